What follows belongs to an exercise in optimizing a design on an open flow for small area; a production flow would make more cautious choices. At most, simulation tests tie the RTL to the original design; equivalence was not proved. Order is by start time. A run may have started before the one above it ended, and the first run may already hold edits. The series may have gaps, and a smaller design here may also do less where the tests do not look. Only the layout flow was run in runs 2 and 3; the RTL was not checked for function there. No driver is modelled on the clock port, so clocking that relies on it looks cheaper here than on a real chip. Power and IR drop assume default switching activity.

==> flow/design.v <==
`timescale 1ns / 1ps
module qam_mapper #(
	parameter B = 8
)(
	input	wire				aclk,
	input	wire				reset,
	input wire	[7:0]		carrier_control,
	input	wire	[B-1: 0]	s_data_in,
	input	wire				s_dvalid,
	output reg				s_dready,
	output wire	[31: 0]	m_data_out,
	input	wire				m_dready,
	output reg				m_dvalid,
	output wire				m_dlast,
	output wire	[9 : 0]	m_symbol_index
	);
	reg		[3:0]	nb;			 
	reg				w1;			 
	reg				fft_valid;
	reg				filled;		 
	reg		[3:0]	carry;		 
	reg		[4:0]	idx;
	reg				o_nz;
	reg		[5:0]	o_sym;
	reg		[5:0]	lo [2:13];	 
	reg		[5:0]	ul [2:14];	 
	wire	[7:0]	d = s_data_in;
	wire			acc = s_dready & s_dvalid;
	wire	[5:0]	sy_p0  = d[7:2];				 
	wire	[5:0]	sy_p1  = {carry[1:0], d[7:4]};	 
	wire	[5:0]	sy_p2a = {carry[3:0], d[7:6]};	 
	wire	[5:0]	sy_p2b = d[5:0];				 
	always @(posedge aclk or posedge reset) begin
		if (reset) begin
			s_dready	<= 1'b1;
			w1			<= 1'b0;
			nb			<= 4'd0;
			fft_valid	<= 1'b0;
			filled		<= 1'b0;
		end else begin
			if (acc) begin
				s_dready	<= 1'b0;
				w1			<= 1'b1;
				nb			<= (nb == 4'd11) ? 4'd0 : nb + 4'd1;
				if (nb == 4'd11) filled <= 1'b1;
			end else if (!s_dready) begin
				w1			<= 1'b0;
				if (!w1) s_dready <= 1'b1;
			end
			if (!s_dready && !w1 && nb >= 4'd6)
				fft_valid <= 1'b1;
			else if (idx == 5'd31)
				fft_valid <= 1'b0;
		end
	end
	always @(posedge aclk) begin
		if (acc) begin
			carry <= d[3:0];
			case (nb)
				4'd2:  begin lo[2]  <= sy_p2a; lo[3]  <= sy_p2b; end
				4'd3:  lo[4]  <= sy_p0;
				4'd4:  lo[5]  <= sy_p1;
				4'd5:  begin lo[6]  <= sy_p2a; lo[7]  <= sy_p2b; end
				4'd7:  lo[9]  <= sy_p1;
				4'd8:  begin lo[10] <= sy_p2a; lo[11] <= sy_p2b; end
				4'd9:  lo[12] <= sy_p0;
				4'd10: lo[13] <= sy_p1;
				default: ;
			endcase
			if (nb == 4'd11) begin
				ul[2]  <= lo[2];  ul[3]  <= lo[3];  ul[4]  <= lo[4];
				ul[5]  <= lo[5];  ul[6]  <= lo[6];  ul[7]  <= lo[7];
				ul[9]  <= lo[9];  ul[10] <= lo[10]; ul[11] <= lo[11];
				ul[12] <= lo[12]; ul[13] <= lo[13]; ul[14] <= sy_p2a;
			end
		end
	end
	reg		[5:0]	rd;
	reg				rd_ok;		 
	reg				rd_up;		 
	always @(*) begin
		rd = 6'd0; rd_ok = filled; rd_up = 1'b0;
		case (idx)
			5'd9:  begin rd = lo[9];  rd_ok = filled | (nb >= 4'd8);  end
			5'd10: begin rd = lo[10]; rd_ok = filled | (nb >= 4'd9);  end
			5'd11: begin rd = lo[11]; rd_ok = filled | (nb >= 4'd9);  end
			5'd12: begin rd = lo[12]; rd_ok = filled | (nb >= 4'd10); end
			5'd13: begin rd = lo[13]; rd_ok = filled | (nb >= 4'd11); end
			5'd14: rd = ul[14];
			5'd18: begin rd = ul[14]; rd_up = 1'b1; end
			5'd19: begin rd = ul[13]; rd_up = 1'b1; end
			5'd20: begin rd = ul[12]; rd_up = 1'b1; end
			5'd21: begin rd = ul[11]; rd_up = 1'b1; end
			5'd22: begin rd = ul[10]; rd_up = 1'b1; end
			5'd23: begin rd = ul[9];  rd_up = 1'b1; end
			5'd25: begin rd = ul[7];  rd_up = 1'b1; end
			5'd26: begin rd = ul[6];  rd_up = 1'b1; end
			5'd27: begin rd = ul[5];  rd_up = 1'b1; end
			5'd28: begin rd = ul[4];  rd_up = 1'b1; end
			5'd29: begin rd = ul[3];  rd_up = 1'b1; end
			5'd30: begin rd = ul[2];  rd_up = 1'b1; end
			default: ;
		endcase
	end
	reg		[2:0]	cbit;
	reg				is_data;
	reg				is_zero;
	always @(*) begin
		is_data = 1'b0; is_zero = 1'b0; cbit = 3'd1;
		case (idx)
			5'd0, 5'd16:			is_zero = 1'b1;
			5'd1, 5'd31:			cbit = 3'd1;
			5'd8, 5'd24:			cbit = 3'd4;
			5'd15, 5'd17:			cbit = 3'd7;
			5'd2, 5'd3, 5'd4:		cbit = 3'd2;
			5'd5, 5'd6, 5'd7:		cbit = 3'd3;
			5'd9, 5'd10, 5'd11:		begin cbit = 3'd5; is_data = 1'b1; end
			5'd12, 5'd13, 5'd14:	begin cbit = 3'd6; is_data = 1'b1; end
			5'd18, 5'd19, 5'd20:	begin cbit = 3'd6; is_data = 1'b1; end
			5'd21, 5'd22, 5'd23:	begin cbit = 3'd5; is_data = 1'b1; end
			5'd25, 5'd26, 5'd27:	begin cbit = 3'd3; is_data = 1'b1; end
			default:				begin cbit = 3'd2; is_data = 1'b1; end	 
		endcase
	end
	wire	[5:0]	dsym = rd_ok ? (rd ^ {3'b000, rd_up, 2'b00}) : 6'd0;
	always @(posedge aclk or posedge reset) begin
		if (reset) begin
			idx			<= 5'd0;
			m_dvalid	<= 1'b0;
			o_nz		<= 1'b0;
		end else begin
			m_dvalid	<= fft_valid;
			if (fft_valid) begin
				idx		<= idx + 5'd1;
				o_nz	<= !is_zero && carrier_control[cbit];
			end
		end
	end
	always @(posedge aclk) begin
		if (fft_valid)
			o_sym <= is_data ? dsym : 6'd36;
	end
	function [15:0] qam_level;
		input [2:0] k;
		begin
			case (k)
				3'd0: qam_level = 16'h8020;
				3'd1: qam_level = 16'ha4a9;
				3'd2: qam_level = 16'hedbb;
				3'd3: qam_level = 16'hc932;
				3'd4: qam_level = 16'h7fe0;
				3'd5: qam_level = 16'h5b57;
				3'd6: qam_level = 16'h1245;
				default: qam_level = 16'h36ce;
			endcase
		end
	endfunction
	assign m_data_out = o_nz ? {qam_level(o_sym[5:3]), qam_level(o_sym[2:0])} : 32'h0;
	assign m_dlast = m_dvalid & (idx == 5'd0);
	assign m_symbol_index = {5'd0, idx};
endmodule
==> flow/run.sh <==
#!/bin/bash
# synth_recipe.tcl (not shown) runs the flow's synth.tcl, then flattens the netlist and writes it again
# the make line also repeats each setting of config.mk as NAME=value (left out here)
make -C /OpenROAD-flow-scripts/flow DESIGN_CONFIG=/design/flow/config.mk WORK_HOME=/design/flow/orfs CLKGATE_MAP_FILE= SYNTH_SCRIPT=/design/flow/synth_recipe.tcl finish
==> flow/config.mk <==
export PLATFORM = sky130hd
export DESIGN_NAME = qam_mapper
export DESIGN_NICKNAME = qam_mapper
export VERILOG_FILES = /design/flow/design.v
export SDC_FILE = /design/flow/constraint.sdc
export NUM_CORES = 4
export LEC_CHECK = 0
export CAP_MARGIN = 20
export CORE_MARGIN = 2
export CORE_UTILIZATION = 40
export SLEW_MARGIN = 20
==> flow/constraint.sdc <==
create_clock -name core_clock -period 14.0 [get_ports {aclk}]
set_input_delay 2.8000 -clock core_clock [delete_from_list [all_inputs] [get_ports {aclk}]]
set_output_delay 2.8000 -clock core_clock [all_outputs]
set_load 0.01 [all_outputs]
==> metrics.cfg, run 1 <==
[synthesis]
netlist_top_cells_area = edfxtp_1 (63%), dfrtp_1 (5.0%), ha_1 (1.9%)
ys_ff_latch = 163
synth_flop_cell = edfxtp_1
synthDistinctLibCells = 68
yosysSeqAreaShare_pct = 68.2
synthArstFlopShare_pct = 9.20
syn_inst = 499
ys_warn_count = 3
synth_edf_count = 148
syn_avg_cell_area_um2 = 14.2
synth_top_area_share_pct = 62.9
synth_area_mm2 = 0.00707
synth_top_cell_by_area = edfxtp_1

[floorplanning]
core_mm2 = 0.0173
dieArea_mm2 = 0.0187
fp.dieH_um = 137
io_pins = 65
die_w_um = 137
num_rows = 48
start_util_pct = 40.9

[critical_path]
critPathMaxStageDelay_ns = 0.53
regToRegSetupSlack_ns = 11.13
crit_slowest_cell = clkdlybuf4s50_1
crit_required_ns = 11.20
path_cells = inv_1, ha_1, nor2b_1, and3_1, clkdlybuf4s50_1
cp_top_family = buffers and inverters
cp_num_buf_inv = 2
critical_path_class = reg -> out
crit_path_end_kind = primary output
worstPathArrival_ns = 2.44
critical_path_peak_fanout = 10
worst_setup_path_start_kind = flop

[clock_tree]
clkLatencyLatePin_ns = 0.42
cts_resized = 0
cts_tree = done
clkTransAtPathRegs_ns = 0.06
clk_root_buffer_cell = clkbuf_16
postCtsHoldBufs = 0
cts_sinks = 163
htreeDepth = 4
cts_made_buffers = 17
postCtsSetupBuffers = 0
clk_path_buf_depth = 2

[global_routing]
grt_pass1_vias = 4276
antenna_found_initial = 0
grt_max_degree = 70
met2_usage_pct = 29.5
grt-busiest-layer = met2
met3_usage_pct = 5.74
grt_pass1_wl_um = 25100
grt_overflow = 0
use_met1_pct = 23.8
groute.usage.overall_pct = 18.6

[pwr]
ir_worst_vdd_v = 0.000120
p_leak_uw = 0.00287
p_per_area_mw_per_mm2 = 210
total_power_uw = 1750

[sta]
max_slew_margin_pct = 36.8
rsz0062_at_grt = false
tns_ns = 0
drv_slew = 0
fin_ws_ns = 8.76
setup_viol = 0
tightest_slew_ns = 0.947
min_period_over_period_pct = 37.4
clock-skew-final_ns = 0.0104
max_freq_mhz = 191
final_hold_viol_count = 0
fin_crit_ns = 5.24

[run]
drv_cap = 0

[final_layout]
fill_cells = 1498
final_cell_mix = edfxtp_1 (148), clkdlybuf4s50_1 (58), nand2_1 (33)
drive_above_1_share_pct = 11.2
final_nets = 574
area_growth_pct = 18.0
final_common_cell = edfxtp_1
antenna_cells = 0
multi_input_area_mm2 = 0.00197
final_area_mm2 = 0.00834
ff_latch_area_mm2 = 0.00482

[place]
gp_congestion = 0.897
placed_cell_area_mm2 = 0.00775
place_ws_ns = 8.51
dp_hpwl_um = 10800
io_buffers = 58

[routing]
initialDrtViolationCount = 377
drc_errors = 0
num_vias = 4363
ant_nets = 0
wl_per_cell_um = 21.1
vias_per_cell = 5.59
drt_first_pass_iters = 6
wl_um = 16500

[hold_path]
hp-class = reg -> reg

[status]
status = finished clean

==> state kept, by name, summed over array words and instances (netlist names), 4 cells and up <==
name,cells
idx,5
carry,4
o_sym,6
lo,66
nb,4
ul,72
==> cells in the mapped netlist, drive strengths merged (2+ instances only) <==
| cell | count |
|---|---|
| nor2 | 19 |
| o211a | 3 |
| o32ai | 2 |
| or2 | 2 |
| nor2b | 9 |
| buf | 31 |
| o22ai | 6 |
| a22o | 3 |
| a21o | 2 |
| o21ai | 19 |
| a21boi | 3 |
| edfxtp | 148 |
| xnor2 | 3 |
| a22oi | 16 |
| clkbuf | 13 |
| a221oi | 5 |
| nor3 | 5 |
| a32oi | 4 |
| nand4 | 2 |
| o21bai | 2 |
| o211ai | 3 |
| mux2i | 11 |
| xor2 | 6 |
| a222oi | 4 |
| nand3b | 2 |
| mux2 | 5 |
| and2b | 2 |
| o31ai | 4 |
| ha | 11 |
| a2bb2oi | 2 |
| nand4b | 2 |
| nand2 | 34 |
| nand2b | 7 |
| a211oi | 4 |
| a21oi | 16 |
| o21a | 4 |
| inv | 12 |
| dfrtp | 14 |
| and3 | 4 |
| and4b | 5 |
| nor4 | 2 |
| and2 | 16 |
| nand3 | 17 |
==> through the flow <==
step / instances / hold WS [ns] / util, %
after detailed placement: 749 / 0.405 / 44.8
after global routing: 781 / 0.421 / 48.2
after global placement: 749 / 0.401 / 44.8
after floorplan: 503 / 0.400 / -
final: 781 / 0.417 / 48.2
after CTS: 781 / 0.417 / 48.2
==> worst paths after layout <==
check                                 to     start  cells past startpoint
worst max register to register  o_sym[4]    idx[1]                      8
worst min-delay path            ul[5][4]  lo[5][4]                      0
min in group asynchronous             w1     reset                      2
max in group asynchronous       m_dvalid     reset                      2
worst min register to register  ul[5][4]  lo[5][4]                      0
worst max-delay path             m_dlast    idx[1]                      5
==> power breakdown <==
part           internal, µW  switching, µW
clock                   280            181
combinational           269            367
sequential              599           54.5
total                  1150            603
==> logic make-up after synthesis <==
| kind of cell | Yosys count | synth area share (%) |
|---|---|---|
| mux | 16 | 2.35 |
| buf+inv | 57 | 4.64 |
| simple gates | 132 | 10.3 |
| other cells | 1 | 0.0531 |
| fa+ha+maj | 11 | 1.95 |
| xor+xnor | 9 | 1.12 |
| flops | 163 | 68.2 |
| compound gates | 110 | 11.4 |
==> per-layer routing <==
layer / wire, µm / vias up / part of all wire [%]
met2: 7770 / 189 / 47
met5: 0 / - / 0
met4: 506 / 0 / 3.1
met3: 1200 / 29 / 7.3
li1: - / 1980 / -
met1: 6980 / 2165 / 42
==> area by class of cell <==
cell class / instances / area share [%]
Clock inverter: 13 / 1.89
Clock buffer: 19 / 5.19
Timing Repair Buffer: 65 / 7.59
Inverter: 13 / 0.585
Tap cell: 225 / 3.38
Multi-Input combinational cell: 283 / 23.6
Sequential cell: 163 / 57.8
==> run 2, diff against run 1 <==
--- a/flow/design.v
+++ b/flow/design.v
@@ -137,8 +137,7 @@
 		end
 	end
 	always @(posedge aclk) begin
-		if (fft_valid)
-			o_sym <= is_data ? dsym : 6'd36;
+		o_sym <= (fft_valid && is_data) ? dsym : 6'd36;
 	end
 	function [15:0] qam_level;
 		input [2:0] k;
--- a/flow/config.mk
+++ b/flow/config.mk
@@ -5,7 +5,10 @@
 export SDC_FILE = /design/flow/constraint.sdc
 export NUM_CORES = 4
 export LEC_CHECK = 0
+export ABC_AREA = 1
 export CAP_MARGIN = 20
 export CORE_MARGIN = 2
-export CORE_UTILIZATION = 40
+export CORE_UTILIZATION = 70
+export CTS_BUF_LIST = sky130_fd_sc_hd__clkbuf_8
+export PLACE_DENSITY = 0.8
 export SLEW_MARGIN = 20
==> metrics.cfg, run 2 <==
[sta]
fin_crit_ns = 5.23  ; was 5.24 ns
tightest_slew_ns = 0.849  ; was 0.947 ns
rsz0062_at_grt = false  ; unchanged
final_hold_viol_count = 0  ; unchanged
max_slew_margin_pct = 43.2  ; was 36.8%
max_freq_mhz = 191  ; about the same
tns_ns = 0  ; unchanged
min_period_over_period_pct = 37.4  ; about the same
fin_ws_ns = 8.77  ; was 8.76 ns
clock-skew-final_ns = 0.0117  ; was 0.0104 ns
setup_viol = 0  ; unchanged
drv_slew = 0  ; unchanged

[synthesis]
synth_compound_gate_area_share_pct = 3.28  ; was 11.4%
synth_top_area_share_pct = 62.1  ; was 62.9%
ys_ff_latch = 163  ; unchanged
synthAdderAreaFrac_pct = 2.00  ; was 1.95%
synth_edf_count = 142  ; was 148
netlist_top_cells_area = edfxtp_1 (62%), nand2_1 (9.3%), dfrtp_1 (5.1%)  ; was edfxtp_1 (63%), dfrtp_1 (5.0%), ha_1 (1.9%)
synth_area_mm2 = 0.00687  ; was 0.00707 mm²
synthArstFlopShare_pct = 9.20  ; unchanged
synthMuxAreaShare_pct = 0  ; was 2.35%
yosys.area_share.simple_pct = 20.1  ; was 10.3%
synthDistinctLibCells = 37  ; was 68
synthXorXnorAreaFrac_pct = 0.255  ; was 1.12%
synth_top_cell_by_area = edfxtp_1  ; unchanged
yosysSeqAreaShare_pct = 69.3  ; was 68.2%
syn_inst = 593  ; was 499
synth_top_family_by_area = simple AND/OR/NAND/NOR gates  ; was compound AO/OA/AOI/OAI gates
synth_common_cells = nand2_1 (171), edfxtp_1 (142), nor2_1 (53)  ; was edfxtp_1 (148), nand2_1 (33), nor2_1 (19)
synth_flop_cell = edfxtp_1  ; unchanged
syn_avg_cell_area_um2 = 11.6  ; was 14.2 µm²
ys_warn_count = 3  ; unchanged
yosysMostFrequentCell = nand2_1  ; was edfxtp_1

[pwr]
p_clk_share_pct = 22.2  ; was 26.3%
switchingPower_uw = 552  ; was 603 µW
internal_power_uw = 952  ; was 1150 µW
p_per_area_mw_per_mm2 = 191  ; was 210 mW/mm²
ir_worst_vdd_v = 0.000123  ; was 0.000120 V
seqPwrFrac_pct = 43.0  ; was 37.3%
netSwitchingFraction_pct = 36.7  ; was 34.4%
p_comb_share_pct = 34.8  ; was 36.4%
p_leak_uw = 0.00297  ; was 0.00287 µW

[hold_path]
whs_path_depth = 0  ; unchanged
holdPathEnd = ul[6][0]  ; was ul[5][4]
hp-class = reg -> reg  ; unchanged
hp-start = lo[6][0]  ; was lo[5][4]

[floorplanning]
fp.dieH_um = 103  ; was 137 µm
dieArea_mm2 = 0.0106  ; was 0.0187 mm²
start_util_pct = 71.2  ; was 40.9%
io_pins = 65  ; unchanged
num_rows = 36  ; was 48
core_mm2 = 0.00964  ; was 0.0173 mm²
die_w_um = 103  ; was 137 µm

[place]
io_buffers = 58  ; unchanged
dp_hpwl_um = 10400  ; was 10800 µm
place_ws_ns = 8.44  ; was 8.51 ns
gp_congestion = 0.903  ; was 0.897

[clock_tree]
clkTransAtPathRegs_ns = 0.09  ; was 0.06 ns
cts_sinks = 163  ; unchanged
cts_tree = done  ; unchanged
postCtsHoldBufs = 0  ; unchanged
cts_made_buffers = 17  ; unchanged
clk_root_buffer_cell = clkbuf_8  ; was clkbuf_16
htreeDepth = 4  ; unchanged
cts_resized = 0  ; unchanged
postCtsSetupBuffers = 0  ; unchanged
clkLatencyLatePin_ns = 0.45  ; was 0.42 ns
clk_path_buf_depth = 2  ; unchanged

[critical_path]
critical_path_class = reg -> out  ; unchanged
r2r_cells = 5  ; was 8
crit_slowest_cell = clkdlybuf4s50_1  ; unchanged
regToRegSetupSlack_ns = 11.11  ; was 11.13 ns
cp_top_family = buffers and inverters  ; unchanged
worstReg2RegEnd = ul[5][0]  ; was o_sym[4]
r2r-start = s_dready  ; was idx[1]
critPathMaxStageDelay_ns = 0.54  ; was 0.53 ns
worst_setup_path_start_kind = flop  ; unchanged
worstPathArrival_ns = 2.43  ; was 2.44 ns
crit_path_end_kind = primary output  ; unchanged
critical_path_peak_fanout = 8  ; was 10
cp_num_buf_inv = 2  ; unchanged
crit_required_ns = 11.20  ; about the same
path_cells = inv_1, ha_1, nand2_1, nor2_1, nand2_1, nor2_1, clkdlybuf4s50_1  ; was inv_1, ha_1, nor2b_1, and3_1, clkdlybuf4s50_1

[final_layout]
final_common_cell = nand2_1  ; was edfxtp_1
final_nets = 684  ; was 574
drive_above_1_share_pct = 10.8  ; was 11.2%
largestRegisters = ul: 72 flops, lo: 66 flops, o_sym: 6 flops  ; unchanged
largest_reg_flops = 72  ; unchanged
area_growth_pct = 14.8  ; was 18.0%
antenna_cells = 0  ; unchanged
regMostFlops = ul  ; unchanged
final_cell_mix = nand2_1 (171), edfxtp_1 (142), clkdlybuf4s50_1 (58)  ; was edfxtp_1 (148), clkdlybuf4s50_1 (58), nand2_1 (33)

[global_routing]
grt_pass1_vias = 4392  ; was 4276
grt_overflow = 0  ; unchanged
antenna_found_initial = 0  ; unchanged
grt_max_degree = 45  ; was 70
grt_pass1_wl_um = 22600  ; was 25100 µm
groute.usage.overall_pct = 30.4  ; was 18.6%

[status]
status = finished clean  ; unchanged

[routing]
wl_per_cell_um = 19.3  ; was 21.1 µm
initialDrtViolationCount = 471  ; was 377
ant_nets = 0  ; unchanged
num_vias = 4646  ; was 4363
wl_um = 15400  ; was 16500 µm
vias_per_cell = 5.81  ; was 5.59
drt_first_pass_iters = 6  ; unchanged
drc_errors = 0  ; unchanged

[run]
drv_cap = 0  ; unchanged

[run 2: changes by cell type after synthesis, moves of 8 or more]
cell,change
nand2_1,+138
nor2_1,+34
inv_1,+24
nand4_1,+20
a22oi_1,-15
and2_1,-15
nor2_2,+12
mux2i_1,-11
clkbuf_1,-10
inv_2,+9
o21ai_0,-9
nand3_1,+8
nor2b_1,-8
[run 2: kinds of logic (layout without fill, tap and decap cells)]
logic type | count (synthesis) | count (layout)
AOI/OAI and AO/OA | 38 | 38
and+or+nand+nor | 308 | 308
adders and majority gates | 11 | 11
DFF | 163 | 163
other | 1 | 5
buffers and inverters | 70 | 139
xor gates and xnor gates | 2 | 2
[run 2: worst max-delay path by stage]
stage	startpoint	to	slack (ns)	depth (start not counted)
CTS	idx[1]	m_dlast	8.76	7
global route	idx[1]	m_dlast	8.61	7
floorplan	s_dvalid	ul[10][0]	7.21	4
detailed placement	s_dvalid	ul[3][5]	8.44	6
finish	idx[1]	m_dlast	8.77	7
global placement	s_dvalid	ul[3][5]	8.48	6
[run 2: routing by layer]
layer	track usage [%]	up-vias	part of all wire (%)
met5	0	-	0
met4	14.3	0	3.4
met3	7.25	43	10
met2	51.8	284	51
met1	36.9	2187	36
li1	-	2132	-
[run 2: power groups by stage]
stage	combinational [µW]	clock [µW]	sequential (µW)
after floorplan	366	0	628
after global placement	498	0	652
after detailed placement	515	0	655
after CTS	521	335	645
after global routing	577	350	655
final	524	334	646
[run 2: final cells by class]
class | instances | area (µm²)
Clock buffer | 17 | 234
Tap cell | 133 | 166
Fill cell | 569 | 1760
Inverter | 46 | 173
Multi-Input combinational cell | 364 | 1790
Sequential cell | 163 | 4760
Clock inverter | 15 | 155
Timing Repair Buffer | 61 | 603
[run 2: metrics by stage]
step / power (µW) / instances / hold WS [ns] / area, µm² / utilization, %
floorplan: 994 / 597 / 0.352 / 6880 / -
global placement: 1150 / 767 / 0.401 / 7490 / 77.7
detailed placement: 1170 / 767 / 0.398 / 7490 / 77.7
CTS: 1500 / 799 / 0.423 / 7880 / 81.7
global route: 1580 / 799 / 0.430 / 7880 / 81.8
finish: 1500 / 799 / 0.420 / 7880 / 81.8
==> run 3, diff against run 2 <==
--- a/flow/design.v
+++ b/flow/design.v
@@ -14,7 +14,9 @@
 	output wire				m_dlast,
 	output wire	[9 : 0]	m_symbol_index
 	);
-	reg		[3:0]	nb;			 
+	reg		[1:0]	ph;			 
+	reg		[1:0]	gr;			 
+	wire			last = (gr == 2'd3) && (ph == 2'd2);	 
 	reg				w1;			 
 	reg				fft_valid;
 	reg				filled;		 
@@ -34,20 +36,22 @@
 		if (reset) begin
 			s_dready	<= 1'b1;
 			w1			<= 1'b0;
-			nb			<= 4'd0;
+			ph			<= 2'd0;
+			gr			<= 2'd0;
 			fft_valid	<= 1'b0;
 			filled		<= 1'b0;
 		end else begin
 			if (acc) begin
 				s_dready	<= 1'b0;
 				w1			<= 1'b1;
-				nb			<= (nb == 4'd11) ? 4'd0 : nb + 4'd1;
-				if (nb == 4'd11) filled <= 1'b1;
+				ph			<= (ph == 2'd2) ? 2'd0 : ph + 2'd1;
+				if (ph == 2'd2) gr <= gr + 2'd1;
+				if (last) filled <= 1'b1;
 			end else if (!s_dready) begin
 				w1			<= 1'b0;
 				if (!w1) s_dready <= 1'b1;
 			end
-			if (!s_dready && !w1 && nb >= 4'd6)
+			if (!s_dready && !w1 && gr[1])
 				fft_valid <= 1'b1;
 			else if (idx == 5'd31)
 				fft_valid <= 1'b0;
@@ -56,18 +60,18 @@
 	always @(posedge aclk) begin
 		if (acc) begin
 			carry <= d[3:0];
-			case (nb)
-				4'd2:  begin lo[2]  <= sy_p2a; lo[3]  <= sy_p2b; end
-				4'd3:  lo[4]  <= sy_p0;
-				4'd4:  lo[5]  <= sy_p1;
-				4'd5:  begin lo[6]  <= sy_p2a; lo[7]  <= sy_p2b; end
-				4'd7:  lo[9]  <= sy_p1;
-				4'd8:  begin lo[10] <= sy_p2a; lo[11] <= sy_p2b; end
-				4'd9:  lo[12] <= sy_p0;
-				4'd10: lo[13] <= sy_p1;
+			case ({gr, ph})
+				4'b0010: begin lo[2]  <= sy_p2a; lo[3]  <= sy_p2b; end
+				4'b0100: lo[4]  <= sy_p0;
+				4'b0101: lo[5]  <= sy_p1;
+				4'b0110: begin lo[6]  <= sy_p2a; lo[7]  <= sy_p2b; end
+				4'b1001: lo[9]  <= sy_p1;
+				4'b1010: begin lo[10] <= sy_p2a; lo[11] <= sy_p2b; end
+				4'b1100: lo[12] <= sy_p0;
+				4'b1101: lo[13] <= sy_p1;
 				default: ;
 			endcase
-			if (nb == 4'd11) begin
+			if (last) begin
 				ul[2]  <= lo[2];  ul[3]  <= lo[3];  ul[4]  <= lo[4];
 				ul[5]  <= lo[5];  ul[6]  <= lo[6];  ul[7]  <= lo[7];
 				ul[9]  <= lo[9];  ul[10] <= lo[10]; ul[11] <= lo[11];
@@ -75,33 +79,25 @@
 			end
 		end
 	end
-	reg		[5:0]	rd;
-	reg				rd_ok;		 
-	reg				rd_up;		 
-	always @(*) begin
-		rd = 6'd0; rd_ok = filled; rd_up = 1'b0;
-		case (idx)
-			5'd9:  begin rd = lo[9];  rd_ok = filled | (nb >= 4'd8);  end
-			5'd10: begin rd = lo[10]; rd_ok = filled | (nb >= 4'd9);  end
-			5'd11: begin rd = lo[11]; rd_ok = filled | (nb >= 4'd9);  end
-			5'd12: begin rd = lo[12]; rd_ok = filled | (nb >= 4'd10); end
-			5'd13: begin rd = lo[13]; rd_ok = filled | (nb >= 4'd11); end
-			5'd14: rd = ul[14];
-			5'd18: begin rd = ul[14]; rd_up = 1'b1; end
-			5'd19: begin rd = ul[13]; rd_up = 1'b1; end
-			5'd20: begin rd = ul[12]; rd_up = 1'b1; end
-			5'd21: begin rd = ul[11]; rd_up = 1'b1; end
-			5'd22: begin rd = ul[10]; rd_up = 1'b1; end
-			5'd23: begin rd = ul[9];  rd_up = 1'b1; end
-			5'd25: begin rd = ul[7];  rd_up = 1'b1; end
-			5'd26: begin rd = ul[6];  rd_up = 1'b1; end
-			5'd27: begin rd = ul[5];  rd_up = 1'b1; end
-			5'd28: begin rd = ul[4];  rd_up = 1'b1; end
-			5'd29: begin rd = ul[3];  rd_up = 1'b1; end
-			5'd30: begin rd = ul[2];  rd_up = 1'b1; end
-			default: ;
-		endcase
-	end
+	wire			f   = fft_valid & filled;
+	wire			s9  = fft_valid & (idx == 5'd9)  & (filled | gr == 2'd3 | (gr == 2'd2 && ph == 2'd2));
+	wire			s10 = fft_valid & (idx == 5'd10) & (filled | gr == 2'd3);
+	wire			s11 = fft_valid & (idx == 5'd11) & (filled | gr == 2'd3);
+	wire			s12 = fft_valid & (idx == 5'd12) & (filled | (gr == 2'd3 && ph != 2'd0));
+	wire			s13 = fft_valid & (idx == 5'd13) & (filled | last);
+	wire			s14 = f & (idx == 5'd14);
+	wire			s18 = f & (idx == 5'd18);
+	wire			s19 = f & (idx == 5'd19);
+	wire			s20 = f & (idx == 5'd20);
+	wire			s21 = f & (idx == 5'd21);
+	wire			s22 = f & (idx == 5'd22);
+	wire			s23 = f & (idx == 5'd23);
+	wire			s25 = f & (idx == 5'd25);
+	wire			s26 = f & (idx == 5'd26);
+	wire			s27 = f & (idx == 5'd27);
+	wire			s28 = f & (idx == 5'd28);
+	wire			s29 = f & (idx == 5'd29);
+	wire			s30 = f & (idx == 5'd30);
 	reg		[2:0]	cbit;
 	reg				is_data;
 	reg				is_zero;
@@ -122,7 +118,16 @@
 			default:				begin cbit = 3'd2; is_data = 1'b1; end	 
 		endcase
 	end
-	wire	[5:0]	dsym = rd_ok ? (rd ^ {3'b000, rd_up, 2'b00}) : 6'd0;
+	wire			pil = !(fft_valid && is_data);	 
+	wire	[5:0]	F   = 6'b000100;
+	wire	[5:0]	nsym =
+		  {6{s9}}  & lo[9]  | {6{s10}} & lo[10] | {6{s11}} & lo[11]
+		| {6{s12}} & lo[12] | {6{s13}} & lo[13] | {6{s14}} & ul[14]
+		| {6{s18}} & (ul[14] ^ F) | {6{s19}} & (ul[13] ^ F) | {6{s20}} & (ul[12] ^ F)
+		| {6{s21}} & (ul[11] ^ F) | {6{s22}} & (ul[10] ^ F) | {6{s23}} & (ul[9] ^ F)
+		| {6{s25}} & (ul[7] ^ F)  | {6{s26}} & (ul[6] ^ F)  | {6{s27}} & (ul[5] ^ F)
+		| {6{s28}} & (ul[4] ^ F)  | {6{s29}} & (ul[3] ^ F)  | {6{s30}} & (ul[2] ^ F)
+		| {6{pil}} & 6'd36;
 	always @(posedge aclk or posedge reset) begin
 		if (reset) begin
 			idx			<= 5'd0;
@@ -137,7 +142,7 @@
 		end
 	end
 	always @(posedge aclk) begin
-		o_sym <= (fft_valid && is_data) ? dsym : 6'd36;
+		o_sym <= nsym;
 	end
 	function [15:0] qam_level;
 		input [2:0] k;
==> flow/flow/run.sh (new file) <==
#!/bin/bash
set -euo pipefail
bash standard.sh \
  "BUFFER_PORTS_ARGS=-buffer_cell sky130_fd_sc_hd__buf_1" \
  "CTS_ARGS=-sink_clustering_enable -repair_clock_nets -dont_use_dummy_load -buf_list sky130_fd_sc_hd__clkbuf_8" \
  finish > standard.log 2>&1
==> flow/standard.sh (new file) <==
#!/bin/bash
# synth_recipe.tcl (not shown) runs the flow's synth.tcl, then flattens the netlist and writes it again
# the make line also repeats each setting of config.mk as NAME=value (left out here)
make -C /OpenROAD-flow-scripts/flow DESIGN_CONFIG=/design/flow/config.mk WORK_HOME=/design/flow/orfs CLKGATE_MAP_FILE= SYNTH_SCRIPT=/design/flow/synth_recipe.tcl "${@:-finish}"
--- a/flow/config.mk
+++ b/flow/config.mk
@@ -8,7 +8,5 @@
 export ABC_AREA = 1
 export CAP_MARGIN = 20
 export CORE_MARGIN = 2
-export CORE_UTILIZATION = 70
-export CTS_BUF_LIST = sky130_fd_sc_hd__clkbuf_8
-export PLACE_DENSITY = 0.8
+export CORE_UTILIZATION = 40
 export SLEW_MARGIN = 20
removed: flow/run.sh
==> metrics.cfg, run 3 <==
[synthesis]
synth_common_cells = nand2_1 (144), edfxtp_1 (142), inv_1 (56), nor2_1 (56), nand3_1 (33)  ; was nand2_1 (171), edfxtp_1 (142), nor2_1 (53)
netlist_top_cells_area = edfxtp_1 (63%), nand2_1 (8.0%), dfrtp_1 (5.2%)  ; was edfxtp_1 (62%), nand2_1 (9.3%), dfrtp_1 (5.1%)
syn_inst = 575  ; was 593
ys_ff_latch = 163  ; unchanged
synth_top_cell_by_area = edfxtp_1  ; unchanged
synth_area_mm2 = 0.00678  ; was 0.00687 mm²
synth_top_area_share_pct = 62.9  ; was 62.1%
yosysSeqAreaShare_pct = 70.3  ; was 69.3%
syn_avg_cell_area_um2 = 11.8  ; was 11.6 µm²
yosysMostFrequentCell = nand2_1  ; unchanged
synthDistinctLibCells = 35  ; was 37
synth_edf_count = 142  ; unchanged
synth_flop_cell = edfxtp_1  ; unchanged
synthArstFlopShare_pct = 9.20  ; unchanged
ys_warn_count = 3  ; unchanged

[clock_tree]
cts_resized = 0  ; unchanged
postCtsSetupBuffers = 0  ; unchanged
cts_tree = done  ; unchanged
cts_made_buffers = 17  ; unchanged
clkLatencyLatePin_ns = 0.46  ; was 0.45 ns
cts_sinks = 163  ; unchanged
clk_root_buffer_cell = clkbuf_8  ; unchanged
clk_path_buf_depth = 2  ; unchanged
clkTransAtPathRegs_ns = 0.07  ; was 0.09 ns
postCtsHoldBufs = 0  ; unchanged
htreeDepth = 4  ; unchanged

[floorplanning]
core_mm2 = 0.0166  ; was 0.00964 mm²
start_util_pct = 40.9  ; was 71.2%
num_rows = 47  ; was 36
io_pins = 65  ; unchanged
fp.dieH_um = 134  ; was 103 µm
dieArea_mm2 = 0.0180  ; was 0.0106 mm²
die_w_um = 134  ; was 103 µm

[hold_path]
hp-class = reg -> reg  ; unchanged
whs_path_depth = 0  ; unchanged
holdPathEnd = ul[5][1]  ; was ul[6][0]
hp-start = lo[5][1]  ; was lo[6][0]

[sta]
max_freq_mhz = 219  ; was 191 MHz
fin_crit_ns = 4.56  ; was 5.23 ns
final_hold_viol_count = 0  ; unchanged
tightest_slew_ns = 0.954  ; was 0.849 ns
clock-skew-final_ns = 0.0396  ; was 0.0117 ns
setup_viol = 0  ; unchanged
tns_ns = 0  ; unchanged
drv_slew = 0  ; unchanged
min_period_over_period_pct = 32.6  ; was 37.4%
rsz0062_at_grt = false  ; unchanged
max_slew_margin_pct = 36.4  ; was 43.2%

[place]
dp_hpwl_um = 10000  ; was 10400 µm
io_buffers = 58  ; unchanged
placed_cell_area_mm2 = 0.00714  ; was 0.00749 mm²
gp_congestion = 0.846  ; was 0.903

[critical_path]
path_cells = nor2_2, nand2_1, nor2_1, buf_1  ; was inv_1, ha_1, nand2_1, nor2_1, nand2_1, nor2_1, clkdlybuf4s50_1
critPathMaxStageDelay_ns = 0.60  ; was 0.54 ns
critical_path_class = reg -> out  ; unchanged
regToRegSetupSlack_ns = 11.64  ; was 11.11 ns
r2r_cells = 5  ; unchanged
crit_slowest_cell = dfrtp_1  ; was clkdlybuf4s50_1
worstPathArrival_ns = 1.76  ; was 2.43 ns
worst_setup_path_start_kind = flop  ; unchanged
worstReg2RegEnd = ul[2][2]  ; was ul[5][0]
crit_required_ns = 11.20  ; about the same
crit_path_end_kind = primary output  ; unchanged
r2r-start = s_dready  ; unchanged
critical_path_peak_fanout = 15  ; was 8

[final_layout]
ff_latch_area_mm2 = 0.00476  ; unchanged
largest_reg_flops = 72  ; unchanged
regMostFlops = ul  ; unchanged
final_area_mm2 = 0.00739  ; was 0.00788 mm²
largestRegisters = ul: 72 flops, lo: 66 flops, o_sym: 6 flops  ; unchanged
final_common_cell = nand2_1  ; unchanged
drive_above_1_share_pct = 8.03  ; was 10.8%
area_growth_pct = 9.01  ; was 14.8%
finalCoreUtilization_pct = 44.5  ; was 81.8%
antenna_cells = 0  ; unchanged
multi_input_area_mm2 = 0.00166  ; was 0.00179 mm²
final_cell_mix = nand2_1 (144), edfxtp_1 (142), buf_1 (58)  ; was nand2_1 (171), edfxtp_1 (142), clkdlybuf4s50_1 (58)
fill_cells = 1562  ; was 569
final_nets = 668  ; was 684

[pwr]
total_power_uw = 1280  ; was 1500 µW
p_leak_uw = 0.00274  ; was 0.00297 µW
ir_worst_vdd_v = 0.0000682  ; was 0.000123 V
p_per_area_mw_per_mm2 = 173  ; was 191 mW/mm²

[routing]
drt_first_pass_iters = 5  ; was 6
wl_per_cell_um = 17.1  ; was 19.3 µm
wl_um = 14600  ; was 15400 µm
num_vias = 4239  ; was 4646
ant_nets = 0  ; unchanged
initialDrtViolationCount = 411  ; was 471
vias_per_cell = 4.96  ; was 5.81
drc_errors = 0  ; unchanged

[global_routing]
grt_pass1_wl_um = 22800  ; was 22600 µm
groute.usage.overall_pct = 17.3  ; was 30.4%
grt_pass1_vias = 4067  ; was 4392
grt_overflow = 0  ; unchanged
grt_max_degree = 73  ; was 45
antenna_found_initial = 0  ; unchanged

[status]
status = finished clean  ; unchanged

[run]
drv_cap = 0  ; unchanged

-- run 3: cell types whose count changed after synthesis, moves of 3 or more --
cell / previous run / this run
nor2_1: 53 / 56
o21ai_0: 9 / 14
a22o_1: 5 / 0
a211oi_1: 3 / 0
nor2_2: 12 / 6
nand4_1: 22 / 15
clkbuf_1: 3 / 0
inv_2: 10 / 5
nand3_1: 25 / 33
a21oi_1: 15 / 12
nand2_1: 171 / 144
inv_1: 35 / 56
-- run 3: final cells by class --
| type | instances | area share (%) |
|---|---|---|
| Clock buffer | 17 | 3.17 |
| Inverter | 62 | 3.15 |
| Multi-Input combinational cell | 334 | 22.4 |
| Sequential cell | 163 | 64.5 |
| Tap cell | 220 | 3.73 |
| Timing Repair Buffer | 59 | 3.05 |
-- run 3: worst max-delay path, delay by kind of cell, from the launching register on --
family | cells | cell delay (ns)
flops | 1 | 0.60
buf+inv | 1 | 0.16
simple gates | 3 | 0.57
-- run 3: layer usage --
metal  part of all wire, %  global-route usage, %  up-vias
met3                   5.7                   3.70       16
met5                     0                      0        -
met1                    46                   23.8     2057
li1                      -                      -     2028
met2                    47                   27.5      138
met4                   1.2                   5.79        0
-- run 3: kinds of logic (layout without fill, tap and decap cells) --
kind of cell             after synthesis  after routing  share of synthesized area [%]
other                                  1              5                         0.0553
flip-flops                           163            163                           70.3
buffers and inverters                 82            138                           5.71
AO/OA/AOI/OAI                         32             32                           2.64
XOR/XNOR                               3              3                          0.388
adder cells (fa/ha/maj)               11             11                           2.03
AND/OR/NAND/NOR                      283            283                           18.9
-- run 3: metrics by stage --
step	worst slack (ns)	hold WS [ns]	std cells
after floorplan	7.29	0.393	579
after global placement	9.36	0.401	838
after detailed placement	9.31	0.405	838
after CTS	9.42	0.409	855
after global routing	9.25	0.416	855
final	9.44	0.411	855
-- run 3: worst max path at each step --
stage	startpoint	endpoint	cells after the start
floorplan	s_dvalid	ul[10][0]	4
global placement	s_dvalid	lo[10][0]	5
detailed placement	s_dvalid	lo[11][4]	5
CTS	idx[2]	m_dlast	4
global route	idx[2]	m_dlast	4
finish	idx[2]	m_dlast	4
-- run 3: report_power, final --
part | leakage [µW] | internal, µW | switching (µW)
sequential | 0.00150 | 582 | 52.5
clock | 0.000122 | 107 | 140
combinational | 0.00112 | 121 | 276
==> run 4, diff against run 3 <==
--- a/flow/design.v
+++ b/flow/design.v
@@ -79,25 +79,33 @@
 			end
 		end
 	end
-	wire			f   = fft_valid & filled;
-	wire			s9  = fft_valid & (idx == 5'd9)  & (filled | gr == 2'd3 | (gr == 2'd2 && ph == 2'd2));
-	wire			s10 = fft_valid & (idx == 5'd10) & (filled | gr == 2'd3);
-	wire			s11 = fft_valid & (idx == 5'd11) & (filled | gr == 2'd3);
-	wire			s12 = fft_valid & (idx == 5'd12) & (filled | (gr == 2'd3 && ph != 2'd0));
-	wire			s13 = fft_valid & (idx == 5'd13) & (filled | last);
-	wire			s14 = f & (idx == 5'd14);
-	wire			s18 = f & (idx == 5'd18);
-	wire			s19 = f & (idx == 5'd19);
-	wire			s20 = f & (idx == 5'd20);
-	wire			s21 = f & (idx == 5'd21);
-	wire			s22 = f & (idx == 5'd22);
-	wire			s23 = f & (idx == 5'd23);
-	wire			s25 = f & (idx == 5'd25);
-	wire			s26 = f & (idx == 5'd26);
-	wire			s27 = f & (idx == 5'd27);
-	wire			s28 = f & (idx == 5'd28);
-	wire			s29 = f & (idx == 5'd29);
-	wire			s30 = f & (idx == 5'd30);
+	reg		[5:0]	rd;
+	reg				rd_ok;		 
+	reg				rd_up;		 
+	always @(*) begin
+		rd = 6'd0; rd_ok = filled; rd_up = 1'b0;
+		case (idx)
+			5'd9:  begin rd = lo[9];  rd_ok = filled | (gr == 2'd3 || (gr == 2'd2 && ph == 2'd2));  end
+			5'd10: begin rd = lo[10]; rd_ok = filled | (gr == 2'd3);  end
+			5'd11: begin rd = lo[11]; rd_ok = filled | (gr == 2'd3);  end
+			5'd12: begin rd = lo[12]; rd_ok = filled | (gr == 2'd3 && ph != 2'd0); end
+			5'd13: begin rd = lo[13]; rd_ok = filled | last; end
+			5'd14: rd = ul[14];
+			5'd18: begin rd = ul[14]; rd_up = 1'b1; end
+			5'd19: begin rd = ul[13]; rd_up = 1'b1; end
+			5'd20: begin rd = ul[12]; rd_up = 1'b1; end
+			5'd21: begin rd = ul[11]; rd_up = 1'b1; end
+			5'd22: begin rd = ul[10]; rd_up = 1'b1; end
+			5'd23: begin rd = ul[9];  rd_up = 1'b1; end
+			5'd25: begin rd = ul[7];  rd_up = 1'b1; end
+			5'd26: begin rd = ul[6];  rd_up = 1'b1; end
+			5'd27: begin rd = ul[5];  rd_up = 1'b1; end
+			5'd28: begin rd = ul[4];  rd_up = 1'b1; end
+			5'd29: begin rd = ul[3];  rd_up = 1'b1; end
+			5'd30: begin rd = ul[2];  rd_up = 1'b1; end
+			default: ;
+		endcase
+	end
 	reg		[2:0]	cbit;
 	reg				is_data;
 	reg				is_zero;
@@ -118,16 +126,7 @@
 			default:				begin cbit = 3'd2; is_data = 1'b1; end	 
 		endcase
 	end
-	wire			pil = !(fft_valid && is_data);	 
-	wire	[5:0]	F   = 6'b000100;
-	wire	[5:0]	nsym =
-		  {6{s9}}  & lo[9]  | {6{s10}} & lo[10] | {6{s11}} & lo[11]
-		| {6{s12}} & lo[12] | {6{s13}} & lo[13] | {6{s14}} & ul[14]
-		| {6{s18}} & (ul[14] ^ F) | {6{s19}} & (ul[13] ^ F) | {6{s20}} & (ul[12] ^ F)
-		| {6{s21}} & (ul[11] ^ F) | {6{s22}} & (ul[10] ^ F) | {6{s23}} & (ul[9] ^ F)
-		| {6{s25}} & (ul[7] ^ F)  | {6{s26}} & (ul[6] ^ F)  | {6{s27}} & (ul[5] ^ F)
-		| {6{s28}} & (ul[4] ^ F)  | {6{s29}} & (ul[3] ^ F)  | {6{s30}} & (ul[2] ^ F)
-		| {6{pil}} & 6'd36;
+	wire	[5:0]	dsym = rd_ok ? (rd ^ {3'b000, rd_up, 2'b00}) : 6'd0;
 	always @(posedge aclk or posedge reset) begin
 		if (reset) begin
 			idx			<= 5'd0;
@@ -142,7 +141,7 @@
 		end
 	end
 	always @(posedge aclk) begin
-		o_sym <= nsym;
+		o_sym <= (fft_valid && is_data) ? dsym : 6'd36;
 	end
 	function [15:0] qam_level;
 		input [2:0] k;
==> metrics.cfg, run 4 <==
[place]
dp_hpwl_um = 9920  ; was 10000 µm
gp_congestion = 0.855  ; was 0.846
io_buffers = 58  ; unchanged

[global_routing]
grt_max_degree = 73  ; unchanged
grt_pass1_wl_um = 21800  ; was 22800 µm
antenna_found_initial = 0  ; unchanged
groute.usage.overall_pct = 16.3  ; was 17.3%
grt_overflow = 0  ; unchanged
grt_pass1_vias = 4065  ; was 4067

[clock_tree]
clk_root_buffer_cell = clkbuf_8  ; unchanged
postCtsHoldBufs = 0  ; unchanged
postCtsSetupBuffers = 0  ; unchanged
clk_path_buf_depth = 2  ; unchanged
cts_tree = done  ; unchanged
htreeDepth = 4  ; unchanged
cts_sinks = 163  ; unchanged
cts_resized = 0  ; unchanged
cts_made_buffers = 17  ; unchanged
clkLatencyLatePin_ns = 0.45  ; was 0.46 ns
clkTransAtPathRegs_ns = 0.08  ; was 0.07 ns

[final_layout]
largest_reg_flops = 72  ; unchanged
largestRegisters = ul: 72 flops, lo: 66 flops, o_sym: 6 flops  ; unchanged
antenna_cells = 0  ; unchanged
fill_cells = 1502  ; was 1562
drive_above_1_share_pct = 4.35  ; was 8.03%
final_nets = 677  ; was 668
final_cell_mix = nand2_1 (183), edfxtp_1 (142), buf_1 (58)  ; was nand2_1 (144), edfxtp_1 (142), buf_1 (58)
area_growth_pct = 8.99  ; was 9.01%
regMostFlops = ul  ; unchanged
final_common_cell = nand2_1  ; unchanged

[sta]
max_freq_mhz = 213  ; was 219 MHz
clock-skew-final_ns = 0.0244  ; was 0.0396 ns
drv_slew = 0  ; unchanged
max_slew_margin_pct = 39.0  ; was 36.4%
fin_crit_ns = 4.71  ; was 4.56 ns
final_hold_viol_count = 0  ; unchanged
rsz0062_at_grt = false  ; unchanged
min_period_over_period_pct = 33.6  ; was 32.6%
tightest_slew_ns = 0.915  ; was 0.954 ns
tns_ns = 0  ; unchanged
setup_viol = 0  ; unchanged

[critical_path]
crit_cells = 7  ; was 4
regToRegSetupSlack_ns = 11.60  ; was 11.64 ns
setup.worst_path.start = idx[1]  ; was idx[2]
cp_num_buf_inv = 2  ; was 1
worst_setup_path_start_kind = flop  ; unchanged
crit_required_ns = 11.20  ; about the same
cp_top_family = flip-flops  ; unchanged
worstReg2RegEnd = o_sym[2]  ; was ul[2][2]
critPathMaxStageDelay_ns = 0.44  ; was 0.60 ns
r2r-start = idx[3]  ; was s_dready
path_cells = inv_1, ha_1, nand2_1, nor2_1, nand2_1, nor2_1, buf_1  ; was nor2_2, nand2_1, nor2_1, buf_1
worstPathArrival_ns = 1.91  ; was 1.76 ns
critPathCapture = m_dlast  ; unchanged
critical_path_peak_fanout = 6  ; was 15
r2r_cells = 11  ; was 5
critical_path_class = reg -> out  ; unchanged
crit_slowest_cell = dfrtp_1  ; unchanged
crit_path_end_kind = primary output  ; unchanged

[pwr]
seqPwrFrac_pct = 49.7  ; was 49.6%
p_comb_share_pct = 30.9  ; was 31.0%
p_clk_share_pct = 19.4  ; was 19.3%
p_per_area_mw_per_mm2 = 174  ; was 173 mW/mm²
netSwitchingFraction_pct = 36.6  ; about the same
total_power_uw = 1280  ; about the same
switchingPower_uw = 467  ; was 469 µW
ir_worst_vdd_v = 0.0000697  ; was 0.0000682 V
internal_power_uw = 810  ; about the same
p_leak_uw = 0.00275  ; was 0.00274 µW

[synthesis]
synthArstFlopShare_pct = 9.20  ; unchanged
yosysSeqAreaShare_pct = 70.7  ; was 70.3%
syn_avg_cell_area_um2 = 11.5  ; was 11.8 µm²
synth_edf_count = 142  ; unchanged
synth_flop_cell = edfxtp_1  ; unchanged
syn_inst = 587  ; was 575
synth_top_area_share_pct = 63.3  ; was 62.9%
ys_ff_latch = 163  ; unchanged
synth_top_cell_by_area = edfxtp_1  ; unchanged
netlist_top_cells_area = edfxtp_1 (63%), nand2_1 (10%), dfrtp_1 (5.2%)  ; was edfxtp_1 (63%), nand2_1 (8.0%), dfrtp_1 (5.2%)
synth_area_mm2 = 0.00673  ; was 0.00678 mm²
yosysMostFrequentCell = nand2_1  ; unchanged
synth_common_cells = nand2_1 (183), edfxtp_1 (142), nor2_1 (60)  ; was nand2_1 (144), edfxtp_1 (142), inv_1 (56), nor2_1 (56), nand3_1 (33)
synthDistinctLibCells = 31  ; was 35
ys_warn_count = 3  ; unchanged

[floorplanning]
num_rows = 47  ; unchanged
start_util_pct = 40.8  ; was 40.9%
dieArea_mm2 = 0.0179  ; was 0.0180 mm²
core_mm2 = 0.0165  ; was 0.0166 mm²
io_pins = 65  ; unchanged
die_w_um = 134  ; about the same
fp.dieH_um = 134  ; about the same

[routing]
vias_per_cell = 4.97  ; was 4.96
ant_nets = 0  ; unchanged
num_vias = 4296  ; was 4239
drt_first_pass_iters = 6  ; was 5
drc_errors = 0  ; unchanged
wl_per_cell_um = 16.2  ; was 17.1 µm
initialDrtViolationCount = 419  ; was 411
wl_um = 14000  ; was 14600 µm

[hold_path]
hp-class = reg -> reg  ; unchanged

[status]
status = finished clean  ; unchanged

[run]
drv_cap = 0  ; unchanged

[run 4: worst min-delay path by stage]
stage	from	to	slack [ns]	cells after the start
CTS	lo[2][3]	ul[2][3]	0.41	0
detailed placement	lo[3][3]	ul[3][3]	0.40	0
floorplan	fft_valid	m_dvalid	0.35	0
global route	lo[5][2]	ul[5][2]	0.43	0
finish	lo[2][3]	ul[2][3]	0.41	0
global placement	lo[3][1]	ul[3][1]	0.40	0
[run 4: power by group through the flow]
stage | Clock (µW) | Combinational (µW) | Sequential, µW
after CTS | 254 | 395 | 634
after global routing | 270 | 450 | 642
after global placement | 0 | 387 | 641
after detailed placement | 0 | 394 | 644
after floorplan | 0 | 321 | 621
final | 247 | 395 | 635
[run 4: area by class of cell]
cell class	instances	area (µm²)	area share, %
inverter	48	180	2.45
multi-input combinational	357	1660	22.7
tap	220	275	3.75
timing repair buffer	59	225	3.07
clock buffer	17	234	3.19
sequential	163	4760	64.9
[run 4: layer usage]
layer / routed length, µm / global-route usage, % / part of all wire (%) / vias to the layer above
li1: - / - / - / 2077
met4: 199 / 5.67 / 1.4 / 0
met3: 866 / 3.61 / 6.2 / 18
met1: 6330 / 22.1 / 45 / 2029
met2: 6570 / 26.0 / 47 / 172
met5: 0 / 0 / 0 / -
[run 4: logic make-up after synthesis]
group                      synth area share, %
and+or+nand+nor                           18.8
DFF                                       70.7
buffers and inverters                     5.04
AOI/OAI and AO/OA                         2.95
adders and majority gates                 2.04
xor gates and xnor gates                 0.390
other                                   0.0557
[run 4: per-stage QoR]
| stage | hold WS [ns] | worst slack (ns) | utilization, % | instance area (µm²) | cells |
|---|---|---|---|---|---|
| 3_5_place_dp | 0.405 | 9.29 | 43.0 | 7100 | 847 |
| 3_3_place_gp | 0.400 | 9.31 | 43.0 | 7100 | 847 |
| 5_1_grt | 0.432 | 9.14 | 44.4 | 7340 | 864 |
| 2_1_floorplan | 0.352 | 7.52 | - | 6750 | 591 |
| 6_report | 0.414 | 9.29 | 44.4 | 7340 | 864 |
| 4_1_cts | 0.414 | 9.28 | 44.4 | 7340 | 864 |
==> run 5, diff against run 4 <==
==> flow/flow/run.sh (replaced) <==
#!/bin/bash
set -euo pipefail
rm -rf scripts_area
cp -r "$FLOW_HOME/scripts" scripts_area
cp flow/abc_area.script scripts_area/abc_area.script
bash standard.sh \
  "SCRIPTS_DIR=$PWD/scripts_area" \
  "ADDER_MAP_FILE=" \
  "BUFFER_PORTS_ARGS=-buffer_cell sky130_fd_sc_hd__buf_1" \
  "CTS_ARGS=-sink_clustering_enable -repair_clock_nets -dont_use_dummy_load -buf_list sky130_fd_sc_hd__clkbuf_8" \
  finish > standard.log 2>&1
==> flow/flow/abc_area.script (new file) <==
strash
dch -f
amap
topo
==> metrics.cfg, run 5 <==
[critical_path]
critPathMaxStageDelay_ns = 0.46  ; was 0.44 ns
crit_required_ns = 11.20  ; about the same
crit_path_end_kind = primary output  ; unchanged
critical_path_class = reg -> out  ; unchanged
crit_slowest_cell = dfrtp_1  ; unchanged
worst_setup_path_start_kind = flop  ; unchanged
critical_path_peak_fanout = 7  ; was 6
worstPathArrival_ns = 2.01  ; was 1.91 ns
cp_num_buf_inv = 2  ; unchanged
cp_top_family = simple AND/OR/NAND/NOR gates  ; was flip-flops
cpMostUsedCell = nor2_1
path_cells = nor2_1, clkinv_1, nor2_1, and3_1, buf_1  ; was inv_1, ha_1, nand2_1, nor2_1, nand2_1, nor2_1, buf_1

[floorplanning]
die_w_um = 129  ; was 134 µm
core_mm2 = 0.0152  ; was 0.0165 mm²
io_pins = 65  ; unchanged
num_rows = 45  ; was 47
fp.dieH_um = 129  ; was 134 µm
start_util_pct = 40.9  ; was 40.8%
dieArea_mm2 = 0.0166  ; was 0.0179 mm²

[pwr]
ir_worst_vdd_v = 0.0000614  ; was 0.0000697 V
switchingPower_uw = 404  ; was 467 µW
netSwitchingFraction_pct = 33.8  ; was 36.6%
p_per_area_mw_per_mm2 = 174  ; about the same
seqPwrFrac_pct = 51.9  ; was 49.7%
p_leak_uw = 0.00217  ; was 0.00275 µW
p_clk_share_pct = 20.7  ; was 19.4%
p_comb_share_pct = 27.4  ; was 30.9%
internal_power_uw = 790  ; was 810 µW

[clock_tree]
clkLatencyLatePin_ns = 0.45  ; about the same
clkTransAtPathRegs_ns = 0.08  ; about the same
cts_sinks = 163  ; unchanged
postCtsSetupBuffers = 0  ; unchanged
postCtsHoldBufs = 0  ; unchanged
clk_root_buffer_cell = clkbuf_8  ; unchanged
cts_made_buffers = 17  ; unchanged
cts_resized = 0  ; unchanged
clk_path_buf_depth = 2  ; unchanged
htreeDepth = 4  ; unchanged
cts_tree = done  ; unchanged

[synthesis]
synth_flop_cell = edfxtp_1  ; unchanged
synthArstFlopShare_pct = 9.20  ; unchanged
syn_avg_cell_area_um2 = 14.6  ; was 11.5 µm²
netlist_top_cells_area = edfxtp_1 (69%), dfrtp_1 (5.6%), nor2_1 (3.2%)  ; was edfxtp_1 (63%), nand2_1 (10%), dfrtp_1 (5.2%)
synth_top_area_share_pct = 68.6  ; was 63.3%
synth_area_mm2 = 0.00622  ; was 0.00673 mm²
synthXorXnorAreaFrac_pct = 0  ; was 0.390%
yosysMostFrequentCell = edfxtp_1  ; was nand2_1
syn_inst = 426  ; was 587
synthDistinctLibCells = 36  ; was 31
synth_top_cell_by_area = edfxtp_1  ; unchanged
synth_top_family_by_area = compound AO/OA/AOI/OAI gates  ; was simple AND/OR/NAND/NOR gates
yosysSeqAreaShare_pct = 76.6  ; was 70.7%
ys_ff_latch = 163  ; unchanged
yosys.area_share.simple_pct = 7.77  ; was 18.8%
synthMuxAreaShare_pct = 0  ; unchanged
ys_warn_count = 3  ; unchanged
synth_compound_gate_area_share_pct = 10.9  ; was 2.95%
synth_edf_count = 142  ; unchanged
synthAdderAreaFrac_pct = 0  ; was 2.04%
synth_common_cells = edfxtp_1 (142), nor2_1 (53), clkinv_1 (43)  ; was nand2_1 (183), edfxtp_1 (142), nor2_1 (60)

[final_layout]
largest_reg_flops = 72  ; unchanged
ff_latch_area_mm2 = 0.00476  ; unchanged
area_growth_pct = 10.1  ; was 8.99%
drive_above_1_share_pct = 5.48  ; was 4.35%
final_nets = 515  ; was 677
regMostFlops = ul  ; unchanged
final_common_cell = edfxtp_1  ; was nand2_1
fill_cells = 1346  ; was 1502
multi_input_area_mm2 = 0.00120  ; was 0.00166 mm²
largestRegisters = ul: 72 flops, lo: 66 flops, o_sym: 6 flops  ; unchanged
antenna_cells = 0  ; unchanged
final_cell_mix = edfxtp_1 (142), buf_1 (58), nor2_1 (50)  ; was nand2_1 (183), edfxtp_1 (142), buf_1 (58)

[routing]
wl_um = 13300  ; was 14000 µm
vias_per_cell = 5.49  ; was 4.97
wl_per_cell_um = 19.5  ; was 16.2 µm
drc_errors = 0  ; unchanged
initialDrtViolationCount = 489  ; was 419
drt_first_pass_iters = 5  ; was 6
ant_nets = 0  ; unchanged
num_vias = 3742  ; was 4296

[sta]
tns_ns = 0  ; unchanged
drv_slew = 0  ; unchanged
max_freq_mhz = 208  ; was 213 MHz
min_period_over_period_pct = 34.3  ; was 33.6%
max_slew_margin_pct = 34.6  ; was 39.0%
tightest_slew_ns = 0.974  ; was 0.915 ns
final_hold_viol_count = 0  ; unchanged
clock-skew-final_ns = 0.0262  ; was 0.0244 ns
fin_crit_ns = 4.81  ; was 4.71 ns
setup_viol = 0  ; unchanged
fin_ws_ns = 9.19  ; was 9.29 ns
rsz0062_at_grt = false  ; unchanged

[place]
dp_hpwl_um = 9060  ; was 9920 µm
io_buffers = 58  ; unchanged
gp_congestion = 0.830  ; was 0.855
place_ws_ns = 9.25  ; was 9.29 ns

[status]
status = finished clean  ; unchanged

[run]
drv_cap = 0  ; unchanged

[global_routing]
groute.usage.overall_pct = 17.0  ; was 16.3%
grt_overflow = 0  ; unchanged
grt_pass1_wl_um = 20200  ; was 21800 µm
grt_max_degree = 74  ; was 73
grt_pass1_vias = 3671  ; was 4065
antenna_found_initial = 0  ; unchanged

[hold_path]
hp-class = reg -> reg  ; unchanged

==> run 5: cell count changes after synthesis, sizes merged, moves of 7 or more <==
cell    change
nand4      -13
o22ai      +10
clkinv     +43
nand2     -157
a22o       +10
ha         -11
nor2        -8
a221oi     +12
a21oi       -7
nand3      -18
inv        -48
==> run 5: path summary, 6_finish.rpt <==
check	startpoint	endpoint	slack, ns	depth (start not counted)
min in group asynchronous	reset	gr[1]	2.31	2
worst min-delay path	lo[2][0]	ul[2][0]	0.41	0
worst min register to register	lo[2][0]	ul[2][0]	0.41	0
worst max register to register	idx[2]	o_sym[0]	10.50	10
max in group asynchronous	reset	s_dready	11.38	2
worst max-delay path	idx[0]	m_dlast	9.19	5
==> run 5: kinds of logic after synthesis <==
logic type             Yosys count
flip-flops                     163
buffers and inverters           60
AND/OR/NAND/NOR                112
other                            1
AO/OA/AOI/OAI                   90
==> run 5: worst reg2reg max path: stages (launching register included) <==
cell,delay (ns)
dfrtp_1,0.43
clkinv_1,0.16
nor2_1,0.28
clkinv_1,0.26
nor3_1,0.84
clkinv_1,0.21
o21ai_0,0.20
nand3_1,0.09
a31oi_1,0.33
o21ai_0,0.29
a31oi_1,0.29
==> run 5: layout make-up <==
type / instances / area share, %
multi-input cells: 207 / 17.5
clock buffers: 17 / 3.42
flip-flops and latches: 163 / 69.5
well taps: 188 / 3.44
repair buffers: 63 / 3.73
inverters: 43 / 2.36
==> run 5: power groups by stage <==
stage | Clock, µW | Sequential, µW | Combinational [µW]
2_1_floorplan | 0 | 622 | 246
3_3_place_gp | 0 | 627 | 318
3_5_place_dp | 0 | 630 | 324
4_1_cts | 253 | 620 | 326
5_1_grt | 273 | 627 | 371
6_report | 247 | 620 | 327
==> run 5: through the flow <==
step | power [µW] | hold slack (ns) | instance area, µm² | cells | utilization (%)
final | 1190 | 0.407 | 6850 | 681 | 45.0
after global routing | 1270 | 0.414 | 6850 | 681 | 45.0
after CTS | 1200 | 0.410 | 6840 | 681 | 45.0
after detailed placement | 955 | 0.405 | 6610 | 664 | 43.5
after global placement | 945 | 0.401 | 6600 | 664 | 43.4
after floorplan | 868 | 0.400 | 6230 | 430 | -
==> run 5: routing by layer <==
| metal | vias to the layer above | wire [µm] | GRT usage, % |
|---|---|---|---|
| met5 | - | 0 | 0 |
| met1 | 1821 | 5780 | 21.7 |
| li1 | 1740 | - | - |
| met4 | 0 | 269 | 8.38 |
| met2 | 160 | 6300 | 27.0 |
| met3 | 21 | 948 | 4.74 |
==> run 6, diff against run 5 <==
==> flow/flow/abc_area.script (replaced) <==
strash
dch -f
amap
strash
dch -f
amap
topo
==> metrics.cfg, run 6 <==
[final_layout]
ff_latch_area_mm2 = 0.00476  ; unchanged
largestRegisters = ul: 72 flops, lo: 66 flops, o_sym: 6 flops  ; unchanged
area_growth_pct = 10.7  ; was 10.1%
multi_input_area_mm2 = 0.00115  ; was 0.00120 mm²
drive_above_1_share_pct = 6.11  ; was 5.48%
final_cells = 663  ; was 681
fill_cells = 1361  ; was 1346
antenna_cells = 0  ; unchanged
final_nets = 497  ; was 515
regMostFlops = ul  ; unchanged
final_common_cell = edfxtp_1  ; unchanged
largest_reg_flops = 72  ; unchanged
final_cell_mix = edfxtp_1 (142), buf_1 (58), nor2_1 (55)  ; was edfxtp_1 (142), buf_1 (58), nor2_1 (50)

[critical_path]
r2r_cells = 9  ; was 10
cp_num_buf_inv = 2  ; unchanged
worstPathArrival_ns = 2.04  ; was 2.01 ns
critPathMaxStageDelay_ns = 0.47  ; was 0.46 ns
crit_slowest_cell = dfrtp_1  ; unchanged
cp_top_family = simple AND/OR/NAND/NOR gates  ; unchanged
crit_path_end_kind = primary output  ; unchanged
crit_required_ns = 11.20  ; about the same
critical_path_peak_fanout = 8  ; was 7
worstReg2RegEnd = o_sym[2]  ; was o_sym[0]
cpMostUsedCell = nor2_1  ; unchanged
path_cells = nor2_1, clkinv_1, nor2_1, and3_1, buf_1  ; unchanged
regToRegSetupSlack_ns = 10.97  ; was 10.50 ns
worst_setup_path_start_kind = flop  ; unchanged
r2r-start = idx[3]  ; was idx[2]
critical_path_class = reg -> out  ; unchanged

[pwr]
p_leak_uw = 0.00214  ; was 0.00217 µW
ir_worst_vdd_v = 0.0000569  ; was 0.0000614 V
p_per_area_mw_per_mm2 = 179  ; was 174 mW/mm²
total_power_uw = 1210  ; was 1190 µW

[sta]
drv_slew = 0  ; unchanged
max_slew_margin_pct = 33.8  ; was 34.6%
tns_ns = 0  ; unchanged
rsz0062_at_grt = false  ; unchanged
min_period_over_period_pct = 34.5  ; was 34.3%
max_freq_mhz = 207  ; was 208 MHz
tightest_slew_ns = 0.985  ; was 0.974 ns
fin_ws_ns = 9.16  ; was 9.19 ns
setup_viol = 0  ; unchanged
holdWs_ns = 0.417  ; was 0.407 ns
fin_crit_ns = 4.84  ; was 4.81 ns
final_hold_viol_count = 0  ; unchanged
clock-skew-final_ns = 0.0278  ; was 0.0262 ns

[routing]
drt_first_pass_iters = 6  ; was 5
num_vias = 3785  ; was 3742
wl_um = 14000  ; was 13300 µm
ant_nets = 0  ; unchanged
wl_per_cell_um = 21.1  ; was 19.5 µm
drc_errors = 0  ; unchanged
initialDrtViolationCount = 563  ; was 489
vias_per_cell = 5.71  ; was 5.49

[synthesis]
synth_top_cell_by_area = edfxtp_1  ; unchanged
synthArstFlopShare_pct = 9.20  ; unchanged
netlist_top_cells_area = edfxtp_1 (70%), dfrtp_1 (5.7%), a222oi_1 (3.8%)  ; was edfxtp_1 (69%), dfrtp_1 (5.6%), nor2_1 (3.2%)
yosysSeqAreaShare_pct = 77.7  ; was 76.6%
synthDistinctLibCells = 36  ; unchanged
synth_edf_count = 142  ; unchanged
synth_area_mm2 = 0.00613  ; was 0.00622 mm²
ys_warn_count = 3  ; unchanged
synth_top_area_share_pct = 69.6  ; was 68.6%
syn_inst = 405  ; was 426
synth_common_cells = edfxtp_1 (142), nor2_1 (57), clkinv_1 (33)  ; was edfxtp_1 (142), nor2_1 (53), clkinv_1 (43)
yosysMostFrequentCell = edfxtp_1  ; unchanged
syn_avg_cell_area_um2 = 15.1  ; was 14.6 µm²
synth_flop_cell = edfxtp_1  ; unchanged
ys_ff_latch = 163  ; unchanged

[global_routing]
grt_overflow = 0  ; unchanged
grt_pass1_wl_um = 21100  ; was 20200 µm
grt_max_degree = 73  ; was 74
groute.usage.overall_pct = 18.0  ; was 17.0%
grt_pass1_vias = 3633  ; was 3671
antenna_found_initial = 0  ; unchanged

[floorplanning]
io_pins = 65  ; unchanged
die_w_um = 128  ; was 129 µm
core_mm2 = 0.0151  ; was 0.0152 mm²
start_util_pct = 40.6  ; was 40.9%
dieArea_mm2 = 0.0163  ; was 0.0166 mm²
fp.dieH_um = 128  ; was 129 µm
num_rows = 45  ; unchanged

[place]
gp_congestion = 0.895  ; was 0.830
dp.cells = 646  ; was 664
place_ws_ns = 9.32  ; was 9.25 ns
dp_hpwl_um = 9110  ; was 9060 µm
io_buffers = 58  ; unchanged

[clock_tree]
postCtsSetupBuffers = 0  ; unchanged
postCtsHoldBufs = 0  ; unchanged
cts_sinks = 163  ; unchanged
clk_path_buf_depth = 2  ; unchanged
htreeDepth = 4  ; unchanged
cts_tree = done  ; unchanged
cts_resized = 0  ; unchanged
clkLatencyLatePin_ns = 0.45  ; about the same
clk_root_buffer_cell = clkbuf_8  ; unchanged
cts_made_buffers = 17  ; unchanged
clkTransAtPathRegs_ns = 0.07  ; was 0.08 ns

[hold_path]
hp-class = reg -> reg  ; unchanged
holdPathEnd = ul[2][4]  ; was ul[2][0]
hp-start = lo[2][4]  ; was lo[2][0]
whs_path_depth = 0  ; unchanged

[run]
drv_cap = 0  ; unchanged

[status]
status = finished clean  ; unchanged

## run 6: changes by cell type after synthesis, moves of 6 or more
cell      before  now
a222oi_1       6   23
clkinv_1      43   33
nand2_1       26   17
a221oi_1      12    4
a22o_1        11    3
o22ai_1       11    5
## run 6: layout make-up
type	instances	share of cell area [%]
multi-input cells	196	17.0
repair buffers	66	4.10
inverters	33	1.83
clock buffers	17	3.45
well taps	188	3.47
flip-flops and latches	163	70.2
## run 6: per-layer routing
metal / wire length (µm) / track usage [%] / vias up
li1: - / - / 1706
met1: 6130 / 24.4 / 1870
met2: 6470 / 27.8 / 187
met3: 1030 / 4.30 / 22
met4: 374 / 8.47 / 0
met5: 0 / 0 / -
## run 6: metrics by stage
stage               instance area (µm²)  utilization (%)
finish                             6780             45.0
global route                       6780             45.0
CTS                                6780             44.9
detailed placement                 6550             43.4
global placement                   6550             43.4
floorplan                          6140                -
## run 6: worst max-delay path by stage
stage | end | start | slack [ns] | cells past startpoint
after floorplan | ul[10][0] | s_dvalid | 7.30 | 4
after global placement | ul[2][1] | s_dvalid | 9.40 | 6
after detailed placement | ul[2][1] | s_dvalid | 9.32 | 6
after CTS | m_dlast | idx[0] | 9.16 | 5
after global routing | m_dlast | idx[0] | 8.95 | 5
final | m_dlast | idx[0] | 9.16 | 5
## run 6: power breakdown
group | internal, µW | switching [µW] | total [µW]
clock | 107 | 135 | 242
combinational | 110 | 241 | 351
sequential | 578 | 40.8 | 619
total | 796 | 417 | 1210
## run 6: cell families after synthesis
group,count (synthesis),synth area share [%]
DFF,163,77.7
and+or+nand+nor,105,7.43
AOI/OAI and AO/OA,86,10.7
buffers and inverters,50,4.10
other,1,0.0612
==> run 7, diff against run 6 <==
==> flow/flow/run.sh (replaced) <==
#!/bin/bash
set -euo pipefail
rm -rf scripts_area
cp -r "$FLOW_HOME/scripts" scripts_area
cp flow/abc_area.script scripts_area/abc_area.script
bash standard.sh \
  "SCRIPTS_DIR=$PWD/scripts_area" \
  "ADDER_MAP_FILE=" \
  "BUFFER_PORTS_ARGS=-buffer_cell sky130_fd_sc_hd__buf_1" \
  "CTS_ARGS=-sink_clustering_enable -repair_clock_nets -dont_use_dummy_load -buf_list sky130_fd_sc_hd__clkbuf_4" \
  "POST_CTS_TCL=$PWD/flow/post_cts.tcl" "POST_CTS_SLEW_NS=0.100" \
  finish > standard.log 2>&1
==> flow/flow/post_cts.tcl (new file) <==
# Sourced by ORFS's cts.tcl after CTS (POST_CTS_TCL). CTS builds the tree from
# clkbuf_4 cells; a leaf buffer whose clock pins would see a slow slew is
# swapped for a clkbuf_8, then the placement is legalized again.
estimate_parasitics -placement
set upsized 0
foreach inst [get_cells *] {
  if {[get_property $inst ref_name] ne "sky130_fd_sc_hd__clkbuf_4"} { continue }
  set worst 0.0
  foreach opin [get_pins -of_objects $inst -filter "direction == output"] {
    foreach net [get_nets -of_objects $opin] {
      foreach p [get_pins -of_objects $net -filter "direction == input"] {
        foreach e {rise fall} {
          set s [get_property $p slew_max_$e]
          if {[string is double -strict $s] && $s > $worst} { set worst $s }
        }
      }
    }
  }
  puts "post_cts: [get_full_name $inst] worst load slew $worst"
  if {$worst > $::env(POST_CTS_SLEW_NS)} {
    replace_cell $inst sky130_fd_sc_hd__clkbuf_8
    incr upsized
  }
}
puts "post_cts: upsized $upsized clock buffers"
if {$upsized > 0} {
  estimate_parasitics -placement
  detailed_placement
  check_placement -verbose
}
==> metrics.cfg, run 7 <==
[status]
status = finished clean  ; unchanged

[synthesis]
synth_top_family_by_area = compound AO/OA/AOI/OAI gates  ; unchanged
synth_area_mm2 = 0.00613  ; unchanged
synth_compound_gate_area_share_pct = 10.7  ; unchanged
synthXorXnorAreaFrac_pct = 0  ; unchanged
syn_inst = 405  ; unchanged
netlist_top_cells_area = edfxtp_1 (70%), dfrtp_1 (5.7%), a222oi_1 (3.8%)  ; unchanged
synthAdderAreaFrac_pct = 0  ; unchanged
synth_top_cell_by_area = edfxtp_1  ; unchanged
synth_flop_cell = edfxtp_1  ; unchanged
synthArstFlopShare_pct = 9.20  ; unchanged
yosys.area_share.simple_pct = 7.43  ; unchanged
yosysMostFrequentCell = edfxtp_1  ; unchanged
syn_avg_cell_area_um2 = 15.1  ; unchanged
synth_edf_count = 142  ; unchanged
synthDistinctLibCells = 36  ; unchanged
ys_warn_count = 3  ; unchanged
yosysSeqAreaShare_pct = 77.7  ; unchanged
synth_common_cells = edfxtp_1 (142), nor2_1 (57), clkinv_1 (33)  ; unchanged
synth_top_area_share_pct = 69.6  ; unchanged
synthMuxAreaShare_pct = 0  ; unchanged
ys_ff_latch = 163  ; unchanged

[global_routing]
grt_max_degree = 73  ; unchanged
use_met1_pct = 24.3  ; was 24.4%
grt-busiest-layer = met2  ; unchanged
met3_usage_pct = 4.38  ; was 4.30%
met2_usage_pct = 27.6  ; was 27.8%
groute.usage.overall_pct = 17.9  ; was 18.0%
grt_overflow = 0  ; unchanged
grt_pass1_wl_um = 21100  ; about the same
antenna_found_initial = 0  ; unchanged
grt_pass1_vias = 3636  ; was 3633

[final_layout]
drive_above_1_share_pct = 6.11  ; unchanged
fill_cells = 1373  ; was 1361
largest_reg_flops = 72  ; unchanged
antenna_cells = 0  ; unchanged
final_cell_mix = edfxtp_1 (142), buf_1 (58), nor2_1 (55)  ; unchanged
final_nets = 497  ; unchanged
finalCoreUtilization_pct = 44.6  ; was 45.0%
final_common_cell = edfxtp_1  ; unchanged
regMostFlops = ul  ; unchanged
largestRegisters = ul: 72 flops, lo: 66 flops, o_sym: 6 flops  ; unchanged
area_growth_pct = 9.74  ; was 10.7%

[pwr]
p_leak_uw = 0.00212  ; was 0.00214 µW
p_per_area_mw_per_mm2 = 176  ; was 179 mW/mm²
ir_worst_vdd_v = 0.0000529  ; was 0.0000569 V
total_power_uw = 1180  ; was 1210 µW

[critical_path]
critPathCapture = m_dlast  ; unchanged
path_cells = nor2_1, clkinv_1, nor2_1, and3_1, buf_1  ; unchanged
worst_setup_path_start_kind = flop  ; unchanged
worstReg2RegEnd = o_sym[2]  ; unchanged
worstPathArrival_ns = 2.05  ; was 2.04 ns
critical_path_class = reg -> out  ; unchanged
setup.worst_path.start = idx[0]  ; unchanged
regToRegSetupSlack_ns = 10.97  ; about the same
crit_slowest_cell = dfrtp_1  ; unchanged
critPathMaxStageDelay_ns = 0.48  ; was 0.47 ns
critical_path_peak_fanout = 8  ; unchanged
r2r-start = idx[3]  ; unchanged
r2r_cells = 10  ; was 9
crit_required_ns = 11.20  ; about the same
crit_path_end_kind = primary output  ; unchanged
cpMostUsedCell = nor2_1  ; unchanged

[hold_path]
whs_path_depth = 0  ; unchanged
hp-class = reg -> reg  ; unchanged

[floorplanning]
core_mm2 = 0.0151  ; unchanged
start_util_pct = 40.6  ; unchanged
dieArea_mm2 = 0.0163  ; unchanged
fp.dieH_um = 128  ; unchanged
die_w_um = 128  ; unchanged
io_pins = 65  ; unchanged
num_rows = 45  ; unchanged

[sta]
rsz0062_at_grt = false  ; unchanged
fin_crit_ns = 4.85  ; was 4.84 ns
min_period_over_period_pct = 34.6  ; was 34.5%
final_hold_viol_count = 0  ; unchanged
tns_ns = 0  ; unchanged
max_slew_margin_pct = 36.2  ; was 33.8%
tightest_slew_ns = 0.957  ; was 0.985 ns
setup_viol = 0  ; unchanged
clock-skew-final_ns = 0.0359  ; was 0.0278 ns
max_freq_mhz = 206  ; was 207 MHz
drv_slew = 0  ; unchanged

[clock_tree]
cts_sinks = 163  ; unchanged
clkTransAtPathRegs_ns = 0.10  ; was 0.07 ns
cts_tree = done  ; unchanged
clkLatencyLatePin_ns = 0.44  ; was 0.45 ns

[routing]
vias_per_cell = 5.71  ; about the same
wl_per_cell_um = 21.1  ; about the same
initialDrtViolationCount = 549  ; was 563
wl_um = 14000  ; about the same
num_vias = 3789  ; was 3785
drc_errors = 0  ; unchanged
drt_first_pass_iters = 5  ; was 6
ant_nets = 0  ; unchanged

[run]
drv_cap = 0  ; unchanged

[place]
dp_hpwl_um = 9110  ; unchanged
io_buffers = 58  ; unchanged
gp_congestion = 0.895  ; unchanged

## run 7: cell counts after synthesis
Identical to the previous run, type by type.
## run 7: cell type report
cell class                 instances  area (µm²)  area share, %
sequential                       163        4760           70.8
clock buffer                      17         178           2.64
inverter                          33         124           1.84
timing repair buffer              66         278           4.13
multi-input combinational        196        1150           17.1
tap                              188         235           3.50
## run 7: metal layers
| layer | wire length, µm | up-vias |
|---|---|---|
| met2 | 6330 | 216 |
| met3 | 1200 | 30 |
| met5 | 0 | - |
| met4 | 468 | 0 |
| li1 | - | 1710 |
| met1 | 5990 | 1833 |
## run 7: kinds of logic after synthesis
kind of cell           after synthesis
AOI/OAI and AO/OA                   86
buffers and inverters               50
DFF                                163
other                                1
and+or+nand+nor                    105
## run 7: worst min-delay path by stage
stage | start | endpoint | slack (ns)
2_1_floorplan | lo[2][0] | ul[2][0] | 0.40
3_5_place_dp | lo[2][3] | ul[2][3] | 0.40
5_1_grt | lo[2][4] | ul[2][4] | 0.38
3_3_place_gp | lo[6][0] | ul[6][0] | 0.40
6_report | lo[2][4] | ul[2][4] | 0.38
## run 7: worst max-delay path, delay by kind of cell, from the launching register on
family / cells / cell delay [ns]
and+or+nand+nor: 3 / 0.76
DFF: 1 / 0.48
buffers and inverters: 2 / 0.38
## run 7: per-stage QoR
stage | instance area, µm² | hold WS [ns] | setup slack, ns | cells
floorplan | 6140 | 0.400 | 7.30 | 409
global placement | 6550 | 0.402 | 9.40 | 646
detailed placement | 6550 | 0.405 | 9.32 | 646
global route | 6730 | 0.384 | 8.94 | 663
finish | 6730 | 0.380 | 9.15 | 663
## run 7: power breakdown
| part | internal, µW | switching, µW |
|---|---|---|
| logic | 110 | 242 |
| registers | 578 | 40.7 |
| clock network | 80.4 | 131 |
| total | 769 | 414 |
==> run 8, diff against run 7 <==
--- a/flow/flow/run.sh
+++ b/flow/flow/run.sh
@@ -8,5 +8,5 @@
   "ADDER_MAP_FILE=" \
   "BUFFER_PORTS_ARGS=-buffer_cell sky130_fd_sc_hd__buf_1" \
   "CTS_ARGS=-sink_clustering_enable -repair_clock_nets -dont_use_dummy_load -buf_list sky130_fd_sc_hd__clkbuf_4" \
-  "POST_CTS_TCL=$PWD/flow/post_cts.tcl" "POST_CTS_SLEW_NS=0.100" \
+  "POST_CTS_TCL=$PWD/flow/post_cts.tcl" "POST_CTS_SLEW_NS=0.112" \
   finish > standard.log 2>&1
==> flow/flow/post_cts.tcl (replaced) <==
# Sourced by ORFS's cts.tcl after CTS (POST_CTS_TCL). CTS builds the tree from
# clkbuf_4 cells. While some clock buffer's loads would see a slew above
# POST_CTS_SLEW_NS, the buffer whose loads see the slowest slew is swapped for
# the next larger clkbuf; then the placement is legalized again.
proc load_slew {inst} {
  set worst 0.0
  foreach opin [get_pins -of_objects $inst -filter "direction == output"] {
    foreach net [get_nets -of_objects $opin] {
      foreach p [get_pins -of_objects $net -filter "direction == input"] {
        foreach e {rise fall} {
          set s [get_property $p slew_max_$e]
          if {[string is double -strict $s] && $s > $worst} { set worst $s }
        }
      }
    }
  }
  return $worst
}
set next(sky130_fd_sc_hd__clkbuf_4) sky130_fd_sc_hd__clkbuf_8
set next(sky130_fd_sc_hd__clkbuf_8) sky130_fd_sc_hd__clkbuf_16
set upsized 0
for {set iter 0} {$iter < 40} {incr iter} {
  estimate_parasitics -placement
  set worst_inst ""
  set worst 0.0
  foreach inst [get_cells *] {
    set ref [get_property $inst ref_name]
    if {![info exists next($ref)]} { continue }
    set s [load_slew $inst]
    if {$s > $worst} { set worst $s; set worst_inst $inst }
  }
  if {$worst_inst eq "" || $worst <= $::env(POST_CTS_SLEW_NS)} { break }
  set ref [get_property $worst_inst ref_name]
  puts "post_cts: [get_full_name $worst_inst] ($ref) worst load slew $worst, upsized"
  replace_cell $worst_inst $next($ref)
  incr upsized
}
puts "post_cts: upsized $upsized times; worst load slew now $worst"
if {$upsized > 0} {
  detailed_placement
  check_placement -verbose
  estimate_parasitics -placement
}
==> metrics.cfg, run 8 <==
[hold_path]
whs_path_depth = 0  ; unchanged
hp-start = lo[4][5]  ; was lo[2][4]
hp-class = reg -> reg  ; unchanged

[synthesis]
synth_top_cell_by_area = edfxtp_1  ; unchanged
ys_ff_latch = 163  ; unchanged
synth_edf_count = 142  ; unchanged
synthArstFlopShare_pct = 9.20  ; unchanged
netlist_top_cells_area = edfxtp_1 (70%), dfrtp_1 (5.7%), a222oi_1 (3.8%)  ; unchanged
synth_area_mm2 = 0.00613  ; unchanged
yosysSeqAreaShare_pct = 77.7  ; unchanged
synthDistinctLibCells = 36  ; unchanged
ys_warn_count = 3  ; unchanged
synth_top_area_share_pct = 69.6  ; unchanged
syn_avg_cell_area_um2 = 15.1  ; unchanged
synth_common_cells = edfxtp_1 (142), nor2_1 (57), clkinv_1 (33)  ; unchanged
yosysMostFrequentCell = edfxtp_1  ; unchanged
syn_inst = 405  ; unchanged
synth_flop_cell = edfxtp_1  ; unchanged

[floorplanning]
num_rows = 45  ; unchanged
dieArea_mm2 = 0.0163  ; unchanged
core_mm2 = 0.0151  ; unchanged
die_w_um = 128  ; unchanged
start_util_pct = 40.6  ; unchanged
fp.dieH_um = 128  ; unchanged
io_pins = 65  ; unchanged

[sta]
max_slew_margin_pct = 36.0  ; was 36.2%
final_hold_viol_count = 0  ; unchanged
fin_ws_ns = 9.23  ; was 9.15 ns
max_freq_mhz = 209  ; was 206 MHz
fin_crit_ns = 4.77  ; was 4.85 ns
tns_ns = 0  ; unchanged
min_period_over_period_pct = 34.1  ; was 34.6%
tightest_slew_ns = 0.959  ; was 0.957 ns
drv_slew = 0  ; unchanged
rsz0062_at_grt = false  ; unchanged
clock-skew-final_ns = 0.0296  ; was 0.0359 ns
setup_viol = 0  ; unchanged

[global_routing]
groute.usage.overall_pct = 18.0  ; was 17.9%
grt_pass1_vias = 3623  ; was 3636
grt_pass1_wl_um = 21000  ; was 21100 µm
grt_overflow = 0  ; unchanged
antenna_found_initial = 0  ; unchanged
grt_max_degree = 73  ; unchanged

[critical_path]
worstPathArrival_ns = 1.97  ; was 2.05 ns
worst_setup_path_start_kind = flop  ; unchanged
r2r-start = idx[3]  ; unchanged
crit_required_ns = 11.20  ; about the same
setup.worst_path.start = idx[0]  ; unchanged
r2r_cells = 9  ; was 10
critPathMaxStageDelay_ns = 0.48  ; about the same
critical_path_peak_fanout = 8  ; unchanged
crit_path_end_kind = primary output  ; unchanged
cp_top_family = simple AND/OR/NAND/NOR gates  ; unchanged
regToRegSetupSlack_ns = 10.99  ; was 10.97 ns
path_cells = nor2_1, clkinv_1, nor2_1, and3_1, buf_1  ; unchanged
cp_num_buf_inv = 2  ; unchanged
cpMostUsedCell = nor2_1  ; unchanged
crit_cells = 5  ; unchanged
crit_slowest_cell = dfrtp_1  ; unchanged
critical_path_class = reg -> out  ; unchanged

[routing]
wl_per_cell_um = 21.0  ; was 21.1 µm
vias_per_cell = 5.73  ; was 5.71
ant_nets = 0  ; unchanged
initialDrtViolationCount = 593  ; was 549
drc_errors = 0  ; unchanged
num_vias = 3798  ; was 3789
drt_first_pass_iters = 6  ; was 5
wl_um = 13900  ; was 14000 µm

[place]
io_buffers = 58  ; unchanged
gp_congestion = 0.895  ; unchanged
dp_hpwl_um = 9110  ; unchanged
place_ws_ns = 9.32  ; unchanged
placed_cell_area_mm2 = 0.00655  ; unchanged

[clock_tree]
cts_sinks = 163  ; unchanged
clkTransAtPathRegs_ns = 0.09  ; was 0.10 ns
clkLatencyLatePin_ns = 0.37  ; was 0.44 ns
cts_tree = done  ; unchanged

[final_layout]
ff_latch_area_mm2 = 0.00476  ; unchanged
regMostFlops = ul  ; unchanged
final_cell_mix = edfxtp_1 (142), buf_1 (58), nor2_1 (55)  ; unchanged
largest_reg_flops = 72  ; unchanged
area_growth_pct = 9.61  ; was 9.74%
final_nets = 497  ; unchanged
final_area_mm2 = 0.00672  ; was 0.00673 mm²
final_common_cell = edfxtp_1  ; unchanged
multi_input_area_mm2 = 0.00115  ; unchanged
largestRegisters = ul: 72 flops, lo: 66 flops, o_sym: 6 flops  ; unchanged
antenna_cells = 0  ; unchanged
drive_above_1_share_pct = 6.11  ; unchanged
fill_cells = 1376  ; was 1373

[status]
status = finished clean  ; unchanged

[pwr]
ir_worst_vdd_v = 0.0000622  ; was 0.0000529 V
p_leak_uw = 0.00211  ; was 0.00212 µW
p_per_area_mw_per_mm2 = 175  ; was 176 mW/mm²
total_power_uw = 1180  ; about the same

[run]
drv_cap = 0  ; unchanged

[run 8: cell counts after synthesis]
Identical to the previous run, type by type.
[run 8: final cells by class]
| class | instances | area share [%] |
|---|---|---|
| clock buffer | 17 | 2.53 |
| inverter | 33 | 1.84 |
| multi-input combinational | 196 | 17.1 |
| sequential | 163 | 70.9 |
| tap | 188 | 3.50 |
| timing repair buffer | 66 | 4.13 |
[run 8: power breakdown]
part / leakage, µW / internal, µW / switching (µW)
registers: 0.00150 / 577 / 40.5
logic: 0.000516 / 110 / 240
clock network: 0.0000963 / 78.7 / 130
[run 8: cells by family (layout without fill, tap and decap cells)]
family / count (synthesis) / in the layout / share of synthesized area [%]
buffers and inverters: 50 / 116 / 4.10
other: 1 / 5 / 0.0612
flip-flops: 163 / 163 / 77.7
AND/OR/NAND/NOR: 105 / 105 / 7.43
AO/OA/AOI/OAI: 86 / 86 / 10.7
[run 8: per-layer routing]
layer	GRT usage [%]	part of all wire, %	routed length [µm]
met3	4.51	10	1450
met1	24.3	41	5660
met4	8.34	2.6	361
met2	27.6	46	6430
met5	0	0	0
[run 8: worst paths after layout]
kind	endpoint
worst max-delay path	m_dlast
worst min-delay path	ul[4][5]
worst max register to register	o_sym[2]
worst min register to register	ul[4][5]
max in group asynchronous	s_dready
min in group asynchronous	idx[3]
[run 8: per-stage QoR]
| step | util (%) | cells | hold WS, ns |
|---|---|---|---|
| after floorplan | - | 409 | 0.400 |
| after global placement | 43.4 | 646 | 0.402 |
| after detailed placement | 43.4 | 646 | 0.405 |
| after global routing | 44.5 | 663 | 0.418 |
| final | 44.5 | 663 | 0.403 |
==> run 9, diff against run 8 <==
--- a/flow/config.mk
+++ b/flow/config.mk
@@ -8,5 +8,5 @@
 export ABC_AREA = 1
 export CAP_MARGIN = 20
 export CORE_MARGIN = 2
-export CORE_UTILIZATION = 40
+export CORE_UTILIZATION = 60
 export SLEW_MARGIN = 20
==> metrics.cfg, run 9 <==
[global_routing]
grt_max_degree = 73  ; unchanged
groute.usage.overall_pct = 25.5  ; was 18.0%
grt_overflow = 0  ; unchanged
antenna_found_initial = 0  ; unchanged
grt_pass1_vias = 3580  ; was 3623
grt_pass1_wl_um = 20200  ; was 21000 µm

[clock_tree]
clkLatencyLatePin_ns = 0.36  ; was 0.37 ns
cts_tree = done  ; unchanged
clkTransAtPathRegs_ns = 0.11  ; was 0.09 ns
cts_sinks = 163  ; unchanged

[routing]
num_vias = 3723  ; was 3798
wl_per_cell_um = 21.8  ; was 21.0 µm
drt_first_pass_iters = 5  ; was 6
drc_errors = 0  ; unchanged
wl_um = 13300  ; was 13900 µm
initialDrtViolationCount = 561  ; was 593
ant_nets = 0  ; unchanged
vias_per_cell = 6.11  ; was 5.73

[hold_path]
whs_path_depth = 0  ; unchanged
holdPathEnd = ul[4][4]  ; was ul[4][5]
hp-class = reg -> reg  ; unchanged
hp-start = lo[4][4]  ; was lo[4][5]

[synthesis]
synth_top_area_share_pct = 69.6  ; unchanged
synthDistinctLibCells = 36  ; unchanged
netlist_top_cells_area = edfxtp_1 (70%), dfrtp_1 (5.7%), a222oi_1 (3.8%)  ; unchanged
synth_edf_count = 142  ; unchanged
ys_ff_latch = 163  ; unchanged
yosysSeqAreaShare_pct = 77.7  ; unchanged
yosysMostFrequentCell = edfxtp_1  ; unchanged
syn_inst = 405  ; unchanged
synth_flop_cell = edfxtp_1  ; unchanged
ys_warn_count = 3  ; unchanged
synth_common_cells = edfxtp_1 (142), nor2_1 (57), clkinv_1 (33)  ; unchanged
syn_avg_cell_area_um2 = 15.1  ; unchanged
synth_area_mm2 = 0.00613  ; unchanged
synth_top_cell_by_area = edfxtp_1  ; unchanged
synthArstFlopShare_pct = 9.20  ; unchanged

[place]
io_buffers = 58  ; unchanged
place_ws_ns = 9.36  ; was 9.32 ns
dp_hpwl_um = 8590  ; was 9110 µm
gp_congestion = 0.931  ; was 0.895
placed_cell_area_mm2 = 0.00648  ; was 0.00655 mm²

[critical_path]
setup.worst_path.start = idx[0]  ; unchanged
cpMostUsedCell = nor2_1  ; unchanged
worst_setup_path_start_kind = flop  ; unchanged
crit_slowest_cell = dfrtp_1  ; unchanged
crit_path_end_kind = primary output  ; unchanged
cp_top_family = simple AND/OR/NAND/NOR gates  ; unchanged
cp_num_buf_inv = 2  ; unchanged
r2r_cells = 9  ; unchanged
crit_required_ns = 11.20  ; about the same
critical_path_class = reg -> out  ; unchanged
crit_cells = 5  ; unchanged
worstPathArrival_ns = 1.96  ; was 1.97 ns
path_cells = nor2_1, clkinv_1, nor2_1, and3_1, buf_1  ; unchanged
r2r-start = idx[3]  ; unchanged
critPathMaxStageDelay_ns = 0.47  ; was 0.48 ns
regToRegSetupSlack_ns = 10.90  ; was 10.99 ns
critical_path_peak_fanout = 8  ; unchanged
worstReg2RegEnd = o_sym[2]  ; unchanged

[floorplanning]
start_util_pct = 62.1  ; was 40.6%
io_pins = 65  ; unchanged
core_mm2 = 0.00986  ; was 0.0151 mm²
dieArea_mm2 = 0.0110  ; was 0.0163 mm²
num_rows = 36  ; was 45
die_w_um = 105  ; was 128 µm
fp.dieH_um = 105  ; was 128 µm

[sta]
setup_viol = 0  ; unchanged
drv_slew = 0  ; unchanged
holdWs_ns = 0.410  ; was 0.403 ns
fin_crit_ns = 4.76  ; was 4.77 ns
clock-skew-final_ns = 0.0348  ; was 0.0296 ns
final_hold_viol_count = 0  ; unchanged
tns_ns = 0  ; unchanged
max_freq_mhz = 210  ; was 209 MHz
min_period_over_period_pct = 34.0  ; was 34.1%
fin_ws_ns = 9.24  ; was 9.23 ns
tightest_slew_ns = 1.13  ; was 0.959 ns
max_slew_margin_pct = 22.9  ; was 36.0%
rsz0062_at_grt = false  ; unchanged

[pwr]
netSwitchingFraction_pct = 34.7  ; was 34.9%
total_power_uw = 1180  ; about the same
p_comb_share_pct = 30.0  ; was 29.8%
p_clk_share_pct = 17.7  ; about the same
seqPwrFrac_pct = 52.3  ; was 52.5%
p_leak_uw = 0.00212  ; was 0.00211 µW
internal_power_uw = 769  ; was 767 µW
switchingPower_uw = 409  ; was 411 µW
p_per_area_mw_per_mm2 = 177  ; was 175 mW/mm²
ir_worst_vdd_v = 0.0000815  ; was 0.0000622 V

[final_layout]
final_nets = 498  ; was 497
drive_above_1_share_pct = 6.09  ; was 6.11%
largest_reg_flops = 72  ; unchanged
fill_cells = 714  ; was 1376
regMostFlops = ul  ; unchanged
area_growth_pct = 8.53  ; was 9.61%
final_cell_mix = edfxtp_1 (142), buf_1 (58), nor2_1 (56)  ; was edfxtp_1 (142), buf_1 (58), nor2_1 (55)
antenna_cells = 0  ; unchanged
final_area_mm2 = 0.00665  ; was 0.00672 mm²
final_common_cell = edfxtp_1  ; unchanged
largestRegisters = ul: 72 flops, lo: 66 flops, o_sym: 6 flops  ; unchanged

[run]
drv_cap = 0  ; unchanged

[status]
status = finished clean  ; unchanged

run 9: cell counts after synthesis:
No cell type changed its count.
run 9: cells by family (layout without fill, tap and decap cells):
group           after synthesis  in the layout  synth area share [%]
flops                       163            163                  77.7
simple gates                105            105                  7.43
compound gates               86             86                  10.7
buf+inv                      50            117                  4.10
other cells                   1              5                0.0612
run 9: layout make-up:
type	count	area (µm²)	area share, %
sequential	163	4760	71.6
timing repair buffer	67	285	4.29
clock buffer	17	170	2.56
inverter	33	124	1.86
multi-input combinational	196	1150	17.2
tap	133	166	2.50
run 9: worst register-to-register path, cell delays in order, from the launching register on:
cell      delay [ns]
dfrtp_1         0.44
clkinv_1        0.16
nor2_1          0.28
clkinv_1        0.29
nor4_2          0.97
a222oi_1        0.29
nand4b_1        0.20
nor2_1          0.06
a21oi_1         0.17
o21ai_0         0.10
run 9: metal layers:
layer | global-route usage, % | share of wire [%] | vias to the layer above
met4 | 12.6 | 4.4 | 0
met1 | 33.9 | 40 | 1776
met3 | 6.30 | 8.0 | 33
li1 | - | - | 1709
met2 | 39.8 | 48 | 205
met5 | 0 | 0 | -
run 9: how the worst max path moves through the flow:
stage	slack, ns	end
after global placement	9.41	lo[5][5]
after detailed placement	9.36	ul[3][5]
after global routing	9.04	m_dlast
after floorplan	7.30	ul[10][0]
final	9.24	m_dlast
run 9: power groups by stage:
stage / clock, µW / sequential [µW] / combinational (µW)
after global routing: 231 / 623 / 391
after global placement: 0 / 625 / 342
after floorplan: 0 / 621 / 250
final: 208 / 616 / 353
after detailed placement: 0 / 627 / 350
run 9: metrics by stage:
step	cells	utilization, %
after floorplan	409	-
after global placement	592	65.7
after detailed placement	592	65.7
after global routing	609	67.4
final	609	67.4
==> run 10, diff against run 9 <==
--- a/flow/config.mk
+++ b/flow/config.mk
@@ -8,5 +8,5 @@
 export ABC_AREA = 1
 export CAP_MARGIN = 20
 export CORE_MARGIN = 2
-export CORE_UTILIZATION = 60
+export CORE_UTILIZATION = 75
 export SLEW_MARGIN = 20
==> metrics.cfg, run 10 <==
[status]
status = finished clean  ; unchanged

[synthesis]
synthMuxAreaShare_pct = 0  ; unchanged
syn_avg_cell_area_um2 = 15.1  ; unchanged
ys_ff_latch = 163  ; unchanged
synth_area_mm2 = 0.00613  ; unchanged
synth_common_cells = edfxtp_1 (142), nor2_1 (57), clkinv_1 (33)  ; unchanged
netlist_top_cells_area = edfxtp_1 (70%), dfrtp_1 (5.7%), a222oi_1 (3.8%)  ; unchanged
yosys.area_share.simple_pct = 7.43  ; unchanged
synth_edf_count = 142  ; unchanged
yosysMostFrequentCell = edfxtp_1  ; unchanged
synthXorXnorAreaFrac_pct = 0  ; unchanged
synth_flop_cell = edfxtp_1  ; unchanged
synthArstFlopShare_pct = 9.20  ; unchanged
ys_warn_count = 3  ; unchanged
synth_top_cell_by_area = edfxtp_1  ; unchanged
synthAdderAreaFrac_pct = 0  ; unchanged
yosysSeqAreaShare_pct = 77.7  ; unchanged
synth_top_area_share_pct = 69.6  ; unchanged
synth_compound_gate_area_share_pct = 10.7  ; unchanged
syn_inst = 405  ; unchanged
synth_top_family_by_area = compound AO/OA/AOI/OAI gates  ; unchanged
synthDistinctLibCells = 36  ; unchanged

[run]
drv_cap = 0  ; unchanged

[place]
dp.cells = 560  ; was 592
dp_hpwl_um = 8650  ; was 8590 µm
io_buffers = 58  ; unchanged
gp_congestion = 0.942  ; was 0.931

[floorplanning]
start_util_pct = 78.5  ; was 62.1%
die_w_um = 94.4  ; was 105 µm
fp.dieH_um = 94.4  ; was 105 µm
num_rows = 32  ; was 36
dieArea_mm2 = 0.00891  ; was 0.0110 mm²
io_pins = 65  ; unchanged
core_mm2 = 0.00781  ; was 0.00986 mm²

[global_routing]
antenna_found_initial = 0  ; unchanged
groute.usage.overall_pct = 32.7  ; was 25.5%
grt_pass1_wl_um = 20100  ; was 20200 µm
grt_max_degree = 73  ; unchanged
grt_pass1_vias = 3645  ; was 3580
grt_overflow = 0  ; unchanged

[sta]
max_freq_mhz = 207  ; was 210 MHz
tns_ns = 0  ; unchanged
clock-skew-final_ns = 0.0418  ; was 0.0348 ns
setup_viol = 0  ; unchanged
min_period_over_period_pct = 34.5  ; was 34.0%
drv_slew = 0  ; unchanged
final_hold_viol_count = 0  ; unchanged
fin_crit_ns = 4.83  ; was 4.76 ns
rsz0062_at_grt = false  ; unchanged
tightest_slew_ns = 1.09  ; was 1.13 ns
max_slew_margin_pct = 26.5  ; was 22.9%

[clock_tree]
clkTransAtPathRegs_ns = 0.11  ; about the same
clkLatencyLatePin_ns = 0.36  ; about the same
cts_sinks = 163  ; unchanged
cts_tree = done  ; unchanged

[final_layout]
final_cell_mix = edfxtp_1 (142), buf_1 (58), nor2_1 (56)  ; unchanged
largest_reg_flops = 72  ; unchanged
final_nets = 497  ; was 498
largestRegisters = ul: 72 flops, lo: 66 flops, o_sym: 6 flops  ; unchanged
final_cells = 577  ; was 609
area_growth_pct = 7.72  ; was 8.53%
antenna_cells = 0  ; unchanged
fill_cells = 376  ; was 714
drive_above_1_share_pct = 5.89  ; was 6.09%
final_common_cell = edfxtp_1  ; unchanged
regMostFlops = ul  ; unchanged

[critical_path]
cp_num_buf_inv = 2  ; unchanged
cpMostUsedCell = nor2_1  ; unchanged
r2r-start = idx[3]  ; unchanged
r2r_cells = 9  ; unchanged
worstPathArrival_ns = 2.03  ; was 1.96 ns
crit_path_end_kind = primary output  ; unchanged
crit_slowest_cell = dfrtp_1  ; unchanged
critical_path_class = reg -> out  ; unchanged
worst_setup_path_start_kind = flop  ; unchanged
crit_required_ns = 11.20  ; about the same
critical_path_peak_fanout = 8  ; unchanged
worstReg2RegEnd = o_sym[2]  ; unchanged
cp_top_family = simple AND/OR/NAND/NOR gates  ; unchanged
regToRegSetupSlack_ns = 10.89  ; was 10.90 ns
path_cells = nor2_1, clkinv_1, nor2_1, and3_1, buf_1  ; unchanged
critPathMaxStageDelay_ns = 0.48  ; was 0.47 ns

[routing]
wl_um = 13700  ; was 13300 µm
vias_per_cell = 6.91  ; was 6.11
met3_length_um = 1700  ; was 1060 µm
wl_met2_um = 6820  ; was 6310 µm
drt_first_pass_iters = 7  ; was 5
drc_errors = 0  ; unchanged
met1Wirelength_um = 4640  ; was 5310 µm
ant_nets = 0  ; unchanged
num_vias = 3985  ; was 3723
topRoutingLayerUsed = met4  ; unchanged
initialDrtViolationCount = 593  ; was 561
wl_per_cell_um = 23.7  ; was 21.8 µm

[pwr]
ir_worst_vdd_v = 0.000139  ; was 0.0000815 V
total_power_uw = 1170  ; was 1180 µW
p_per_area_mw_per_mm2 = 178  ; was 177 mW/mm²
p_leak_uw = 0.00211  ; was 0.00212 µW

[hold_path]
holdPathEnd = ul[4][4]  ; unchanged
hp-start = lo[4][4]  ; unchanged
hp-class = reg -> reg  ; unchanged
whs_path_depth = 0  ; unchanged

run 10: cells by family (layout without fill, tap and decap cells):
kind of cell / count (synthesis) / in the layout
flip-flops: 163 / 163
other: 1 / 5
buffers and inverters: 50 / 116
AND/OR/NAND/NOR: 105 / 105
AO/OA/AOI/OAI: 86 / 86
run 10: how the worst max path moves through the flow:
stage	slack [ns]	cells after the start	endpoint	startpoint
floorplan	7.30	4	ul[10][0]	s_dvalid
global placement	9.46	6	ul[4][1]	s_dvalid
detailed placement	9.41	6	ul[3][5]	s_dvalid
global route	9.03	5	m_dlast	idx[0]
finish	9.17	5	m_dlast	idx[0]
run 10: worst register-to-register path: cells and delay by family, from the launching register on:
family / cells / cell delay (ns)
AND/OR/NAND/NOR: 4 / 1.53
flip-flops: 1 / 0.47
buffers and inverters: 2 / 0.47
AO/OA/AOI/OAI: 3 / 0.51
run 10: where the power goes:
part	internal, µW	switching (µW)
clock network	75.7	129
registers	577	41.8
logic	110	240
total	763	411
run 10: area by class of cell:
cell class | count | area, µm² | area share (%)
Inverter | 33 | 124 | 1.88
Timing Repair Buffer | 66 | 278 | 4.21
Sequential cell | 163 | 4760 | 72.1
Clock buffer | 17 | 164 | 2.48
Tap cell | 102 | 128 | 1.93
Multi-Input combinational cell | 196 | 1150 | 17.4
run 10: stage by stage:
step           instance area, µm²  setup slack [ns]  hold slack [ns]  utilization, %
2_1_floorplan                6140              7.30            0.400               -
3_3_place_gp                 6430              9.46            0.400            82.4
3_5_place_dp                 6430              9.41            0.405            82.4
5_1_grt                      6600              9.03            0.416            84.6
6_report                     6600              9.17            0.411            84.6
run 10: routing by layer:
layer,GRT usage (%),up-vias
li1,-,1708
met3,9.82,51
met5,0,-
met4,15.2,0
met2,54.2,353
met1,40.2,1873
==> run 11, diff against run 10 <==
--- a/flow/flow/post_cts.tcl
+++ b/flow/flow/post_cts.tcl
@@ -1,6 +1,6 @@
 # Sourced by ORFS's cts.tcl after CTS (POST_CTS_TCL). CTS builds the tree from
 # clkbuf_4 cells. While some clock buffer's loads would see a slew above
-# POST_CTS_SLEW_NS, the buffer whose loads see the slowest slew is swapped for
+# POST_CTS_SLEW_NS, the CTS buffer whose loads see the slowest slew is swapped for
 # the next larger clkbuf; then the placement is legalized again.
 proc load_slew {inst} {
   set worst 0.0
@@ -26,6 +26,7 @@
   foreach inst [get_cells *] {
     set ref [get_property $inst ref_name]
     if {![info exists next($ref)]} { continue }
+    if {![string match clkbuf_* [get_full_name $inst]]} { continue }
     set s [load_slew $inst]
     if {$s > $worst} { set worst $s; set worst_inst $inst }
   }
--- a/flow/config.mk
+++ b/flow/config.mk
@@ -8,5 +8,5 @@
 export ABC_AREA = 1
 export CAP_MARGIN = 20
 export CORE_MARGIN = 2
-export CORE_UTILIZATION = 75
+export CORE_UTILIZATION = 40
 export SLEW_MARGIN = 20
==> metrics.cfg, run 11 <==
[synthesis]
synth_top_cell_by_area = edfxtp_1  ; unchanged
netlist_top_cells_area = edfxtp_1 (70%), dfrtp_1 (5.7%), a222oi_1 (3.8%)  ; unchanged
synth_area_mm2 = 0.00613  ; unchanged
ys_ff_latch = 163  ; unchanged
synth_edf_count = 142  ; unchanged
yosysMostFrequentCell = edfxtp_1  ; unchanged
synthDistinctLibCells = 36  ; unchanged
synth_common_cells = edfxtp_1 (142), nor2_1 (57), clkinv_1 (33)  ; unchanged
ys_warn_count = 3  ; unchanged
synth_flop_cell = edfxtp_1  ; unchanged
syn_inst = 405  ; unchanged
synth_top_area_share_pct = 69.6  ; unchanged
synthArstFlopShare_pct = 9.20  ; unchanged
yosysSeqAreaShare_pct = 77.7  ; unchanged
syn_avg_cell_area_um2 = 15.1  ; unchanged

[place]
gp_congestion = 0.895  ; was 0.942
dp.cells = 646  ; was 560
dp_hpwl_um = 9110  ; was 8650 µm
io_buffers = 58  ; unchanged

[critical_path]
critPathMaxStageDelay_ns = 0.48  ; about the same
critical_path_peak_fanout = 8  ; unchanged
setup.worst_path.start = idx[0]  ; unchanged
worstReg2RegEnd = o_sym[2]  ; unchanged
r2r_cells = 9  ; unchanged
critPathCapture = m_dlast  ; unchanged
path_cells = nor2_1, clkinv_1, nor2_1, and3_1, buf_1  ; unchanged
cp_num_buf_inv = 2  ; unchanged
cpMostUsedCell = nor2_1  ; unchanged
worst_setup_path_start_kind = flop  ; unchanged
regToRegSetupSlack_ns = 10.99  ; was 10.89 ns
crit_cells = 5  ; unchanged
cp_top_family = simple AND/OR/NAND/NOR gates  ; unchanged
crit_required_ns = 11.20  ; about the same
crit_slowest_cell = dfrtp_1  ; unchanged
crit_path_end_kind = primary output  ; unchanged
critical_path_class = reg -> out  ; unchanged
r2r-start = idx[3]  ; unchanged
worstPathArrival_ns = 1.97  ; was 2.03 ns

[clock_tree]
cts_sinks = 163  ; unchanged
clkLatencyLatePin_ns = 0.37  ; was 0.36 ns
clkTransAtPathRegs_ns = 0.09  ; was 0.11 ns
cts_tree = done  ; unchanged

[final_layout]
largestRegisters = ul: 72 flops, lo: 66 flops, o_sym: 6 flops  ; unchanged
regMostFlops = ul  ; unchanged
final_common_cell = edfxtp_1  ; unchanged
final_nets = 497  ; unchanged
final_cells = 663  ; was 577
area_growth_pct = 9.61  ; was 7.72%
fill_cells = 1376  ; was 376
drive_above_1_share_pct = 6.11  ; was 5.89%
antenna_cells = 0  ; unchanged
largest_reg_flops = 72  ; unchanged
final_cell_mix = edfxtp_1 (142), buf_1 (58), nor2_1 (55)  ; was edfxtp_1 (142), buf_1 (58), nor2_1 (56)

[routing]
num_vias = 3798  ; was 3985
wl_per_cell_um = 21.0  ; was 23.7 µm
drc_errors = 0  ; unchanged
ant_nets = 0  ; unchanged
vias_per_cell = 5.73  ; was 6.91
initialDrtViolationCount = 593  ; unchanged
drt_first_pass_iters = 6  ; was 7
wl_um = 13900  ; was 13700 µm

[pwr]
switchingPower_uw = 411  ; about the same
p_comb_share_pct = 29.8  ; about the same
netSwitchingFraction_pct = 34.9  ; was 35.0%
seqPwrFrac_pct = 52.5  ; was 52.8%
p_clk_share_pct = 17.7  ; was 17.5%
internal_power_uw = 767  ; was 763 µW
ir_worst_vdd_v = 0.0000622  ; was 0.000139 V
p_per_area_mw_per_mm2 = 175  ; was 178 mW/mm²
p_leak_uw = 0.00211  ; about the same

[sta]
max_freq_mhz = 209  ; was 207 MHz
final_hold_viol_count = 0  ; unchanged
tns_ns = 0  ; unchanged
min_period_over_period_pct = 34.1  ; was 34.5%
tightest_slew_ns = 0.959  ; was 1.09 ns
clock-skew-final_ns = 0.0296  ; was 0.0418 ns
rsz0062_at_grt = false  ; unchanged
fin_crit_ns = 4.77  ; was 4.83 ns
max_slew_margin_pct = 36.0  ; was 26.5%
drv_slew = 0  ; unchanged
setup_viol = 0  ; unchanged

[global_routing]
grt_overflow = 0  ; unchanged
groute.usage.overall_pct = 18.0  ; was 32.7%
grt_max_degree = 73  ; unchanged
grt_pass1_wl_um = 21000  ; was 20100 µm
antenna_found_initial = 0  ; unchanged
grt_pass1_vias = 3623  ; was 3645

[status]
status = finished clean  ; unchanged

[run]
drv_cap = 0  ; unchanged

[floorplanning]
dieArea_mm2 = 0.0163  ; was 0.00891 mm²
die_w_um = 128  ; was 94.4 µm
num_rows = 45  ; was 32
start_util_pct = 40.6  ; was 78.5%
core_mm2 = 0.0151  ; was 0.00781 mm²
io_pins = 65  ; unchanged
fp.dieH_um = 128  ; was 94.4 µm

[hold_path]
whs_path_depth = 0  ; unchanged
hp-class = reg -> reg  ; unchanged

run 11: how the worst min path moves through the flow:
stage,start,endpoint
floorplan,lo[2][0],ul[2][0]
global placement,lo[6][0],ul[6][0]
detailed placement,lo[2][3],ul[2][3]
global route,lo[4][5],ul[4][5]
finish,lo[4][5],ul[4][5]
run 11: layout make-up:
type	count	area (µm²)	share of cell area, %
Tap cell	188	235	3.50
Multi-Input combinational cell	196	1150	17.1
Timing Repair Buffer	66	278	4.13
Inverter	33	124	1.84
Clock buffer	17	170	2.53
Sequential cell	163	4760	70.9
run 11: cells by family after synthesis:
logic type | count (synthesis) | synth area share (%)
AOI/OAI and AO/OA | 86 | 10.7
and+or+nand+nor | 105 | 7.43
buffers and inverters | 50 | 4.10
DFF | 163 | 77.7
other | 1 | 0.0612
run 11: per-layer routing:
layer / vias up / global-route usage, % / share of wire, %
li1: 1712 / - / -
met1: 1839 / 24.3 / 41
met2: 223 / 27.6 / 46
met3: 24 / 4.51 / 10
met4: 0 / 8.34 / 2.6
met5: - / 0 / 0
run 11: power by group through the flow:
stage               Clock (µW)  Sequential, µW  Combinational, µW
detailed placement           0             629                347
finish                     209             618                351
global route               234             625                391
floorplan                    0             621                250
global placement             0             627                341
run 11: metrics by stage:
step / utilization [%] / total power, µW / cell area [µm²] / hold slack [ns] / setup WS (ns)
2_1_floorplan: - / 872 / 6140 / 0.400 / 7.30
3_3_place_gp: 43.4 / 968 / 6550 / 0.402 / 9.40
3_5_place_dp: 43.4 / 976 / 6550 / 0.405 / 9.32
5_1_grt: 44.5 / 1250 / 6720 / 0.418 / 9.02
6_report: 44.5 / 1180 / 6720 / 0.403 / 9.23
==> run 12, diff against run 11 <==
--- a/flow/config.mk
+++ b/flow/config.mk
@@ -6,7 +6,7 @@
 export NUM_CORES = 4
 export LEC_CHECK = 0
 export ABC_AREA = 1
-export CAP_MARGIN = 20
+export CAP_MARGIN = 0
 export CORE_MARGIN = 2
 export CORE_UTILIZATION = 40
-export SLEW_MARGIN = 20
+export SLEW_MARGIN = 0
==> metrics.cfg, run 12 <==
[sta]
setup_viol = 0  ; unchanged
tns_ns = 0  ; unchanged
fin_crit_ns = 4.78  ; was 4.77 ns
max_freq_mhz = 209  ; about the same
max_slew_margin_pct = 13.2  ; was 36.0%
drv_slew = 0  ; unchanged
rsz0062_at_grt = false  ; unchanged
min_period_over_period_pct = 34.1  ; about the same
clock-skew-final_ns = 0.0296  ; about the same
tightest_slew_ns = 1.27  ; was 0.959 ns
final_hold_viol_count = 0  ; unchanged

[routing]
vias_per_cell = 5.71  ; was 5.73
wl_per_cell_um = 21.1  ; was 21.0 µm
drt_first_pass_iters = 6  ; unchanged
ant_nets = 0  ; unchanged
initialDrtViolationCount = 588  ; was 593
drc_errors = 0  ; unchanged
wl_um = 14000  ; was 13900 µm
num_vias = 3783  ; was 3798

[floorplanning]
start_util_pct = 40.6  ; unchanged
core_mm2 = 0.0151  ; unchanged
die_w_um = 128  ; unchanged
num_rows = 45  ; unchanged
fp.dieH_um = 128  ; unchanged
io_pins = 65  ; unchanged
dieArea_mm2 = 0.0163  ; unchanged

[clock_tree]
cts_sinks = 163  ; unchanged
clkTransAtPathRegs_ns = 0.09  ; about the same
cts_tree = done  ; unchanged
clkLatencyLatePin_ns = 0.37  ; about the same

[critical_path]
crit_path_end_kind = primary output  ; unchanged
regToRegSetupSlack_ns = 10.79  ; was 10.99 ns
r2r_cells = 8  ; was 9
worstPathArrival_ns = 1.98  ; was 1.97 ns
r2r-start = idx[4]  ; was idx[3]
worstReg2RegEnd = o_sym[4]  ; was o_sym[2]
critical_path_class = reg -> out  ; unchanged
crit_slowest_cell = dfrtp_1  ; unchanged
critPathCapture = m_dlast  ; unchanged
setup.worst_path.start = idx[0]  ; unchanged
path_cells = nor2_1, clkinv_1, nor2_1, and3_1, buf_1  ; unchanged
critical_path_peak_fanout = 8  ; unchanged
worst_setup_path_start_kind = flop  ; unchanged
critPathMaxStageDelay_ns = 0.48  ; about the same
cpMostUsedCell = nor2_1  ; unchanged
crit_required_ns = 11.20  ; about the same

[place]
gp_congestion = 0.895  ; unchanged
dp_hpwl_um = 9110  ; about the same
io_buffers = 58  ; unchanged

[synthesis]
ys_ff_latch = 163  ; unchanged
syn_avg_cell_area_um2 = 15.1  ; unchanged
syn_inst = 405  ; unchanged
yosysSeqAreaShare_pct = 77.7  ; unchanged
netlist_top_cells_area = edfxtp_1 (70%), dfrtp_1 (5.7%), a222oi_1 (3.8%)  ; unchanged
ys_warn_count = 3  ; unchanged
synth_top_cell_by_area = edfxtp_1  ; unchanged
synth_flop_cell = edfxtp_1  ; unchanged
synthArstFlopShare_pct = 9.20  ; unchanged
synth_top_area_share_pct = 69.6  ; unchanged
synth_area_mm2 = 0.00613  ; unchanged
synth_edf_count = 142  ; unchanged
synth_common_cells = edfxtp_1 (142), nor2_1 (57), clkinv_1 (33)  ; unchanged
synthDistinctLibCells = 36  ; unchanged
yosysMostFrequentCell = edfxtp_1  ; unchanged

[global_routing]
antenna_found_initial = 0  ; unchanged
groute.usage.overall_pct = 18.0  ; about the same
grt_pass1_wl_um = 21000  ; about the same
grt_max_degree = 73  ; unchanged
grt_overflow = 0  ; unchanged
grt_pass1_vias = 3620  ; was 3623

[final_layout]
antenna_cells = 0  ; unchanged
fill_cells = 1376  ; unchanged
final_cell_mix = edfxtp_1 (142), buf_1 (58), nor2_1 (55)  ; unchanged
drive_above_1_share_pct = 6.11  ; unchanged
largestRegisters = ul: 72 flops, lo: 66 flops, o_sym: 6 flops  ; unchanged
largest_reg_flops = 72  ; unchanged
final_common_cell = edfxtp_1  ; unchanged
regMostFlops = ul  ; unchanged
area_growth_pct = 9.57  ; was 9.61%
final_nets = 497  ; unchanged

[pwr]
p_per_area_mw_per_mm2 = 175  ; about the same
ir_worst_vdd_v = 0.0000628  ; was 0.0000622 V
p_leak_uw = 0.00211  ; about the same
total_power_uw = 1180  ; about the same

[run]
drv_cap = 0  ; unchanged

[hold_path]
hp-class = reg -> reg  ; unchanged

[status]
status = finished clean  ; unchanged

-- run 12: cell counts after synthesis --
Identical to the previous run, type by type.
-- run 12: through the flow --
stage | area, µm² | util, % | hold WS (ns) | worst slack (ns) | std cells
floorplan | 6140 | - | 0.400 | 7.30 | 409
global placement | 6550 | 43.4 | 0.402 | 9.40 | 646
detailed placement | 6550 | 43.4 | 0.405 | 9.32 | 646
global route | 6720 | 44.5 | 0.418 | 9.02 | 663
finish | 6720 | 44.5 | 0.403 | 9.22 | 663
-- run 12: logic make-up after synthesis --
family | synth area share (%)
buffers and inverters | 4.10
AND/OR/NAND/NOR | 7.43
other | 0.0612
AO/OA/AOI/OAI | 10.7
flip-flops | 77.7
-- run 12: final cells by class --
class                           instances  area (µm²)  area share (%)
Sequential cell                       163        4760            70.9
Multi-Input combinational cell        196        1150            17.1
Timing Repair Buffer                   66         278            4.14
Tap cell                              188         235            3.50
Clock buffer                           17         170            2.53
Inverter                               33         124            1.84
-- run 12: worst min-delay path by stage --
stage | start | endpoint | slack (ns) | cells past startpoint
global route | lo[4][5] | ul[4][5] | 0.42 | 0
finish | lo[4][5] | ul[4][5] | 0.40 | 0
detailed placement | lo[2][3] | ul[2][3] | 0.40 | 0
floorplan | lo[2][0] | ul[2][0] | 0.40 | 0
global placement | lo[6][0] | ul[6][0] | 0.40 | 0
-- run 12: per-layer routing --
| layer | global-route usage (%) | up-vias | routed length (µm) |
|---|---|---|---|
| met5 | 0 | - | 0 |
| met4 | 8.34 | 0 | 452 |
| met3 | 4.51 | 28 | 1300 |
| met2 | 27.6 | 209 | 6350 |
| met1 | 24.3 | 1835 | 5870 |
| li1 | - | 1711 | - |
-- run 12: where the power goes --
part / internal [µW] / switching, µW
logic: 109 / 241
clock network: 78.7 / 130
registers: 577 / 40.6
-- run 12: worst max-delay path: cells and delay by family, from the launching register on --
| family | cells | cell delay (ns) |
|---|---|---|
| flip-flops | 1 | 0.48 |
| AND/OR/NAND/NOR | 3 | 0.76 |
| buffers and inverters | 2 | 0.38 |
==> run 13, diff against run 12 <==
--- a/flow/config.mk
+++ b/flow/config.mk
@@ -6,7 +6,8 @@
 export NUM_CORES = 4
 export LEC_CHECK = 0
 export ABC_AREA = 1
-export CAP_MARGIN = 0
+export CAP_MARGIN = 20
 export CORE_MARGIN = 2
 export CORE_UTILIZATION = 40
-export SLEW_MARGIN = 0
+export GPL_TIMING_DRIVEN = 0
+export SLEW_MARGIN = 20
==> metrics.cfg, run 13 <==
[synthesis]
yosysSeqAreaShare_pct = 77.7  ; unchanged
ys_warn_count = 3  ; unchanged
yosysMostFrequentCell = edfxtp_1  ; unchanged
syn_inst = 405  ; unchanged
synth_top_family_by_area = compound AO/OA/AOI/OAI gates  ; unchanged
ys_ff_latch = 163  ; unchanged
synthAdderAreaFrac_pct = 0  ; unchanged
netlist_top_cells_area = edfxtp_1 (70%), dfrtp_1 (5.7%), a222oi_1 (3.8%)  ; unchanged
synthDistinctLibCells = 36  ; unchanged
synth_flop_cell = edfxtp_1  ; unchanged
synth_top_cell_by_area = edfxtp_1  ; unchanged
synthMuxAreaShare_pct = 0  ; unchanged
synth_top_area_share_pct = 69.6  ; unchanged
synthXorXnorAreaFrac_pct = 0  ; unchanged
synth_common_cells = edfxtp_1 (142), nor2_1 (57), clkinv_1 (33)  ; unchanged
synth_compound_gate_area_share_pct = 10.7  ; unchanged
yosys.area_share.simple_pct = 7.43  ; unchanged
synth_edf_count = 142  ; unchanged
syn_avg_cell_area_um2 = 15.1  ; unchanged
synth_area_mm2 = 0.00613  ; unchanged
synthArstFlopShare_pct = 9.20  ; unchanged

[routing]
drt_first_pass_iters = 6  ; unchanged
initialDrtViolationCount = 527  ; was 588
drc_errors = 0  ; unchanged
wl_um = 14200  ; was 14000 µm
ant_nets = 0  ; unchanged
vias_per_cell = 5.69  ; was 5.71
wl_per_cell_um = 21.1  ; about the same
num_vias = 3844  ; was 3783

[hold_path]
hp-class = reg -> reg  ; unchanged

[pwr]
p_per_area_mw_per_mm2 = 176  ; was 175 mW/mm²
p_leak_uw = 0.00219  ; was 0.00211 µW
ir_worst_vdd_v = 0.0000669  ; was 0.0000628 V

[status]
status = finished clean  ; unchanged

[floorplanning]
fp.dieH_um = 128  ; unchanged
dieArea_mm2 = 0.0163  ; unchanged
core_mm2 = 0.0151  ; unchanged
io_pins = 65  ; unchanged
die_w_um = 128  ; unchanged
start_util_pct = 40.6  ; unchanged
num_rows = 45  ; unchanged

[sta]
max_slew_margin_pct = 32.1  ; was 13.2%
rsz0062_at_grt = false  ; unchanged
min_period_over_period_pct = 34.3  ; was 34.1%
drv_slew = 0  ; unchanged
tightest_slew_ns = 1.01  ; was 1.27 ns
final_hold_viol_count = 0  ; unchanged
clock-skew-final_ns = 0.0413  ; was 0.0296 ns
max_freq_mhz = 208  ; was 209 MHz
tns_ns = 0  ; unchanged
setup_viol = 0  ; unchanged
fin_crit_ns = 4.81  ; was 4.78 ns

[final_layout]
regMostFlops = ul  ; unchanged
final_nets = 510  ; was 497
antenna_cells = 0  ; unchanged
drive_above_1_share_pct = 10.0  ; was 6.11%
final_common_cell = edfxtp_1  ; unchanged
final_cell_mix = edfxtp_1 (142), buf_1 (58), nor2_1 (53)  ; was edfxtp_1 (142), buf_1 (58), nor2_1 (55)
largest_reg_flops = 72  ; unchanged
largestRegisters = ul: 72 flops, lo: 66 flops, o_sym: 6 flops  ; unchanged
final_cells = 676  ; was 663
area_growth_pct = 12.4  ; was 9.57%

[global_routing]
grt_pass1_wl_um = 21700  ; was 21000 µm
groute.usage.overall_pct = 18.4  ; was 18.0%
grt_overflow = 0  ; unchanged
grt_max_degree = 29  ; was 73
grt_pass1_vias = 3728  ; was 3620
antenna_found_initial = 0  ; unchanged

[clock_tree]
clkLatencyLatePin_ns = 0.38  ; was 0.37 ns
clkTransAtPathRegs_ns = 0.12  ; was 0.09 ns
cts_tree = done  ; unchanged
cts_sinks = 163  ; unchanged

[place]
gp_congestion = 0.866  ; was 0.895
io_buffers = 58  ; unchanged
dp_hpwl_um = 9470  ; was 9110 µm
dp.cells = 659  ; was 646

[critical_path]
crit_required_ns = 11.20  ; about the same
crit_path_end_kind = primary output  ; unchanged
critical_path_peak_fanout = 9  ; was 8
critical_path_class = reg -> out  ; unchanged
worst_setup_path_start_kind = flop  ; unchanged
regToRegSetupSlack_ns = 10.96  ; was 10.79 ns
worstPathArrival_ns = 2.01  ; was 1.98 ns

[run]
drv_cap = 0  ; unchanged

[run 13: worst paths after layout]
path / start / endpoint / cells after the start
setup / recovery: o_nz / m_data_out[29] / 6
hold / removal: lo[4][0] / ul[4][0] / 0
setup reg to reg: idx[3] / o_sym[2] / 10
hold reg to reg: lo[4][0] / ul[4][0] / 0
max in group asynchronous: reset / s_dready / 2
min in group asynchronous: reset / idx[3] / 2
[run 13: power breakdown]
| group | total (µW) | switching [µW] | leakage, µW | internal [µW] |
|---|---|---|---|---|
| sequential | 620 | 42.3 | 0.00150 | 577 |
| combinational | 382 | 250 | 0.000597 | 131 |
| clock | 212 | 133 | 0.0000963 | 78.7 |
[run 13: worst max-delay path, cell delays in order (launching register included)]
cell and delay [ns]:
dfrtp_1 0.42, clkinv_1 0.25, nor2_1 0.33, clkinv_1 0.13
o22ai_1 0.22, buf_4 0.15, buf_1 0.14
[run 13: kinds of logic (layout without fill, tap and decap cells)]
logic type	Yosys count	in the layout
other cells	1	5
simple gates	105	105
compound gates	86	86
flops	163	163
buf+inv	50	129
[run 13: layout make-up]
| class | instances | area (µm²) |
|---|---|---|
| clock buffer | 17 | 170 |
| multi-input combinational | 196 | 1180 |
| sequential | 163 | 4760 |
| tap | 188 | 235 |
| buffer | 17 | 128 |
| inverter | 33 | 124 |
| timing repair buffer | 62 | 288 |
| fill | 1342 | 8200 |
[run 13: per-layer routing]
layer,vias up,share of wire [%],global-route usage (%)
met1,1852,41,23.5
met5,-,0,0
met3,31,9.6,5.05
met2,219,46,29.4
li1,1742,-,-
met4,0,3.3,8.27
[run 13: through the flow]
stage | hold WS, ns | area (µm²) | power (µW) | util [%] | setup WS (ns)
after global routing | 0.406 | 6890 | 1290 | 45.6 | 8.96
after floorplan | 0.400 | 6140 | 872 | - | 7.30
after detailed placement | 0.405 | 6710 | 1010 | 44.5 | 9.27
after global placement | 0.400 | 6600 | 986 | 43.7 | 5.92
final | 0.387 | 6890 | 1210 | 45.6 | 9.19
==> run 14, diff against run 13 <==
==> flow/flow/abc_area.script (replaced) <==
strash
dch -f
amap -F 20 -A 30 -C 1000
topo
--- a/flow/flow/post_cts.tcl
+++ b/flow/flow/post_cts.tcl
@@ -1,12 +1,13 @@
 # Sourced by ORFS's cts.tcl after CTS (POST_CTS_TCL). CTS builds the tree from
-# clkbuf_4 cells. While some clock buffer's loads would see a slew above
-# POST_CTS_SLEW_NS, the CTS buffer whose loads see the slowest slew is swapped for
+# clkbuf_4 cells. While some flip-flop clock pin would see a slew above
+# POST_CTS_SLEW_NS, the CTS buffer driving the slowest one is swapped for
 # the next larger clkbuf; then the placement is legalized again.
 proc load_slew {inst} {
   set worst 0.0
   foreach opin [get_pins -of_objects $inst -filter "direction == output"] {
     foreach net [get_nets -of_objects $opin] {
       foreach p [get_pins -of_objects $net -filter "direction == input"] {
+        if {[get_property $p lib_pin_name] ne "CLK"} { continue }
         foreach e {rise fall} {
           set s [get_property $p slew_max_$e]
           if {[string is double -strict $s] && $s > $worst} { set worst $s }
--- a/flow/config.mk
+++ b/flow/config.mk
@@ -9,5 +9,4 @@
 export CAP_MARGIN = 20
 export CORE_MARGIN = 2
 export CORE_UTILIZATION = 40
-export GPL_TIMING_DRIVEN = 0
 export SLEW_MARGIN = 20
==> metrics.cfg, run 14 <==
[floorplanning]
fp.dieH_um = 128  ; about the same
dieArea_mm2 = 0.0164  ; was 0.0163 mm²
core_mm2 = 0.0151  ; about the same
die_w_um = 128  ; about the same
num_rows = 45  ; unchanged
start_util_pct = 40.7  ; was 40.6%
io_pins = 65  ; unchanged

[synthesis]
synth_edf_count = 142  ; unchanged
synthDistinctLibCells = 35  ; was 36
synthArstFlopShare_pct = 9.20  ; unchanged
synth_area_mm2 = 0.00616  ; was 0.00613 mm²
ys_warn_count = 3  ; unchanged
netlist_top_cells_area = edfxtp_1 (69%), dfrtp_1 (5.7%), nor2_1 (2.9%)  ; was edfxtp_1 (70%), dfrtp_1 (5.7%), a222oi_1 (3.8%)
ys_ff_latch = 163  ; unchanged
synth_flop_cell = edfxtp_1  ; unchanged
yosysMostFrequentCell = edfxtp_1  ; unchanged
synth_top_area_share_pct = 69.2  ; was 69.6%
yosysSeqAreaShare_pct = 77.3  ; was 77.7%
synth_common_cells = edfxtp_1 (142), nor2_1 (47), clkinv_1 (34)  ; was edfxtp_1 (142), nor2_1 (57), clkinv_1 (33)
syn_inst = 407  ; was 405
syn_avg_cell_area_um2 = 15.1  ; about the same
synth_top_cell_by_area = edfxtp_1  ; unchanged

[global_routing]
grt_pass1_wl_um = 20400  ; was 21700 µm
groute.usage.overall_pct = 16.9  ; was 18.4%
grt_overflow = 0  ; unchanged
grt_max_degree = 74  ; was 29
antenna_found_initial = 0  ; unchanged
grt_pass1_vias = 3672  ; was 3728

[status]
status = finished clean  ; unchanged

[critical_path]
crit_path_end_kind = primary output  ; unchanged
worstPathArrival_ns = 2.37  ; was 2.01 ns
crit_required_ns = 11.20  ; about the same
critical_path_class = reg -> out  ; unchanged
critical_path_peak_fanout = 13  ; was 9
worst_setup_path_start_kind = flop  ; unchanged

[sta]
setup_viol = 0  ; unchanged
max_slew_margin_pct = 31.5  ; was 32.1%
drv_slew = 0  ; unchanged
fin_crit_ns = 5.17  ; was 4.81 ns
max_freq_mhz = 193  ; was 208 MHz
rsz0062_at_grt = false  ; unchanged
final_hold_viol_count = 0  ; unchanged
tns_ns = 0  ; unchanged
min_period_over_period_pct = 37.0  ; was 34.3%
clock-skew-final_ns = 0.0377  ; was 0.0413 ns
tightest_slew_ns = 1.02  ; was 1.01 ns

[clock_tree]
clkTransAtPathRegs_ns = 0.10  ; was 0.12 ns
cts_tree = done  ; unchanged
clkLatencyLatePin_ns = 0.53  ; was 0.38 ns
cts_sinks = 163  ; unchanged

[routing]
initialDrtViolationCount = 453  ; was 527
wl_per_cell_um = 20.0  ; was 21.1 µm
num_vias = 3792  ; was 3844
drt_first_pass_iters = 5  ; was 6
ant_nets = 0  ; unchanged
wl_um = 13300  ; was 14200 µm
drc_errors = 0  ; unchanged
vias_per_cell = 5.71  ; was 5.69

[place]
io_buffers = 58  ; unchanged
dp_hpwl_um = 9010  ; was 9470 µm
dp.cells = 647  ; was 659
gp_congestion = 0.854  ; was 0.866

[final_layout]
antenna_cells = 0  ; unchanged
fill_cells = 1358  ; was 1342
regMostFlops = ul  ; unchanged
final_nets = 498  ; was 510
area_growth_pct = 9.43  ; was 12.4%
final_cell_mix = edfxtp_1 (142), buf_1 (58), nor2_1 (46)  ; was edfxtp_1 (142), buf_1 (58), nor2_1 (53)
drive_above_1_share_pct = 6.09  ; was 10.0%
largest_reg_flops = 72  ; unchanged
final_cells = 664  ; was 676
final_common_cell = edfxtp_1  ; unchanged
largestRegisters = ul: 72 flops, lo: 66 flops, o_sym: 6 flops  ; unchanged

[pwr]
p_leak_uw = 0.00208  ; was 0.00219 µW
switchingPower_uw = 399  ; was 426 µW
internal_power_uw = 752  ; was 787 µW
netSwitchingFraction_pct = 34.7  ; was 35.1%
p_comb_share_pct = 29.0  ; was 31.5%
seqPwrFrac_pct = 53.6  ; was 51.1%
ir_worst_vdd_v = 0.0000479  ; was 0.0000669 V
p_per_area_mw_per_mm2 = 171  ; was 176 mW/mm²
p_clk_share_pct = 17.4  ; was 17.5%

[run]
drv_cap = 0  ; unchanged

[hold_path]
hp-class = reg -> reg  ; unchanged

## run 14: final timing paths
| kind | from | to | slack (ns) | cells after the start |
|---|---|---|---|---|
| min in group asynchronous | reset | m_dvalid | 2.22 | 2 |
| min reg2reg | lo[4][5] | ul[4][5] | 0.42 | 0 |
| max | o_nz | m_data_out[20] | 8.83 | 6 |
| max reg2reg | idx[3] | o_sym[5] | 10.67 | 9 |
| max in group asynchronous | reset | s_dready | 11.46 | 2 |
| min | lo[4][5] | ul[4][5] | 0.42 | 0 |
## run 14: final cells by class
cell class / count / area [µm²] / share of cell area, %
Sequential cell: 163 / 4760 / 70.6
Clock buffer: 17 / 159 / 2.36
Multi-Input combinational cell: 197 / 1190 / 17.6
Timing Repair Buffer: 65 / 270 / 4.01
Tap cell: 188 / 235 / 3.49
Inverter: 34 / 128 / 1.89
## run 14: power groups by stage
stage          sequential, µW  clock [µW]  combinational, µW
2_1_floorplan             622           0                248
3_3_place_gp              626           0                322
3_5_place_dp              628           0                332
5_1_grt                   624         224                374
6_report                  618         201                333
## run 14: kinds of logic (layout without fill, tap and decap cells)
| group | after synthesis | count (layout) | synth area share [%] |
|---|---|---|---|
| simple gates | 98 | 98 | 6.97 |
| other cells | 1 | 5 | 0.0609 |
| flops | 163 | 163 | 77.3 |
| compound gates | 94 | 94 | 11.5 |
| buf+inv | 51 | 116 | 4.14 |
## run 14: metrics by stage
step	power [µW]	setup slack [ns]	utilization, %	cell area (µm²)	hold WS (ns)
global route	1220	8.58	44.5	6740	0.431
detailed placement	960	9.26	43.4	6570	0.405
finish	1150	8.83	44.5	6740	0.422
global placement	948	9.23	43.4	6570	0.401
floorplan	869	7.27	-	6170	0.400
## run 14: critical path, cell delays in order (launching register included)
cell	delay, ns
dfrtp_1	0.34
clkinv_1	0.30
nor2_1	0.35
clkinv_1	0.18
a21oi_1	0.35
o21a_1	0.18
buf_1	0.15
## run 14: layer usage
layer	vias to the layer above	wire length, µm	track usage, %
li1	1721	-	-
met2	176	6180	26.9
met3	23	1040	4.05
met1	1872	5820	22.8
met4	0	261	6.21
met5	-	0	0
==> run 15, diff against run 14 <==
==> flow/flow/abc_area.script (replaced) <==
strash
dch -f
amap
strash
dch -f
amap
topo
==> metrics.cfg, run 15 <==
[status]
status = finished clean  ; unchanged

[synthesis]
yosysSeqAreaShare_pct = 77.7  ; was 77.3%
synth_common_cells = edfxtp_1 (142), nor2_1 (57), clkinv_1 (33)  ; was edfxtp_1 (142), nor2_1 (47), clkinv_1 (34)
synth_flop_cell = edfxtp_1  ; unchanged
yosysMostFrequentCell = edfxtp_1  ; unchanged
ys_ff_latch = 163  ; unchanged
synth_top_cell_by_area = edfxtp_1  ; unchanged
syn_avg_cell_area_um2 = 15.1  ; about the same
synthArstFlopShare_pct = 9.20  ; unchanged
synthDistinctLibCells = 36  ; was 35
ys_warn_count = 3  ; unchanged
synth_area_mm2 = 0.00613  ; was 0.00616 mm²
synth_top_area_share_pct = 69.6  ; was 69.2%
netlist_top_cells_area = edfxtp_1 (70%), dfrtp_1 (5.7%), a222oi_1 (3.8%)  ; was edfxtp_1 (69%), dfrtp_1 (5.7%), nor2_1 (2.9%)
syn_inst = 405  ; was 407
synth_edf_count = 142  ; unchanged

[critical_path]
critical_path_peak_fanout = 8  ; was 13
cp_num_buf_inv = 2  ; was 3
crit_path_end_kind = primary output  ; unchanged
worst_setup_path_start_kind = flop  ; unchanged
crit_slowest_cell = dfrtp_1  ; was nor2_1
path_cells = nor2_1, clkinv_1, nor2_1, and3_1, buf_1  ; was clkinv_1, nor2_1, clkinv_1, a21oi_1, o21a_1, buf_1
crit_required_ns = 11.20  ; about the same
critPathMaxStageDelay_ns = 0.48  ; was 0.35 ns
worstPathArrival_ns = 2.17  ; was 2.37 ns
cp_top_family = simple AND/OR/NAND/NOR gates  ; was buffers and inverters
cpMostUsedCell = nor2_1  ; was clkinv_1
critical_path_class = reg -> out  ; unchanged

[sta]
tightest_slew_ns = 0.997  ; was 1.02 ns
clock-skew-final_ns = 0.0313  ; was 0.0377 ns
final_hold_viol_count = 0  ; unchanged
drv_slew = 0  ; unchanged
fin_ws_ns = 9.03  ; was 8.83 ns
min_period_over_period_pct = 35.5  ; was 37.0%
tns_ns = 0  ; unchanged
fin_crit_ns = 4.97  ; was 5.17 ns
max_freq_mhz = 201  ; was 193 MHz
max_slew_margin_pct = 33.3  ; was 31.5%
rsz0062_at_grt = false  ; unchanged
setup_viol = 0  ; unchanged

[final_layout]
multi_input_area_mm2 = 0.00115  ; was 0.00119 mm²
largestRegisters = ul: 72 flops, lo: 66 flops, o_sym: 6 flops  ; unchanged
regMostFlops = ul  ; unchanged
area_growth_pct = 9.43  ; about the same
final_nets = 497  ; was 498
drive_above_1_share_pct = 6.11  ; was 6.09%
finalCoreUtilization_pct = 44.5  ; about the same
ff_latch_area_mm2 = 0.00476  ; unchanged
final_cell_mix = edfxtp_1 (142), buf_1 (58), nor2_1 (55)  ; was edfxtp_1 (142), buf_1 (58), nor2_1 (46)
fill_cells = 1377  ; was 1358
largest_reg_flops = 72  ; unchanged
antenna_cells = 0  ; unchanged
final_common_cell = edfxtp_1  ; unchanged
final_area_mm2 = 0.00671  ; was 0.00674 mm²

[routing]
wl_um = 14000  ; was 13300 µm
wl_per_cell_um = 21.1  ; was 20.0 µm
initialDrtViolationCount = 545  ; was 453
num_vias = 3775  ; was 3792
vias_per_cell = 5.69  ; was 5.71
drt_first_pass_iters = 7  ; was 5
drc_errors = 0  ; unchanged
ant_nets = 0  ; unchanged

[place]
io_buffers = 58  ; unchanged
dp_hpwl_um = 9110  ; was 9010 µm
place_ws_ns = 9.32  ; was 9.26 ns
placed_cell_area_mm2 = 0.00655  ; was 0.00657 mm²
gp_congestion = 0.895  ; was 0.854

[pwr]
internal_power_uw = 758  ; was 752 µW
switchingPower_uw = 414  ; was 399 µW
ir_worst_vdd_v = 0.0000526  ; was 0.0000479 V
total_power_uw = 1170  ; was 1150 µW
netSwitchingFraction_pct = 35.3  ; was 34.7%
p_leak_uw = 0.00211  ; was 0.00208 µW
p_per_area_mw_per_mm2 = 175  ; was 171 mW/mm²
p_clk_share_pct = 17.1  ; was 17.4%
seqPwrFrac_pct = 52.8  ; was 53.6%
p_comb_share_pct = 30.1  ; was 29.0%

[clock_tree]
clkTransAtPathRegs_ns = 0.09  ; was 0.10 ns
cts_tree = done  ; unchanged
clkLatencyLatePin_ns = 0.56  ; was 0.53 ns
cts_sinks = 163  ; unchanged

[floorplanning]
start_util_pct = 40.6  ; was 40.7%
core_mm2 = 0.0151  ; about the same
fp.dieH_um = 128  ; about the same
die_w_um = 128  ; about the same
dieArea_mm2 = 0.0163  ; was 0.0164 mm²
num_rows = 45  ; unchanged
io_pins = 65  ; unchanged

[global_routing]
grt_max_degree = 73  ; was 74
grt_pass1_wl_um = 21000  ; was 20400 µm
grt_overflow = 0  ; unchanged
antenna_found_initial = 0  ; unchanged
grt_pass1_vias = 3629  ; was 3672
groute.usage.overall_pct = 17.9  ; was 16.9%

[hold_path]
hp-class = reg -> reg  ; unchanged

[run]
drv_cap = 0  ; unchanged

-- run 15: cell count changes in the layout (fill, tap and decap cells not counted), sizes merged, moves of 4 or more --
cell,change
a22oi,-13
nand2,-4
a222oi,+8
o22ai,-7
nor2,+10
o21ai,+4
a21oi,+4
-- run 15: area by class of cell --
type	instances	share of cell area [%]
Tap cell	188	3.51
Timing Repair Buffer	66	4.14
Multi-Input combinational cell	196	17.2
Clock buffer	17	2.37
Inverter	33	1.85
Sequential cell	163	71.0
-- run 15: final timing paths --
check | start | slack (ns) | cells after the start | to
max in group asynchronous | reset | 11.47 | 2 | s_dready
setup / recovery | idx[0] | 9.03 | 5 | m_dlast
min in group asynchronous | reset | 2.20 | 2 | idx[3]
setup reg to reg | idx[3] | 10.95 | 9 | o_sym[2]
hold / removal | lo[3][2] | 0.39 | 0 | ul[3][2]
hold reg to reg | lo[3][2] | 0.39 | 0 | ul[3][2]
-- run 15: cells by family after synthesis --
family | Yosys count | share of synthesized area, %
AOI/OAI and AO/OA | 86 | 10.7
and+or+nand+nor | 105 | 7.43
buffers and inverters | 50 | 4.10
other | 1 | 0.0612
DFF | 163 | 77.7
-- run 15: metrics by stage --
stage | hold WS, ns | std cells
global placement | 0.402 | 646
finish | 0.392 | 663
global route | 0.415 | 663
detailed placement | 0.405 | 646
floorplan | 0.400 | 409
-- run 15: layer usage --
layer	GRT usage, %	up-vias	part of all wire (%)
li1	-	1705	-
met1	24.3	1819	42
met2	27.6	218	45
met3	4.38	33	9.1
met4	8.34	0	3.4
met5	0	-	0
-- run 15: worst register-to-register path: cells and delay by family (launching register included) --
family / cells / cell delay [ns]
simple gates: 4 / 1.43
compound gates: 3 / 0.53
buf+inv: 2 / 0.48
flops: 1 / 0.46
-- run 15: power groups by stage --
stage	Sequential [µW]	Combinational [µW]	Clock [µW]
3_5_place_dp	629	347	0
3_3_place_gp	627	341	0
6_report	618	353	201
2_1_floorplan	621	250	0
5_1_grt	625	391	226
==> run 16, diff against run 15 <==
==> flow/flow/run.sh (replaced) <==
#!/bin/bash
set -euo pipefail
rm -rf scripts_area
cp -r "$FLOW_HOME/scripts" scripts_area
cp flow/abc_area.script scripts_area/abc_area.script
bash standard.sh \
  "SCRIPTS_DIR=$PWD/scripts_area" \
  "ADDER_MAP_FILE=" \
  "BUFFER_PORTS_ARGS=-buffer_cell sky130_fd_sc_hd__buf_1" \
  "CTS_ARGS=-sink_clustering_enable -repair_clock_nets -dont_use_dummy_load -buf_list sky130_fd_sc_hd__clkbuf_4 -sink_clustering_levels 1 -sink_clustering_size 12 -sink_clustering_max_diameter 60" \
  "POST_CTS_TCL=$PWD/flow/post_cts.tcl" "POST_CTS_SLEW_NS=0.112" \
  finish > standard.log 2>&1
==> metrics.cfg, run 16 <==
[global_routing]
grt_pass1_wl_um = 21000  ; unchanged
groute.usage.overall_pct = 17.9  ; unchanged
grt_pass1_vias = 3629  ; unchanged
antenna_found_initial = 0  ; unchanged
grt_overflow = 0  ; unchanged
grt_max_degree = 73  ; unchanged

[critical_path]
crit_required_ns = 11.20  ; about the same
cpMostUsedCell = nor2_1  ; unchanged
critical_path_class = reg -> out  ; unchanged
regToRegSetupSlack_ns = 10.95  ; about the same
path_cells = nor2_1, clkinv_1, nor2_1, and3_1, buf_1  ; unchanged
crit_slowest_cell = dfrtp_1  ; unchanged
worst_setup_path_start_kind = flop  ; unchanged
worstPathArrival_ns = 2.17  ; about the same
critical_path_peak_fanout = 8  ; unchanged
crit_path_end_kind = primary output  ; unchanged
critPathMaxStageDelay_ns = 0.48  ; about the same

[routing]
drc_errors = 0  ; unchanged
initialDrtViolationCount = 545  ; unchanged
wl_per_cell_um = 21.1  ; unchanged
ant_nets = 0  ; unchanged
wl_um = 14000  ; unchanged
vias_per_cell = 5.69  ; unchanged
drt_first_pass_iters = 7  ; unchanged
num_vias = 3775  ; unchanged

[floorplanning]
io_pins = 65  ; unchanged
num_rows = 45  ; unchanged
dieArea_mm2 = 0.0163  ; unchanged
die_w_um = 128  ; unchanged
start_util_pct = 40.6  ; unchanged
core_mm2 = 0.0151  ; unchanged
fp.dieH_um = 128  ; unchanged

[synthesis]
ys_warn_count = 3  ; unchanged
synth_edf_count = 142  ; unchanged
yosysSeqAreaShare_pct = 77.7  ; unchanged
ys_ff_latch = 163  ; unchanged
synth_area_mm2 = 0.00613  ; unchanged
syn_avg_cell_area_um2 = 15.1  ; unchanged
yosysMostFrequentCell = edfxtp_1  ; unchanged
syn_inst = 405  ; unchanged
synth_top_cell_by_area = edfxtp_1  ; unchanged
synth_top_area_share_pct = 69.6  ; unchanged
synth_flop_cell = edfxtp_1  ; unchanged
synthDistinctLibCells = 36  ; unchanged
netlist_top_cells_area = edfxtp_1 (70%), dfrtp_1 (5.7%), a222oi_1 (3.8%)  ; unchanged
synth_common_cells = edfxtp_1 (142), nor2_1 (57), clkinv_1 (33)  ; unchanged
synthArstFlopShare_pct = 9.20  ; unchanged

[hold_path]
hp-class = reg -> reg  ; unchanged

[sta]
max_freq_mhz = 201  ; unchanged
drv_slew = 0  ; unchanged
final_hold_viol_count = 0  ; unchanged
tns_ns = 0  ; unchanged
max_slew_margin_pct = 33.3  ; unchanged
tightest_slew_ns = 0.997  ; unchanged
min_period_over_period_pct = 35.5  ; unchanged
setup_viol = 0  ; unchanged
fin_crit_ns = 4.97  ; unchanged
rsz0062_at_grt = false  ; unchanged
clock-skew-final_ns = 0.0313  ; unchanged

[final_layout]
finalCoreUtilization_pct = 44.5  ; unchanged
antenna_cells = 0  ; unchanged
largestRegisters = ul: 72 flops, lo: 66 flops, o_sym: 6 flops  ; unchanged
regMostFlops = ul  ; unchanged
final_cell_mix = edfxtp_1 (142), buf_1 (58), nor2_1 (55)  ; unchanged
final_common_cell = edfxtp_1  ; unchanged
final_area_mm2 = 0.00671  ; unchanged
largest_reg_flops = 72  ; unchanged
final_nets = 497  ; unchanged
fill_cells = 1377  ; unchanged
area_growth_pct = 9.43  ; unchanged
drive_above_1_share_pct = 6.11  ; unchanged

[place]
placed_cell_area_mm2 = 0.00655  ; unchanged
dp_hpwl_um = 9110  ; unchanged
io_buffers = 58  ; unchanged
gp_congestion = 0.895  ; unchanged

[clock_tree]
clkTransAtPathRegs_ns = 0.09  ; about the same
clkLatencyLatePin_ns = 0.56  ; about the same
cts_sinks = 163  ; unchanged
cts_tree = done  ; unchanged

[pwr]
p_clk_share_pct = 17.1  ; about the same
ir_worst_vdd_v = 0.0000526  ; unchanged
p_comb_share_pct = 30.1  ; about the same
switchingPower_uw = 414  ; unchanged
p_per_area_mw_per_mm2 = 175  ; unchanged
netSwitchingFraction_pct = 35.3  ; unchanged
seqPwrFrac_pct = 52.8  ; about the same
internal_power_uw = 758  ; unchanged
p_leak_uw = 0.00211  ; unchanged

[status]
status = finished clean  ; unchanged

[run]
drv_cap = 0  ; unchanged

run 16: cell counts in the layout (fill, tap and decap cells not counted):
Identical to the previous run, type by type.
run 16: worst max-delay path, delay by kind of cell (launching register included):
kind / cells / cell delay, ns
buffers and inverters: 2 / 0.38
AND/OR/NAND/NOR: 3 / 0.77
flip-flops: 1 / 0.48
run 16: path summary, 6_finish.rpt:
check	depth (start not counted)	end	from
max	5	m_dlast	idx[0]
min	0	ul[3][2]	lo[3][2]
max reg2reg	9	o_sym[2]	idx[3]
min reg2reg	0	ul[3][2]	lo[3][2]
max in group asynchronous	2	s_dready	reset
min in group asynchronous	2	idx[3]	reset
run 16: layout make-up:
| cell class | count | area (µm²) | area share (%) |
|---|---|---|---|
| timing repair buffer | 66 | 278 | 4.14 |
| sequential | 163 | 4760 | 71.0 |
| multi-input combinational | 196 | 1150 | 17.2 |
| tap | 188 | 235 | 3.51 |
| inverter | 33 | 124 | 1.85 |
| clock buffer | 17 | 159 | 2.37 |
run 16: metrics by stage:
stage               power, µW  hold WS [ns]  setup slack, ns  instances
finish                   1170         0.392             9.03        663
global route             1240         0.415             8.81        663
detailed placement        976         0.405             9.32        646
global placement          968         0.402             9.40        646
floorplan                 872         0.400             7.30        409
run 16: kinds of logic after synthesis:
logic type | synth area share, %
compound gates | 10.7
other cells | 0.0612
simple gates | 7.43
buf+inv | 4.10
flops | 77.7
run 16: power by group through the flow:
stage	combinational [µW]	clock, µW	sequential, µW
2_1_floorplan	250	0	621
3_3_place_gp	341	0	627
3_5_place_dp	347	0	629
5_1_grt	391	226	625
6_report	353	201	618
run 16: layer usage:
metal	share of wire, %	GRT usage, %	vias to the layer above	wire, µm
met3	9.1	4.38	33	1270
met5	0	0	-	0
met4	3.4	8.34	0	472
li1	-	-	1705	-
met1	42	24.3	1819	5940
met2	45	27.6	218	6310
==> run 17, diff against run 16 <==
==> flow/flow/run.sh (replaced) <==
#!/bin/bash
set -euo pipefail
rm -rf scripts_area
cp -r "$FLOW_HOME/scripts" scripts_area
cp flow/abc_area.script scripts_area/abc_area.script
bash standard.sh \
  "SCRIPTS_DIR=$PWD/scripts_area" \
  "ADDER_MAP_FILE=" \
  "BUFFER_PORTS_ARGS=-buffer_cell sky130_fd_sc_hd__buf_1" \
  "CTS_ARGS=-sink_clustering_enable -repair_clock_nets -dont_use_dummy_load -buf_list sky130_fd_sc_hd__clkbuf_8 -sink_clustering_size 25 -sink_clustering_max_diameter 150" \
  "POST_CTS_TCL=$PWD/flow/post_cts.tcl" "POST_CTS_SLEW_NS=0.112" \
  finish > standard.log 2>&1
==> metrics.cfg, run 17 <==
[status]
status = finished clean  ; unchanged

[final_layout]
final_common_cell = edfxtp_1  ; unchanged
final_nets = 497  ; unchanged
largestRegisters = ul: 72 flops, lo: 66 flops, o_sym: 6 flops  ; unchanged
multi_input_area_mm2 = 0.00115  ; unchanged
largest_reg_flops = 72  ; unchanged
drive_above_1_share_pct = 6.11  ; unchanged
final_cell_mix = edfxtp_1 (142), buf_1 (58), nor2_1 (55)  ; unchanged
ff_latch_area_mm2 = 0.00476  ; unchanged
area_growth_pct = 10.7  ; was 9.43%
fill_cells = 1361  ; was 1377
antenna_cells = 0  ; unchanged
regMostFlops = ul  ; unchanged

[clock_tree]
clkLatencyLatePin_ns = 0.45  ; was 0.56 ns
cts_tree = done  ; unchanged
cts_sinks = 163  ; unchanged
clkTransAtPathRegs_ns = 0.07  ; was 0.09 ns

[hold_path]
hp-class = reg -> reg  ; unchanged

[critical_path]
cpMostUsedCell = nor2_1  ; unchanged
critical_path_peak_fanout = 8  ; unchanged
critical_path_class = reg -> out  ; unchanged
crit_slowest_cell = dfrtp_1  ; unchanged
cp_top_family = simple AND/OR/NAND/NOR gates  ; unchanged
crit_required_ns = 11.20  ; about the same
crit_path_end_kind = primary output  ; unchanged
critPathMaxStageDelay_ns = 0.47  ; was 0.48 ns
cp_num_buf_inv = 2  ; unchanged
path_cells = nor2_1, clkinv_1, nor2_1, and3_1, buf_1  ; unchanged
regToRegSetupSlack_ns = 10.97  ; was 10.95 ns
worst_setup_path_start_kind = flop  ; unchanged
worstPathArrival_ns = 2.04  ; was 2.17 ns

[sta]
rsz0062_at_grt = false  ; unchanged
final_hold_viol_count = 0  ; unchanged
holdWs_ns = 0.417  ; was 0.392 ns
max_freq_mhz = 207  ; was 201 MHz
tns_ns = 0  ; unchanged
fin_crit_ns = 4.84  ; was 4.97 ns
max_slew_margin_pct = 33.8  ; was 33.3%
clock-skew-final_ns = 0.0278  ; was 0.0313 ns
drv_slew = 0  ; unchanged
min_period_over_period_pct = 34.5  ; was 35.5%
setup_viol = 0  ; unchanged
tightest_slew_ns = 0.985  ; was 0.997 ns

[synthesis]
syn_inst = 405  ; unchanged
syn_avg_cell_area_um2 = 15.1  ; unchanged
netlist_top_cells_area = edfxtp_1 (70%), dfrtp_1 (5.7%), a222oi_1 (3.8%)  ; unchanged
synth_common_cells = edfxtp_1 (142), nor2_1 (57), clkinv_1 (33)  ; unchanged
synthArstFlopShare_pct = 9.20  ; unchanged
synth_top_cell_by_area = edfxtp_1  ; unchanged
yosysMostFrequentCell = edfxtp_1  ; unchanged
ys_ff_latch = 163  ; unchanged
synth_area_mm2 = 0.00613  ; unchanged
yosysSeqAreaShare_pct = 77.7  ; unchanged
synthDistinctLibCells = 36  ; unchanged
synth_top_area_share_pct = 69.6  ; unchanged
synth_edf_count = 142  ; unchanged
synth_flop_cell = edfxtp_1  ; unchanged
ys_warn_count = 3  ; unchanged

[floorplanning]
fp.dieH_um = 128  ; unchanged
die_w_um = 128  ; unchanged
core_mm2 = 0.0151  ; unchanged
num_rows = 45  ; unchanged
start_util_pct = 40.6  ; unchanged
io_pins = 65  ; unchanged
dieArea_mm2 = 0.0163  ; unchanged

[routing]
wl_um = 14000  ; about the same
met3_length_um = 1030  ; was 1270 µm
num_vias = 3785  ; was 3775
topRoutingLayerUsed = met4  ; unchanged
met1Wirelength_um = 6130  ; was 5940 µm
initialDrtViolationCount = 563  ; was 545
vias_per_cell = 5.71  ; was 5.69
drc_errors = 0  ; unchanged
wl_per_cell_um = 21.1  ; about the same
wl_met2_um = 6470  ; was 6310 µm
drt_first_pass_iters = 6  ; was 7
ant_nets = 0  ; unchanged

[global_routing]
grt_pass1_wl_um = 21100  ; was 21000 µm
grt_max_degree = 73  ; unchanged
groute.usage.overall_pct = 18.0  ; was 17.9%
antenna_found_initial = 0  ; unchanged
grt_pass1_vias = 3633  ; was 3629
grt_overflow = 0  ; unchanged

[place]
dp_hpwl_um = 9110  ; unchanged
io_buffers = 58  ; unchanged
gp_congestion = 0.895  ; unchanged

[pwr]
p_leak_uw = 0.00214  ; was 0.00211 µW
ir_worst_vdd_v = 0.0000569  ; was 0.0000526 V
p_per_area_mw_per_mm2 = 179  ; was 175 mW/mm²
total_power_uw = 1210  ; was 1170 µW

[run]
drv_cap = 0  ; unchanged

==> run 17: cell type report <==
type                            instances  share of cell area (%)
Tap cell                              188                    3.47
Sequential cell                       163                    70.2
Multi-Input combinational cell        196                    17.0
Inverter                               33                    1.83
Timing Repair Buffer                   66                    4.10
Clock buffer                           17                    3.45
==> run 17: power by group <==
part,switching [µW],internal [µW]
clock network,135,107
registers,40.8,578
logic,241,110
==> run 17: cells by family after synthesis <==
family | Yosys count | share of synthesized area (%)
buffers and inverters | 50 | 4.10
AND/OR/NAND/NOR | 105 | 7.43
AO/OA/AOI/OAI | 86 | 10.7
flip-flops | 163 | 77.7
other | 1 | 0.0612
==> run 17: worst paths after layout <==
check / startpoint / endpoint / depth (start not counted)
setup / recovery: idx[0] / m_dlast / 5
hold / removal: lo[2][4] / ul[2][4] / 0
setup reg to reg: idx[3] / o_sym[2] / 9
hold reg to reg: lo[2][4] / ul[2][4] / 0
max in group asynchronous: reset / s_dready / 2
min in group asynchronous: reset / ph[1] / 2
==> run 17: per-stage QoR <==
step,utilization [%],setup slack [ns],cell area (µm²),cells
2_1_floorplan,-,7.30,6140,409
3_3_place_gp,43.4,9.40,6550,646
3_5_place_dp,43.4,9.32,6550,646
5_1_grt,45.0,8.95,6780,663
6_report,45.0,9.16,6780,663
==> run 17: per-layer routing <==
metal	vias to the layer above	GRT usage [%]
li1	1706	-
met1	1870	24.4
met2	187	27.8
met3	22	4.30
met4	0	8.47
met5	-	0
==> run 18, diff against run 17 <==
==> flow/flow/run.sh (replaced) <==
#!/bin/bash
set -euo pipefail
rm -rf scripts_area
cp -r "$FLOW_HOME/scripts" scripts_area
cp flow/abc_area.script scripts_area/abc_area.script
bash standard.sh \
  "SCRIPTS_DIR=$PWD/scripts_area" \
  "ADDER_MAP_FILE=" \
  "BUFFER_PORTS_ARGS=-buffer_cell sky130_fd_sc_hd__buf_1" \
  "CTS_ARGS=-sink_clustering_enable -repair_clock_nets -dont_use_dummy_load -buf_list sky130_fd_sc_hd__clkbuf_4" \
  "POST_CTS_TCL=$PWD/flow/post_cts.tcl" "POST_CTS_SLEW_NS=0.112" \
  finish > standard.log 2>&1
==> flow/flow/abc_area.script (replaced) <==
strash
&get -n
&deepsyn -T 60
&put
dch -f
amap
strash
dch -f
amap
topo
==> metrics.cfg, run 18 <==
[status]
status = finished clean  ; unchanged

[clock_tree]
clkLatencyLatePin_ns = 0.55  ; was 0.45 ns
clkTransAtPathRegs_ns = 0.11  ; was 0.07 ns
cts_sinks = 163  ; unchanged
cts_tree = done  ; unchanged

[synthesis]
syn_avg_cell_area_um2 = 15.4  ; was 15.1 µm²
syn_inst = 396  ; was 405
ys_ff_latch = 163  ; unchanged
synthAdderAreaFrac_pct = 0  ; unchanged
synthMuxAreaShare_pct = 0  ; unchanged
synth_top_area_share_pct = 69.9  ; was 69.6%
netlist_top_cells_area = edfxtp_1 (70%), dfrtp_1 (5.7%), nor2_1 (2.3%)  ; was edfxtp_1 (70%), dfrtp_1 (5.7%), a222oi_1 (3.8%)
yosysSeqAreaShare_pct = 78.1  ; was 77.7%
yosys.area_share.simple_pct = 7.45  ; was 7.43%
synth_top_family_by_area = compound AO/OA/AOI/OAI gates  ; unchanged
synth_top_cell_by_area = edfxtp_1  ; unchanged
ys_warn_count = 3  ; unchanged
synth_edf_count = 142  ; unchanged
synthXorXnorAreaFrac_pct = 0  ; unchanged
yosysMostFrequentCell = edfxtp_1  ; unchanged
synth_compound_gate_area_share_pct = 10.5  ; was 10.7%
synth_common_cells = edfxtp_1 (142), nor2_1 (37), clkinv_1 (30)  ; was edfxtp_1 (142), nor2_1 (57), clkinv_1 (33)
synth_area_mm2 = 0.00610  ; was 0.00613 mm²
synthDistinctLibCells = 38  ; was 36
synth_flop_cell = edfxtp_1  ; unchanged
synthArstFlopShare_pct = 9.20  ; unchanged

[critical_path]
worst_setup_path_start_kind = flop  ; unchanged
cp_num_buf_inv = 1  ; was 2
crit_required_ns = 11.20  ; about the same
worstPathArrival_ns = 2.01  ; was 2.04 ns
critical_path_class = reg -> out  ; unchanged
critical_path_peak_fanout = 12  ; was 8
crit_path_end_kind = primary output  ; unchanged
critPathMaxStageDelay_ns = 0.54  ; was 0.47 ns
path_cells = o32ai_1, and3_1, buf_1  ; was nor2_1, clkinv_1, nor2_1, and3_1, buf_1
cp_top_family = flip-flops  ; was simple AND/OR/NAND/NOR gates
crit_slowest_cell = dfrtp_1  ; unchanged

[sta]
fin_ws_ns = 9.19  ; was 9.16 ns
fin_crit_ns = 4.81  ; was 4.84 ns
setup_viol = 0  ; unchanged
tightest_slew_ns = 1.05  ; was 0.985 ns
max_slew_margin_pct = 29.6  ; was 33.8%
drv_slew = 0  ; unchanged
min_period_over_period_pct = 34.4  ; was 34.5%
max_freq_mhz = 208  ; was 207 MHz
rsz0062_at_grt = false  ; unchanged
final_hold_viol_count = 0  ; unchanged
tns_ns = 0  ; unchanged
clock-skew-final_ns = 0.0350  ; was 0.0278 ns

[place]
place_ws_ns = 9.23  ; was 9.32 ns
io_buffers = 57  ; was 58
dp_hpwl_um = 9640  ; was 9110 µm
dp.cells = 641  ; was 646
gp_congestion = 0.864  ; was 0.895

[global_routing]
grt_pass1_wl_um = 21700  ; was 21100 µm
groute.usage.overall_pct = 18.7  ; was 18.0%
antenna_found_initial = 0  ; unchanged
grt_pass1_vias = 3569  ; was 3633
grt_max_degree = 75  ; was 73
grt_overflow = 0  ; unchanged

[routing]
num_vias = 3697  ; was 3785
drc_errors = 0  ; unchanged
ant_nets = 0  ; unchanged
vias_per_cell = 5.62  ; was 5.71
wl_um = 14500  ; was 14000 µm
initialDrtViolationCount = 457  ; was 563
wl_per_cell_um = 22.1  ; was 21.1 µm
drt_first_pass_iters = 5  ; was 6

[floorplanning]
dieArea_mm2 = 0.0162  ; was 0.0163 mm²
num_rows = 45  ; unchanged
fp.dieH_um = 127  ; was 128 µm
start_util_pct = 40.6  ; about the same
io_pins = 65  ; unchanged
core_mm2 = 0.0150  ; was 0.0151 mm²
die_w_um = 127  ; was 128 µm

[final_layout]
multi_input_area_mm2 = 0.00113  ; was 0.00115 mm²
regMostFlops = ul  ; unchanged
fill_cells = 1343  ; was 1361
antenna_cells = 0  ; unchanged
ff_latch_area_mm2 = 0.00476  ; unchanged
drive_above_1_share_pct = 7.23  ; was 6.11%
final_cells = 658  ; was 663
final_common_cell = edfxtp_1  ; unchanged
area_growth_pct = 9.79  ; was 10.7%
largest_reg_flops = 72  ; unchanged
final_cell_mix = edfxtp_1 (142), buf_1 (57), nor2_1 (35)  ; was edfxtp_1 (142), buf_1 (58), nor2_1 (55)
largestRegisters = ul: 72 flops, lo: 66 flops, o_sym: 6 flops  ; unchanged
finalCoreUtilization_pct = 44.5  ; was 45.0%
final_nets = 492  ; was 497

[pwr]
p_per_area_mw_per_mm2 = 188  ; was 179 mW/mm²
ir_worst_vdd_v = 0.0000576  ; was 0.0000569 V
p_leak_uw = 0.00215  ; was 0.00214 µW

[run]
drv_cap = 0  ; unchanged

[hold_path]
hp-class = reg -> reg  ; unchanged

## run 18: cell types whose count changed in the layout (fill, tap and decap cells not counted), moves of 7 or more
cell,previous run,this run
a32oi_1,1,8
nor2_1,55,35
a222oi_1,23,6
clkbuf_8,17,3
clkbuf_4,0,14
## run 18: power breakdown
group / internal (µW) / total [µW] / switching (µW)
Sequential: 586 / 643 / 56.7
Clock: 64.4 / 197 / 133
Combinational: 133 / 420 / 287
## run 18: final cells by class
type	instances	share of cell area, %
sequential	163	71.1
timing repair buffer	70	4.65
multi-input combinational	190	16.8
clock buffer	17	2.19
inverter	30	1.68
tap	188	3.51
## run 18: cell families (layout without fill, tap and decap cells)
kind of cell           count (synthesis)  after routing
AO/OA/AOI/OAI                         86             86
buffers and inverters                 47            117
flip-flops                           163            163
other                                  1              5
AND/OR/NAND/NOR                       99             99
## run 18: stage by stage
| stage | total power [µW] | hold WS, ns | instance area, µm² |
|---|---|---|---|
| 2_1_floorplan | 915 | 0.391 | 6110 |
| 3_5_place_dp | 1070 | 0.405 | 6550 |
| 5_1_grt | 1340 | 0.389 | 6690 |
| 6_report | 1260 | 0.389 | 6690 |
| 3_3_place_gp | 1060 | 0.402 | 6550 |
## run 18: final timing paths
check / startpoint / slack (ns) / endpoint / depth (start not counted)
min in group asynchronous: reset / 2.19 / w1 / 2
max in group asynchronous: reset / 11.50 / s_dready / 2
min: lo[6][0] / 0.39 / ul[6][0] / 0
max reg2reg: idx[4] / 10.23 / o_sym[5] / 9
max: idx[2] / 9.19 / m_dlast / 3
min reg2reg: lo[6][0] / 0.39 / ul[6][0] / 0
## run 18: metal layers
| layer | routed length (µm) | GRT usage (%) | vias up | share of wire [%] |
|---|---|---|---|---|
| li1 | - | - | 1670 | - |
| met1 | 6120 | 25.4 | 1797 | 42 |
| met2 | 6680 | 29.3 | 212 | 46 |
| met3 | 1460 | 5.44 | 18 | 10 |
| met4 | 246 | 5.82 | 0 | 1.7 |
| met5 | 0 | 0 | - | 0 |
## run 18: worst reg2reg max path, stage by stage, from the launching register on
cell and delay, ns:
dfrtp_1 0.75, clkinv_1 0.57, nor3_1 0.90, clkinv_1 0.46
o21ai_0 0.35, a221oi_1 0.08, a21boi_0 0.15, nand4_1 0.14
a2111oi_0 0.11, o21ai_0 0.19

-- separate check: timing with driven ports --
In the flow no input, the clock included, has a driving cell. The finished layouts below were timed again as built, in two steps.
Step 1: set_driving_cell puts a clkbuf_16 on aclk and a buf_2 on each other input, an assumption about the parent block.
Step 2 times the ports against the registers' clock, not the clock port: input delays grow and output delays shrink by t, the midpoint of the rising clock arrivals with the driver on.
Three values: ideal ports, drivers, drivers and shift; two values: the first two.
run | shift t [ns] | slack for setup (ns) | worst setup path after step 2 | slew at the worst register clock pin (ns) | worst slew at a driven data input, ns
run 1 | 0.454 | 8.758 / 8.721 / 8.498 | input to register | 0.07 / 0.07 | 0.04
run 2 | 0.476 | 8.768 / 8.736 / 8.361 | input to register | 0.09 / 0.09 | 0.05
run 3 | 0.474 | 9.443 / 9.405 / 9.302 | input to register | 0.10 / 0.10 | 0.04
run 4 | 0.473 | 9.295 / 9.260 / 9.339 | input to register | 0.09 / 0.09 | 0.03
run 5 | 0.471 | 9.191 / 9.156 / 9.364 | input to register | 0.09 / 0.09 | 0.03
run 6 | 0.471 | 9.164 / 9.129 / 9.278 | input to register | 0.09 / 0.09 | 0.03
run 7 | 0.458 | 9.152 / 9.118 / 9.295 | input to register | 0.10 / 0.10 | 0.03
run 8 | 0.395 | 9.226 / 9.186 / 9.302 | input to register | 0.10 / 0.10 | 0.03
run 9 | 0.386 | 9.236 / 9.197 / 9.354 | input to register | 0.11 / 0.11 | 0.03
run 10 | 0.382 | 9.166 / 9.127 / 9.333 | input to register | 0.11 / 0.11 | 0.03
run 11 | 0.395 | 9.226 / 9.186 / 9.302 | input to register | 0.10 / 0.10 | 0.03
run 12 | 0.396 | 9.223 / 9.184 / 9.302 | input to register | 0.10 / 0.10 | 0.03
run 13 | 0.394 | 9.193 / 9.155 / 9.337 | input to register | 0.12 / 0.12 | 0.03
run 14 | 0.549 | 8.826 / 8.792 / 9.255 | input to register | 0.11 / 0.11 | 0.03
run 15 | 0.574 | 9.028 / 8.995 / 9.282 | input to register | 0.11 / 0.11 | 0.03
run 16 | 0.574 | 9.028 / 8.995 / 9.282 | input to register | 0.11 / 0.11 | 0.03
run 17 | 0.471 | 9.164 / 9.129 / 9.278 | input to register | 0.09 / 0.09 | 0.03
run 18 | 0.568 | 9.191 / 9.157 / 9.197 | input to register | 0.11 / 0.11 | 0.04
After both steps every run listed still meets setup and hold. The setup slack of run 2, which loses most, moves by -0.032 ns with the drivers and by -0.407 ns with both steps.
